Context: an optimization exercise on an open-source flow, tuned for small area and a short achievable clock period. The choices shown serve that exercise and are no tape-out recipe.
The RTL was checked by simulation tests, not by an equivalence proof against the original design.
Runs are listed by start time; runs that overlapped did not see each other's results, and the first one shown may already differ from the original design.
Some runs may be left out. An edit can pass the tests and still lose a function that they never use.
Power and IR drop assume default switching activity.

**flow/constraint.sdc**
```tcl
create_clock -name core_clock -period 11.0 [get_ports {clk}]
set_input_delay 2.2000 -clock core_clock [delete_from_list [all_inputs] [get_ports {clk}]]
set_output_delay 2.2000 -clock core_clock [all_outputs]
set_load 0.01 [all_outputs]
```
**flow/design.v**
```verilog
module matrix(
	input clk,
	input [16:0] in,
	input [16:0] slope,
	output reg [16:0] out
);
reg [15:0] matrix [15:0];
reg [15:0] temp;
wire [15:0] input1;
assign input1 = in[15:0];
wire [15:0] slope_in;
assign slope_in = slope[15:0];
always @ (*) begin
		matrix[0] = {16{1'b0}};
		matrix[1] = {16{1'b0}};
		matrix[2] = {16{1'b0}};
		matrix[3] = {16{1'b0}};
		matrix[4] = {16{1'b0}};
		matrix[5] = {16{1'b0}};
		matrix[6] = {16{1'b0}};
		matrix[7] = {16{1'b0}};
		matrix[8] = {16{1'b0}};
		matrix[9] = {16{1'b0}};
		matrix[10] = {16{1'b0}};
		matrix[11] = {16{1'b0}};
		matrix[12] = {16{1'b0}};
		matrix[13] = {16{1'b0}};
		matrix[14] = {16{1'b0}};
		matrix[15] = {16{1'b0}};
		case(slope_in)
		16'b0000000000000001: begin
			matrix[0] = 16'b1111111111111111;
			end
		16'b0000000000000011: begin
			matrix[1] = 16'b1111111100000000;
			matrix[0] = 16'b0000000011111111;
			end
		16'b0000000000000111: begin
			matrix[2] = 16'b0011111000000000;
			matrix[1] = 16'b0000000111111000;
			matrix[0] = 16'b0000000000000111;
			end
		16'b0000000000001111: begin
			matrix[3] = 16'b0111100000000000;
			matrix[2] = 16'b0000011110000000;
			matrix[1] = 16'b0000000001111000;
			matrix[0] = 16'b0000000000000111;
			end
		16'b0000000000011111: begin
			matrix[4] = 16'b0111000000000000;
			matrix[3] = 16'b0000111000000000;
			matrix[2] = 16'b0000000111100000;
			matrix[1] = 16'b0000000000011100;
			matrix[0] = 16'b0000000000000011;
			end
		16'b0000000000111111: begin
			matrix[5] = 16'b0110000000000000;
			matrix[4] = 16'b0001110000000000;
			matrix[3] = 16'b0000001110000000;
			matrix[2] = 16'b0000000001100000;
			matrix[1] = 16'b0000000000011100;
			matrix[0] = 16'b0000000000000011;
			end
		16'b0000000001111111: begin
			matrix[6] = 16'b0110000000000000;
			matrix[5] = 16'b0001100000000000;
			matrix[4] = 16'b0000011000000000;
			matrix[3] = 16'b0000000111000000;
			matrix[2] = 16'b0000000000110000;
			matrix[1] = 16'b0000000000001100;
			matrix[0] = 16'b0000000000000011;
			end
		16'b0000000011111111: begin  
			matrix[7] = 16'b1100000000000000;
			matrix[6] = 16'b0011000000000000;
			matrix[5] = 16'b0000110000000000;
			matrix[4] = 16'b0000001100000000;
			matrix[3] = 16'b0000000011000000;
			matrix[2] = 16'b0000000000110000;
			matrix[1] = 16'b0000000000001100;
			matrix[0] = 16'b0000000000000011;
			end
		16'b0000000111111111: begin  
			matrix[8] = 16'b1100000000000000;
			matrix[7] = 16'b0011000000000000;
			matrix[6] = 16'b0000110000000000;
			matrix[5] = 16'b0000001000000000;
			matrix[4] = 16'b0000000110000000;
			matrix[3] = 16'b0000000001100000;
			matrix[2] = 16'b0000000000011000;
			matrix[1] = 16'b0000000000000110;
			matrix[0] = 16'b0000000000000001;
			end
		16'b0000001111111111: begin
			matrix[9] = 16'b1100000000000000;
			matrix[8] = 16'b0010000000000000;
			matrix[7] = 16'b0001100000000000;
			matrix[6] = 16'b0000011000000000;
			matrix[5] = 16'b0000000100000000;
			matrix[4] = 16'b0000000011000000;
			matrix[3] = 16'b0000000000100000;
			matrix[2] = 16'b0000000000011000;
			matrix[1] = 16'b0000000000000110;
			matrix[0] = 16'b0000000000000001;
			end
		16'b0000011111111111: begin
			matrix[10] = 16'b1100000000000000;
			matrix[9] = 16'b0010000000000000;
			matrix[8] = 16'b0001100000000000;
			matrix[7] = 16'b0000010000000000;
			matrix[6] = 16'b0000001000000000;
			matrix[5] = 16'b0000000110000000;
			matrix[4] = 16'b0000000001000000;
			matrix[3] = 16'b0000000000110000;
			matrix[2] = 16'b0000000000001000;
			matrix[1] = 16'b0000000000000110;
			matrix[0] = 16'b0000000000000001;
			end
		16'b0000111111111111: begin
			matrix[11] = 16'b1000000000000000;
			matrix[10] = 16'b0110000000000000;
			matrix[9] = 16'b0001000000000000;
			matrix[8] = 16'b0000100000000000;
			matrix[7] = 16'b0000011000000000;
			matrix[6] = 16'b0000000100000000;
			matrix[5] = 16'b0000000010000000;
			matrix[4] = 16'b0000000001100000;
			matrix[3] = 16'b0000000000010000;
			matrix[2] = 16'b0000000000001000;
			matrix[1] = 16'b0000000000000110;
			matrix[0] = 16'b0000000000000001;
			end
		16'b0001111111111111: begin
			matrix[12] = 16'b1000000000000000;
			matrix[11] = 16'b0110000000000000;
			matrix[10] = 16'b0001000000000000;
			matrix[9] = 16'b0000100000000000;
			matrix[8] = 16'b0000010000000000;
			matrix[7] = 16'b0000001000000000;
			matrix[6] = 16'b0000000110000000;
			matrix[5] = 16'b0000000001000000;
			matrix[4] = 16'b0000000000100000;
			matrix[3] = 16'b0000000000010000;
			matrix[2] = 16'b0000000000001100;
			matrix[1] = 16'b0000000000000010;
			matrix[0] = 16'b0000000000000001;
			end
		16'b0011111111111111: begin
			matrix[13] = 16'b1000000000000000;
			matrix[12] = 16'b0100000000000000;
			matrix[11] = 16'b0010000000000000;
			matrix[10] = 16'b0001100000000000;
			matrix[9] = 16'b0000010000000000;
			matrix[8] = 16'b0000001000000000;
			matrix[7] = 16'b0000000100000000;
			matrix[6] = 16'b0000000010000000;
			matrix[5] = 16'b0000000001000000;
			matrix[4] = 16'b0000000000100000;
			matrix[3] = 16'b0000000000011000;
			matrix[2] = 16'b0000000000000100;
			matrix[1] = 16'b0000000000000010;
			matrix[0] = 16'b0000000000000001;
			end
		16'b0111111111111111: begin
			matrix[14] = 16'b1000000000000000;
			matrix[13] = 16'b0100000000000000;
			matrix[12] = 16'b0010000000000000;
			matrix[11] = 16'b0001000000000000;
			matrix[10] = 16'b0000100000000000;
			matrix[9] = 16'b0000010000000000;
			matrix[8] = 16'b0000001000000000;
			matrix[7] = 16'b0000000110000000;
			matrix[6] = 16'b0000000001000000;
			matrix[5] = 16'b0000000000100000;
			matrix[4] = 16'b0000000000010000;
			matrix[3] = 16'b0000000000001000;
			matrix[2] = 16'b0000000000000100;
			matrix[1] = 16'b0000000000000010;
			matrix[0] = 16'b0000000000000001;
			end
		16'b1111111111111111: begin
			matrix[15] = 16'b1000000000000000;
			matrix[14] = 16'b0100000000000000;
			matrix[13] = 16'b0010000000000000;
			matrix[12] = 16'b0001000000000000;
			matrix[11] = 16'b0000100000000000;
			matrix[10] = 16'b0000010000000000;
			matrix[9] = 16'b0000001000000000;
			matrix[8] = 16'b0000000100000000;
			matrix[7] = 16'b0000000010000000;
			matrix[6] = 16'b0000000001000000;
			matrix[5] = 16'b0000000000100000;
			matrix[4] = 16'b0000000000010000;
			matrix[3] = 16'b0000000000001000;
			matrix[2] = 16'b0000000000000100;
			matrix[1] = 16'b0000000000000010;
			matrix[0] = 16'b0000000000000001;
		end
	endcase
end
always @ (*) begin
		temp[0] = |(input1 & matrix[0]);
		temp[1] = |(input1 & matrix[1]);
		temp[2] = |(input1 & matrix[2]);
		temp[3] = |(input1 & matrix[3]);
		temp[4] = |(input1 & matrix[4]);
		temp[5] = |(input1 & matrix[5]);
		temp[6] = |(input1 & matrix[6]);
		temp[7] = |(input1 & matrix[7]);
		temp[8] = |(input1 & matrix[8]);
		temp[9] = |(input1 & matrix[9]);
		temp[10] = |(input1 & matrix[10]);
		temp[11] = |(input1 & matrix[11]);
		temp[12] = |(input1 & matrix[12]);
		temp[13] = |(input1 & matrix[13]);
		temp[14] = |(input1 & matrix[14]);
		temp[15] = |(input1 & matrix[15]);
end
always @ (posedge clk) begin
		out[15:0] <= temp;
		out[16] <= in[16] ^ slope[16];
end
endmodule
module add(
	input clk,
	input rst,
	input [16:0] in,
	input [32:0] total,
	output reg [32:0] out
);
integer in_count;
integer total_count;
localparam [15:0] ones = 16'b1111111111111111;
reg [15:0] temp;
reg [16:0] pad;
reg [16:0] sum;
reg [32:0] res;
always @ (posedge clk) begin
	res = out;
	if(rst) begin
		res = {33{1'b0}};
	end else begin
	in_count = in[0] + in[1] + in[2] + in[3] + in[4] + in[5] + in[6] + in[7] + in[8] + in[9] + in[10] + in[11] + in[12] + in[13] + in[14] + in[15];
	total_count = total[0] + total[1] + total[2] + total[3] + total[4] + total[5] + total[6] + total[7] + total[8] + total[9] + total[10] + total[11] +
		total[12] + total[13] + total[14] + total[15] + total[16] + total[17] + total[18] + total[19] + total[20] + total[21] + total[22] +
		total[23] + total[24] + total[25] + total[26] + total[27] + total[28] + total[29] + total[30] + total[31];
	if(in[16] == 1'b1 && total[32] == 1'b0) begin
		if(in_count > total_count) begin
			if(total_count - (in_count - total_count) > 0) begin
				res = total >> (total_count - (in_count - total_count));
				res[32] = 1'b1;
			end
			if(total_count - (in_count - total_count) < 0) begin
				res = total << -(total_count - (in_count - total_count));
				temp = ones >> (16-(-(total_count - (in_count - total_count))));
				res = res | temp;
				res[32] = 1'b1;
			end
		end
		if(in_count <= total_count) begin
			res = total >> in_count;
			res[32] = 1'b0;
		end
	end
	if(in[16] == 1'b0 && total[32] == 1'b1) begin
		if(in_count > total_count) begin
			if(total_count - (in_count - total_count) >= 0) begin
				res = total >> (total_count - (in_count - total_count));
				res[32] = 1'b0;
			end
			if(total_count - (in_count - total_count) < 0) begin
				res = total << -(total_count - (in_count - total_count));
				temp = ones >> (16-(-(total_count - (in_count - total_count))));
				res = res | temp;
				res[32] = 1'b0;
			end
		end
		if(total_count > in_count) begin
			res[32] = 1'b0;
			res = total >> in_count;
			res[32] = 1'b1;
		end
	end
	if(in[16] == 1'b1 && total[32] == 1'b1) begin
		res = total << in_count;
		res = res | in;
		res[32] = 1'b1;
	end
	if(in[16] == 1'b0 && total[32] == 1'b0) begin
		res = total << in_count;
		res = res | in;
		res[32] = 1'b0;
	end
	end
	out <= res;
end
endmodule
module squish(
	input [32:0] in,
	output reg [16:0] out
);
integer total;
reg [31:0] matrix [31:0];
localparam integer shift = 2;
localparam [31:0] slope = 32'b00000000000000000000000000000011;
always @ (*) begin 
	matrix[0] = slope;
	matrix[1] = matrix[0] << shift;
	matrix[2] = matrix[1] << shift;
	matrix[3] = matrix[2] << shift;
	matrix[4] = matrix[3] << shift;
	matrix[5] = matrix[4] << shift;
	matrix[6] = matrix[5] << shift;
	matrix[7] = matrix[6] << shift;
	matrix[8] = matrix[7] << shift;
	matrix[9] = matrix[8] << shift;
	matrix[10] = matrix[9] << shift;
	matrix[11] = matrix[10] << shift;
	matrix[12] = matrix[11] << shift;
	matrix[13] = matrix[12] << shift;
	matrix[14] = matrix[13] << shift;
	matrix[15] = matrix[14] << shift;
	total = in[0] + in[1] + in[2] + in[3] + in[4] + in[5] + in[6] + in[7] + in[8] + in[9] + in[10] + in[11] + in[12] + in[13] + in[14] + in[15]
	+ in[16] + in[17] + in[18] + in[19] + in[20] + in[21] + in[22] + in[23] + in[24] + in[25] + in[26] + in[27] + in[28] + in[29] + in[30] + in[31];
	if(total <= 16) begin
		out[15:0] = in[15:0];
		out[16] = in[32];
	end else begin
		out[0] = |(in & matrix[0]);
		out[1] = |(in & matrix[1]);
		out[2] = |(in & matrix[2]);
		out[3] = |(in & matrix[3]);
		out[4] = |(in & matrix[4]);
		out[5] = |(in & matrix[5]);
		out[6] = |(in & matrix[6]);
		out[7] = |(in & matrix[7]);
		out[8] = |(in & matrix[8]);
		out[9] = |(in & matrix[9]);
		out[10] = |(in & matrix[10]);
		out[11] = |(in & matrix[11]);
		out[12] = |(in & matrix[12]);
		out[13] = |(in & matrix[13]);
		out[14] = |(in & matrix[14]);
		out[15] = |(in & matrix[15]);
		out[16] = in[32];
	end
end
endmodule
module sigmoid(
	input [16:0] in,
	output reg [16:0] out
);
integer total;
always @ (*) begin
	case (in)
		17'b01111111111111111: out = 17'b01111111111111111;  
		17'b00111111111111111: out = 17'b01111111111111111;  
		17'b00011111111111111: out = 17'b01111111111111111;  
		17'b00001111111111111: out = 17'b01111111111111111;  
		17'b00000111111111111: out = 17'b01111111111111111;  
		17'b00000011111111111: out = 17'b01111111111111111;  
		17'b00000001111111111: out = 17'b01111111111111111;  
		17'b00000000111111111: out = 17'b01111111111111111;  
		17'b00000000011111111: out = 17'b01111111111111111;  
		17'b00000000001111111: out = 17'b01111111111111111;  
		17'b00000000000111111: out = 17'b01111111111111111;  
		17'b00000000000011111: out = 17'b01111111111111111;  
		17'b00000000000001111: out = 17'b01111111111111111;  
		17'b00000000000000111: out = 17'b00111111111111111;  
		17'b00000000000000011: out = 17'b00011111111111111;  
		17'b00000000000000001: out = 17'b00000111111111111;  
		17'b00000000000000000: out = 17'b00000000011111111;  
		17'b10000000000000001: out = 17'b00000000000001111;  
		17'b10000000000000011: out = 17'b00000000000000011;  
		17'b10000000000000111: out = 17'b00000000000000001;  
		17'b10000000000001111: out = 17'b00000000000000000;  
		17'b10000000000011111: out = 17'b00000000000000000;  
		17'b10000000000111111: out = 17'b00000000000000000;  
		17'b10000000001111111: out = 17'b00000000000000000;  
		17'b10000000011111111: out = 17'b00000000000000000;  
		17'b10000000111111111: out = 17'b00000000000000000;  
		17'b10000001111111111: out = 17'b00000000000000000;  
		17'b10000011111111111: out = 17'b00000000000000000;  
		17'b10000111111111111: out = 17'b00000000000000000;  
		17'b10001111111111111: out = 17'b00000000000000000;  
		17'b10011111111111111: out = 17'b00000000000000000;  
		17'b10111111111111111: out = 17'b00000000000000000;  
		17'b11111111111111111: out = 17'b00000000000000000;  
		default: out = 17'b00000000000000000;
	endcase
end
endmodule
module xortally_net(
	input clk,
	input rst,
	input [16:0] x1,
	input [16:0] x2,
	input [16:0] w1,
	input [16:0] w2,
	input [16:0] w3,
	input [16:0] w4,
	input [16:0] w5,
	input [16:0] w6,
	input [16:0] b1,
	input [16:0] b2,
	input [16:0] b3,
	output [16:0] h1,
	output [16:0] h2,
	output [16:0] y
);
wire [32:0] total1 = {33{1'b0}};
wire [32:0] total2 = {33{1'b0}};
wire [32:0] total3 = {33{1'b0}};
wire [16:0] m1_to_a1;
matrix m1(.clk(clk), .in(x1), .slope(w1), .out(m1_to_a1));
wire [32:0] total_a1;
add a1(.clk(clk), .rst(rst), .in(m1_to_a1), .total(total1), .out(total_a1));
wire [16:0] m2_to_a2;
matrix m2(.clk(clk), .in(x2), .slope(w2), .out(m2_to_a2));
wire [32:0] total_a2;
add a2(.clk(clk), .rst(rst), .in(m2_to_a2), .total(total_a1), .out(total_a2));
wire [32:0] total_a3;
add a3(.clk(clk), .rst(rst), .in(b1), .total(total_a2), .out(total_a3));
wire [16:0] sq1_to_sig1;
squish sq1(.in(total_a3), .out(sq1_to_sig1));
sigmoid sig1(.in(sq1_to_sig1), .out(h1));
wire [16:0] m3_to_a4;
matrix m3(.clk(clk), .in(x1), .slope(w3), .out(m3_to_a4));
wire [32:0] total_a4;
add a4(.clk(clk), .rst(rst), .in(m3_to_a4), .total(total2), .out(total_a4));
wire [16:0] m4_to_a5;
matrix m4(.clk(clk), .in(x2), .slope(w4), .out(m4_to_a5));
wire [32:0] total_a5;
add a5(.clk(clk), .rst(rst), .in(m4_to_a5), .total(total_a4), .out(total_a5));
wire [32:0] total_a6;
add a6(.clk(clk), .rst(rst), .in(b2), .total(total_a5), .out(total_a6));
wire [16:0] sq2_to_sig2;
squish sq2(.in(total_a6), .out(sq2_to_sig2));
sigmoid sig2(.in(sq2_to_sig2), .out(h2));
wire [16:0] m5_to_a7;
matrix m5(.clk(clk), .in(h1), .slope(w5), .out(m5_to_a7));
wire [32:0] total_a7;
add a7(.clk(clk), .rst(rst), .in(m5_to_a7), .total(total3), .out(total_a7));
wire [16:0] m6_to_a8;
matrix m6(.clk(clk), .in(h2), .slope(w6), .out(m6_to_a8));
wire [32:0] total_a8;
add a8(.clk(clk), .rst(rst), .in(m6_to_a8), .total(total_a7), .out(total_a8));
wire [32:0] total_a9;
add a9(.clk(clk), .rst(rst), .in(b3), .total(total_a8), .out(total_a9));
wire [16:0] sq3_to_sig3;
squish sq3(.in(total_a9), .out(sq3_to_sig3));
sigmoid sig3(.in(sq3_to_sig3), .out(y));
endmodule
```
**flow/run.sh**
```bash
#!/bin/bash
# synth_recipe.tcl (not shown) runs the flow's synth.tcl, then flattens the netlist and writes it again
# the make line also repeats each setting of config.mk as NAME=value (left out here)
make -C /OpenROAD-flow-scripts/flow DESIGN_CONFIG=/design/flow/config.mk WORK_HOME=/design/flow/orfs CLKGATE_MAP_FILE= SYNTH_SCRIPT=/design/flow/synth_recipe.tcl finish
```
**flow/config.mk**
```make
export PLATFORM = sky130hd
export DESIGN_NAME = xortally_net
export DESIGN_NICKNAME = xortally_net
export VERILOG_FILES = /design/flow/design.v
export SDC_FILE = /design/flow/constraint.sdc
export NUM_CORES = 4
export LEC_CHECK = 0
export CAP_MARGIN = 20
export CORE_MARGIN = 2
export CORE_UTILIZATION = 40
export SLEW_MARGIN = 20
```
==> results of run 1 <==
-- state kept, by name (all words and copies together), names as in the netlist --
signal,count
a2.out,33
a3.out,33
a5.out,33
a6.out,33
a8.out,33
a9.out,33
a1.out,17
a4.out,17
a7.out,17
m1.out,17
m2.out,17
m3.out,17
m4.out,17
m5.out,17
m6.out,17
-- what timing repair did --
item / 4_1_cts / 5_1_grt
resized for setup: 9 / 20
buffers inserted: 1 / 5
hold buffers: 0 / 0
setup endpoints to repair: 7 / 42
pin swaps: 0 / 3
-- cell usage after synthesis, types with 67 or more instances --
library cell / instances / area share [%]
a31oi_1: 186 / 1.6
xnor2_1: 93 / 1.1
buf_2: 67 / 0.46
or3_1: 70 / 0.60
dfxtp_1: 351 / 9.6
clkbuf_1: 630 / 3.2
o22ai_1: 132 / 1.1
o211ai_1: 181 / 1.9
nor3_1: 305 / 2.1
mux2i_1: 420 / 5.8
nand3_1: 326 / 2.2
fa_1: 264 / 7.2
inv_1: 683 / 3.5
buf_1: 121 / 0.62
nor2_1: 1143 / 5.9
nand4_1: 85 / 0.73
nor2b_1: 82 / 0.70
nor4_1: 93 / 0.80
a21oi_1: 984 / 6.7
and3_1: 124 / 1.1
o31ai_1: 74 / 0.76
ha_1: 213 / 3.6
mux4_2: 103 / 3.2
nand2_1: 1445 / 7.4
a221oi_1: 82 / 0.98
mux2_2: 132 / 2.0
o21ai_0: 898 / 6.1
and2_1: 90 / 0.77
o21a_1: 82 / 0.84
nand2b_1: 76 / 0.65
a211oi_1: 273 / 2.8
-- cell usage in the layout (no fill, tap or decap), types with 123 or more instances in the layout --
| cell type | netlist | final |
|---|---|---|
| nand2_1 | 1445 | 1445 |
| nor2_1 | 1143 | 1139 |
| a21oi_1 | 984 | 979 |
| o21ai_0 | 898 | 895 |
| inv_1 | 683 | 677 |
| mux2i_1 | 420 | 418 |
| buf_4 | 28 | 376 |
| dfxtp_1 | 351 | 349 |
| nand3_1 | 326 | 326 |
| nor3_1 | 305 | 303 |
| a211oi_1 | 273 | 271 |
| fa_1 | 264 | 245 |
| clkdlybuf4s50_1 | 0 | 232 |
| ha_1 | 213 | 213 |
| a31oi_1 | 186 | 185 |
| o211ai_1 | 181 | 181 |
| o22ai_1 | 132 | 132 |
| mux2_2 | 132 | 132 |
| and3_1 | 124 | 123 |
-- worst register-to-register path, delay by kind of cell (launching register included) --
kind,cells,cell delay (ns)
AOI/OAI and AO/OA,6,1.76
adders and majority gates,11,4.34
buffers and inverters,6,0.77
DFF,1,0.64
and+or+nand+nor,5,2.01
-- stage by stage --
stage / instances / hold WS [ns] / worst slack [ns] / cell area (µm²)
after detailed placement: 13100 / 0.457 / 0.496 / 78200
after global placement: 13100 / 0.458 / 0.524 / 78200
after global routing: 13200 / 0.502 / -0.00487 / 80300
after floorplan: 10900 / 0.432 / 0.387 / 73100
final: 13200 / 0.464 / 0.290 / 80300
after CTS: 13200 / 0.465 / 0.0284 / 80100
-- layout make-up --
class / count / area [µm²] / area share (%)
multi-input combinational: 9028 / 60600 / 75.5
sequential: 351 / 7030 / 8.75
timing repair buffer: 615 / 5220 / 6.50
tap: 2370 / 2970 / 3.69
inverter: 701 / 2640 / 3.28
clock buffer: 64 / 1380 / 1.71
clock inverter: 28 / 398 / 0.495
antenna: 27 / 67.6 / 0.0841
-- path summary, 6_finish.rpt --
| kind | to | depth (start not counted) |
|---|---|---|
| min | a7.out[8] | 2 |
| min reg2reg | a7.out[8] | 2 |
| max reg2reg | a8.out[7] | 28 |
| max | h1[0] | 26 |
-- cells by family after synthesis --
| kind of cell | count (synthesis) | share of synthesized area (%) |
|---|---|---|
| and+or+nand+nor | 3989 | 24.5 |
| AOI/OAI and AO/OA | 3740 | 33.2 |
| buffers and inverters | 1551 | 8.26 |
| muxes | 658 | 11.0 |
| adders and majority gates | 480 | 10.9 |
| DFF | 351 | 9.62 |
| xor gates and xnor gates | 158 | 2.43 |
| other | 1 | 0.00513 |
-- per-layer routing --
layer	vias to the layer above	wire (µm)
li1	39700	-
met1	43600	155000
met2	6337	187000
met3	1641	39400
met4	8	43300
met5	-	54
==> results.ini, run 1 <==
[status]
status=complete, no violations

[route]
via_count=91200
first_pass_iters=7
wire_per_inst_um=32.2
drcViolationCount=0
via_per_inst=6.92
ant_nets=0
drtIter0Drc=13100
finalWirelength_mm=424

[sta]
period_share_pct=97.4
relSlewSlack_pct=19.5
hold_viol=0
fin_skew_ns=0.0399
setup_viol=0
tns_ns=0
slew_viol_final=0
fmax_mhz=93.4
worstMarginPinSlew_ns=1.20
min_period_ns=10.71

[place]
place.gp.congestion=1.10
port_buffers=236
dp_hpwl_mm=330

[finish]
fill_cells=18900
fin_nets=11400
synthToLayoutAreaGrowth_pct=9.89
fin_util_pct=44.3
drive_gt1_share_pct=8.79

[logic_synthesis]
synth_cell_type_count=132
synth-main-ff-cell=dfxtp_1
synth_cells=10900
synth_edf_count=0
async_flop_share_pct=0
ys_seq_area_share_pct=9.62
synthesis.area_um2=73100
yosysWarnings=6
ys_ff_latch=351
syn_avg_cell_area_um2=6.69

[global_routing]
gr-total-overflow=0
met1_usage_pct=52.1
grt_max_degree=68
grt_pass1_wl_mm=611
grt_use_total_pct=43.9
grt_pass1_vias=86000
antenna_found_initial=32
grt_util_met3_pct=7.68
gr-max-usage-layer=met2
met2_usage_pct=69.2

[floorplanning]
die_h_um=431
die_x_um=431
rows=156
coreArea_um2=181000
io-pin-count=240
initial_core_util_pct=40.3
dieArea_um2=186000

[worst_setup_path]
r2r-start=a7.out[0]
slowest_stage=fa_1
max_stage_delay_ns=0.54
end_kind=output pin
cpMostUsedCell=fa_1
reg2reg_slack_ns=1.40
crit_arrival_ns=8.51
criticalPathCategory=reg2out
cp-start-kind=flip-flop
worstPathMaxFanout=10
cp-startpoint=a3.out[1]
cp_data_required_time_ns=8.80
critPathBufInv=8
crit_family=adder cells

[cts]
clock_path_buffers=3
cts_buffers=51
worstSkewPairLatency_ns=0.72
cts_tree=yes
cts_max_level=2
clock-sinks=351
cts_root_buf=clkbuf_16
path_clk_slew_ns=0.07

[worst_hold_path]
hp-class=reg2reg
min_from=m5.out[8]

[run]
drv_cap=0

Power of run 1 is not shown: default switching activity piles up to over one toggle a cycle in this logic, so the estimate is an artifact.
==> run 2: changes to the inputs <==
==> flow/design.v (replaced) <==
module matrix(
	input clk,
	input [16:0] in,
	input [16:0] slope,
	output reg [16:0] out
);
function [255:0] rows;
	input [15:0] s;
	begin
		rows = 256'd0;
		case (s)
		16'h0001: rows[15:0] = 16'hffff;
		16'h0003: rows[31:0] = {16'hff00, 16'h00ff};
		16'h0007: rows[47:0] = {16'h3e00, 16'h01f8, 16'h0007};
		16'h000f: rows[63:0] = {16'h7800, 16'h0780, 16'h0078, 16'h0007};
		16'h001f: rows[79:0] = {16'h7000, 16'h0e00, 16'h01e0, 16'h001c, 16'h0003};
		16'h003f: rows[95:0] = {16'h6000, 16'h1c00, 16'h0380, 16'h0060, 16'h001c, 16'h0003};
		16'h007f: rows[111:0] = {16'h6000, 16'h1800, 16'h0600, 16'h01c0, 16'h0030, 16'h000c, 16'h0003};
		16'h00ff: rows[127:0] = {16'hc000, 16'h3000, 16'h0c00, 16'h0300, 16'h00c0, 16'h0030, 16'h000c, 16'h0003};
		16'h01ff: rows[143:0] = {16'hc000, 16'h3000, 16'h0c00, 16'h0200, 16'h0180, 16'h0060, 16'h0018, 16'h0006, 16'h0001};
		16'h03ff: rows[159:0] = {16'hc000, 16'h2000, 16'h1800, 16'h0600, 16'h0100, 16'h00c0, 16'h0020, 16'h0018, 16'h0006, 16'h0001};
		16'h07ff: rows[175:0] = {16'hc000, 16'h2000, 16'h1800, 16'h0400, 16'h0200, 16'h0180, 16'h0040, 16'h0030, 16'h0008, 16'h0006, 16'h0001};
		16'h0fff: rows[191:0] = {16'h8000, 16'h6000, 16'h1000, 16'h0800, 16'h0600, 16'h0100, 16'h0080, 16'h0060, 16'h0010, 16'h0008, 16'h0006, 16'h0001};
		16'h1fff: rows[207:0] = {16'h8000, 16'h6000, 16'h1000, 16'h0800, 16'h0400, 16'h0200, 16'h0180, 16'h0040, 16'h0020, 16'h0010, 16'h000c, 16'h0002, 16'h0001};
		16'h3fff: rows[223:0] = {16'h8000, 16'h4000, 16'h2000, 16'h1800, 16'h0400, 16'h0200, 16'h0100, 16'h0080, 16'h0040, 16'h0020, 16'h0018, 16'h0004, 16'h0002, 16'h0001};
		16'h7fff: rows[239:0] = {16'h8000, 16'h4000, 16'h2000, 16'h1000, 16'h0800, 16'h0400, 16'h0200, 16'h0180, 16'h0040, 16'h0020, 16'h0010, 16'h0008, 16'h0004, 16'h0002, 16'h0001};
		16'hffff: rows = {16'h8000, 16'h4000, 16'h2000, 16'h1000, 16'h0800, 16'h0400, 16'h0200, 16'h0100, 16'h0080, 16'h0040, 16'h0020, 16'h0010, 16'h0008, 16'h0004, 16'h0002, 16'h0001};
		default: rows = 256'd0;
		endcase
	end
endfunction
wire [255:0] r = rows(slope[15:0]);
wire [15:0] prod;
genvar k;
generate for (k = 0; k < 16; k = k + 1) begin : g
	assign prod[k] = |(in[15:0] & r[16*k +: 16]);
end endgenerate
always @(posedge clk) begin
	out[15:0] <= prod;
	out[16] <= in[16] ^ slope[16];
end
endmodule
module add_core(
	input [16:0] in,
	input [32:0] t,
	input [5:0] tc,
	output hold,
	output sign,
	output [31:0] res
);
function [4:0] pc16;
	input [15:0] v;
	integer i;
	begin
		pc16 = 5'd0;
		for (i = 0; i < 16; i = i + 1)
			pc16 = pc16 + v[i];
	end
endfunction
wire si = in[16];
wire st = t[32];
wire [4:0] ic = pc16(in[15:0]);
wire opp = si ^ st;
wire [6:0] d = {tc, 1'b0} - {2'b0, ic};    
wire ile = {1'b0, ic} <= tc;
wire ieq = {1'b0, ic} == tc;
wire dz = d == 7'd0;
wire rsel = opp & (ile | ~d[6]);
wire [4:0] ramt = ile ? ic : d[4:0];
wire [4:0] lamt = opp ? -d[4:0] : ic;
wire [32:0] rs = t >> ramt;
wire [31:0] fill = opp ? ({16'd0, 16'hffff} >> (16 - lamt)) : {15'd0, in};
wire [31:0] ls = (t[31:0] << lamt) | fill;
assign hold = opp & ((st & ieq) | (~st & ~ile & dz));
assign sign = opp ? (ile ? st : si) : si;
assign res = rsel ? rs[31:0] : ls;
endmodule
module squish_sigmoid(
	input [32:0] in,
	output reg [7:0] lv
);
function [5:0] pc32;
	input [31:0] v;
	integer i;
	begin
		pc32 = 6'd0;
		for (i = 0; i < 32; i = i + 1)
			pc32 = pc32 + v[i];
	end
endfunction
reg [15:0] q;
reg th;
integer i;
always @(*) begin
	if (pc32(in[31:0]) <= 6'd16)
		q = in[15:0];
	else
		for (i = 0; i < 16; i = i + 1)
			q[i] = in[2*i] | in[2*i+1];
	th = &(~q[15:1] | q[14:0]);
	if (!th)
		lv = 8'd0;
	else if (!in[32])
		lv = {q[3], q[2], q[1], q[0], 4'b1111};
	else
		lv = {5'd0, q[0] & ~q[1], q[0] & ~q[2], q[0] & ~q[3]};
end
endmodule
module xortally_net(
	input clk,
	input rst,
	input [16:0] x1,
	input [16:0] x2,
	input [16:0] w1,
	input [16:0] w2,
	input [16:0] w3,
	input [16:0] w4,
	input [16:0] w5,
	input [16:0] w6,
	input [16:0] b1,
	input [16:0] b2,
	input [16:0] b3,
	output [16:0] h1,
	output [16:0] h2,
	output [16:0] y
);
wire [7:0] lv1, lv2, lv3;
hidden n1(.clk(clk), .rst(rst), .xa(x1), .wa(w1), .xb(x2), .wb(w2), .b(b1), .lv(lv1));
hidden n2(.clk(clk), .rst(rst), .xa(x1), .wa(w3), .xb(x2), .wb(w4), .b(b2), .lv(lv2));
outer n3(.clk(clk), .rst(rst), .la(lv1), .wa(w5), .lb(lv2), .wb(w6), .b(b3), .lv(lv3));
assign h1 = {1'b0, lv1[7], lv1[6], {2{lv1[5]}}, {4{lv1[4]}}, {4{lv1[3]}}, {2{lv1[2]}}, lv1[1], lv1[0]};
assign h2 = {1'b0, lv2[7], lv2[6], {2{lv2[5]}}, {4{lv2[4]}}, {4{lv2[3]}}, {2{lv2[2]}}, lv2[1], lv2[0]};
assign y = {1'b0, lv3[7], lv3[6], {2{lv3[5]}}, {4{lv3[4]}}, {4{lv3[3]}}, {2{lv3[2]}}, lv3[1], lv3[0]};
endmodule
module hidden(
	input clk,
	input rst,
	input [16:0] xa,
	input [16:0] wa,
	input [16:0] xb,
	input [16:0] wb,
	input [16:0] b,
	output [7:0] lv
);
function [4:0] pc16;
	input [15:0] v;
	integer i;
	begin
		pc16 = 5'd0;
		for (i = 0; i < 16; i = i + 1)
			pc16 = pc16 + v[i];
	end
endfunction
function [5:0] pc32;
	input [31:0] v;
	integer i;
	begin
		pc32 = 6'd0;
		for (i = 0; i < 32; i = i + 1)
			pc32 = pc32 + v[i];
	end
endfunction
wire [16:0] ma, mb;
matrix m_a(.clk(clk), .in(xa), .slope(wa), .out(ma));
matrix m_b(.clk(clk), .in(xb), .slope(wb), .out(mb));
wire [4:0] ca = pc16(ma[15:0]);
reg s1;
reg [15:0] p1;
reg [4:0] c1;
wire h2n, s2n;
wire [31:0] t2n;
reg s2;
reg [31:0] t2;
add_core a2(.in(mb), .t({s1, 16'd0, p1}), .tc({1'b0, c1}), .hold(h2n), .sign(s2n), .res(t2n));
wire h3n, s3n;
wire [31:0] t3n;
reg [32:0] t3;
add_core a3(.in(b), .t({s2, t2}), .tc(pc32(t2)), .hold(h3n), .sign(s3n), .res(t3n));
squish_sigmoid ss(.in(t3), .lv(lv));
always @(posedge clk) begin
	if (rst) begin
		s1 <= 1'b0;
		p1 <= 16'd0;
		c1 <= 5'd0;
		s2 <= 1'b0;
		t2 <= 32'd0;
		t3 <= 33'd0;
	end else begin
		s1 <= ma[16] & (ca != 5'd0);
		p1 <= ma[16] ? ~(16'hffff << ca) : ma[15:0];
		c1 <= ca;
		if (!h2n) begin
			s2 <= s2n;
			t2 <= t2n;
		end
		if (!h3n)
			t3 <= {s3n, t3n};
	end
end
endmodule
module outer(
	input clk,
	input rst,
	input [7:0] la,
	input [16:0] wa,
	input [7:0] lb,
	input [16:0] wb,
	input [16:0] b,
	output [7:0] lv
);
function [4:0] tcount;
	input [15:0] v;
	integer i;
	begin
		tcount = 5'd0;
		for (i = 0; i < 16; i = i + 1)
			if (v[i])
				tcount = i + 1;
	end
endfunction
wire [16:0] ha = {1'b0, la[7], la[6], {2{la[5]}}, {4{la[4]}}, {4{la[3]}}, {2{la[2]}}, la[1], la[0]};
wire [16:0] hb = {1'b0, lb[7], lb[6], {2{lb[5]}}, {4{lb[4]}}, {4{lb[3]}}, {2{lb[2]}}, lb[1], lb[0]};
wire [16:0] ma, mb;
matrix m_a(.clk(clk), .in(ha), .slope(wa), .out(ma));
matrix m_b(.clk(clk), .in(hb), .slope(wb), .out(mb));
wire [4:0] ca = tcount(ma[15:0]);
wire [4:0] cb = tcount(mb[15:0]);
reg s7;
reg [4:0] c7;
reg s8, pv8;
reg [5:0] m8;
reg [3:0] p8;
reg h8n, s8n, pv8n;
reg [5:0] m8n;
reg [3:0] p8n;
reg [5:0] dd;
always @(*) begin
	h8n = 1'b0;
	s8n = mb[16];
	m8n = {1'b0, c7} + {1'b0, cb};
	pv8n = 1'b0;
	p8n = 4'd0;
	dd = {c7, 1'b0} - {1'b0, cb};
	if (mb[16] == s7) begin
		pv8n = mb[16] && m8n <= 6'd16;
	end else if (mb[16]) begin
		if (cb > c7) begin
			h8n = {1'b0, cb} == {c7, 1'b0};
			s8n = 1'b1;
			m8n = cb - c7;
		end else begin
			s8n = 1'b0;
			m8n = c7 - cb;
		end
	end else begin
		if (cb > c7) begin
			s8n = 1'b0;
			m8n = cb - c7;
			pv8n = {c7, 1'b0} > {1'b0, cb};
			p8n = 4'd0 - dd[3:0];
		end else begin
			h8n = cb == c7;
			s8n = 1'b1;
			m8n = c7 - cb;
			pv8n = cb != 5'd0;
			p8n = 4'd0 - cb[3:0];
		end
	end
end
wire [31:0] t8 = ~(32'hffffffff << m8) | ({31'd0, pv8} << {1'b1, p8});
wire h9n, s9n;
wire [31:0] t9n;
reg [32:0] t9;
add_core a9(.in(b), .t({s8, t8}), .tc(m8 + pv8), .hold(h9n), .sign(s9n), .res(t9n));
squish_sigmoid ss(.in(t9), .lv(lv));
always @(posedge clk) begin
	if (rst) begin
		s7 <= 1'b0;
		c7 <= 5'd0;
		s8 <= 1'b0;
		m8 <= 6'd0;
		pv8 <= 1'b0;
		p8 <= 4'd0;
		t9 <= 33'd0;
	end else begin
		s7 <= ma[16] & (ca != 5'd0);
		c7 <= ca;
		if (!h8n) begin
			s8 <= s8n;
			m8 <= m8n;
			pv8 <= pv8n;
			p8 <= p8n;
		end
		if (!h9n)
			t9 <= {s9n, t9n};
	end
end
endmodule
--- a/flow/config.mk
+++ b/flow/config.mk
@@ -5,6 +5,7 @@
 export SDC_FILE = /design/flow/constraint.sdc
 export NUM_CORES = 4
 export LEC_CHECK = 0
+export ABC_AREA = 1
 export CAP_MARGIN = 20
 export CORE_MARGIN = 2
 export CORE_UTILIZATION = 40
==> run 2 against run 1 <==
Clock skew down 0.0079 ns. Worst hold slack better by 0.0075 ns. Synthesized area down 39%. Core utilization down 0.14 points. Flip-flop and latch count down 22. Cell count down 31%. Register-to-register slack better by 1.3 ns. Cell area down 39%. Clock-buffer cell count down 9. Critical path depth unchanged. Synthesized cell count down 30%. Fmax up 6.1%. Largest cell class unchanged.
==> results.ini, run 2 <==
[status]
status=complete, no violations

[place]
dp_hpwl_mm=129  ; -61%
port_buffers=236  ; unchanged
place.gp.congestion=0.960  ; -13%

[global_routing]
grt_use_total_pct=27.9  ; -16 points
grt_pass1_wl_mm=255  ; -58%
grt_pass1_vias=46900  ; -45%
antenna_found_initial=0  ; -100%
grt_util_met3_pct=3.03  ; -4.7 points
met1_usage_pct=37.7  ; -14 points
gr-max-usage-layer=met2
grt_max_degree=112  ; +65%
met2_usage_pct=46.2  ; -23 points
gr-total-overflow=0  ; unchanged

[logic_synthesis]
synth_area_leaders=nand2_1 17%, dfxtp_1 15%, nand3_1 9.1%, inv_1 9.1%, fa_1 9.0%
synth-main-ff-cell=dfxtp_1
synth_cells=7654  ; -30%
async_flop_share_pct=0  ; unchanged
yosys.area.top_type_share_pct=17.5  ; +7.9 points
yosysWarnings=5  ; -1
ys_ff_latch=329  ; -6.3%
yosysTopAreaCell=nand2_1
synth_edf_count=0  ; unchanged
ys_seq_area_share_pct=14.9  ; +5.3 points
syn_avg_cell_area_um2=5.78  ; -14%
synth_cell_type_count=74  ; -44%
yosysMostFrequentCell=nand2_1
yosys-top-cells-count=2060 x nand2_1, 1075 x inv_1, 807 x nand3_1
synthesis.area_um2=44300  ; -39%

[worst_setup_path]
crit_family=adder cells
slowest_stage=o21ai_0
cp_data_required_time_ns=8.80  ; about the same
reg2reg_slack_ns=2.66  ; +1.26 ns
max_stage_delay_ns=0.63  ; +0.09 ns
end_kind=output pin
criticalPathCategory=reg2out
cpMostUsedCell=fa_1
worstPathMaxFanout=27  ; +17
crit_arrival_ns=7.90  ; -0.61 ns
critPathBufInv=7  ; -1
cp-start-kind=flip-flop

[sta]
period_share_pct=91.8  ; -5.6 points
rsz0062_at_grt=no
min_period_ns=10.10  ; -0.615 ns
whs_ns=0.471  ; +0.00748 ns
fmax_mhz=99.1  ; +6.1%
tns_ns=0  ; unchanged
setup_viol=0  ; unchanged
hold_viol=0  ; unchanged
relSlewSlack_pct=27.5  ; +7.9 points
worstMarginPinSlew_ns=1.08  ; -0.117 ns
slew_viol_final=0  ; unchanged
fin_skew_ns=0.0320  ; -0.00789 ns

[cts]
clock-sinks=329  ; -6.3%
cts_max_level=2  ; unchanged
cts_buffers=44  ; -14%
hold_buffers=0  ; unchanged
cts_tree=yes
cts_root_buf=clkbuf_16
worstSkewPairLatency_ns=0.63  ; -0.09 ns
path_clk_slew_ns=0.08  ; about the same
post-cts-setup-buffer-count=0  ; -1
clock_path_buffers=3  ; unchanged
cts_resized=0  ; -9

[floorplanning]
initial_core_util_pct=40.2  ; -0.18 points
io-pin-count=240  ; unchanged
die_x_um=337  ; -22%
dieArea_um2=113000  ; -39%
coreArea_um2=110000  ; -39%
die_h_um=337  ; -22%
rows=122  ; -22%

[worst_hold_path]
hp-class=reg2reg

[route]
via_count=50300  ; -45%
ant_nets=0  ; unchanged
via_per_inst=5.50  ; -20%
drcViolationCount=0  ; unchanged
finalWirelength_mm=162  ; -62%
drtIter0Drc=4898  ; -62%
first_pass_iters=9  ; +2
wire_per_inst_um=17.8  ; -45%

[finish]
drive_gt1_share_pct=3.55  ; -5.2 points
layout_common_cells=2059 x nand2_1, 1073 x inv_1, 807 x nand3_1
synthToLayoutAreaGrowth_pct=10.0
n_antenna_cell=0  ; -100%
largest_registers=n1.t3 x33, n2.t3 x33, n3.t9 x33
fin_nets=8163  ; -28%
final_common_cell=nand2_1

[run]
drv_cap=0  ; unchanged

run 2: cell count changes after synthesis, moves of 259 or more:
cell,previous run,this run
clkbuf_1,630,198
nand2_1,1445,2060
mux2i_1,420,16
a211oi_1,273,14
inv_1,683,1075
nand3_1,326,807
a21oi_1,984,458
nor2_1,1143,631
run 2: cell type report:
type,count,area [µm²]
Clock buffer,55,1210
Clock inverter,27,334
Fill cell,12200,61500
Inverter,1123,4220
Multi-Input combinational cell,5839,31800
Sequential cell,329,6590
Tap cell,1488,1860
Timing Repair Buffer,279,2680
run 2: cell families after synthesis:
logic type / count (synthesis) / synth area share (%)
XOR/XNOR: 49 / 0.987
AO/OA/AOI/OAI: 1590 / 20.3
flip-flops: 329 / 14.9
adder cells (fa/ha/maj): 358 / 13.5
multiplexers: 18 / 0.413
AND/OR/NAND/NOR: 3821 / 36.7
buffers and inverters: 1488 / 13.3
other: 1 / 0.00847
run 2: final timing paths:
path | from | endpoint | cells after the start
worst min register to register | n2.t3[10] | n2.t3[10] | 2
worst min-delay path | n2.t3[10] | n2.t3[10] | 2
worst max-delay path | n3.t9[25] | y[11] | 26
worst max register to register | n2.t2[1] | n2.t3[2] | 28
run 2: worst min-delay path, delay by kind of cell, from the launching register on:
family	cells	cell delay, ns
AO/OA/AOI/OAI	1	0.05
flip-flops	1	0.31
AND/OR/NAND/NOR	1	0.06
run 2: routing by layer:
layer	part of all wire (%)	vias up
met5	0	-
met4	3.2	0
met3	6.3	288
met2	46	1876
met1	44	23200
li1	-	24900
run 2: through the flow:
step | utilization [%] | cells | setup slack [ns] | cell area, µm²
3_5_place_dp | 42.8 | 9058 | 1.59 | 47200
6_report | 44.2 | 9140 | 0.905 | 48700
3_3_place_gp | 42.8 | 9058 | 1.66 | 47200
4_1_cts | 44.2 | 9140 | 0.914 | 48700
2_1_floorplan | - | 7656 | 2.91 | 44300
5_1_grt | 44.2 | 9140 | 0.381 | 48700
Power of run 2 is left out for the same reason.
==> run 3: changes to the inputs <==
--- a/flow/config.mk
+++ b/flow/config.mk
@@ -9,4 +9,5 @@
 export CAP_MARGIN = 20
 export CORE_MARGIN = 2
 export CORE_UTILIZATION = 40
+export SETUP_SLACK_MARGIN = 3
 export SLEW_MARGIN = 20
==> run 3 against run 2 <==
Synthesized cell count did not move. Non-clock buffer count increased by 187. Global-route usage up 0.95 points. Wire length grew 5.7%. First-iteration DRC count up 14%. Clock-buffer cell count did not move. Register-to-register slack better by 0.68 ns. Flip-flop and latch count did not move. Critical path depth rose by 2. Synthesized area did not move. Critical endpoint is now y[12]. Highest routed layer is now met5.
==> results.ini, run 3 <==
[global_routing]
grt_max_degree=111  ; -0.89%
grt_use_total_pct=28.8  ; +0.95 points
gr-total-overflow=0  ; unchanged
antenna_found_initial=1  ; +1
grt_pass1_vias=48200  ; +2.6%
grt_pass1_wl_mm=264  ; +3.4%

[worst_hold_path]
hp-class=reg2reg

[logic_synthesis]
synthesis.area_um2=44300  ; unchanged
async_flop_share_pct=0  ; unchanged
synth-main-ff-cell=dfxtp_1
yosysMostFrequentCell=nand2_1
synth_area_leaders=nand2_1 17%, dfxtp_1 15%, nand3_1 9.1%, inv_1 9.1%, fa_1 9.0%
yosysTopAreaCell=nand2_1
yosys.area.top_type_share_pct=17.5  ; unchanged
synth_cell_type_count=74  ; unchanged
yosys-top-cells-count=2060 x nand2_1, 1075 x inv_1, 807 x nand3_1
synth_edf_count=0  ; unchanged
ys_seq_area_share_pct=14.9  ; unchanged
ys_ff_latch=329  ; unchanged
syn_avg_cell_area_um2=5.78  ; unchanged
yosysWarnings=5  ; unchanged
synth_cells=7654  ; unchanged

[worst_setup_path]
cp-start-kind=flip-flop
criticalPathCategory=reg2out
cp_data_required_time_ns=8.80  ; about the same
critPathBufInv=8  ; +1
slowest_stage=fa_1
worstPathMaxFanout=13  ; -52%
end_kind=output pin
crit_arrival_ns=6.70  ; -1.20 ns
cpMostUsedCell=fa_1
max_stage_delay_ns=0.52  ; -0.11 ns
crit_family=adder cells

[route]
finalWirelength_mm=172  ; +5.7%
wire_per_inst_um=18.3  ; +3.3%
first_pass_iters=9  ; unchanged
ant_nets=0  ; unchanged
via_per_inst=5.60  ; +1.7%
drcViolationCount=0  ; unchanged
drtIter0Drc=5573  ; +14%
via_count=52400  ; +4.1%

[floorplanning]
coreArea_um2=110000  ; unchanged
initial_core_util_pct=40.2  ; unchanged
die_x_um=337  ; unchanged
die_h_um=337  ; unchanged
dieArea_um2=113000  ; unchanged
io-pin-count=240  ; unchanged
rows=122  ; unchanged

[run]
drv_cap=0  ; unchanged

[sta]
min_period_ns=8.90  ; -1.20 ns
fin_skew_ns=0.0359  ; +0.00393 ns
relSlewSlack_pct=31.1  ; +3.7 points
setup_viol=0  ; unchanged
whs_ns=0.486  ; +0.0150 ns
tns_ns=0  ; unchanged
period_share_pct=80.9  ; -11 points
hold_viol=0  ; unchanged
rsz0062_at_grt=yes
worstMarginPinSlew_ns=1.03  ; -0.0491 ns
fmax_mhz=112  ; +13%
slew_viol_final=0  ; unchanged

[place]
place.gp.congestion=0.976  ; +1.7%
dp_hpwl_mm=130  ; +0.62%
port_buffers=236  ; unchanged

[finish]
drive_gt1_share_pct=9.74  ; +6.2 points
largest_registers=n1.t3 x33, n2.t3 x33, n3.t9 x33
layout_common_cells=1978 x nand2_1, 1047 x inv_1, 791 x nand3_1
final_common_cell=nand2_1
fin_nets=8378  ; +2.6%
synthToLayoutAreaGrowth_pct=17.5
n_antenna_cell=0  ; unchanged
fill_cells=11900  ; -2.8%

[cts]
clock_path_buffers=3  ; unchanged
clock-sinks=329  ; unchanged
cts_max_level=2  ; unchanged
path_clk_slew_ns=0.06  ; -0.02 ns
cts_buffers=42  ; -4.5%
worstSkewPairLatency_ns=0.64  ; about the same
cts_root_buf=clkbuf_16
cts_tree=yes

[status]
status=complete, no violations

[run 3: changes by cell type in the layout (fill, tap and decap cells not counted), sizes merged, moves of 7 or more]
cell / previous run / this run
clkdlybuf4s50: 235 / 183
buf: 44 / 272
clkbuf: 55 / 62
nand2: 2077 / 2088
inv: 1110 / 1101
clkinvlp: 5 / 22
[run 3: repair_timing]
item                       4_1_cts  5_1_grt
gates resized for setup        463      251
gates cloned                    22       15
setup buffers                   86       94
setup endpoints to repair      145      145
pin swaps                       86      105
hold buffers                     0        0
[run 3: area by class of cell]
class                           instances  area [µm²]  area share (%)
Clock buffer                           55        1180            2.27
Timing Repair Buffer                  466        4550            8.76
Tap cell                             1488        1860            3.58
Multi-Input combinational cell       5859       33100            63.6
Timing Repair inverter                 10        72.6           0.140
Sequential cell                       329        6640            12.8
Clock inverter                         23         284           0.546
Inverter                             1123        4350            8.37
[run 3: stage by stage]
step	utilization [%]	area [µm²]	setup WS, ns	instances
2_1_floorplan	-	44300	2.97	7656
3_3_place_gp	42.8	47200	1.66	9058
3_5_place_dp	42.8	47200	1.63	9058
4_1_cts	45.5	50200	2.02	9244
5_1_grt	47.2	52000	1.81	9353
6_report	47.2	52000	2.10	9353
[run 3: cell families (layout without fill, tap and decap cells)]
family / after synthesis / count (layout) / share of synthesized area (%)
other: 1 / 3 / 0.00847
and+or+nand+nor: 3821 / 3837 / 36.7
muxes: 18 / 18 / 0.413
adders and majority gates: 358 / 358 / 13.5
xor gates and xnor gates: 49 / 49 / 0.987
buffers and inverters: 1488 / 1677 / 13.3
AOI/OAI and AO/OA: 1590 / 1594 / 20.3
DFF: 329 / 329 / 14.9
[run 3: tightest hold or removal path, stage by stage, from the launching register on]
cell,delay [ns]
dfxtp_1,0.32
nand2_1,0.06
a21oi_1,0.06
[run 3: final timing paths]
kind,start,endpoint,slack (ns),cells past startpoint
worst max-delay path,n3.t9[19],y[12],2.10,28
worst min register to register,n2.t3[10],n2.t3[10],0.49,2
worst max register to register,n1.t2[0],n1.t3[0],3.34,26
worst min-delay path,n2.t3[10],n2.t3[10],0.49,2
[run 3: routing by layer]
metal | routed length (µm) | part of all wire [%] | track usage, % | vias to the layer above
met5 | 13 | 0.0076 | 0 | -
met4 | 6240 | 3.6 | 9.62 | 2
met3 | 12100 | 7.1 | 3.26 | 367
met2 | 79000 | 46 | 47.9 | 2295
met1 | 74200 | 43 | 38.7 | 24300
li1 | - | - | - | 25400
Power of run 3 is left out for the same reason.
==> run 4: changes to the inputs <==
--- a/flow/design.v
+++ b/flow/design.v
@@ -40,6 +40,171 @@
 	out[16] <= in[16] ^ slope[16];
 end
 endmodule
+module matrix_t(
+	input clk,
+	input [16:0] in,
+	input [16:0] slope,
+	output reg sign,
+	output reg [4:0] count
+);
+wire [15:0] w = slope[15:0];
+wire valid = w[0] & (&(w[14:0] | ~w[15:1]));
+wire [16:0] we = {1'b0, w};
+wire [16:1] dec;
+wire [15:0] o;
+genvar n;
+generate for (n = 1; n <= 16; n = n + 1) begin : d
+	assign dec[n] = valid & we[n-1] & ~we[n];
+end endgenerate
+assign o[0] = (dec[1] & in[0])
+	| (dec[2] & in[0])
+	| (dec[3] & in[0])
+	| (dec[4] & in[0])
+	| (dec[5] & in[0])
+	| (dec[6] & in[0])
+	| (dec[7] & in[0])
+	| (dec[8] & in[0])
+	| (dec[9] & in[0])
+	| (dec[10] & in[0])
+	| (dec[11] & in[0])
+	| (dec[12] & in[0])
+	| (dec[13] & in[0])
+	| (dec[14] & in[0])
+	| (dec[15] & in[0])
+	| (dec[16] & in[0]);
+assign o[1] = (dec[2] & in[8])
+	| (dec[3] & in[3])
+	| (dec[4] & in[3])
+	| (dec[5] & in[2])
+	| (dec[6] & in[2])
+	| (dec[7] & in[2])
+	| (dec[8] & in[2])
+	| (dec[9] & in[1])
+	| (dec[10] & in[1])
+	| (dec[11] & in[1])
+	| (dec[12] & in[1])
+	| (dec[13] & in[1])
+	| (dec[14] & in[1])
+	| (dec[15] & in[1])
+	| (dec[16] & in[1]);
+assign o[2] = (dec[3] & in[9])
+	| (dec[4] & in[7])
+	| (dec[5] & in[5])
+	| (dec[6] & in[5])
+	| (dec[7] & in[4])
+	| (dec[8] & in[4])
+	| (dec[9] & in[3])
+	| (dec[10] & in[3])
+	| (dec[11] & in[3])
+	| (dec[12] & in[3])
+	| (dec[13] & in[2])
+	| (dec[14] & in[2])
+	| (dec[15] & in[2])
+	| (dec[16] & in[2]);
+assign o[3] = (dec[4] & in[11])
+	| (dec[5] & in[9])
+	| (dec[6] & in[7])
+	| (dec[7] & in[6])
+	| (dec[8] & in[6])
+	| (dec[9] & in[5])
+	| (dec[10] & in[5])
+	| (dec[11] & in[4])
+	| (dec[12] & in[4])
+	| (dec[13] & in[4])
+	| (dec[14] & in[3])
+	| (dec[15] & in[3])
+	| (dec[16] & in[3]);
+assign o[4] = (dec[5] & in[12])
+	| (dec[6] & in[10])
+	| (dec[7] & in[9])
+	| (dec[8] & in[8])
+	| (dec[9] & in[7])
+	| (dec[10] & in[6])
+	| (dec[11] & in[6])
+	| (dec[12] & in[5])
+	| (dec[13] & in[5])
+	| (dec[14] & in[5])
+	| (dec[15] & in[4])
+	| (dec[16] & in[4]);
+assign o[5] = (dec[6] & in[13])
+	| (dec[7] & in[11])
+	| (dec[8] & in[10])
+	| (dec[9] & in[9])
+	| (dec[10] & in[8])
+	| (dec[11] & in[7])
+	| (dec[12] & in[7])
+	| (dec[13] & in[6])
+	| (dec[14] & in[6])
+	| (dec[15] & in[5])
+	| (dec[16] & in[5]);
+assign o[6] = (dec[7] & in[13])
+	| (dec[8] & in[12])
+	| (dec[9] & in[10])
+	| (dec[10] & in[9])
+	| (dec[11] & in[9])
+	| (dec[12] & in[8])
+	| (dec[13] & in[7])
+	| (dec[14] & in[7])
+	| (dec[15] & in[6])
+	| (dec[16] & in[6]);
+assign o[7] = (dec[8] & in[14])
+	| (dec[9] & in[12])
+	| (dec[10] & in[11])
+	| (dec[11] & in[10])
+	| (dec[12] & in[9])
+	| (dec[13] & in[9])
+	| (dec[14] & in[8])
+	| (dec[15] & in[7])
+	| (dec[16] & in[7]);
+assign o[8] = (dec[9] & in[14])
+	| (dec[10] & in[13])
+	| (dec[11] & in[11])
+	| (dec[12] & in[11])
+	| (dec[13] & in[10])
+	| (dec[14] & in[9])
+	| (dec[15] & in[9])
+	| (dec[16] & in[8]);
+assign o[9] = (dec[10] & in[14])
+	| (dec[11] & in[13])
+	| (dec[12] & in[12])
+	| (dec[13] & in[11])
+	| (dec[14] & in[10])
+	| (dec[15] & in[10])
+	| (dec[16] & in[9]);
+assign o[10] = (dec[11] & in[14])
+	| (dec[12] & in[13])
+	| (dec[13] & in[12])
+	| (dec[14] & in[11])
+	| (dec[15] & in[11])
+	| (dec[16] & in[10]);
+assign o[11] = (dec[12] & in[15])
+	| (dec[13] & in[13])
+	| (dec[14] & in[13])
+	| (dec[15] & in[12])
+	| (dec[16] & in[11]);
+assign o[12] = (dec[13] & in[15])
+	| (dec[14] & in[14])
+	| (dec[15] & in[13])
+	| (dec[16] & in[12]);
+assign o[13] = (dec[14] & in[15])
+	| (dec[15] & in[14])
+	| (dec[16] & in[13]);
+assign o[14] = (dec[15] & in[15])
+	| (dec[16] & in[14]);
+assign o[15] = (dec[16] & in[15]);
+integer i;
+reg [4:0] c;
+always @(*) begin
+	c = 5'd0;
+	for (i = 0; i < 16; i = i + 1)
+		if (o[i])
+			c = i + 1;
+end
+always @(posedge clk) begin
+	sign <= in[16] ^ slope[16];
+	count <= c;
+end
+endmodule
 module add_core(
 	input [16:0] in,
 	input [32:0] t,
@@ -61,50 +226,43 @@
 wire st = t[32];
 wire [4:0] ic = pc16(in[15:0]);
 wire opp = si ^ st;
-wire [6:0] d = {tc, 1'b0} - {2'b0, ic};    
 wire ile = {1'b0, ic} <= tc;
 wire ieq = {1'b0, ic} == tc;
-wire dz = d == 7'd0;
-wire rsel = opp & (ile | ~d[6]);
-wire [4:0] ramt = ile ? ic : d[4:0];
-wire [4:0] lamt = opp ? -d[4:0] : ic;
-wire [32:0] rs = t >> ramt;
-wire [31:0] fill = opp ? ({16'd0, 16'hffff} >> (16 - lamt)) : {15'd0, in};
-wire [31:0] ls = (t[31:0] << lamt) | fill;
-assign hold = opp & ((st & ieq) | (~st & ~ile & dz));
+wire [6:0] base = opp ? {tc, 1'b0} + 7'd16 : 7'd16;
+wire [6:0] sd = base - {2'b0, ic};
+wire [5:0] s = (opp & ile) ? {1'b0, ic} + 6'd16 : sd[5:0];
+wire [48:0] x = {st, t[31:0], {16{opp}}};
+wire [48:0] xs = x >> s;
+assign hold = opp & ((st & ieq) | (~st & ~ile & (sd[5:0] == 6'd16)));
 assign sign = opp ? (ile ? st : si) : si;
-assign res = rsel ? rs[31:0] : ls;
+assign res = xs[31:0] | (opp ? 32'd0 : {15'd0, in});
 endmodule
 module squish_sigmoid(
 	input [32:0] in,
-	output reg [7:0] lv
+	output [7:0] lv
 );
-function [5:0] pc32;
-	input [31:0] v;
+function [4:0] pc16;
+	input [15:0] v;
 	integer i;
 	begin
-		pc32 = 6'd0;
-		for (i = 0; i < 32; i = i + 1)
-			pc32 = pc32 + v[i];
+		pc16 = 5'd0;
+		for (i = 0; i < 16; i = i + 1)
+			pc16 = pc16 + v[i];
 	end
 endfunction
-reg [15:0] q;
-reg th;
-integer i;
-always @(*) begin
-	if (pc32(in[31:0]) <= 6'd16)
-		q = in[15:0];
-	else
-		for (i = 0; i < 16; i = i + 1)
-			q[i] = in[2*i] | in[2*i+1];
-	th = &(~q[15:1] | q[14:0]);
-	if (!th)
-		lv = 8'd0;
-	else if (!in[32])
-		lv = {q[3], q[2], q[1], q[0], 4'b1111};
-	else
-		lv = {5'd0, q[0] & ~q[1], q[0] & ~q[2], q[0] & ~q[3]};
-end
+wire [15:0] dq = in[15:0];
+wire [15:0] pq;
+genvar i;
+generate for (i = 0; i < 16; i = i + 1) begin : p
+	assign pq[i] = in[2*i] | in[2*i+1];
+end endgenerate
+wire dth = &(~dq[15:1] | dq[14:0]);
+wire pth = &(~pq[15:1] | pq[14:0]);
+wire big = pc16(in[31:16]) + pc16(in[15:0]) > 6'd16;
+wire [7:0] dlv = !dth ? 8'd0 :
+	!in[32] ? {dq[3:0], 4'b1111} : {5'd0, dq[0] & ~dq[1], dq[0] & ~dq[2], dq[0] & ~dq[3]};
+wire [7:0] plv = {8{pth & ~in[32]}};
+assign lv = big ? plv : dlv;
 endmodule
 module xortally_net(
 	input clk,
@@ -208,23 +366,12 @@
 	input [16:0] b,
 	output [7:0] lv
 );
-function [4:0] tcount;
-	input [15:0] v;
-	integer i;
-	begin
-		tcount = 5'd0;
-		for (i = 0; i < 16; i = i + 1)
-			if (v[i])
-				tcount = i + 1;
-	end
-endfunction
 wire [16:0] ha = {1'b0, la[7], la[6], {2{la[5]}}, {4{la[4]}}, {4{la[3]}}, {2{la[2]}}, la[1], la[0]};
 wire [16:0] hb = {1'b0, lb[7], lb[6], {2{lb[5]}}, {4{lb[4]}}, {4{lb[3]}}, {2{lb[2]}}, lb[1], lb[0]};
-wire [16:0] ma, mb;
-matrix m_a(.clk(clk), .in(ha), .slope(wa), .out(ma));
-matrix m_b(.clk(clk), .in(hb), .slope(wb), .out(mb));
-wire [4:0] ca = tcount(ma[15:0]);
-wire [4:0] cb = tcount(mb[15:0]);
+wire sa, sb;
+wire [4:0] ca, cb;
+matrix_t m_a(.clk(clk), .in(ha), .slope(wa), .sign(sa), .count(ca));
+matrix_t m_b(.clk(clk), .in(hb), .slope(wb), .sign(sb), .count(cb));
 reg s7;
 reg [4:0] c7;
 reg s8, pv8;
@@ -236,14 +383,14 @@
 reg [5:0] dd;
 always @(*) begin
 	h8n = 1'b0;
-	s8n = mb[16];
+	s8n = sb;
 	m8n = {1'b0, c7} + {1'b0, cb};
 	pv8n = 1'b0;
 	p8n = 4'd0;
 	dd = {c7, 1'b0} - {1'b0, cb};
-	if (mb[16] == s7) begin
-		pv8n = mb[16] && m8n <= 6'd16;
-	end else if (mb[16]) begin
+	if (sb == s7) begin
+		pv8n = sb && m8n <= 6'd16;
+	end else if (sb) begin
 		if (cb > c7) begin
 			h8n = {1'b0, cb} == {c7, 1'b0};
 			s8n = 1'b1;
@@ -283,7 +430,7 @@
 		p8 <= 4'd0;
 		t9 <= 33'd0;
 	end else begin
-		s7 <= ma[16] & (ca != 5'd0);
+		s7 <= sa & (ca != 5'd0);
 		c7 <= ca;
 		if (!h8n) begin
 			s8 <= s8n;
--- a/flow/config.mk
+++ b/flow/config.mk
@@ -8,6 +8,5 @@
 export ABC_AREA = 1
 export CAP_MARGIN = 20
 export CORE_MARGIN = 2
-export CORE_UTILIZATION = 40
-export SETUP_SLACK_MARGIN = 3
+export CORE_UTILIZATION = 60
 export SLEW_MARGIN = 20
==> run 4 against run 3 <==
Register-to-register slack got worse by 0.87 ns. Critical path depth decreased by 9. Global-route usage increased by 7.2 points. Worst hold slack got worse by 0.055 ns. Synthesized cell count decreased by 23%. Cell count decreased by 28%. Clock-buffer cell count decreased by 8. Flip-flop and latch count decreased by 22. Clock skew decreased by 0.016 ns. First-iteration DRC count decreased by 20%. Critical path type unchanged. Highest routed layer is now met4.
==> results.ini, run 4 <==
[worst_setup_path]
crit_chain=inv_1 -> fa_1 -> fa_1 -> fa_1 -> fa_1 -> fa_1 -> fa_1 -> inv_1 -> ha_1 -> fa_1 -> or2_2 -> nor2_1 -> nand3_1 -> a21oi_1 -> nand2_1 -> nand2_1 -> o21ai_0 -> inv_1 -> clkdlybuf4s50_1
cp-start-kind=flip-flop
end_kind=output pin
worstRegToRegCells=25  ; -3.8%
slowest_stage=fa_1
cp_data_required_time_ns=8.80  ; about the same
criticalPathCategory=reg2out
cp-startpoint=n1.t3[0]
crit_arrival_ns=7.38  ; +0.68 ns
cpMostUsedCell=fa_1
max_stage_delay_ns=0.58  ; +0.06 ns
cp_num_cells=19  ; -32%
worstPathMaxFanout=14  ; +1
critPathBufInv=4  ; -4
r2r-start=n2.t2[1]
crit_family=adder cells

[worst_hold_path]
min_from=n3.m_a.count[0]
hp-class=reg2reg
hold_depth=2  ; unchanged

[floorplanning]
rows=90  ; -26%
io-pin-count=240  ; unchanged
coreArea_um2=60100  ; -45%
die_x_um=250  ; -26%
dieArea_um2=62500  ; -45%
initial_core_util_pct=60.4  ; +20 points
die_h_um=250  ; -26%

[sta]
period_share_pct=87.1  ; +6.2 points
worstMarginPinSlew_ns=1.06  ; +0.0304 ns
hold_viol=0  ; unchanged
relSlewSlack_pct=29.1  ; -2.1 points
tns_ns=0  ; unchanged
setup_viol=0  ; unchanged
fin_skew_ns=0.0201  ; -0.0158 ns
min_period_ns=9.58  ; +0.680 ns
slew_viol_final=0  ; unchanged
fmax_mhz=104  ; -7.1%
rsz0062_at_grt=no

[global_routing]
grt_pass1_wl_mm=185  ; -30%
grt_use_total_pct=36.0  ; +7.2 points
gr-total-overflow=0  ; unchanged
grt_max_degree=72  ; -35%
grt_pass1_vias=36300  ; -25%
antenna_found_initial=2  ; +1

[logic_synthesis]
synth_cell_type_count=70  ; -5.4%
ys_seq_area_share_pct=16.9  ; +2.1 points
ys_ff_latch=307  ; -6.7%
synth_area_leaders=dfxtp_1 17%, nand2_1 15%, fa_1 11%, inv_1 10%, o21ai_0 8.0%
yosysMostFrequentCell=nand2_1
synth_edf_count=0  ; unchanged
yosysTopAreaCell=dfxtp_1
synth-main-ff-cell=dfxtp_1
synthesis.area_um2=36300  ; -18%
synth_cells=5913  ; -23%
yosys-top-cells-count=1431 x nand2_1, 982 x inv_1, 582 x o21ai_0
syn_avg_cell_area_um2=6.14  ; +6.1%
async_flop_share_pct=0  ; unchanged
yosys.area.top_type_share_pct=16.9  ; -0.54 points
yosysWarnings=6  ; +1

[route]
drtIter0Drc=4456  ; -20%
finalWirelength_mm=116  ; -33%
drcViolationCount=0  ; unchanged
ant_nets=0  ; unchanged
via_count=39300  ; -25%
wire_per_inst_um=17.2  ; -6.4%
via_per_inst=5.83  ; +4.2%
first_pass_iters=7  ; -2

[cts]
clock_path_buffers=3  ; unchanged
hold_buffers=0  ; unchanged
cts_root_buf=clkbuf_16
worstSkewPairLatency_ns=0.57  ; -0.07 ns
cts_buffers=37  ; -12%
cts_tree=yes
post-cts-setup-buffer-count=0  ; -100%
path_clk_slew_ns=0.07  ; about the same
cts_max_level=2  ; unchanged
cts_resized=0  ; -100%
clock-sinks=307  ; -6.7%

[finish]
stdcell_count=6746  ; -28%
layout_common_cells=1430 x nand2_1, 981 x inv_1, 579 x o21ai_0
largest_registers=n1.t3 x33, n2.t3 x33, n3.t9 x33
drive_gt1_share_pct=3.22  ; -6.5 points
final_common_cell=nand2_1
fin_nets=6479  ; -23%
synthToLayoutAreaGrowth_pct=9.48
fin_util_pct=66.1  ; +19 points
final_area_um2=39700  ; -24%

[status]
status=complete, no violations

[place]
placed_cells=6678  ; -26%
post_dp_cell_area_um2=38500  ; -18%
dp_hpwl_mm=91.8  ; -29%
port_buffers=236  ; unchanged
place.gp.congestion=1.03  ; +5.2%

[run]
drv_cap=0  ; unchanged

[run 4: cell types whose count changed after synthesis, moves of 22 or more]
cell and change:
nor2_1 -200, dfxtp_1 -22, nand3b_1 -22, a21oi_1 -65, nand4_1 -51, nand3_1 -425
clkbuf_1 -42, buf_2 -46, inv_1 -93, nand2_1 -629, o21ai_0 -119
[run 4: layer usage]
layer | share of wire [%] | wire [µm] | global-route usage (%)
met1 | 43 | 49300 | 48.6
met2 | 46 | 52700 | 59.2
met3 | 8.0 | 9260 | 3.96
met4 | 3.9 | 4500 | 13.9
met5 | 0 | 0 | 0
[run 4: cell type report]
cell class	count	area, µm²
multi-input combinational	4319	25000
inverter	1008	3790
clock inverter	19	233
sequential	307	6150
tap	782	978
antenna	2	5.00
fill	5786	20400
clock buffer	47	1020
timing repair buffer	262	2550
[run 4: path summary, 6_finish.rpt]
check	slack [ns]	endpoint
max	1.42	h1[15]
min	0.43	n3.c7[0]
max reg2reg	2.47	n2.t3[6]
min reg2reg	0.43	n3.c7[0]
[run 4: cell families after synthesis]
family / share of synthesized area [%]
flip-flops: 16.9
buffers and inverters: 14.2
other: 0.0103
adder cells (fa/ha/maj): 16.3
multiplexers: 0.303
AO/OA/AOI/OAI: 22.8
XOR/XNOR: 1.25
AND/OR/NAND/NOR: 28.1
[run 4: worst register-to-register path, stage by stage (launching register included)]
cell and delay, ns:
dfxtp_1 0.48, ha_1 0.30, inv_1 0.07, fa_1 0.42, inv_1 0.09, fa_1 0.45
fa_1 0.51, fa_1 0.43, fa_1 0.49, inv_1 0.05, fa_1 0.45, fa_1 0.44
fa_1 0.49, o21ai_1 0.18, xor2_1 0.25, ha_1 0.28, a21oi_1 0.14, o22ai_1 0.09
nand2_1 0.10, nand2_1 0.36, o21ai_4 0.83, inv_2 0.52, a21oi_1 0.61, a21oi_1 0.19
a21oi_1 0.15, nor2_1 0.05
[run 4: per-stage QoR]
stage                     setup WS, ns  hold WS [ns]
after global routing              1.02         0.461
final                             1.42         0.431
after CTS                         1.40         0.436
after floorplan                   3.32         0.400
after detailed placement          1.56         0.427
after global placement            1.69         0.415
Power of run 4 is left out for the same reason.
==> run 5: changes to the inputs <==
--- a/flow/config.mk
+++ b/flow/config.mk
@@ -9,4 +9,5 @@
 export CAP_MARGIN = 20
 export CORE_MARGIN = 2
 export CORE_UTILIZATION = 60
+export SETUP_SLACK_MARGIN = 4
 export SLEW_MARGIN = 20
==> run 5 against run 4 <==
Synthesized area did not move. The run now fails in 5_1_grt. Synthesized cell count did not move.
==> results.ini, run 5 <==
[logic_synthesis]
synth-main-ff-cell=dfxtp_1
yosysMostFrequentCell=nand2_1
ys_ff_latch=307  ; unchanged
synth_area_leaders=dfxtp_1 17%, nand2_1 15%, fa_1 11%, inv_1 10%, o21ai_0 8.0%
yosys.area.top_type_share_pct=16.9  ; unchanged
syn_avg_cell_area_um2=6.14  ; unchanged
synth_cells=5913  ; unchanged
yosysWarnings=6  ; unchanged
ys_seq_area_share_pct=16.9  ; unchanged
synthesis.area_um2=36300  ; unchanged
async_flop_share_pct=0  ; unchanged
yosysTopAreaCell=dfxtp_1
synth_cell_type_count=70  ; unchanged
yosys-top-cells-count=1431 x nand2_1, 982 x inv_1, 582 x o21ai_0
synth_edf_count=0  ; unchanged

[cts]
cts_max_level=2  ; unchanged
clock-sinks=307  ; unchanged
cts_root_buf=clkbuf_16
cts_buffers=37  ; unchanged
clock_path_buffers=3  ; unchanged
hold_buffers=0  ; unchanged

[sta]
worst_endpoint=y[15]
endpoint_type=output port

[status]
status=aborted with a tool error
firstError=[ERROR GRT-0232] Routing congestion too high. Check the congestion heatmap in the GUI.
failed_stage=5_1_grt

[floorplanning]
rows=90  ; unchanged
initial_core_util_pct=60.4  ; unchanged
io-pin-count=240  ; unchanged
die_h_um=250  ; unchanged
die_x_um=250  ; unchanged

[global_routing]
grt_max_degree=84
gr-total-overflow=33
antenna_found_initial=20
grt_use_total_pct=72.2

[place]
port_buffers=236  ; unchanged
dp_hpwl_mm=92.2  ; +0.41%
place.gp.congestion=1.05  ; +2.5%

[run 5: cell counts after synthesis]
No cell type changed its count.
[run 5: cell families after synthesis]
logic type | share of synthesized area (%)
compound gates | 22.8
xor+xnor | 1.25
simple gates | 28.1
mux | 0.303
other cells | 0.0103
buf+inv | 14.2
flops | 16.9
fa+ha+maj | 16.3
[run 5: worst max path at each step]
stage,startpoint,end,slack [ns]
global placement,b3[13],n3.t9[5],2.00
CTS,n1.t3[15],h1[15],2.93
floorplan,n1.t3[1],h1[13],3.64
detailed placement,b3[13],n3.t9[5],1.92
[run 5: through the flow]
stage | utilization, % | cells | cell area (µm²) | hold WS [ns] | setup slack [ns]
global placement | 64.7 | 6678 | 38900 | 0.418 | 2.00
floorplan | - | 5915 | 36900 | 0.400 | 3.64
detailed placement | 64.7 | 6678 | 38900 | 0.416 | 1.92
CTS | 74.8 | 7010 | 45000 | 0.421 | 2.93
[run 5: repair_timing]
item	4_1_cts
pin swaps	257
endpoints found under the hold margin	0
endpoints found under the setup margin	170
resized for setup	984
cloned	56
buffers inserted	209
[run 5: metal layers]
metal | overflow | global-route usage (%)
met4 | 14 | 60.8
met1 | 2 | 75.4
met5 | 0 | 46.0
met2 | 8 | 86.0
met3 | 9 | 59.7
==> run 6: changes to the inputs <==
--- a/flow/design.v
+++ b/flow/design.v
@@ -207,24 +207,15 @@
 endmodule
 module add_core(
 	input [16:0] in,
+	input [4:0] ic,
 	input [32:0] t,
 	input [5:0] tc,
 	output hold,
 	output sign,
 	output [31:0] res
 );
-function [4:0] pc16;
-	input [15:0] v;
-	integer i;
-	begin
-		pc16 = 5'd0;
-		for (i = 0; i < 16; i = i + 1)
-			pc16 = pc16 + v[i];
-	end
-endfunction
 wire si = in[16];
 wire st = t[32];
-wire [4:0] ic = pc16(in[15:0]);
 wire opp = si ^ st;
 wire ile = {1'b0, ic} <= tc;
 wire ieq = {1'b0, ic} == tc;
@@ -237,19 +228,142 @@
 assign sign = opp ? (ile ? st : si) : si;
 assign res = xs[31:0] | (opp ? 32'd0 : {15'd0, in});
 endmodule
+module sort16(
+	input [15:0] v,
+	output [15:0] t
+);
+wire s0h = v[0] | v[1];
+wire s0l = v[0] & v[1];
+wire s1h = v[2] | v[3];
+wire s1l = v[2] & v[3];
+wire s2h = s0h | s1h;
+wire s2l = s0h & s1h;
+wire s3h = s0l | s1l;
+wire s3l = s0l & s1l;
+wire s4h = s3h | s2l;
+wire s4l = s3h & s2l;
+wire s5h = v[4] | v[5];
+wire s5l = v[4] & v[5];
+wire s6h = v[6] | v[7];
+wire s6l = v[6] & v[7];
+wire s7h = s5h | s6h;
+wire s7l = s5h & s6h;
+wire s8h = s5l | s6l;
+wire s8l = s5l & s6l;
+wire s9h = s8h | s7l;
+wire s9l = s8h & s7l;
+wire s10h = s2h | s7h;
+wire s10l = s2h & s7h;
+wire s11h = s4l | s9l;
+wire s11l = s4l & s9l;
+wire s12h = s11h | s10l;
+wire s12l = s11h & s10l;
+wire s13h = s4h | s9h;
+wire s13l = s4h & s9h;
+wire s14h = s3l | s8l;
+wire s14l = s3l & s8l;
+wire s15h = s14h | s13l;
+wire s15l = s14h & s13l;
+wire s16h = s13h | s12h;
+wire s16l = s13h & s12h;
+wire s17h = s15h | s12l;
+wire s17l = s15h & s12l;
+wire s18h = s15l | s11l;
+wire s18l = s15l & s11l;
+wire s19h = v[8] | v[9];
+wire s19l = v[8] & v[9];
+wire s20h = v[10] | v[11];
+wire s20l = v[10] & v[11];
+wire s21h = s19h | s20h;
+wire s21l = s19h & s20h;
+wire s22h = s19l | s20l;
+wire s22l = s19l & s20l;
+wire s23h = s22h | s21l;
+wire s23l = s22h & s21l;
+wire s24h = v[12] | v[13];
+wire s24l = v[12] & v[13];
+wire s25h = v[14] | v[15];
+wire s25l = v[14] & v[15];
+wire s26h = s24h | s25h;
+wire s26l = s24h & s25h;
+wire s27h = s24l | s25l;
+wire s27l = s24l & s25l;
+wire s28h = s27h | s26l;
+wire s28l = s27h & s26l;
+wire s29h = s21h | s26h;
+wire s29l = s21h & s26h;
+wire s30h = s23l | s28l;
+wire s30l = s23l & s28l;
+wire s31h = s30h | s29l;
+wire s31l = s30h & s29l;
+wire s32h = s23h | s28h;
+wire s32l = s23h & s28h;
+wire s33h = s22l | s27l;
+wire s33l = s22l & s27l;
+wire s34h = s33h | s32l;
+wire s34l = s33h & s32l;
+wire s35h = s32h | s31h;
+wire s35l = s32h & s31h;
+wire s36h = s34h | s31l;
+wire s36l = s34h & s31l;
+wire s37h = s34l | s30l;
+wire s37l = s34l & s30l;
+wire s38h = s10h | s29h;
+wire s38l = s10h & s29h;
+wire s39h = s17l | s36l;
+wire s39l = s17l & s36l;
+wire s40h = s39h | s38l;
+wire s40l = s39h & s38l;
+wire s41h = s16l | s35l;
+wire s41l = s16l & s35l;
+wire s42h = s18l | s37l;
+wire s42l = s18l & s37l;
+wire s43h = s42h | s41l;
+wire s43l = s42h & s41l;
+wire s44h = s41h | s40h;
+wire s44l = s41h & s40h;
+wire s45h = s43h | s40l;
+wire s45l = s43h & s40l;
+wire s46h = s43l | s39l;
+wire s46l = s43l & s39l;
+wire s47h = s16h | s35h;
+wire s47l = s16h & s35h;
+wire s48h = s18h | s37h;
+wire s48l = s18h & s37h;
+wire s49h = s48h | s47l;
+wire s49l = s48h & s47l;
+wire s50h = s17h | s36h;
+wire s50l = s17h & s36h;
+wire s51h = s14l | s33l;
+wire s51l = s14l & s33l;
+wire s52h = s51h | s50l;
+wire s52l = s51h & s50l;
+wire s53h = s50h | s49h;
+wire s53l = s50h & s49h;
+wire s54h = s52h | s49l;
+wire s54l = s52h & s49l;
+wire s55h = s52l | s48l;
+wire s55l = s52l & s48l;
+wire s56h = s47h | s44h;
+wire s56l = s47h & s44h;
+wire s57h = s53h | s44l;
+wire s57l = s53h & s44l;
+wire s58h = s53l | s45h;
+wire s58l = s53l & s45h;
+wire s59h = s54h | s45l;
+wire s59l = s54h & s45l;
+wire s60h = s54l | s46h;
+wire s60l = s54l & s46h;
+wire s61h = s55h | s46l;
+wire s61l = s55h & s46l;
+wire s62h = s55l | s42l;
+wire s62l = s55l & s42l;
+assign t = {s51l, s62l, s62h, s61l, s61h, s60l, s60h, s59l, s59h, s58l, s58h, s57l, s57h, s56l, s56h, s38h};
+endmodule
 module squish_sigmoid(
 	input [32:0] in,
 	output [7:0] lv
 );
-function [4:0] pc16;
-	input [15:0] v;
-	integer i;
-	begin
-		pc16 = 5'd0;
-		for (i = 0; i < 16; i = i + 1)
-			pc16 = pc16 + v[i];
-	end
-endfunction
 wire [15:0] dq = in[15:0];
 wire [15:0] pq;
 genvar i;
@@ -258,7 +372,14 @@
 end endgenerate
 wire dth = &(~dq[15:1] | dq[14:0]);
 wire pth = &(~pq[15:1] | pq[14:0]);
-wire big = pc16(in[31:16]) + pc16(in[15:0]) > 6'd16;
+wire [15:0] tl, th;
+sort16 sl(.v(in[15:0]), .t(tl));
+sort16 sh(.v(in[31:16]), .t(th));
+wire [15:0] th_r;
+generate for (i = 0; i < 16; i = i + 1) begin : r
+	assign th_r[i] = th[15 - i];
+end endgenerate
+wire big = |(tl & th_r);
 wire [7:0] dlv = !dth ? 8'd0 :
 	!in[32] ? {dq[3:0], 4'b1111} : {5'd0, dq[0] & ~dq[1], dq[0] & ~dq[2], dq[0] & ~dq[3]};
 wire [7:0] plv = {8{pth & ~in[32]}};
@@ -309,6 +430,18 @@
 			pc16 = pc16 + v[i];
 	end
 endfunction
+function [4:0] tcount16;
+	input [15:0] t;
+	reg [16:0] h;
+	begin
+		h = {t, 1'b1} & ~{1'b0, t};    
+		tcount16[4] = h[16];
+		tcount16[3] = |h[15:8];
+		tcount16[2] = |{h[15:12], h[7:4]};
+		tcount16[1] = |{h[15:14], h[11:10], h[7:6], h[3:2]};
+		tcount16[0] = |{h[15], h[13], h[11], h[9], h[7], h[5], h[3], h[1]};
+	end
+endfunction
 function [5:0] pc32;
 	input [31:0] v;
 	integer i;
@@ -329,11 +462,19 @@
 wire [31:0] t2n;
 reg s2;
 reg [31:0] t2;
-add_core a2(.in(mb), .t({s1, 16'd0, p1}), .tc({1'b0, c1}), .hold(h2n), .sign(s2n), .res(t2n));
+wire [15:0] mbt;
+sort16 mbs(.v(mb[15:0]), .t(mbt));
+add_core a2(.in(mb), .ic(tcount16(mbt)), .t({s1, 16'd0, p1}), .tc({1'b0, c1}), .hold(h2n), .sign(s2n), .res(t2n));
 wire h3n, s3n;
 wire [31:0] t3n;
 reg [32:0] t3;
-add_core a3(.in(b), .t({s2, t2}), .tc(pc32(t2)), .hold(h3n), .sign(s3n), .res(t3n));
+wire [15:0] t2l, t2h;
+sort16 tsl(.v(t2[15:0]), .t(t2l));
+sort16 tsh(.v(t2[31:16]), .t(t2h));
+wire [5:0] tc2 = tcount16(t2l) + tcount16(t2h);
+wire [15:0] bt;
+sort16 bs(.v(b[15:0]), .t(bt));
+add_core a3(.in(b), .ic(tcount16(bt)), .t({s2, t2}), .tc(tc2), .hold(h3n), .sign(s3n), .res(t3n));
 squish_sigmoid ss(.in(t3), .lv(lv));
 always @(posedge clk) begin
 	if (rst) begin
@@ -366,6 +507,27 @@
 	input [16:0] b,
 	output [7:0] lv
 );
+function [4:0] pc16;
+	input [15:0] v;
+	integer i;
+	begin
+		pc16 = 5'd0;
+		for (i = 0; i < 16; i = i + 1)
+			pc16 = pc16 + v[i];
+	end
+endfunction
+function [4:0] tcount16;
+	input [15:0] t;
+	reg [16:0] h;
+	begin
+		h = {t, 1'b1} & ~{1'b0, t};    
+		tcount16[4] = h[16];
+		tcount16[3] = |h[15:8];
+		tcount16[2] = |{h[15:12], h[7:4]};
+		tcount16[1] = |{h[15:14], h[11:10], h[7:6], h[3:2]};
+		tcount16[0] = |{h[15], h[13], h[11], h[9], h[7], h[5], h[3], h[1]};
+	end
+endfunction
 wire [16:0] ha = {1'b0, la[7], la[6], {2{la[5]}}, {4{la[4]}}, {4{la[3]}}, {2{la[2]}}, la[1], la[0]};
 wire [16:0] hb = {1'b0, lb[7], lb[6], {2{lb[5]}}, {4{lb[4]}}, {4{lb[3]}}, {2{lb[2]}}, lb[1], lb[0]};
 wire sa, sb;
@@ -418,7 +580,9 @@
 wire h9n, s9n;
 wire [31:0] t9n;
 reg [32:0] t9;
-add_core a9(.in(b), .t({s8, t8}), .tc(m8 + pv8), .hold(h9n), .sign(s9n), .res(t9n));
+wire [15:0] bt;
+sort16 bs(.v(b[15:0]), .t(bt));
+add_core a9(.in(b), .ic(tcount16(bt)), .t({s8, t8}), .tc(m8 + pv8), .hold(h9n), .sign(s9n), .res(t9n));
 squish_sigmoid ss(.in(t9), .lv(lv));
 always @(posedge clk) begin
 	if (rst) begin
--- a/flow/config.mk
+++ b/flow/config.mk
@@ -8,6 +8,6 @@
 export ABC_AREA = 1
 export CAP_MARGIN = 20
 export CORE_MARGIN = 2
-export CORE_UTILIZATION = 60
+export CORE_UTILIZATION = 45
 export SETUP_SLACK_MARGIN = 4
 export SLEW_MARGIN = 20
==> run 6 against run 5 <==
The run now finishes clean. Synthesized area rose by 14%. Synthesized cell count up 33%.
==> results.ini, run 6 <==
[route]
first_pass_iters=6
via_count=50200
via_per_inst=5.49
ant_nets=0
drtIter0Drc=4875
drcViolationCount=0
finalWirelength_mm=150
wire_per_inst_um=16.4

[floorplanning]
initial_core_util_pct=45.2  ; -15 points
die_h_um=307  ; +23%
die_x_um=307  ; +23%
coreArea_um2=91400
rows=111  ; +23%
dieArea_um2=94300
io-pin-count=240  ; unchanged

[logic_synthesis]
syn_avg_cell_area_um2=5.26  ; -14%
synth_cell_type_count=75  ; +7.1%
yosysTopAreaCell=nand2_1
synth_edf_count=0  ; unchanged
ys_seq_area_share_pct=14.9  ; -2.1 points
synth-main-ff-cell=dfxtp_1
async_flop_share_pct=0  ; unchanged
yosys.area.top_type_share_pct=21.4  ; +4.5 points
yosysMostFrequentCell=nand2_1
yosysWarnings=4  ; -2
synth_area_leaders=nand2_1 21%, dfxtp_1 15%, inv_1 10%, nor2_1 8.5%, nand3_1 7.8%
synthesis.area_um2=41300  ; +14%
ys_ff_latch=307  ; unchanged
synth_cells=7853  ; +33%
yosys-top-cells-count=2358 x nand2_1, 1114 x inv_1, 934 x nor2_1

[run]
drv_cap=0

[finish]
layout_common_cells=2353 x nand2_1, 1108 x inv_1, 927 x nor2_1
synthToLayoutAreaGrowth_pct=12.3
largest_registers=n1.t3 x33, n2.t3 x33, n3.t9 x33
final_common_cell=nand2_1
drive_gt1_share_pct=5.02
fin_nets=8239
final_area_um2=46400

[cts]
clock-sinks=307  ; unchanged
cts_max_level=2  ; unchanged
clock_path_buffers=3  ; unchanged
cts_tree=yes
path_clk_slew_ns=0.06
cts_buffers=39  ; +5.4%
worstSkewPairLatency_ns=0.58
cts_root_buf=clkbuf_16

[sta]
period_share_pct=60.5
fmax_mhz=150
fin_skew_ns=0.0338
setup_viol=0
slew_viol_final=0
tns_ns=0
min_period_ns=6.65
hold_viol=0
rsz0062_at_grt=no
relSlewSlack_pct=29.7
worstMarginPinSlew_ns=1.06

[worst_setup_path]
cp-startpoint=n1.t2[17]
cpMostUsedCell=nand2_1
r2r-start=n1.t2[17]
crit_arrival_ns=7.14
reg2reg_slack_ns=4.35
end_kind=flip-flop
cp_data_required_time_ns=11.48
max_stage_delay_ns=0.46
worstRegToRegCells=39
worstPathMaxFanout=32
slowest_stage=fa_1
r2r-end=n1.t3[5]
criticalPathCategory=reg2reg
cp-start-kind=flip-flop

[global_routing]
gr-total-overflow=0
grt_pass1_wl_mm=237
grt_pass1_vias=45200
antenna_found_initial=9
grt_max_degree=109
grt_use_total_pct=30.5

[status]
status=complete, no violations

[power_and_ir_drop]
power_leakage_nw=22.8
ir_worst_vdd_mv=0.196
p_per_area_nw_per_um2=204

[worst_hold_path]
hp-class=reg2reg
hold_depth=2
min_to=n3.c7[1]
min_from=n3.m_a.count[1]

[place]
port_buffers=236  ; unchanged
dp_hpwl_mm=119  ; +29%
post_dp_cell_area_um2=44100  ; +13%
place.gp.congestion=0.964  ; -8.4%

[run 6: cell types whose count changed after synthesis, moves of 28 or more]
cell / before / now
o21ai_1: 43 / 104
nor3_1: 69 / 134
a31oi_1: 76 / 23
nand4_1: 42 / 117
fa_1: 198 / 30
o22ai_1: 77 / 149
ha_1: 157 / 99
nor2_1: 431 / 934
nor4_1: 16 / 59
nand2_1: 1431 / 2358
nand3_1: 382 / 643
or2_2: 32 / 69
inv_1: 982 / 1114
buf_2: 64 / 92
[run 6: timing repair]
item                       CTS  global route
resized for setup           37           142
hold buffers                 0             0
pin swaps                    3            20
setup endpoints to repair   96           113
gates cloned                 4             9
setup buffers                3            31
[run 6: cell type report]
class	instances	area, µm²
fill	10000	45000
multi-input combinational	6105	29800
sequential	307	6190
inverter	1159	4400
timing repair buffer	307	3130
tap	1186	1480
clock buffer	48	1030
clock inverter	22	317
timing repair inverter	2	15.0
antenna	5	12.5
[run 6: cell families (layout without fill, tap and decap cells)]
logic type      count (synthesis)  in the layout  share of synthesized area, %
buf+inv                      1448           1538                          13.9
xor+xnor                       36             36                         0.781
other cells                     1              8                       0.00907
flops                         307            307                          14.9
simple gates                 4439           4444                          45.1
compound gates               1480           1480                          20.6
fa+ha+maj                     129            129                          4.45
mux                            13             13                         0.315
[run 6: stage by stage]
stage               hold slack (ns)  power (mW)  utilization, %  setup WS, ns  std cells
floorplan                     0.400        6.09               -          4.96       7855
finish                        0.435        9.48            50.8          4.35       9141
global route                  0.463        10.4            50.8          3.96       9136
global placement              0.420        7.57            48.2          2.37       9019
CTS                           0.435        9.06            49.9          4.00       9096
detailed placement            0.423        7.58            48.2          2.33       9019
[run 6: worst max-delay path by stage]
stage	slack, ns	end	depth (start not counted)
after floorplan	4.96	n2.t3[6]	35
after detailed placement	2.33	n3.t9[29]	28
after global placement	2.37	n3.t9[28]	28
after global routing	3.96	n1.t3[16]	40
after CTS	4.00	n2.t3[15]	35
final	4.35	n1.t3[5]	39
[run 6: per-layer routing]
layer / share of wire [%] / wire (µm) / global-route usage (%) / vias to the layer above
li1: - / - / - / 25700
met5: 0.0087 / 13 / 0 / -
met4: 2.6 / 3950 / 8.33 / 2
met2: 45 / 67600 / 50.6 / 1730
met3: 6.8 / 10200 / 3.21 / 260
met1: 46 / 68400 / 41.9 / 22500
[run 6: where the power goes]
part,total [mW],internal [mW],switching (mW)
combinational,6.61,2.16,4.45
sequential,1.49,1.29,0.204
clock,1.38,0.817,0.564
total,9.48,4.26,5.22
[run 6: critical path: cells and delay by family (launching register included)]
kind,cells,cell delay (ns)
AND/OR/NAND/NOR,19,2.58
AO/OA/AOI/OAI,9,1.72
adder cells (fa/ha/maj),3,1.05
buffers and inverters,7,0.65
flip-flops,1,0.36
XOR/XNOR,1,0.17
==> run 7: changes to the inputs <==
==> flow/design.v: back to that of run 4 <==
--- a/flow/config.mk
+++ b/flow/config.mk
@@ -9,5 +9,5 @@
 export CAP_MARGIN = 20
 export CORE_MARGIN = 2
 export CORE_UTILIZATION = 45
-export SETUP_SLACK_MARGIN = 4
+export SETUP_SLACK_MARGIN = 3
 export SLEW_MARGIN = 20
==> run 7 against run 6 <==
Global-route usage down 1.4 points. Critical path type is now reg2out. Register-to-register slack worse by 1.0 ns. Critical path depth down 15. Fmax down 17%. Cell area down 8.6%. Still clean on timing, DRC and antenna. Highest routed layer is now met4. Clock skew down 0.011 ns. Worst hold slack worse by 0.0014 ns. Cell count down 22%. Wire length down 16%. Core utilization up 2.1 points.
==> results.ini, run 7 <==
[status]
status=complete, no violations

[place]
post_dp_cell_area_um2=38800  ; -12%
dp_hpwl_mm=96.4  ; -19%
placed_cells=6959  ; -23%
port_buffers=236  ; unchanged
place.gp.congestion=0.980  ; +1.6%

[cts]
path_clk_slew_ns=0.06  ; about the same
cts_tree=yes
cts_max_level=2  ; unchanged
cts_root_buf=clkbuf_16
cts_buffers=39  ; unchanged
clock_path_buffers=3  ; unchanged
clock-sinks=307  ; unchanged
worstSkewPairLatency_ns=0.59  ; about the same
hold_buffers=0  ; unchanged

[worst_setup_path]
slowest_stage=fa_2
endpoint=y[0]
cp-start-kind=flip-flop
crit_chain=inv_2 -> fa_1 -> fa_1 -> inv_2 -> fa_1 -> inv_2 -> fa_2 -> fa_2 -> fa_2 -> inv_2 -> ha_4 -> inv_4 -> nor2_2 -> a211oi_2 -> xor2_1 -> nand4_1 -> nand2_1 -> nand3_2 -> nor2_2 -> inv_2 -> nand2_4 -> inv_6 -> o31ai_4 -> buf_2
r2r-end=n1.t3[15]
max_stage_delay_ns=0.57  ; +0.11 ns
end_kind=output pin
cp_data_required_time_ns=8.80  ; -2.68 ns
crit_arrival_ns=5.79  ; -1.35 ns
worstPathMaxFanout=5  ; -84%
worstRegToRegCells=29  ; -26%
cpMostUsedCell=inv_2
cp-startpoint=n3.t9[27]
criticalPathCategory=reg2out
r2r-start=n1.t2[1]
reg2reg_slack_ns=3.32  ; -1.03 ns

[logic_synthesis]
yosys.area.top_type_share_pct=16.9  ; -4.5 points
syn_avg_cell_area_um2=6.14  ; +17%
yosysTopAreaCell=dfxtp_1
synthesis.area_um2=36300  ; -12%
ys_ff_latch=307  ; unchanged
yosysMostFrequentCell=nand2_1
synth_cells=5913  ; -25%
synth_area_leaders=dfxtp_1 17%, nand2_1 15%, fa_1 11%, inv_1 10%, o21ai_0 8.0%
synth_edf_count=0  ; unchanged
async_flop_share_pct=0  ; unchanged
yosys-top-cells-count=1431 x nand2_1, 982 x inv_1, 582 x o21ai_0
synth_cell_type_count=70  ; -6.7%
ys_seq_area_share_pct=16.9  ; +2.1 points
synth-main-ff-cell=dfxtp_1
yosysWarnings=6  ; +2

[floorplanning]
coreArea_um2=80200  ; -12%
dieArea_um2=82900  ; -12%
die_h_um=288  ; -6.2%
rows=104  ; -6.3%
die_x_um=288  ; -6.2%
io-pin-count=240  ; unchanged
initial_core_util_pct=45.3  ; +0.051 points

[route]
ant_nets=0  ; unchanged
wire_per_inst_um=17.5  ; +6.6%
finalWirelength_mm=126  ; -16%
via_count=39500  ; -21%
via_per_inst=5.51  ; +0.28%
first_pass_iters=7  ; +1
drcViolationCount=0  ; unchanged
drtIter0Drc=3619  ; -26%

[global_routing]
grt_use_total_pct=29.1  ; -1.4 points
grt_max_degree=74  ; -32%
grt_util_met3_pct=2.29  ; -0.92 points
met1_usage_pct=38.2  ; -3.7 points
gr-max-usage-layer=met2
grt_pass1_wl_mm=196  ; -17%
antenna_found_initial=1  ; -8
grt_pass1_vias=36700  ; -19%
gr-total-overflow=0  ; unchanged
met2_usage_pct=50.5  ; -0.15 points

[worst_hold_path]
hp-class=reg2reg

[finish]
drive_gt1_share_pct=8.82  ; +3.8 points
synthToLayoutAreaGrowth_pct=16.9
n_antenna_cell=0  ; -5
largest_registers=n1.t3 x33, n2.t3 x33, n3.t9 x33
stdcell_count=7174  ; -22%
layout_common_cells=1402 x nand2_1, 943 x inv_1, 542 x o21ai_0
fin_nets=6631  ; -20%
final_area_um2=42400  ; -8.6%
final_common_cell=nand2_1
fill_cells=8376  ; -17%

[run]
drv_cap=0  ; unchanged

[sta]
period_share_pct=72.6  ; +12 points
fmax_mhz=125  ; -17%
rsz0062_at_grt=yes
relSlewSlack_pct=34.3  ; +4.6 points
fin_skew_ns=0.0227  ; -0.0110 ns
whs_ns=0.433  ; -0.00143 ns
min_period_ns=7.99  ; +1.33 ns
worstMarginPinSlew_ns=0.984  ; -0.0708 ns
slew_viol_final=0  ; unchanged
hold_viol=0  ; unchanged
tns_ns=0  ; unchanged
setup_viol=0  ; unchanged

run 7: cell count changes in the layout (fill, tap and decap cells not counted), sizes merged, moves of 42 or more:
cell	previous run	this run
fa	30	198
ha	99	157
or2	104	44
nor3	142	69
o22ai	155	77
inv	1149	995
nor4	59	17
a31oi	23	76
nand4	117	42
nand3	643	384
nor2	946	440
nand2	2385	1450
buf	65	199
run 7: final cells by class:
| type | count | area, µm² | area share (%) |
|---|---|---|---|
| repair inverters | 7 | 50.0 | 0.118 |
| flip-flops and latches | 307 | 6210 | 14.7 |
| well taps | 1060 | 1330 | 3.13 |
| inverters | 1008 | 3880 | 9.15 |
| clock buffers | 49 | 1060 | 2.51 |
| repair buffers | 393 | 3840 | 9.06 |
| multi-input cells | 4331 | 25800 | 60.8 |
| clock inverters | 19 | 255 | 0.602 |
run 7: timing repair:
| item | 4_1_cts | 5_1_grt |
|---|---|---|
| cloned | 8 | 18 |
| endpoints found under the setup margin | 144 | 144 |
| resized for setup | 367 | 192 |
| pin swaps | 64 | 71 |
| setup buffers | 57 | 64 |
run 7: critical path: cells and delay by family (launching register included):
kind	cells	cell delay (ns)
AO/OA/AOI/OAI	2	0.29
XOR/XNOR	1	0.17
adder cells (fa/ha/maj)	7	3.27
buffers and inverters	8	0.52
flip-flops	1	0.35
AND/OR/NAND/NOR	6	0.58
run 7: worst min path at each step:
stage	slack, ns	cells past startpoint	to	from
after CTS	0.43	2	n3.c7[0]	n3.m_a.count[0]
after global placement	0.42	2	n3.c7[0]	n3.m_a.count[0]
after floorplan	0.40	2	n3.c7[1]	n3.m_a.count[1]
after global routing	0.43	2	n3.c7[0]	n3.m_a.count[0]
final	0.43	2	n3.c7[0]	n3.m_a.count[0]
after detailed placement	0.42	2	n3.c7[0]	n3.m_a.count[0]
run 7: cell families (layout without fill, tap and decap cells):
logic type,Yosys count,after routing,synth area share [%]
compound gates,1439,1447,22.8
other cells,1,3,0.0103
buf+inv,1289,1476,14.2
simple gates,2460,2464,28.1
fa+ha+maj,355,355,16.3
xor+xnor,51,51,1.25
flops,307,307,16.9
mux,11,11,0.303
run 7: per-stage QoR:
| stage | setup WS, ns | utilization (%) |
|---|---|---|
| after floorplan | 3.32 | - |
| after global placement | 1.53 | 48.5 |
| after global routing | 2.73 | 52.9 |
| after detailed placement | 1.53 | 48.5 |
| after CTS | 2.87 | 51.2 |
| final | 3.01 | 52.9 |
run 7: metal layers:
metal / vias to the layer above / wire [µm]
met2: 1433 / 60500
met3: 280 / 6460
met1: 18100 / 54200
met4: 0 / 4450
met5: - / 0
li1: 19700 / -
Power of run 7 is not shown: default switching activity piles up to over one toggle a cycle in this logic, so the estimate is an artifact.
==> run 8: changes to the inputs <==
==> flow/design.v: back to that of run 6 <==
--- a/flow/config.mk
+++ b/flow/config.mk
@@ -9,5 +9,5 @@
 export CAP_MARGIN = 20
 export CORE_MARGIN = 2
 export CORE_UTILIZATION = 45
-export SETUP_SLACK_MARGIN = 3
+export SETUP_SLACK_MARGIN = 5
 export SLEW_MARGIN = 20
==> run 8 against run 7 <==
Still clean. Worst hold slack worse by 0.0049 ns. Synthesized area increased by 14%. Die area is 14% higher. First-iteration DRC count rose by 50%. Flip-flop and latch count is the same. Synthesized cell count up 33%. Critical path depth grew 26. Highest routed layer is now met5.
==> results.ini, run 8 <==
[logic_synthesis]
yosys-top-cells-count=2358 x nand2_1, 1114 x inv_1, 934 x nor2_1
synth-main-ff-cell=dfxtp_1
synth_cell_type_count=75  ; +7.1%
ys_ff_latch=307  ; unchanged
yosysMostFrequentCell=nand2_1
async_flop_share_pct=0  ; unchanged
syn_avg_cell_area_um2=5.26  ; -14%
yosysTopAreaCell=nand2_1
yosysWarnings=4  ; -2
synth_cells=7853  ; +33%
synth_edf_count=0  ; unchanged
ys_seq_area_share_pct=14.9  ; -2.1 points
yosys.area.top_type_share_pct=21.4  ; +4.5 points
synthesis.area_um2=41300  ; +14%
synth_area_leaders=nand2_1 21%, dfxtp_1 15%, inv_1 10%, nor2_1 8.5%, nand3_1 7.8%

[worst_setup_path]
worstPathMaxFanout=8  ; +3
end_kind=flip-flop
slowest_stage=fa_2
worstRegToRegCells=50  ; +72%
r2r-end=n2.t3[15]
reg2reg_slack_ns=4.78  ; +1.46 ns
crit_arrival_ns=6.68  ; +0.89 ns
cp_data_required_time_ns=11.46  ; +2.66 ns
r2r-start=n2.t2[20]
max_stage_delay_ns=0.41  ; -0.16 ns
cp-start-kind=flip-flop
criticalPathCategory=reg2reg

[route]
via_per_inst=5.62  ; +2.0%
drtIter0Drc=5423  ; +50%
first_pass_iters=6  ; -1
ant_nets=0  ; unchanged
via_count=52500  ; +33%
wire_per_inst_um=17.1  ; -2.1%
finalWirelength_mm=160  ; +27%
drcViolationCount=0  ; unchanged

[floorplanning]
io-pin-count=240  ; unchanged
die_h_um=307  ; +6.6%
rows=111  ; +6.7%
initial_core_util_pct=45.2  ; -0.051 points
coreArea_um2=91400  ; +14%
die_x_um=307  ; +6.6%
dieArea_um2=94300  ; +14%

[cts]
cts_root_buf=clkbuf_16
cts_tree=yes
worstSkewPairLatency_ns=0.57  ; -0.02 ns
clock-sinks=307  ; unchanged
cts_buffers=39  ; unchanged
path_clk_slew_ns=0.06  ; about the same
clock_path_buffers=3  ; unchanged
cts_max_level=2  ; unchanged

[power_and_ir_drop]
ir_worst_vdd_mv=0.233
power_leakage_nw=25.0
p_per_area_nw_per_um2=234

[place]
dp_hpwl_mm=118  ; +22%
port_buffers=236  ; unchanged
placed_cells=9017  ; +30%
place.gp.congestion=1.00  ; +2.3%

[sta]
tns_ns=0  ; unchanged
relSlewSlack_pct=30.4  ; -3.9 points
setup_viol=0  ; unchanged
period_share_pct=56.5  ; -16 points
worstMarginPinSlew_ns=1.04  ; +0.0595 ns
hold_viol=0  ; unchanged
slew_viol_final=0  ; unchanged
fin_skew_ns=0.0302  ; +0.00747 ns
rsz0062_at_grt=yes
min_period_ns=6.22  ; -1.77 ns
whs_ns=0.429  ; -0.00494 ns
fmax_mhz=161  ; +28%

[global_routing]
antenna_found_initial=7  ; +6
gr-total-overflow=0  ; unchanged
grt_pass1_wl_mm=244  ; +24%
grt_max_degree=86  ; +16%
grt_pass1_vias=47000  ; +28%
grt_use_total_pct=31.3  ; +2.2 points

[finish]
fill_cells=9404  ; +12%
final_common_cell=nand2_1
synthToLayoutAreaGrowth_pct=25.6
stdcell_count=9344  ; +30%
largest_registers=n1.t3 x33, n2.t3 x33, n3.t9 x33
layout_common_cells=2190 x nand2_1, 1007 x inv_1, 818 x nor2_1
multi_input_area_um2=32900  ; +28%
fin_nets=8439  ; +27%
drive_gt1_share_pct=17.5  ; +8.6 points
regArea_um2=6350  ; +2.2%

[worst_hold_path]
min_to=n3.c7[1]
min_from=n3.m_a.count[1]
hold_depth=2  ; unchanged
hp-class=reg2reg

[status]
status=complete, no violations

[run]
drv_cap=0  ; unchanged

-- run 8: changes by cell type after synthesis, moves of 37 or more --
cell,before,now
nand2_1,1431,2358
nor2_1,431,934
nand3_1,382,643
fa_1,198,30
inv_1,982,1114
nand4_1,42,117
o22ai_1,77,149
nor3_1,69,134
o21ai_1,43,104
ha_1,157,99
a31oi_1,76,23
nor4_1,16,59
or2_2,32,69
-- run 8: kinds of logic (layout without fill, tap and decap cells) --
logic type	Yosys count	after routing	synth area share [%]
other cells	1	9	0.00907
buf+inv	1448	1740	13.9
fa+ha+maj	129	129	4.45
xor+xnor	36	36	0.781
compound gates	1480	1480	20.6
mux	13	13	0.315
simple gates	4439	4444	45.1
flops	307	307	14.9
-- run 8: metrics by stage --
stage / worst slack (ns) / utilization [%] / cell area [µm²] / power (mW)
detailed placement: 2.22 / 48.2 / 44000 / 7.56
global placement: 2.24 / 48.2 / 44000 / 7.54
finish: 4.78 / 56.8 / 51900 / 12.2
CTS: 4.81 / 53.0 / 48400 / 10.2
global route: 4.49 / 56.8 / 51900 / 13.0
floorplan: 5.01 / - / 41300 / 6.09
-- run 8: per-layer routing --
metal,global-route usage (%),wire [µm],vias up
met3,3.27,11400,411
met2,52.8,72800,2136
met4,9.43,5590,4
met1,42.1,70300,23800
li1,-,-,26200
met5,0,26,-
-- run 8: worst max-delay path by stage --
stage / from / end / slack, ns / depth (start not counted)
2_1_floorplan: b2[8] / n2.t3[6] / 5.01 / 35
3_3_place_gp: b3[8] / n3.t9[20] / 2.24 / 29
3_5_place_dp: b3[12] / n3.t9[20] / 2.22 / 29
4_1_cts: n2.t2[21] / n2.t3[7] / 4.81 / 49
5_1_grt: n2.t2[17] / n2.t3[15] / 4.49 / 50
6_report: n2.t2[20] / n2.t3[15] / 4.78 / 50
-- run 8: final cells by class --
class	instances	share of cell area, %
Timing Repair inverter	13	0.200
Antenna cell	6	0.0289
Clock inverter	21	0.634
Timing Repair Buffer	496	9.76
Sequential cell	307	12.2
Tap cell	1186	2.86
Inverter	1159	8.78
Multi-Input combinational cell	6105	63.4
Clock buffer	51	2.15
-- run 8: worst max-delay path, delay by kind of cell (launching register included) --
family          cells  cell delay, ns
xor+xnor            1            0.26
compound gates     10            1.46
fa+ha+maj           3            0.84
buf+inv            15            1.33
simple gates       21            1.79
flops               1            0.40
-- run 8: timing repair --
action,in CTS,in global routing
setup endpoints to repair,135,207
hold endpoints to repair,0,0
pin swaps,167,280
hold buffers,0,0
gates resized for setup,597,925
setup buffers,112,97
cloned,25,15
-- run 8: power by group --
group	leakage (nW)	internal (mW)	total, mW	switching [mW]
clock network	0.692	0.889	1.45	0.564
registers	2.55	1.30	1.53	0.232
logic	21.8	3.50	9.18	5.68
total	25.0	5.69	12.2	6.48
==> run 9: changes to the inputs <==
==> flow/flow/run.sh (new file) <==
#!/bin/bash
# Standard layout, with the port buffers taken from the smallest buffer cell.
set -o pipefail
cp standard.sh standard_sh_copy.txt
export BUFFER_PORTS_ARGS="-buffer_cell sky130_fd_sc_hd__buf_1"
bash standard.sh > standard.log 2>&1
==> flow/standard.sh (new file) <==
#!/bin/bash
# synth_recipe.tcl (not shown) runs the flow's synth.tcl, then flattens the netlist and writes it again
# the make line also repeats each setting of config.mk as NAME=value (left out here)
make -C /OpenROAD-flow-scripts/flow DESIGN_CONFIG=/design/flow/config.mk WORK_HOME=/design/flow/orfs CLKGATE_MAP_FILE= SYNTH_SCRIPT=/design/flow/synth_recipe.tcl "${@:-finish}"
--- a/flow/config.mk
+++ b/flow/config.mk
@@ -9,5 +9,5 @@
 export CAP_MARGIN = 20
 export CORE_MARGIN = 2
 export CORE_UTILIZATION = 45
-export SETUP_SLACK_MARGIN = 5
+export SETUP_SLACK_MARGIN = 4
 export SLEW_MARGIN = 20
removed: flow/run.sh
==> run 9 against run 8 <==
Critical path type unchanged. Clock skew fell by 0.0032 ns. Non-clock buffer count fell by 206. Die area is the same.
==> results.ini, run 9 <==
[status]
status=complete, no violations

[route]
via_count=50100  ; -4.6%
via_per_inst=5.49  ; -2.2%
finalWirelength_mm=147  ; -8.3%
first_pass_iters=8  ; +2
drcViolationCount=0  ; unchanged
ant_nets=0  ; unchanged
wire_per_inst_um=16.1  ; -6.1%
drtIter0Drc=4676  ; -14%

[power_and_ir_drop]
ir_worst_vdd_mv=0.231  ; -0.63%
switching_share_pct=55.4  ; +2.2 points
p_per_area_nw_per_um2=209  ; -11%
switchingPower_mw=5.17  ; -20%
power.internal_mw=4.16  ; -27%
power_leakage_nw=21.9  ; -13%
p_clk_share_pct=14.6  ; +2.7 points
share_comb_of_total_power_pct=69.4  ; -6.1 points
seqPwrFrac_pct=16.0  ; +3.4 points

[worst_setup_path]
end_kind=flip-flop
max_stage_delay_ns=0.47  ; +0.06 ns
cp_data_required_time_ns=11.42  ; -0.04 ns
slowest_stage=fa_1
criticalPathCategory=reg2reg
worstPathMaxFanout=32  ; +24
cp-start-kind=flip-flop
crit_arrival_ns=7.07  ; +0.39 ns

[finish]
stdcell_count=9122  ; -2.4%
final_area_um2=44600  ; -14%
largest_registers=n1.t3 x33, n2.t3 x33, n3.t9 x33
synthToLayoutAreaGrowth_pct=7.96
layout_common_cells=2351 x nand2_1, 1107 x inv_1, 925 x nor2_1
final_common_cell=nand2_1
fin_nets=8220  ; -2.6%
drive_gt1_share_pct=4.67  ; -13 points
fill_cells=10300  ; +9.2%

[sta]
tns_ns=0  ; unchanged
fmax_mhz=150  ; -6.5%
worstMarginPinSlew_ns=1.06  ; +0.0141 ns
relSlewSlack_pct=29.5  ; -0.94 points
hold_viol=0  ; unchanged
fin_skew_ns=0.0270  ; -0.00315 ns
period_share_pct=60.5  ; +3.9 points
setup_viol=0  ; unchanged
rsz0062_at_grt=no
slew_viol_final=0  ; unchanged
min_period_ns=6.65  ; +0.434 ns

[floorplanning]
coreArea_um2=91400  ; unchanged
rows=111  ; unchanged
initial_core_util_pct=45.2  ; unchanged
dieArea_um2=94300  ; unchanged
die_h_um=307  ; unchanged
die_x_um=307  ; unchanged
io-pin-count=240  ; unchanged

[cts]
cts_max_level=2  ; unchanged
clock-sinks=307  ; unchanged
path_clk_slew_ns=0.06  ; about the same
worstSkewPairLatency_ns=0.60  ; +0.03 ns
clock_path_buffers=3  ; unchanged
hold_buffers=0  ; unchanged
cts_buffers=39  ; unchanged
cts_tree=yes
cts_root_buf=clkbuf_16

[logic_synthesis]
yosysTopAreaCell=nand2_1
synthesis.area_um2=41300  ; unchanged
ys_ff_latch=307  ; unchanged
yosysWarnings=4  ; unchanged
yosys.area.top_type_share_pct=21.4  ; unchanged
synth_edf_count=0  ; unchanged
yosys-top-cells-count=2358 x nand2_1, 1114 x inv_1, 934 x nor2_1
synth_cells=7853  ; unchanged
ys_seq_area_share_pct=14.9  ; unchanged
syn_avg_cell_area_um2=5.26  ; unchanged
synth_cell_type_count=75  ; unchanged
async_flop_share_pct=0  ; unchanged
synth_area_leaders=nand2_1 21%, dfxtp_1 15%, inv_1 10%, nor2_1 8.5%, nand3_1 7.8%
synth-main-ff-cell=dfxtp_1
yosysMostFrequentCell=nand2_1

[run]
drv_cap=0  ; unchanged

[place]
place.gp.congestion=0.974  ; -2.9%
post_dp_cell_area_um2=42600  ; -3.3%
dp_hpwl_mm=117  ; -0.87%
placed_cells=9018  ; +0.011%
port_buffers=236  ; unchanged

[worst_hold_path]
hp-class=reg2reg

[global_routing]
grt_pass1_vias=44700  ; -4.8%
grt_max_degree=93  ; +8.1%
grt_use_total_pct=29.8  ; -1.6 points
gr-total-overflow=0  ; unchanged
antenna_found_initial=7  ; unchanged
grt_pass1_wl_mm=232  ; -4.6%

[run 9: final cells by class]
type                       instances  area (µm²)  area share, %
timing repair inverter             3        20.0         0.0449
multi-input combinational       6102       29700           66.6
antenna                            6        15.0         0.0336
tap                             1186        1480           3.33
timing repair buffer             290        1460           3.28
inverter                        1159        4400           9.86
sequential                       307        6180           13.9
clock inverter                    17         239          0.536
clock buffer                      52        1080           2.43
[run 9: layer usage]
metal	GRT usage (%)	up-vias	routed length [µm]
li1	-	25700	-
met1	41.7	22400	67600
met2	49.0	1787	65700
met3	2.65	247	9770
met4	7.84	2	3730
met5	0	-	11
[run 9: what timing repair did]
| item | in CTS | in global routing |
|---|---|---|
| buffers inserted | 2 | 18 |
| resized for setup | 16 | 138 |
| gates cloned | 4 | 5 |
| pin swaps | 1 | 15 |
| setup endpoints to repair | 57 | 96 |
[run 9: final timing paths]
path / slack [ns] / depth (start not counted) / from / end
worst min-delay path: 0.42 / 2 / n3.m_a.count[1] / n3.c7[1]
worst max register to register: 4.35 / 37 / n1.t2[14] / n1.t3[24]
worst max-delay path: 4.35 / 37 / n1.t2[14] / n1.t3[24]
worst min register to register: 0.42 / 2 / n3.m_a.count[1] / n3.c7[1]
[run 9: cell families after synthesis]
kind of cell,Yosys count,synth area share (%)
buf+inv,1448,13.9
compound gates,1480,20.6
other cells,1,0.00907
xor+xnor,36,0.781
flops,307,14.9
simple gates,4439,45.1
mux,13,0.315
fa+ha+maj,129,4.45
[run 9: power groups by stage]
stage,registers (mW),logic (mW),clock network (mW)
2_1_floorplan,1.42,4.67,0
3_5_place_dp,1.51,5.96,0
4_1_cts,1.49,6.04,1.38
6_report,1.49,6.48,1.36
3_3_place_gp,1.51,5.94,0
5_1_grt,1.52,7.29,1.42
[run 9: critical path: cells and delay by family, from the launching register on]
family / cells / cell delay (ns)
simple gates: 14 / 2.41
compound gates: 11 / 1.70
fa+ha+maj: 3 / 1.07
buf+inv: 8 / 0.69
flops: 1 / 0.43
xor+xnor: 1 / 0.17
[run 9: metrics by stage]
stage               utilization [%]  power [mW]  setup WS [ns]  hold slack, ns
global route                   48.8        10.2           3.95           0.453
global placement               46.6        7.45           2.86           0.421
floorplan                         -        6.09           4.96           0.400
CTS                            48.1        8.91           3.99           0.424
finish                         48.8        9.34           4.35           0.422
detailed placement             46.6        7.47           2.77           0.415
==> run 10: changes to the inputs <==
==> flow/flow/run.sh (replaced) <==
#!/bin/bash
# The standard layout (standard.sh, which runs the ORFS make targets and
# keeps each step's log under orfs/logs), with the port buffers that ORFS's
# buffer_ports adds taken from the smallest buffer cell instead of the one it
# picks itself. Everything else, synthesis included, is the standard flow.
set -o pipefail
export BUFFER_PORTS_ARGS="-buffer_cell sky130_fd_sc_hd__buf_1"
bash standard.sh > standard.log 2>&1
==> run 10 against run 9 <==
Fmax is the same. Largest power group unchanged. Still clean on timing, DRC and antenna. Register-to-register slack is essentially flat. Global-route usage is the same. Cell count is the same.
==> results.ini, run 10 <==
[status]
status=complete, no violations

[power_and_ir_drop]
ir_worst_vdd_mv=0.231  ; unchanged
p_per_area_nw_per_um2=209  ; unchanged
switching_share_pct=55.4  ; unchanged
power.internal_mw=4.16  ; unchanged
share_comb_of_total_power_pct=69.4  ; about the same
p_total_mw=9.34  ; unchanged
seqPwrFrac_pct=16.0  ; about the same
switchingPower_mw=5.17  ; unchanged
power_leakage_nw=21.9  ; unchanged
p_clk_share_pct=14.6  ; about the same

[finish]
final_area_um2=44600  ; unchanged
layout_common_cells=2351 x nand2_1, 1107 x inv_1, 925 x nor2_1
stdcell_count=9122  ; unchanged
largest_registers=n1.t3 x33, n2.t3 x33, n3.t9 x33
synthToLayoutAreaGrowth_pct=7.96  ; unchanged
fin_util_pct=48.8  ; unchanged
drive_gt1_share_pct=4.67  ; unchanged
fill_cells=10300  ; unchanged
final_common_cell=nand2_1
fin_nets=8220  ; unchanged

[cts]
path_clk_slew_ns=0.06  ; about the same
cts_tree=yes
cts_buffers=39  ; unchanged
clock_path_buffers=3  ; unchanged
cts_max_level=2  ; unchanged
clock-sinks=307  ; unchanged
worstSkewPairLatency_ns=0.60  ; about the same
cts_root_buf=clkbuf_16
hold_buffers=0  ; unchanged

[route]
via_count=50100  ; unchanged
drcViolationCount=0  ; unchanged
top_layer_used=met5
routed-wl-met2_mm=65.7  ; unchanged
drtIter0Drc=4676  ; unchanged
finalWirelength_mm=147  ; unchanged
wire_per_inst_um=16.1  ; unchanged
route.met3.wl_mm=9.77  ; unchanged
ant_nets=0  ; unchanged
first_pass_iters=8  ; unchanged
met1_length_mm=67.6  ; unchanged
via_per_inst=5.49  ; unchanged

[worst_setup_path]
criticalPathCategory=reg2reg
end_kind=flip-flop
slowest_stage=fa_1
worstPathMaxFanout=32  ; unchanged
cp-start-kind=flip-flop
cp_data_required_time_ns=11.42  ; about the same
max_stage_delay_ns=0.47  ; about the same
crit_arrival_ns=7.07  ; about the same

[sta]
period_share_pct=60.5  ; unchanged
hold_viol=0  ; unchanged
slew_viol_final=0  ; unchanged
setup_viol=0  ; unchanged
relSlewSlack_pct=29.5  ; unchanged
min_period_ns=6.65  ; unchanged
rsz0062_at_grt=no
fmax_mhz=150  ; unchanged
whs_ns=0.422  ; unchanged
fin_skew_ns=0.0270  ; unchanged
tns_ns=0  ; unchanged
worstMarginPinSlew_ns=1.06  ; unchanged
setup_ws_ns=4.35  ; unchanged

[place]
post_dp_cell_area_um2=42600  ; unchanged
place.gp.congestion=0.974  ; unchanged
port_buffers=236  ; unchanged
dp_hpwl_mm=117  ; unchanged
placed_cells=9018  ; unchanged
preCtsSetupSlack_ns=2.77  ; unchanged

[logic_synthesis]
synth_cell_type_count=75  ; unchanged
yosys.area.top_type_share_pct=21.4  ; unchanged
syn_avg_cell_area_um2=5.26  ; unchanged
synth-main-ff-cell=dfxtp_1
yosys-top-cells-count=2358 x nand2_1, 1114 x inv_1, 934 x nor2_1
synth_edf_count=0  ; unchanged
ys_ff_latch=307  ; unchanged
yosysWarnings=4  ; unchanged
synth_cells=7853  ; unchanged
yosysTopAreaCell=nand2_1
ys_seq_area_share_pct=14.9  ; unchanged
synthesis.area_um2=41300  ; unchanged
async_flop_share_pct=0  ; unchanged
yosysMostFrequentCell=nand2_1
synth_area_leaders=nand2_1 21%, dfxtp_1 15%, inv_1 10%, nor2_1 8.5%, nand3_1 7.8%

[floorplanning]
die_h_um=307  ; unchanged
io-pin-count=240  ; unchanged
die_x_um=307  ; unchanged
coreArea_um2=91400  ; unchanged
dieArea_um2=94300  ; unchanged
initial_core_util_pct=45.2  ; unchanged
rows=111  ; unchanged

[global_routing]
gr-total-overflow=0  ; unchanged
grt_pass1_vias=44700  ; unchanged
grt_pass1_wl_mm=232  ; unchanged
grt_max_degree=93  ; unchanged
antenna_found_initial=7  ; unchanged
grt_use_total_pct=29.8  ; unchanged

[worst_hold_path]
hp-class=reg2reg

[run]
drv_cap=0  ; unchanged

## run 10: cell counts in the layout (fill, tap and decap cells not counted)
No cell type changed its count.
## run 10: path summary, 6_finish.rpt
kind / to / slack, ns / startpoint / depth (start not counted)
max: n1.t3[24] / 4.35 / n1.t2[14] / 37
max reg2reg: n1.t3[24] / 4.35 / n1.t2[14] / 37
min: n3.c7[1] / 0.42 / n3.m_a.count[1] / 2
min reg2reg: n3.c7[1] / 0.42 / n3.m_a.count[1] / 2
## run 10: timing repair
action	4_1_cts	5_1_grt
gates cloned	4	5
setup buffers	2	18
pin swaps	1	15
resized for setup	16	138
setup endpoints to repair	57	96
## run 10: metal layers
metal	vias up	GRT usage, %
li1	25700	-
met3	247	2.65
met2	1787	49.0
met5	-	0
met1	22400	41.7
met4	2	7.84
## run 10: cells by family (layout without fill, tap and decap cells)
kind of cell    after synthesis  count (layout)  share of synthesized area, %
other cells                   1               9                       0.00907
mux                          13              13                         0.315
flops                       307             307                          14.9
simple gates               4439            4441                          45.1
fa+ha+maj                   129             129                          4.45
buf+inv                    1448            1521                          13.9
compound gates             1480            1480                          20.6
xor+xnor                     36              36                         0.781
## run 10: cell type report
class                           instances  area (µm²)  share of cell area (%)
Inverter                             1159        4400                    9.86
Clock inverter                         17         239                   0.536
Antenna cell                            6        15.0                  0.0336
Multi-Input combinational cell       6102       29700                    66.6
Clock buffer                           52        1080                    2.43
Timing Repair Buffer                  290        1460                    3.28
Tap cell                             1186        1480                    3.33
Timing Repair inverter                  3        20.0                  0.0449
Sequential cell                       307        6180                    13.9
## run 10: critical path: cells and delay by family (launching register included)
kind	cells	cell delay (ns)
adders and majority gates	3	1.07
and+or+nand+nor	14	2.41
buffers and inverters	8	0.69
AOI/OAI and AO/OA	11	1.70
xor gates and xnor gates	1	0.17
DFF	1	0.43
## run 10: power groups by stage
| stage | logic [mW] | registers, mW | clock network [mW] |
|---|---|---|---|
| 5_1_grt | 7.29 | 1.52 | 1.42 |
| 4_1_cts | 6.04 | 1.49 | 1.38 |
| 3_5_place_dp | 5.96 | 1.51 | 0 |
| 2_1_floorplan | 4.67 | 1.42 | 0 |
| 3_3_place_gp | 5.94 | 1.51 | 0 |
| 6_report | 6.48 | 1.49 | 1.36 |
==> run 11: changes to the inputs <==
--- a/flow/config.mk
+++ b/flow/config.mk
@@ -9,5 +9,6 @@
 export CAP_MARGIN = 20
 export CORE_MARGIN = 2
 export CORE_UTILIZATION = 45
+export CTS_BUF_LIST = sky130_fd_sc_hd__clkbuf_2 sky130_fd_sc_hd__clkbuf_4 sky130_fd_sc_hd__clkbuf_8
 export SETUP_SLACK_MARGIN = 4
 export SLEW_MARGIN = 20
==> run 11 against run 10 <==
Die area unchanged. Register-to-register slack improved by 0.02 ns. Power is essentially flat. First-iteration DRC count shrank 2.6%. Critical path type unchanged. Critical endpoint unchanged.
==> results.ini, run 11 <==
[worst_setup_path]
max_stage_delay_ns=0.47  ; about the same
end_kind=flip-flop
crit_arrival_ns=7.18  ; +0.11 ns
criticalPathCategory=reg2reg
r2r-end=n1.t3[24]
reg2reg_slack_ns=4.37  ; +0.02 ns
cp_data_required_time_ns=11.55  ; +0.13 ns
r2r-start=n1.t2[1]
cp-start-kind=flip-flop
crit_family=simple AND/OR/NAND/NOR gates
critPathBufInv=8  ; unchanged
worstPathMaxFanout=32  ; unchanged
worstRegToRegCells=37  ; unchanged
slowest_stage=fa_1

[logic_synthesis]
synth_cells=7853  ; unchanged
synth_edf_count=0  ; unchanged
yosys.area.top_type_share_pct=21.4  ; unchanged
syn_avg_cell_area_um2=5.26  ; unchanged
yosys-top-cells-count=2358 x nand2_1, 1114 x inv_1, 934 x nor2_1
async_flop_share_pct=0  ; unchanged
ys_ff_latch=307  ; unchanged
synth-main-ff-cell=dfxtp_1
synth_area_leaders=nand2_1 21%, dfxtp_1 15%, inv_1 10%, nor2_1 8.5%, nand3_1 7.8%
synthesis.area_um2=41300  ; unchanged
yosysWarnings=4  ; unchanged
synth_cell_type_count=75  ; unchanged
yosysMostFrequentCell=nand2_1
yosysTopAreaCell=nand2_1
ys_seq_area_share_pct=14.9  ; unchanged

[floorplanning]
coreArea_um2=91400  ; unchanged
initial_core_util_pct=45.2  ; unchanged
die_h_um=307  ; unchanged
dieArea_um2=94300  ; unchanged
rows=111  ; unchanged
io-pin-count=240  ; unchanged
die_x_um=307  ; unchanged

[cts]
cts_root_buf=clkbuf_8
clock-sinks=307  ; unchanged
cts_max_level=2  ; unchanged
cts_buffers=58  ; +49%
hold_buffers=0  ; unchanged
cts_tree=yes
path_clk_slew_ns=0.06  ; about the same
worstSkewPairLatency_ns=0.71  ; +0.11 ns
clock_path_buffers=3  ; unchanged

[route]
drcViolationCount=0  ; unchanged
ant_nets=0  ; unchanged
first_pass_iters=6  ; -2
finalWirelength_mm=147  ; about the same
drtIter0Drc=4553  ; -2.6%
via_per_inst=5.49  ; about the same
wire_per_inst_um=16.0  ; -0.35%
via_count=50300  ; +0.41%

[finish]
fill_cells=10200  ; -0.23%
final_area_um2=44700  ; +0.26%
drive_gt1_share_pct=5.32  ; +0.65 points
regArea_um2=6180  ; about the same
synthToLayoutAreaGrowth_pct=8.24
fin_nets=8245  ; +0.30%
layout_common_cells=2350 x nand2_1, 1108 x inv_1, 925 x nor2_1
final_common_cell=nand2_1
multi_input_area_um2=29700  ; about the same
largest_registers=n1.t3 x33, n2.t3 x33, n3.t9 x33

[sta]
slew_viol_final=0  ; unchanged
fmax_mhz=151  ; +0.30%
hold_viol=0  ; unchanged
setup_viol=0  ; unchanged
tns_ns=0  ; unchanged
period_share_pct=60.3  ; -0.18 points
rsz0062_at_grt=no
relSlewSlack_pct=28.1  ; -1.3 points
min_period_ns=6.63  ; -0.0202 ns
worstMarginPinSlew_ns=1.08  ; +0.0202 ns
fin_skew_ns=0.0598  ; +0.0327 ns

[power_and_ir_drop]
p_per_area_nw_per_um2=209  ; -0.25%
power_leakage_nw=22.0  ; +0.40%
ir_worst_vdd_mv=0.236  ; +2.1%
p_total_mw=9.34  ; about the same

[global_routing]
grt_pass1_vias=44800  ; +0.10%
grt_pass1_wl_mm=232  ; -0.24%
antenna_found_initial=7  ; unchanged
gr-total-overflow=0  ; unchanged
grt_use_total_pct=29.7  ; -0.093 points
grt_max_degree=93  ; unchanged

[worst_hold_path]
min_to=n3.c7[1]
hold_depth=2  ; unchanged
min_from=n3.m_a.count[1]
hp-class=reg2reg

[place]
dp_hpwl_mm=117  ; unchanged
port_buffers=236  ; unchanged
post_dp_cell_area_um2=42600  ; unchanged
place.gp.congestion=0.974  ; unchanged

[status]
status=complete, no violations

[run]
drv_cap=0  ; unchanged

==> run 11: changes by cell type in the layout (fill, tap and decap cells not counted), sizes merged <==
cell      change
diode         -1
clkinv        +1
clkinvlp      +5
nand2         -1
inv           -4
clkbuf       +36
buf           +4
==> run 11: metal layers <==
layer  global-route usage [%]  up-vias  routed length [µm]
li1                         -    25700                   -
met1                     41.6    22500               67800
met2                     48.6     1795               65800
met3                     2.74      255                9660
met4                     7.83        2                3710
met5                        0        -                  11
==> run 11: worst max-delay path by stage <==
stage | start | endpoint | slack, ns | cells past startpoint
2_1_floorplan | b2[8] | n2.t3[6] | 4.96 | 35
3_3_place_gp | b2[12] | n2.t3[8] | 2.86 | 35
3_5_place_dp | b2[12] | n2.t3[8] | 2.77 | 35
4_1_cts | n1.t2[8] | n1.t3[3] | 3.99 | 32
5_1_grt | n1.t2[8] | n1.t3[24] | 3.95 | 37
6_report | n1.t2[1] | n1.t3[24] | 4.37 | 37
==> run 11: cell families after synthesis <==
kind of cell             after synthesis  synth area share, %
AO/OA/AOI/OAI                       1480                 20.6
XOR/XNOR                              36                0.781
adder cells (fa/ha/maj)              129                 4.45
buffers and inverters               1448                 13.9
flip-flops                           307                 14.9
multiplexers                          13                0.315
other                                  1              0.00907
AND/OR/NAND/NOR                     4439                 45.1
==> run 11: metrics by stage <==
stage / utilization [%] / worst slack, ns / hold slack, ns / std cells
global placement: 46.6 / 2.86 / 0.421 / 9018
CTS: 48.1 / 3.99 / 0.424 / 9127
finish: 49.0 / 4.37 / 0.422 / 9162
global route: 48.9 / 3.95 / 0.464 / 9158
detailed placement: 46.6 / 2.77 / 0.415 / 9018
floorplan: - / 4.96 / 0.400 / 7855
==> run 11: layout make-up <==
| type | instances | area share (%) |
|---|---|---|
| antenna | 5 | 0.0280 |
| timing repair buffer | 296 | 3.46 |
| timing repair inverter | 4 | 0.0559 |
| tap | 1186 | 3.32 |
| clock buffer | 86 | 2.49 |
| clock inverter | 18 | 0.503 |
| inverter | 1159 | 9.83 |
| multi-input combinational | 6101 | 66.5 |
| sequential | 307 | 13.8 |
==> run 11: report_power, final <==
group	internal (mW)	switching [mW]
logic	2.12	4.42
clock network	0.746	0.550
registers	1.29	0.206
total	4.16	5.18
==> run 11: worst reg2reg max path: cells and delay by family, from the launching register on <==
kind / cells / cell delay, ns
buffers and inverters: 8 / 0.71
xor gates and xnor gates: 1 / 0.17
and+or+nand+nor: 14 / 2.40
DFF: 1 / 0.43
AOI/OAI and AO/OA: 11 / 1.68
adders and majority gates: 3 / 1.07
==> run 11: timing repair <==
| action | CTS | global route |
|---|---|---|
| endpoints found under the setup margin | 42 | 98 |
| endpoints found under the hold margin | 0 | 0 |
| pin swaps | 0 | 17 |
| resized for setup | 12 | 155 |
| gates cloned | 3 | 7 |
| setup buffers | 2 | 23 |
==> run 12: changes to the inputs <==
--- a/flow/config.mk
+++ b/flow/config.mk
@@ -9,6 +9,6 @@
 export CAP_MARGIN = 20
 export CORE_MARGIN = 2
 export CORE_UTILIZATION = 45
-export CTS_BUF_LIST = sky130_fd_sc_hd__clkbuf_2 sky130_fd_sc_hd__clkbuf_4 sky130_fd_sc_hd__clkbuf_8
+export PLACE_DENSITY = 0.75
 export SETUP_SLACK_MARGIN = 4
 export SLEW_MARGIN = 20
==> run 12 against run 11 <==
Core utilization shrank 0.28 points. Fmax grew 0.75%. Die area is the same. Cell count shrank 0.49%. Via count grew 0.18%. Critical path depth grew 4. First-iteration DRC count grew 16%. Setup slack gained 0.049 ns. Still clean. Register-to-register slack gained 0.05 ns. Critical endpoint is now n2.t3[8]. Largest power group unchanged.
==> results.ini, run 12 <==
[status]
status=complete, no violations

[power_and_ir_drop]
p_per_area_nw_per_um2=207  ; -0.84%
ir_worst_vdd_mv=0.195  ; -17%
power_leakage_nw=21.8  ; -0.65%

[route]
first_pass_iters=8  ; +2
met1_length_mm=62.2  ; -8.3%
drcViolationCount=0  ; unchanged
via_count=50400  ; +0.18%
drtIter0Drc=5277  ; +16%
top_layer_used=met4
via_per_inst=5.53  ; +0.68%
routed-wl-met2_mm=62.9  ; -4.4%
wire_per_inst_um=15.2  ; -5.0%
finalWirelength_mm=139  ; -5.4%
ant_nets=0  ; unchanged
route.met3.wl_mm=9.30  ; -3.7%

[logic_synthesis]
yosysWarnings=4  ; unchanged
synth_top_family_by_area=simple AND/OR/NAND/NOR gates
synthSimpleGateAreaFrac_pct=45.1  ; unchanged
async_flop_share_pct=0  ; unchanged
yosysMostFrequentCell=nand2_1
ys_ff_latch=307  ; unchanged
synth_cells=7853  ; unchanged
synth_xor_area_share_pct=0.781  ; unchanged
synth-adder-area-share_pct=4.45  ; unchanged
synth-main-ff-cell=dfxtp_1
synth_edf_count=0  ; unchanged
synth-compound-area-share_pct=20.6  ; unchanged
syn_avg_cell_area_um2=5.26  ; unchanged
ys_seq_area_share_pct=14.9  ; unchanged
synth_cell_type_count=75  ; unchanged
yosysTopAreaCell=nand2_1
synthesis.area_um2=41300  ; unchanged
yosys-top-cells-count=2358 x nand2_1, 1114 x inv_1, 934 x nor2_1
synth_area_leaders=nand2_1 21%, dfxtp_1 15%, inv_1 10%, nor2_1 8.5%, nand3_1 7.8%
synthMuxAreaShare_pct=0.315  ; unchanged
yosys.area.top_type_share_pct=21.4  ; unchanged

[cts]
hold_buffers=0  ; unchanged
worstSkewPairLatency_ns=0.59  ; -0.12 ns
clock-sinks=307  ; unchanged
cts_buffers=38  ; -34%
cts_root_buf=clkbuf_16
path_clk_slew_ns=0.07  ; about the same
cts_max_level=2  ; unchanged
clock_path_buffers=3  ; unchanged
cts_tree=yes

[place]
dp_hpwl_mm=110  ; -5.8%
place.gp.congestion=1.00  ; +2.7%
port_buffers=236  ; unchanged
preCtsSetupSlack_ns=2.66  ; -0.109 ns

[worst_setup_path]
cp-start-kind=flip-flop
max_stage_delay_ns=0.41  ; -0.06 ns
crit_arrival_ns=7.08  ; -0.10 ns
worstPathMaxFanout=16  ; -50%
worstRegToRegCells=41  ; +11%
criticalPathCategory=reg2reg
r2r-end=n2.t3[8]
r2r-start=n2.t2[28]
cp_data_required_time_ns=11.49  ; -0.06 ns
cpMostUsedCell=nand2_1
end_kind=flip-flop
reg2reg_slack_ns=4.42  ; +0.05 ns
slowest_stage=fa_2

[floorplanning]
io-pin-count=240  ; unchanged
coreArea_um2=91400  ; unchanged
die_h_um=307  ; unchanged
dieArea_um2=94300  ; unchanged
die_x_um=307  ; unchanged
initial_core_util_pct=45.2  ; unchanged
rows=111  ; unchanged

[finish]
final_common_cell=nand2_1
drive_gt1_share_pct=4.55  ; -0.77 points
largest_registers=n1.t3 x33, n2.t3 x33, n3.t9 x33
synthToLayoutAreaGrowth_pct=7.62
fin_util_pct=48.7  ; -0.28 points
fin_nets=8220  ; -0.30%
layout_common_cells=2354 x nand2_1, 1106 x inv_1, 927 x nor2_1

[sta]
relSlewSlack_pct=30.0  ; +1.9 points
tns_ns=0  ; unchanged
whs_ns=0.434  ; +0.0120 ns
worstMarginPinSlew_ns=1.05  ; -0.0286 ns
setup_viol=0  ; unchanged
rsz0062_at_grt=yes
min_period_ns=6.58  ; -0.0493 ns
hold_viol=0  ; unchanged
fin_skew_ns=0.0326  ; -0.0272 ns
setup_ws_ns=4.42  ; +0.0493 ns
period_share_pct=59.9  ; -0.45 points
slew_viol_final=0  ; unchanged
fmax_mhz=152  ; +0.75%

[worst_hold_path]
min_from=n3.m_a.count[4]
hp-class=reg2reg
min_to=n3.c7[4]
hold_depth=2  ; unchanged

[global_routing]
antenna_found_initial=4  ; -3
grt_pass1_vias=44600  ; -0.39%
grt_max_degree=73  ; -22%
gr-total-overflow=0  ; unchanged
grt_pass1_wl_mm=223  ; -3.8%
grt_use_total_pct=28.2  ; -1.5 points

[run]
drv_cap=0  ; unchanged

## run 12: cell types whose count changed in the layout (fill, tap and decap cells not counted), moves of 4 or more
cell	delta
clkbuf_8	-69
nand2_1	+4
o21ai_1	-7
clkbuf_1	+6
clkbuf_16	+37
o21ai_0	+11
clkbuf_4	-11
## run 12: critical path, delay by kind of cell, from the launching register on
kind                     cells  cell delay (ns)
AND/OR/NAND/NOR             21             2.72
flip-flops                   1             0.38
buffers and inverters        8             0.73
adder cells (fa/ha/maj)      3             0.96
AO/OA/AOI/OAI                8             1.41
XOR/XNOR                     1             0.25
## run 12: report_power, final
part / switching (mW) / internal, mW / total (mW)
Sequential: 0.194 / 1.29 / 1.48
Combinational: 4.34 / 2.09 / 6.43
Clock: 0.549 / 0.751 / 1.30
## run 12: cell type report
cell class	count	area [µm²]
fillers	9872	46900
multi-input cells	6102	29700
flip-flops and latches	307	6180
inverters	1159	4400
well taps	1186	1480
repair buffers	289	1440
clock buffers	50	1060
clock inverters	16	193
repair inverters	5	30.0
diodes	3	7.51
## run 12: metrics by stage
step | area, µm² | cells | total power, mW
2_1_floorplan | 41300 | 7855 | 6.09
3_3_place_gp | 42500 | 9015 | 7.32
3_5_place_dp | 42500 | 9015 | 7.39
4_1_cts | 43900 | 9091 | 8.80
5_1_grt | 44500 | 9116 | 10.1
6_report | 44500 | 9117 | 9.21
## run 12: per-layer routing
layer / vias up / global-route usage, %
li1: 25700 / -
met1: 22500 / 37.8
met2: 1914 / 46.7
met3: 285 / 2.90
met4: 0 / 9.98
met5: - / 0.310
## run 12: worst max path at each step
stage / startpoint / end / slack (ns)
2_1_floorplan: b2[8] / n2.t3[6] / 4.96
3_3_place_gp: b2[0] / n2.t3[4] / 2.79
3_5_place_dp: b2[9] / n2.t3[4] / 2.66
4_1_cts: b3[12] / n3.t9[20] / 4.00
5_1_grt: n1.t2[9] / n1.t3[24] / 3.93
6_report: n2.t2[28] / n2.t3[8] / 4.42
## run 12: cells by family after synthesis
logic type      Yosys count
compound gates         1480
xor+xnor                 36
fa+ha+maj               129
mux                      13
buf+inv                1448
simple gates           4439
flops                   307
other cells               1
## run 12: what timing repair did
action                                  CTS  global route
pin swaps                                 0            16
resized for setup                        16           115
endpoints found under the setup margin   73            97
setup buffers                             6            16
cloned                                    4             7
==> run 13: changes to the inputs <==
--- a/flow/design.v
+++ b/flow/design.v
@@ -360,30 +360,78 @@
 wire s62l = s55l & s42l;
 assign t = {s51l, s62l, s62h, s61l, s61h, s60l, s60h, s59l, s59h, s58l, s58h, s57l, s57h, s56l, s56h, s38h};
 endmodule
+module sort8(
+	input [7:0] v,
+	output [7:0] t
+);
+wire s0h = v[0] | v[1];
+wire s0l = v[0] & v[1];
+wire s1h = v[2] | v[3];
+wire s1l = v[2] & v[3];
+wire s2h = s0h | s1h;
+wire s2l = s0h & s1h;
+wire s3h = s0l | s1l;
+wire s3l = s0l & s1l;
+wire s4h = s3h | s2l;
+wire s4l = s3h & s2l;
+wire s5h = v[4] | v[5];
+wire s5l = v[4] & v[5];
+wire s6h = v[6] | v[7];
+wire s6l = v[6] & v[7];
+wire s7h = s5h | s6h;
+wire s7l = s5h & s6h;
+wire s8h = s5l | s6l;
+wire s8l = s5l & s6l;
+wire s9h = s8h | s7l;
+wire s9l = s8h & s7l;
+wire s10h = s2h | s7h;
+wire s10l = s2h & s7h;
+wire s11h = s4l | s9l;
+wire s11l = s4l & s9l;
+wire s12h = s11h | s10l;
+wire s12l = s11h & s10l;
+wire s13h = s4h | s9h;
+wire s13l = s4h & s9h;
+wire s14h = s3l | s8l;
+wire s14l = s3l & s8l;
+wire s15h = s14h | s13l;
+wire s15l = s14h & s13l;
+wire s16h = s13h | s12h;
+wire s16l = s13h & s12h;
+wire s17h = s15h | s12l;
+wire s17l = s15h & s12l;
+wire s18h = s15l | s11l;
+wire s18l = s15l & s11l;
+assign t = {s14l, s18l, s18h, s17l, s17h, s16l, s16h, s10h};
+endmodule
 module squish_sigmoid(
 	input [32:0] in,
 	output [7:0] lv
 );
 wire [15:0] dq = in[15:0];
 wire [15:0] pq;
+wire [7:0] full;
 genvar i;
 generate for (i = 0; i < 16; i = i + 1) begin : p
 	assign pq[i] = in[2*i] | in[2*i+1];
 end endgenerate
+generate for (i = 0; i < 8; i = i + 1) begin : f
+	assign full[i] = in[2*i] & in[2*i+1];
+end endgenerate
 wire dth = &(~dq[15:1] | dq[14:0]);
 wire pth = &(~pq[15:1] | pq[14:0]);
-wire [15:0] tl, th;
-sort16 sl(.v(in[15:0]), .t(tl));
+wire [15:0] th;
+wire [7:0] tf;
 sort16 sh(.v(in[31:16]), .t(th));
+sort8 sf(.v(full), .t(tf));
 wire [15:0] th_r;
 generate for (i = 0; i < 16; i = i + 1) begin : r
 	assign th_r[i] = th[15 - i];
 end endgenerate
-wire big = |(tl & th_r);
-wire [7:0] dlv = !dth ? 8'd0 :
-	!in[32] ? {dq[3:0], 4'b1111} : {5'd0, dq[0] & ~dq[1], dq[0] & ~dq[2], dq[0] & ~dq[3]};
-wire [7:0] plv = {8{pth & ~in[32]}};
-assign lv = big ? plv : dlv;
+wire big_d = |(dq & th_r);
+wire big_p = th[8] | (|(tf & {th[0], th[1], th[2], th[3], th[4], th[5], th[6], th[7]}));
+wire [7:0] dlv = !in[32] ? {dq[3:0], 4'b1111} : {5'd0, dq[0] & ~dq[1], dq[0] & ~dq[2], dq[0] & ~dq[3]};
+assign lv = dth ? (big_d ? {8{pth & ~in[32]}} : dlv) : {8{pth & ~in[32] & big_p}};
 endmodule
 module xortally_net(
 	input clk,
--- a/flow/config.mk
+++ b/flow/config.mk
@@ -9,6 +9,5 @@
 export CAP_MARGIN = 20
 export CORE_MARGIN = 2
 export CORE_UTILIZATION = 45
-export PLACE_DENSITY = 0.75
 export SETUP_SLACK_MARGIN = 4
 export SLEW_MARGIN = 20
==> run 13 against run 12 <==
Fmax is 0.33% higher. Worst hold slack better by 0.044 ns. Register-to-register slack better by 0.06 ns. Still clean on timing, DRC and antenna. Largest cell class unchanged.
==> results.ini, run 13 <==
[worst_hold_path]
hp-class=reg2reg
hold_depth=2  ; unchanged

[route]
via_per_inst=5.53  ; about the same
finalWirelength_mm=137  ; -1.1%
drtIter0Drc=4855  ; -8.0%
wire_per_inst_um=15.9  ; +4.0%
via_count=47900  ; -4.9%
ant_nets=0  ; unchanged
drcViolationCount=0  ; unchanged
first_pass_iters=6  ; -2

[logic_synthesis]
syn_avg_cell_area_um2=5.36  ; +1.9%
synth_cell_type_count=75  ; unchanged
synth-main-ff-cell=dfxtp_1
yosysMostFrequentCell=nand2_1
yosysWarnings=4  ; unchanged
yosysTopAreaCell=nand2_1
ys_seq_area_share_pct=15.5  ; +0.58 points
ys_ff_latch=307  ; unchanged
yosys-top-cells-count=2146 x nand2_1, 1053 x inv_1, 847 x nor2_1
synth_area_leaders=nand2_1 20%, dfxtp_1 15%, inv_1 9.9%, nor2_1 8.0%, o21ai_0 6.8%
yosys.area.top_type_share_pct=20.3  ; -1.2 points
synthesis.area_um2=39800  ; -3.8%
synth_edf_count=0  ; unchanged
synth_cells=7419  ; -5.5%
async_flop_share_pct=0  ; unchanged

[cts]
clock_path_buffers=3  ; unchanged
path_clk_slew_ns=0.06  ; about the same
cts_max_level=2  ; unchanged
worstSkewPairLatency_ns=0.58  ; about the same
cts_buffers=40  ; +5.3%
cts_root_buf=clkbuf_16
cts_tree=yes
clock-sinks=307  ; unchanged

[status]
status=complete, no violations

[sta]
relSlewSlack_pct=30.2  ; +0.14 points
fmax_mhz=152  ; +0.33%
worstMarginPinSlew_ns=1.05  ; -0.00209 ns
fin_skew_ns=0.0280  ; -0.00456 ns
slew_viol_final=0  ; unchanged
hold_viol=0  ; unchanged
min_period_ns=6.56  ; -0.0218 ns
period_share_pct=59.7  ; -0.20 points
tns_ns=0  ; unchanged
setup_viol=0  ; unchanged
rsz0062_at_grt=no

[global_routing]
grt_pass1_vias=42700  ; -4.3%
grt_pass1_wl_mm=219  ; -2.0%
grt_max_degree=95  ; +30%
grt_use_total_pct=28.9  ; +0.73 points
gr-total-overflow=0  ; unchanged
antenna_found_initial=2  ; -2

[finish]
largest_registers=n1.t3 x33, n2.t3 x33, n3.t9 x33
final_common_cell=nand2_1
drive_gt1_share_pct=4.91  ; +0.35 points
layout_common_cells=2142 x nand2_1, 1052 x inv_1, 844 x nor2_1
fill_cells=9607  ; -2.7%
fin_util_pct=48.9  ; +0.19 points
synthToLayoutAreaGrowth_pct=8.08
n_antenna_cell=0  ; -3
fin_nets=7790  ; -5.2%

[worst_setup_path]
max_stage_delay_ns=0.61  ; +0.20 ns
criticalPathCategory=reg2out
slowest_stage=a2111oi_0
crit_chain=nor2_1 -> nor2_1 -> or2_2 -> nand2_1 -> o211ai_1 -> or2_2 -> nor2_1 -> nand2_1 -> nand2_1 -> nand4_1 -> a2111oi_0 -> nand2_1 -> o21ai_0 -> nand2_1 -> nand2_1 -> inv_1 -> a21oi_1 -> buf_1
crit_arrival_ns=4.36  ; -2.72 ns
cpMostUsedCell=nand2_1
end_kind=output pin
worstPathMaxFanout=7  ; -9
cp-start-kind=flip-flop
cp_data_required_time_ns=8.80  ; -2.69 ns
worstRegToRegCells=36  ; -12%

[run]
drv_cap=0  ; unchanged

[floorplanning]
dieArea_um2=90800  ; -3.7%
rows=109  ; -1.8%
coreArea_um2=88000  ; -3.7%
die_x_um=301  ; -1.9%
io-pin-count=240  ; unchanged
die_h_um=301  ; -1.9%
initial_core_util_pct=45.2  ; about the same

[power_and_ir_drop]
power_leakage_nw=20.6  ; -5.6%
ir_worst_vdd_mv=0.198  ; +1.4%
p_per_area_nw_per_um2=207  ; +0.20%
p_total_mw=8.91  ; -3.2%

[place]
port_buffers=236  ; unchanged
place.gp.congestion=0.970  ; -3.0%
dp_hpwl_mm=109  ; -0.96%

-- run 13: cell types whose count changed in the layout (fill, tap and decap cells not counted), sizes merged, moves of 28 or more --
cell    before   now
nand2     2382  2164
nand3      643   460
nor2       945   858
o21ai      681   738
a21oi      388   354
o211ai      51    80
o22ai      155   184
inv       1147  1119
-- run 13: what timing repair did --
action,in CTS,in global routing
endpoints found under the setup margin,61,97
pin swaps,1,19
resized for setup,13,140
hold buffers,0,0
cloned,0,6
buffers inserted,1,12
-- run 13: cells by family (layout without fill, tap and decap cells) --
family	Yosys count	after routing	share of synthesized area, %
muxes	15	15	0.377
AOI/OAI and AO/OA	1594	1595	23.3
buffers and inverters	1405	1484	14.0
other	1	3	0.00943
adders and majority gates	129	129	4.62
xor gates and xnor gates	38	38	0.912
DFF	307	307	15.5
and+or+nand+nor	3930	3931	41.3
-- run 13: through the flow --
stage | cell area [µm²] | setup WS [ns] | hold WS [ns] | std cells
finish | 43000 | 4.44 | 0.478 | 8667
global route | 43000 | 3.98 | 0.492 | 8667
floorplan | 39800 | 4.74 | 0.400 | 7421
global placement | 41000 | 3.19 | 0.470 | 8576
CTS | 42400 | 4.02 | 0.480 | 8649
detailed placement | 41000 | 3.10 | 0.471 | 8576
-- run 13: area by class of cell --
type,count,area [µm²],share of cell area (%)
sequential,307,6170,14.4
clock inverter,21,262,0.608
inverter,1132,4310,10.0
clock buffer,51,1090,2.54
timing repair buffer,280,1360,3.16
tap,1165,1460,3.39
multi-input combinational,5711,28300,65.9
-- run 13: metal layers --
layer	part of all wire, %	vias up	GRT usage [%]	routed length [µm]
met5	0.0080	-	0	11
li1	-	24500	-	-
met4	3.2	2	9.07	4370
met3	5.9	287	2.51	8160
met1	44	21400	38.4	61200
met2	46	1741	49.3	63800
-- run 13: critical path, delay by kind of cell (launching register included) --
kind,cells,cell delay (ns)
simple gates,12,1.88
buf+inv,2,0.32
compound gates,4,1.25
flops,1,0.32
-- run 13: power by group --
part | switching [mW] | internal (mW) | total [mW]
combinational | 4.15 | 1.90 | 6.05
sequential | 0.238 | 1.28 | 1.52
clock | 0.536 | 0.806 | 1.34
-- run 13: path summary, 6_finish.rpt --
| kind | startpoint | to | slack [ns] |
|---|---|---|---|
| setup / recovery | n3.t9[24] | y[11] | 4.44 |
| hold / removal | n3.t9[25] | n3.t9[25] | 0.48 |
| hold reg to reg | n3.t9[25] | n3.t9[25] | 0.48 |
| setup reg to reg | n1.t2[4] | n1.t3[4] | 4.48 |
==> run 14: changes to the inputs <==
--- a/flow/config.mk
+++ b/flow/config.mk
@@ -9,5 +9,6 @@
 export CAP_MARGIN = 20
 export CORE_MARGIN = 2
 export CORE_UTILIZATION = 45
+export PLACE_DENSITY = 0.75
 export SETUP_SLACK_MARGIN = 4
 export SLEW_MARGIN = 20
==> run 14 against run 13 <==
Wire length decreased by 1.9%. Fmax decreased by 1.2%. First-iteration DRC count is 1.1% higher. Cell area increased by 0.11%. Via count grew 1.2%. Register-to-register slack worse by 0.05 ns. Critical path depth is 15 higher. Combinational power fell by 3%. Clock power increased by 7%. Synthesized cell count stayed put. Die area unchanged. Core utilization rose by 0.054 points.
==> results.ini, run 14 <==
[finish]
drive_gt1_share_pct=4.86  ; -0.042 points
final_common_cell=nand2_1
largest_registers=n1.t3 x33, n2.t3 x33, n3.t9 x33
fin_nets=7792  ; +0.026%
fin_util_pct=48.9  ; +0.054 points
synthToLayoutAreaGrowth_pct=8.20
n_antenna_cell=0  ; unchanged
final_area_um2=43000  ; +0.11%
layout_common_cells=2140 x nand2_1, 1051 x inv_1, 845 x nor2_1

[global_routing]
antenna_found_initial=0  ; -2
grt_max_degree=78  ; -18%
grt_pass1_vias=44000  ; +3.2%
grt_use_total_pct=28.5  ; -0.40 points
grt_pass1_wl_mm=217  ; -0.69%
gr-total-overflow=0  ; unchanged

[floorplanning]
io-pin-count=240  ; unchanged
dieArea_um2=90800  ; unchanged
coreArea_um2=88000  ; unchanged
initial_core_util_pct=45.2  ; unchanged
die_x_um=301  ; unchanged
die_h_um=301  ; unchanged
rows=109  ; unchanged

[worst_setup_path]
reg2reg_slack_ns=4.43  ; -0.05 ns
r2r-start=n1.t2[26]
cp-start-kind=input pin
crit_arrival_ns=7.14  ; +2.78 ns
worstRegToRegCells=37  ; +2.8%
cpMostUsedCell=nand2_1
end_kind=flip-flop
cp_data_required_time_ns=11.50  ; +2.70 ns
r2r-end=n1.t3[11]
slowest_stage=nor3_2
max_stage_delay_ns=0.32  ; -0.29 ns
crit_family=simple AND/OR/NAND/NOR gates
worstPathMaxFanout=45  ; +38
critPathBufInv=9  ; +7
criticalPathCategory=in2reg

[status]
status=complete, no violations

[place]
port_buffers=236  ; unchanged
dp_hpwl_mm=105  ; -3.5%
place.gp.congestion=0.978  ; +0.80%
post_dp_cell_area_um2=41000  ; unchanged

[sta]
slew_viol_final=0  ; unchanged
rsz0062_at_grt=yes
setup_viol=0  ; unchanged
period_share_pct=60.4  ; +0.75 points
min_period_ns=6.65  ; +0.0829 ns
relSlewSlack_pct=34.4  ; +4.3 points
fin_skew_ns=0.0560  ; +0.0280 ns
whs_ns=0.470  ; -0.00800 ns
worstMarginPinSlew_ns=0.975  ; -0.0729 ns
tns_ns=0  ; unchanged
fmax_mhz=150  ; -1.2%
hold_viol=0  ; unchanged

[worst_hold_path]
min_to=n2.p1[15]
hold_depth=2  ; unchanged
min_from=n2.m_a.out[15]
hp-class=reg2reg

[logic_synthesis]
syn_avg_cell_area_um2=5.36  ; unchanged
yosysMostFrequentCell=nand2_1
yosysTopAreaCell=nand2_1
synth_edf_count=0  ; unchanged
synthesis.area_um2=39800  ; unchanged
synth_cell_type_count=75  ; unchanged
yosysWarnings=4  ; unchanged
yosys-top-cells-count=2146 x nand2_1, 1053 x inv_1, 847 x nor2_1
synth-main-ff-cell=dfxtp_1
synth_area_leaders=nand2_1 20%, dfxtp_1 15%, inv_1 9.9%, nor2_1 8.0%, o21ai_0 6.8%
yosys.area.top_type_share_pct=20.3  ; unchanged
ys_ff_latch=307  ; unchanged
ys_seq_area_share_pct=15.5  ; unchanged
synth_cells=7419  ; unchanged
async_flop_share_pct=0  ; unchanged

[cts]
worstSkewPairLatency_ns=0.60  ; +0.02 ns
cts_max_level=2  ; unchanged
cts_buffers=40  ; unchanged
clock_path_buffers=3  ; unchanged
path_clk_slew_ns=0.06  ; about the same
clock-sinks=307  ; unchanged
cts_root_buf=clkbuf_16
cts_tree=yes

[run]
drv_cap=0  ; unchanged

[route]
drcViolationCount=0  ; unchanged
drtIter0Drc=4910  ; +1.1%
first_pass_iters=7  ; +1
via_per_inst=5.59  ; +1.1%
via_count=48500  ; +1.2%
ant_nets=0  ; unchanged
finalWirelength_mm=135  ; -1.9%
wire_per_inst_um=15.6  ; -1.9%

[power_and_ir_drop]
ir_worst_vdd_mv=0.246  ; +25%
p_total_mw=8.84  ; -0.80%
power_leakage_nw=20.6  ; about the same
p_per_area_nw_per_um2=205  ; -0.91%

==> run 14: layout make-up <==
cell class | count | area (µm²)
timing repair inverter | 2 | 15.0
fill | 9465 | 44900
timing repair buffer | 279 | 1360
clock buffer | 51 | 1080
inverter | 1132 | 4320
tap | 1165 | 1460
clock inverter | 22 | 338
multi-input combinational | 5712 | 28300
sequential | 307 | 6180
==> run 14: worst min-delay path: cells and delay by family (launching register included) <==
family	cells	cell delay, ns
compound gates	1	0.06
flops	1	0.31
simple gates	1	0.06
==> run 14: what timing repair did <==
item                       4_1_cts  5_1_grt
pin swaps                        1       20
setup endpoints to repair       91       96
gates cloned                     1        8
hold buffers                     0        0
setup buffers                    1       11
gates resized for setup         13      130
==> run 14: layer usage <==
metal / vias up / global-route usage (%) / share of wire, %
li1: 24500 / - / -
met1: 21400 / 37.0 / 43
met2: 2148 / 47.9 / 45
met3: 403 / 2.92 / 7.3
met4: 0 / 11.9 / 4.4
met5: - / 0 / 0
==> run 14: cell families (layout without fill, tap and decap cells) <==
logic type	Yosys count	count (layout)	share of synthesized area, %
simple gates	3930	3931	41.3
compound gates	1594	1596	23.3
buf+inv	1405	1486	14.0
flops	307	307	15.5
fa+ha+maj	129	129	4.62
xor+xnor	38	38	0.912
mux	15	15	0.377
other cells	1	3	0.00943
==> run 14: per-stage QoR <==
stage | instances | worst slack [ns]
after CTS | 8651 | 4.02
final | 8670 | 4.35
after global routing | 8670 | 3.94
after detailed placement | 8576 | 2.99
after floorplan | 7421 | 4.74
after global placement | 8576 | 3.05
==> run 14: worst max path at each step <==
stage,from,endpoint,slack [ns],depth (start not counted)
floorplan,b1[12],n1.t3[18],4.74,31
global placement,b1[8],n1.t3[2],3.05,29
detailed placement,b1[0],n1.t3[2],2.99,29
CTS,n1.t2[24],n1.t3[2],4.02,39
global route,b3[8],n3.t9[4],3.94,31
finish,b3[7],n3.t9[7],4.35,33
==> run 14: power by group <==
part           leakage, nW  internal (mW)  switching, mW
combinational         17.4           1.88           4.01
clock                0.677          0.852          0.575
sequential            2.52           1.28          0.241
==> run 15: changes to the inputs <==
--- a/flow/config.mk
+++ b/flow/config.mk
@@ -10,5 +10,5 @@
 export CORE_MARGIN = 2
 export CORE_UTILIZATION = 45
 export PLACE_DENSITY = 0.75
-export SETUP_SLACK_MARGIN = 4
+export SETUP_SLACK_MARGIN = 4.5
 export SLEW_MARGIN = 20
==> run 15 against run 14 <==
Worst hold slack better by 0.0017 ns. Sequential share of layout area down 0.22 points. Power up 5.4%. First-iteration DRC count up 6.0%. Synthesized cell count unchanged. Cell area up 2.2%. Flip-flop and latch count unchanged. Core utilization up 1.1 points.
==> results.ini, run 15 <==
[sta]
tns_ns=0  ; unchanged
rsz0062_at_grt=yes
period_share_pct=57.2  ; -3.2 points
fmax_mhz=159  ; +5.6%
min_period_ns=6.29  ; -0.352 ns
whs_ns=0.472  ; +0.00174 ns
fin_skew_ns=0.0553  ; -0.000789 ns
hold_viol=0  ; unchanged
relSlewSlack_pct=36.9  ; +2.4 points
setup_viol=0  ; unchanged
slew_viol_final=0  ; unchanged
worstMarginPinSlew_ns=0.939  ; -0.0361 ns

[logic_synthesis]
synth_cells=7419  ; unchanged
synth_edf_count=0  ; unchanged
syn_avg_cell_area_um2=5.36  ; unchanged
ys_seq_area_share_pct=15.5  ; unchanged
synth-compound-area-share_pct=23.3  ; unchanged
synth-main-ff-cell=dfxtp_1
ys_ff_latch=307  ; unchanged
synth_area_leaders=nand2_1 20%, dfxtp_1 15%, inv_1 9.9%, nor2_1 8.0%, o21ai_0 6.8%
yosys-top-cells-count=2146 x nand2_1, 1053 x inv_1, 847 x nor2_1
yosysWarnings=4  ; unchanged
async_flop_share_pct=0  ; unchanged
synthMuxAreaShare_pct=0.378  ; unchanged
synthesis.area_um2=39800  ; unchanged
yosysMostFrequentCell=nand2_1
synth_cell_type_count=75  ; unchanged
synth-adder-area-share_pct=4.62  ; unchanged
synthSimpleGateAreaFrac_pct=41.3  ; unchanged
yosysTopAreaCell=nand2_1
synth_top_family_by_area=simple AND/OR/NAND/NOR gates
yosys.area.top_type_share_pct=20.3  ; unchanged
synth_xor_area_share_pct=0.912  ; unchanged

[finish]
n_antenna_cell=0  ; unchanged
largest_registers=n1.t3 x33, n2.t3 x33, n3.t9 x33
final_common_cell=nand2_1
fin_util_pct=50.0  ; +1.1 points
fin_nets=7829  ; +0.47%
drive_gt1_share_pct=7.05  ; +2.2 points
layout_common_cells=2121 x nand2_1, 1048 x inv_1, 837 x nor2_1
stdcell_count=8707  ; +0.43%
synthToLayoutAreaGrowth_pct=10.6
fill_cells=9314  ; -1.6%

[power_and_ir_drop]
p_per_area_nw_per_um2=212  ; +3.2%
ir_worst_vdd_mv=0.194  ; -21%
power_leakage_nw=21.0  ; +2.0%
p_total_mw=9.32  ; +5.4%

[route]
via_count=49100  ; +1.2%
drtIter0Drc=5207  ; +6.0%
first_pass_iters=10  ; +3
drcViolationCount=0  ; unchanged
routed-wl-met2_mm=62.5  ; +2.5%
met1_length_mm=58.1  ; -0.11%
via_per_inst=5.64  ; +0.77%
top_layer_used=met4
finalWirelength_mm=137  ; +1.6%
route.met3.wl_mm=10.3  ; +4.2%
wire_per_inst_um=15.7  ; +1.1%
ant_nets=0  ; unchanged

[worst_setup_path]
crit_arrival_ns=6.79  ; -0.35 ns
r2r-start=n2.t2[16]
cp-start-kind=flip-flop
slowest_stage=nor4_2
cp_data_required_time_ns=11.50  ; about the same
criticalPathCategory=reg2reg
end_kind=flip-flop
max_stage_delay_ns=0.38  ; +0.06 ns
worstPathMaxFanout=24  ; -47%
cp-startpoint=n2.t2[16]

[floorplanning]
io-pin-count=240  ; unchanged
rows=109  ; unchanged
die_x_um=301  ; unchanged
dieArea_um2=90800  ; unchanged
initial_core_util_pct=45.2  ; unchanged
die_h_um=301  ; unchanged
coreArea_um2=88000  ; unchanged

[global_routing]
gr-total-overflow=0  ; unchanged
grt_pass1_wl_mm=218  ; +0.51%
grt_max_degree=78  ; unchanged
antenna_found_initial=0  ; unchanged
grt_use_total_pct=28.6  ; +0.14 points
grt_pass1_vias=44200  ; +0.41%

[cts]
cts_root_buf=clkbuf_16
clock-sinks=307  ; unchanged
path_clk_slew_ns=0.06  ; about the same
cts_max_level=2  ; unchanged
clock_path_buffers=3  ; unchanged
cts_buffers=40  ; unchanged
worstSkewPairLatency_ns=0.60  ; about the same
cts_tree=yes

[place]
port_buffers=236  ; unchanged
placed_cells=8576  ; unchanged
place.gp.congestion=0.978  ; unchanged
dp_hpwl_mm=105  ; unchanged

[status]
status=complete, no violations

[worst_hold_path]
hp-class=reg2reg
min_from=n2.m_a.out[15]

[run]
drv_cap=0  ; unchanged

run 15: cell counts after synthesis:
Identical to the previous run, type by type.
run 15: cell families after synthesis:
kind of cell,count (synthesis)
and+or+nand+nor,3930
adders and majority gates,129
xor gates and xnor gates,38
muxes,15
other,1
DFF,307
AOI/OAI and AO/OA,1594
buffers and inverters,1405
run 15: where the power goes:
group          internal, mW  switching, mW
registers              1.28          0.244
clock network         0.852          0.578
logic                  2.15           4.22
total                  4.28           5.04
run 15: worst max-delay path: cells and delay by family, from the launching register on:
family	cells	cell delay, ns
compound gates	8	1.29
xor+xnor	1	0.16
fa+ha+maj	3	0.94
buf+inv	6	0.61
flops	1	0.36
simple gates	18	2.82
run 15: area by class of cell:
| class | instances | area [µm²] | area share, % |
|---|---|---|---|
| inverter | 1132 | 4350 | 9.88 |
| timing repair buffer | 312 | 1730 | 3.94 |
| tap | 1165 | 1460 | 3.31 |
| multi-input combinational | 5715 | 28800 | 65.5 |
| clock buffer | 51 | 1080 | 2.46 |
| sequential | 307 | 6220 | 14.1 |
| clock inverter | 22 | 338 | 0.768 |
| timing repair inverter | 3 | 18.8 | 0.0427 |
run 15: worst paths after layout:
path / endpoint / slack [ns] / cells past startpoint
setup / recovery: n2.t3[16] / 4.71 / 36
hold / removal: n2.p1[15] / 0.47 / 2
setup reg to reg: n2.t3[16] / 4.71 / 36
hold reg to reg: n2.p1[15] / 0.47 / 2
run 15: metrics by stage:
| step | setup WS (ns) | cell area [µm²] |
|---|---|---|
| after CTS | 4.44 | 42700 |
| final | 4.71 | 44000 |
| after floorplan | 4.74 | 39800 |
| after global routing | 4.38 | 44000 |
| after detailed placement | 2.99 | 41000 |
| after global placement | 3.05 | 41000 |
run 15: routing by layer:
layer	GRT usage, %	vias to the layer above
met4	12.2	0
met5	0	-
li1	-	24600
met1	37.1	21900
met2	48.1	2210
met3	3.01	410
run 15: what timing repair did:
action / in CTS / in global routing
gates cloned: 4 / 13
resized for setup: 76 / 262
buffers inserted: 4 / 37
hold buffers: 0 / 0
setup endpoints to repair: 100 / 138
pin swaps: 9 / 57
==> run 16: changes to the inputs <==
--- a/flow/design.v
+++ b/flow/design.v
@@ -510,9 +510,7 @@
 wire [31:0] t2n;
 reg s2;
 reg [31:0] t2;
-wire [15:0] mbt;
-sort16 mbs(.v(mb[15:0]), .t(mbt));
-add_core a2(.in(mb), .ic(tcount16(mbt)), .t({s1, 16'd0, p1}), .tc({1'b0, c1}), .hold(h2n), .sign(s2n), .res(t2n));
+add_core a2(.in(mb), .ic(pc16(mb[15:0])), .t({s1, 16'd0, p1}), .tc({1'b0, c1}), .hold(h2n), .sign(s2n), .res(t2n));
 wire h3n, s3n;
 wire [31:0] t3n;
 reg [32:0] t3;
--- a/flow/config.mk
+++ b/flow/config.mk
@@ -9,6 +9,5 @@
 export CAP_MARGIN = 20
 export CORE_MARGIN = 2
 export CORE_UTILIZATION = 45
-export PLACE_DENSITY = 0.75
-export SETUP_SLACK_MARGIN = 4.5
+export SETUP_SLACK_MARGIN = 4
 export SLEW_MARGIN = 20
==> run 16 against run 15 <==
Highest routed layer is now met5. Worst hold slack got worse by 0.038 ns. Largest power group unchanged. Global-route usage increased by 1.4 points. Critical path type unchanged. Cell area down 1.7%. Synthesized cell count down 3.4%.
==> results.ini, run 16 <==
[status]
status=complete, no violations

[sta]
relSlewSlack_pct=30.0  ; -6.8 points
fin_skew_ns=0.0195  ; -0.0358 ns
hold_viol=0  ; unchanged
period_share_pct=61.0  ; +3.8 points
fmax_mhz=149  ; -6.2%
worstMarginPinSlew_ns=1.04  ; +0.102 ns
setup_viol=0  ; unchanged
rsz0062_at_grt=yes
tns_ns=0  ; unchanged
min_period_ns=6.71  ; +0.419 ns
slew_viol_final=0  ; unchanged

[cts]
hold_buffers=0  ; unchanged
cts_buffers=39  ; -2.5%
cts_max_level=2  ; unchanged
worstSkewPairLatency_ns=0.59  ; about the same
cts_root_buf=clkbuf_16
path_clk_slew_ns=0.07  ; about the same
clock_path_buffers=3  ; unchanged
cts_tree=yes
clock-sinks=307  ; unchanged

[logic_synthesis]
synth-adder-area-share_pct=6.01  ; +1.4 points
synthSimpleGateAreaFrac_pct=39.4  ; -1.9 points
synth_area_leaders=nand2_1 19%, dfxtp_1 16%, inv_1 9.9%, nor2_1 7.5%, o21ai_0 6.8%
synthMuxAreaShare_pct=0.305  ; -0.072 points
synthesis.area_um2=39400  ; -1.0%
synth-main-ff-cell=dfxtp_1
ys_seq_area_share_pct=15.6  ; +0.16 points
ys_ff_latch=307  ; unchanged
yosysTopAreaCell=nand2_1
async_flop_share_pct=0  ; unchanged
synth_xor_area_share_pct=1.06  ; +0.15 points
synth_cells=7166  ; -3.4%
synth_edf_count=0  ; unchanged
yosys-top-cells-count=2002 x nand2_1, 1039 x inv_1, 789 x nor2_1
yosysWarnings=4  ; unchanged
syn_avg_cell_area_um2=5.49  ; +2.5%
synth_cell_type_count=83  ; +11%
yosysMostFrequentCell=nand2_1
synth_top_family_by_area=simple AND/OR/NAND/NOR gates
synth-compound-area-share_pct=23.5  ; +0.18 points
yosys.area.top_type_share_pct=19.1  ; -1.2 points

[finish]
largest_registers=n1.t3 x33, n2.t3 x33, n3.t9 x33
final_area_um2=43200  ; -1.7%
fin_nets=7624  ; -2.6%
synthToLayoutAreaGrowth_pct=9.80
drive_gt1_share_pct=6.96  ; -0.097 points
layout_common_cells=1990 x nand2_1, 1024 x inv_1, 771 x nor2_1
final_common_cell=nand2_1
n_antenna_cell=0  ; unchanged

[global_routing]
grt_pass1_wl_mm=223  ; +2.4%
grt_pass1_vias=42200  ; -4.6%
gr-total-overflow=0  ; unchanged
grt_max_degree=74  ; -5.1%
antenna_found_initial=1  ; +1
grt_use_total_pct=30.0  ; +1.4 points

[route]
via_count=47000  ; -4.2%
finalWirelength_mm=142  ; +3.4%
ant_nets=0  ; unchanged
first_pass_iters=7  ; -3
drtIter0Drc=4374  ; -16%
via_per_inst=5.56  ; -1.4%
wire_per_inst_um=16.8  ; +6.5%
drcViolationCount=0  ; unchanged

[floorplanning]
die_x_um=300  ; -0.51%
rows=108  ; -0.92%
coreArea_um2=86800  ; -1.4%
dieArea_um2=89900  ; -1.0%
initial_core_util_pct=45.4  ; +0.16 points
die_h_um=300  ; -0.51%
io-pin-count=240  ; unchanged

[power_and_ir_drop]
seqPwrFrac_pct=19.4  ; +3.0 points
p_per_area_nw_per_um2=178  ; -16%
share_comb_of_total_power_pct=63.1  ; -5.2 points
p_clk_share_pct=17.5  ; +2.2 points
switching_share_pct=53.4  ; -0.69 points
ir_worst_vdd_mv=0.145  ; -25%
power.internal_mw=3.59  ; -16%
power_leakage_nw=20.0  ; -4.8%
switchingPower_mw=4.11  ; -18%

[worst_setup_path]
cpMostUsedCell=inv_1
criticalPathCategory=reg2reg
slowest_stage=fa_1
max_stage_delay_ns=0.49  ; +0.11 ns
cp-start-kind=flip-flop
crit_arrival_ns=7.21  ; +0.42 ns
worstPathMaxFanout=7  ; -71%
end_kind=flip-flop
cp_data_required_time_ns=11.50  ; about the same

[worst_hold_path]
hp-class=reg2reg

[place]
post_dp_cell_area_um2=40600  ; -1.1%
port_buffers=236  ; unchanged
dp_hpwl_mm=112  ; +6.1%
place.gp.congestion=1.03  ; +5.2%

[run]
drv_cap=0  ; unchanged

-- run 16: final timing paths --
check | slack [ns] | depth (start not counted) | to | start
max | 4.29 | 30 | n1.t2[26] | n1.m_b.out[0]
min | 0.43 | 2 | n3.c7[1] | n3.m_a.count[1]
max reg2reg | 4.29 | 30 | n1.t2[26] | n1.m_b.out[0]
min reg2reg | 0.43 | 2 | n3.c7[1] | n3.m_a.count[1]
-- run 16: power groups by stage --
stage	Combinational [mW]	Clock (mW)	Sequential (mW)
4_1_cts	4.56	1.37	1.49
3_3_place_gp	4.42	0	1.52
2_1_floorplan	3.49	0	1.42
5_1_grt	5.44	1.41	1.52
6_report	4.86	1.35	1.50
3_5_place_dp	4.42	0	1.51
-- run 16: metrics by stage --
step | utilization [%] | total power, mW | hold WS [ns] | cells | worst slack (ns)
2_1_floorplan | - | 4.91 | 0.400 | 7168 | 4.82
3_3_place_gp | 46.8 | 5.93 | 0.415 | 8315 | 3.07
3_5_place_dp | 46.8 | 5.94 | 0.428 | 8315 | 3.12
4_1_cts | 48.7 | 7.42 | 0.429 | 8397 | 4.00
5_1_grt | 49.8 | 8.37 | 0.453 | 8457 | 3.97
6_report | 49.8 | 7.70 | 0.434 | 8457 | 4.29
-- run 16: repair_timing --
item                                    4_1_cts  5_1_grt
pin swaps                                     3       27
gates resized for setup                      53      194
endpoints found under the setup margin      146      160
cloned                                        8       17
setup buffers                                 7       43
-- run 16: cells by family (layout without fill, tap and decap cells) --
group	count (synthesis)	count (layout)
mux	12	12
fa+ha+maj	159	159
compound gates	1555	1560
buf+inv	1392	1518
flops	307	307
other cells	1	3
simple gates	3695	3698
xor+xnor	45	45
-- run 16: cell type report --
type	instances	area (µm²)
Clock inverter	16	240
Timing Repair inverter	13	88.8
Tap cell	1155	1450
Multi-Input combinational cell	5477	28200
Inverter	1116	4270
Fill cell	9540	43500
Clock buffer	51	1090
Sequential cell	307	6170
Timing Repair Buffer	322	1690
-- run 16: critical path, delay by kind of cell, from the launching register on --
kind	cells	cell delay, ns
and+or+nand+nor	7	1.21
AOI/OAI and AO/OA	6	0.90
buffers and inverters	9	0.97
DFF	1	0.32
adders and majority gates	8	3.22
-- run 16: layer usage --
metal / track usage (%) / up-vias / routed length [µm] / part of all wire [%]
met2: 49.0 / 1794 / 63300 / 45
met3: 3.07 / 294 / 9260 / 6.5
met4: 9.51 / 2 / 5040 / 3.6
li1: - / 23700 / - / -
met5: 0 / - / 13 / 0.0092
met1: 41.5 / 21200 / 64100 / 45
==> run 17: changes to the inputs <==
--- a/flow/config.mk
+++ b/flow/config.mk
@@ -9,5 +9,5 @@
 export CAP_MARGIN = 20
 export CORE_MARGIN = 2
 export CORE_UTILIZATION = 45
-export SETUP_SLACK_MARGIN = 4
+export SETUP_SLACK_MARGIN = 4.5
 export SLEW_MARGIN = 20
==> run 17 against run 16 <==
Worst hold slack improved by 0.0036 ns. Synthesized area did not move. First-iteration DRC count rose by 14%. Highest routed layer is now met4. Critical endpoint is now n1.t2[20]. Core utilization rose by 2.9 points. Clock skew fell by 0.00062 ns. Cell area rose by 5.7%. Die area did not move. Flip-flop and latch count did not move.
==> results.ini, run 17 <==
[logic_synthesis]
yosys-top-cells-count=2002 x nand2_1, 1039 x inv_1, 789 x nor2_1
synth_edf_count=0  ; unchanged
synth-main-ff-cell=dfxtp_1
ys_ff_latch=307  ; unchanged
yosysMostFrequentCell=nand2_1
yosys.area.top_type_share_pct=19.1  ; unchanged
synth_cells=7166  ; unchanged
syn_avg_cell_area_um2=5.49  ; unchanged
async_flop_share_pct=0  ; unchanged
yosysTopAreaCell=nand2_1
ys_seq_area_share_pct=15.6  ; unchanged
synthesis.area_um2=39400  ; unchanged
synth_area_leaders=nand2_1 19%, dfxtp_1 16%, inv_1 9.9%, nor2_1 7.5%, o21ai_0 6.8%
synth_cell_type_count=83  ; unchanged
yosysWarnings=4  ; unchanged

[sta]
period_share_pct=59.1  ; -2.0 points
whs_ns=0.438  ; +0.00357 ns
hold_viol=0  ; unchanged
fmax_mhz=154  ; +3.3%
rsz0062_at_grt=yes
tns_ns=0  ; unchanged
slew_viol_final=0  ; unchanged
relSlewSlack_pct=31.8  ; +1.8 points
min_period_ns=6.50  ; -0.217 ns
setup_viol=0  ; unchanged
fin_skew_ns=0.0188  ; -0.000625 ns
worstMarginPinSlew_ns=1.01  ; -0.0269 ns

[power_and_ir_drop]
p_clk_share_pct=16.8  ; -0.7 points
power_leakage_nw=21.0  ; +5.1%
share_comb_of_total_power_pct=64.6  ; +1.5 points
p_per_area_nw_per_um2=176  ; -1.3%
switching_share_pct=53.2  ; -0.20 points
power.internal_mw=3.76  ; +4.9%
switchingPower_mw=4.27  ; +4.0%
p_total_mw=8.04  ; +4.4%
seqPwrFrac_pct=18.6  ; -0.8 points
ir_worst_vdd_mv=0.145  ; -0.47%

[place]
placed_cells=8315  ; unchanged
place.gp.congestion=1.03  ; unchanged
post_dp_cell_area_um2=40600  ; unchanged
port_buffers=236  ; unchanged
dp_hpwl_mm=112  ; unchanged

[global_routing]
grt_util_met3_pct=3.15  ; +0.079 points
gr-total-overflow=0  ; unchanged
antenna_found_initial=0  ; -1
grt_pass1_vias=42900  ; +1.6%
grt_max_degree=74  ; unchanged
grt_pass1_wl_mm=227  ; +1.5%
met1_usage_pct=41.9  ; +0.38 points
gr-max-usage-layer=met2
grt_use_total_pct=30.5  ; +0.50 points
met2_usage_pct=49.8  ; +0.82 points

[route]
drcViolationCount=0  ; unchanged
wire_per_inst_um=17.3  ; +3.0%
ant_nets=0  ; unchanged
drtIter0Drc=4984  ; +14%
first_pass_iters=8  ; +1
finalWirelength_mm=148  ; +4.6%
via_per_inst=5.62  ; +1.1%
via_count=48200  ; +2.6%

[worst_setup_path]
cpMostUsedCell=fa_1
max_stage_delay_ns=0.50  ; about the same
r2r-start=n1.m_b.out[0]
crit_arrival_ns=6.91  ; -0.30 ns
reg2reg_slack_ns=4.50  ; +0.22 ns
worstRegToRegCells=29  ; -3.3%
end_kind=flip-flop
slowest_stage=fa_1
criticalPathCategory=reg2reg
endpoint=n1.t2[20]
r2r-end=n1.t2[20]
worstPathMaxFanout=9  ; +2
cp-start-kind=flip-flop
cp-startpoint=n1.m_b.out[0]
cp_data_required_time_ns=11.41  ; -0.09 ns

[finish]
n_antenna_cell=0  ; unchanged
fin_nets=7748  ; +1.6%
synthToLayoutAreaGrowth_pct=16.1
drive_gt1_share_pct=12.0  ; +5.0 points
final_common_cell=nand2_1
layout_common_cells=1949 x nand2_1, 992 x inv_1, 748 x nor2_1
final_area_um2=45700  ; +5.7%
fill_cells=9303  ; -2.5%
largest_registers=n1.t3 x33, n2.t3 x33, n3.t9 x33
stdcell_count=8581  ; +1.5%

[cts]
path_clk_slew_ns=0.07  ; about the same
cts_max_level=2  ; unchanged
cts_buffers=39  ; unchanged
cts_tree=yes
hold_buffers=0  ; unchanged
worstSkewPairLatency_ns=0.59  ; about the same
clock-sinks=307  ; unchanged
cts_root_buf=clkbuf_16
clock_path_buffers=3  ; unchanged

[run]
drv_cap=0  ; unchanged

[status]
status=complete, no violations

[floorplanning]
die_x_um=300  ; unchanged
initial_core_util_pct=45.4  ; unchanged
coreArea_um2=86800  ; unchanged
io-pin-count=240  ; unchanged
rows=108  ; unchanged
dieArea_um2=89900  ; unchanged
die_h_um=300  ; unchanged

[worst_hold_path]
hp-class=reg2reg

-- run 17: cell counts after synthesis --
No cell type changed its count.
-- run 17: worst min path at each step --
stage / start / to / slack (ns) / depth (start not counted)
after global routing: n3.m_a.count[0] / n3.c7[0] / 0.45 / 2
final: n3.m_a.count[3] / n3.c7[3] / 0.44 / 2
after detailed placement: n3.m_a.count[0] / n3.c7[0] / 0.43 / 2
after global placement: n3.m_a.count[1] / n3.c7[1] / 0.41 / 2
after CTS: n3.m_a.count[0] / n3.c7[0] / 0.43 / 2
after floorplan: n3.m_a.count[1] / n3.c7[1] / 0.40 / 2
-- run 17: kinds of logic (layout without fill, tap and decap cells) --
kind of cell	Yosys count	after routing	synth area share, %
AO/OA/AOI/OAI	1555	1560	23.5
XOR/XNOR	45	45	1.06
adder cells (fa/ha/maj)	159	159	6.01
buffers and inverters	1392	1638	14.1
flip-flops	307	307	15.6
multiplexers	12	12	0.305
other	1	3	0.00953
AND/OR/NAND/NOR	3695	3702	39.4
-- run 17: critical path, delay by kind of cell, from the launching register on --
kind | cells | cell delay (ns)
buf+inv | 8 | 0.80
fa+ha+maj | 8 | 3.22
flops | 1 | 0.34
compound gates | 7 | 1.20
simple gates | 6 | 0.74
-- run 17: power groups by stage --
stage               registers [mW]  clock network (mW)  logic, mW
floorplan                     1.42                   0       3.49
global placement              1.52                   0       4.42
detailed placement            1.51                   0       4.42
CTS                           1.49                1.37       4.70
global route                  1.51                1.41       5.76
finish                        1.49                1.35       5.20
-- run 17: layout make-up --
class                   instances  area, µm²  area share (%)
clock buffers                  51       1090            2.39
flip-flops and latches        307       6240            13.7
repair buffers                434       2850            6.23
repair inverters               21        146           0.320
multi-input cells            5481      29300            64.2
well taps                    1155       1450            3.16
clock inverters                16        240           0.526
inverters                    1116       4360            9.53
-- run 17: per-stage QoR --
step	setup WS (ns)	util (%)
after floorplan	4.82	-
after global placement	3.07	46.8
after detailed placement	3.12	46.8
after CTS	4.46	49.6
after global routing	4.26	52.7
final	4.50	52.7
-- run 17: metal layers --
layer	routed length (µm)	share of wire [%]
met5	0	0
met4	5420	3.7
met3	10600	7.2
met2	66700	45
met1	65400	44
-- run 17: what timing repair did --
action | in CTS | in global routing
gates cloned | 25 | 24
setup endpoints to repair | 160 | 172
pin swaps | 25 | 137
gates resized for setup | 191 | 499
setup buffers | 39 | 111
==> run 18: changes to the inputs <==
--- a/flow/design.v
+++ b/flow/design.v
@@ -510,7 +510,9 @@
 wire [31:0] t2n;
 reg s2;
 reg [31:0] t2;
-add_core a2(.in(mb), .ic(pc16(mb[15:0])), .t({s1, 16'd0, p1}), .tc({1'b0, c1}), .hold(h2n), .sign(s2n), .res(t2n));
+wire [15:0] mbt;
+sort16 mbs(.v(mb[15:0]), .t(mbt));
+add_core a2(.in(mb), .ic(tcount16(mbt)), .t({s1, 16'd0, p1}), .tc({1'b0, c1}), .hold(h2n), .sign(s2n), .res(t2n));
 wire h3n, s3n;
 wire [31:0] t3n;
 reg [32:0] t3;
==> run 18 against run 17 <==
Register-to-register slack gained 0.27 ns. Non-clock buffer count shrank 103. Cell area shrank 2.9%. Clock-buffer cell count is the same. Critical path type is now in2reg. Critical endpoint is now n1.t3[32]. Largest cell class unchanged. Largest power group unchanged.
==> results.ini, run 18 <==
[sta]
fin_skew_ns=0.0284  ; +0.00959 ns
worstMarginPinSlew_ns=1.06  ; +0.0434 ns
hold_viol=0  ; unchanged
setup_ws_ns=4.70  ; +0.197 ns
min_period_ns=6.30  ; -0.197 ns
tns_ns=0  ; unchanged
rsz0062_at_grt=yes
relSlewSlack_pct=29.6  ; -2.3 points
period_share_pct=57.3  ; -1.8 points
fmax_mhz=159  ; +3.1%
whs_ns=0.478  ; +0.0400 ns
setup_viol=0  ; unchanged
slew_viol_final=0  ; unchanged

[place]
dp_hpwl_mm=109  ; -2.4%
place.gp.congestion=0.970  ; -5.7%
preCtsSetupSlack_ns=3.10  ; -0.0257 ns
port_buffers=236  ; unchanged

[worst_setup_path]
crit_arrival_ns=6.75  ; -0.16 ns
end_kind=flip-flop
crit_family=buffers and inverters
worstPathMaxFanout=4  ; -5
cpMostUsedCell=buf_4
slowest_stage=ha_1
cp-start-kind=input pin
max_stage_delay_ns=0.29  ; -0.21 ns
critPathBufInv=16  ; +8
criticalPathCategory=in2reg
cp_data_required_time_ns=11.46  ; +0.05 ns

[cts]
worstSkewPairLatency_ns=0.58  ; about the same
cts_root_buf=clkbuf_16
cts_tree=yes
cts_buffers=40  ; +2.6%
clock-sinks=307  ; unchanged
hold_buffers=0  ; unchanged
cts_max_level=2  ; unchanged
path_clk_slew_ns=0.06  ; about the same
clock_path_buffers=3  ; unchanged

[route]
drtIter0Drc=4500  ; -9.7%
finalWirelength_mm=139  ; -5.9%
via_per_inst=5.55  ; -1.2%
first_pass_iters=6  ; -2
via_count=48400  ; +0.38%
wire_per_inst_um=16.0  ; -7.5%
ant_nets=0  ; unchanged
drcViolationCount=0  ; unchanged

[finish]
regArea_um2=6240  ; about the same
final_common_cell=nand2_1
n_antenna_cell=0  ; unchanged
multi_input_area_um2=29100  ; -0.92%
fill_cells=9434  ; +1.4%
largest_registers=n1.t3 x33, n2.t3 x33, n3.t9 x33
fin_nets=7844  ; +1.2%
drive_gt1_share_pct=8.36  ; -3.6 points
layout_common_cells=2113 x nand2_1, 1037 x inv_1, 827 x nor2_1
synthToLayoutAreaGrowth_pct=11.6

[logic_synthesis]
synth-main-ff-cell=dfxtp_1
yosysTopAreaCell=nand2_1
yosys.area.top_type_share_pct=20.3  ; +1.2 points
syn_avg_cell_area_um2=5.36  ; -2.4%
yosys-top-cells-count=2146 x nand2_1, 1053 x inv_1, 847 x nor2_1
synth_edf_count=0  ; unchanged
synth_cell_type_count=75  ; -9.6%
async_flop_share_pct=0  ; unchanged
synth_area_leaders=nand2_1 20%, dfxtp_1 15%, inv_1 9.9%, nor2_1 8.0%, o21ai_0 6.8%
synth_cells=7419  ; +3.5%
synthesis.area_um2=39800  ; +1.0%
ys_seq_area_share_pct=15.5  ; -0.16 points
yosysWarnings=4  ; unchanged
yosysMostFrequentCell=nand2_1
ys_ff_latch=307  ; unchanged

[power_and_ir_drop]
seqPwrFrac_pct=16.0  ; -2.6 points
p_total_mw=9.50  ; +18%
p_clk_share_pct=14.1  ; -2.7 points
switchingPower_mw=5.18  ; +21%
share_comb_of_total_power_pct=69.9  ; +5.3 points
power_leakage_nw=21.2  ; +0.91%
power.internal_mw=4.32  ; +15%
p_per_area_nw_per_um2=214  ; +22%
ir_worst_vdd_mv=0.229  ; +58%
switching_share_pct=54.6  ; +1.4 points

[run]
drv_cap=0  ; unchanged

[global_routing]
gr-total-overflow=0  ; unchanged
grt_pass1_wl_mm=221  ; -2.6%
grt_use_total_pct=29.2  ; -1.4 points
grt_max_degree=95  ; +28%
met2_usage_pct=50.0  ; +0.23 points
grt_pass1_vias=43000  ; +0.28%
gr-max-usage-layer=met2
antenna_found_initial=3  ; +3
met1_usage_pct=38.6  ; -3.3 points
grt_util_met3_pct=2.43  ; -0.72 points

[floorplanning]
dieArea_um2=90800  ; +1.0%
die_x_um=301  ; +0.51%
rows=109  ; +0.93%
coreArea_um2=88000  ; +1.4%
die_h_um=301  ; +0.51%
initial_core_util_pct=45.2  ; -0.16 points
io-pin-count=240  ; unchanged

[worst_hold_path]
hp-class=reg2reg

[status]
status=complete, no violations

run 18: cell types whose count changed after synthesis, moves of 13 or more:
| cell | change |
|---|---|
| a21oi_1 | +25 |
| a21oi_2 | -13 |
| a31oi_1 | -25 |
| buf_2 | +28 |
| clkbuf_1 | -14 |
| fa_1 | -20 |
| inv_1 | +14 |
| nand2_1 | +144 |
| nand2_2 | -18 |
| nand4_1 | +49 |
| nor2_1 | +58 |
| nor3_1 | +16 |
| o21ai_1 | +29 |
| o22ai_1 | +47 |
run 18: final cells by class:
| class | count | area share (%) |
|---|---|---|
| timing repair buffer | 331 | 4.29 |
| inverter | 1132 | 9.81 |
| clock inverter | 21 | 0.589 |
| multi-input combinational | 5712 | 65.5 |
| sequential | 307 | 14.1 |
| clock buffer | 51 | 2.46 |
| timing repair inverter | 2 | 0.0282 |
| tap | 1165 | 3.28 |
run 18: kinds of logic (layout without fill, tap and decap cells):
logic type | Yosys count | in the layout | share of synthesized area (%)
DFF | 307 | 307 | 15.5
AOI/OAI and AO/OA | 1594 | 1595 | 23.3
and+or+nand+nor | 3930 | 3932 | 41.3
muxes | 15 | 15 | 0.377
buffers and inverters | 1405 | 1537 | 14.0
xor gates and xnor gates | 38 | 38 | 0.912
adders and majority gates | 129 | 129 | 4.62
other | 1 | 3 | 0.00943
run 18: per-layer routing:
metal	vias up	wire length (µm)
met5	-	11
met4	2	4430
li1	24600	-
met2	1802	65300
met3	305	8410
met1	21700	61100
run 18: worst paths after layout:
kind,from,endpoint,slack (ns),cells after the start
setup / recovery,b1[13],n1.t3[32],4.70,32
hold reg to reg,n2.t3[23],n2.t3[23],0.48,2
hold / removal,n2.t3[23],n2.t3[23],0.48,2
setup reg to reg,n1.t2[17],n1.t3[32],4.77,38
run 18: worst reg2reg max path, delay by kind of cell (launching register included):
family | cells | cell delay [ns]
and+or+nand+nor | 9 | 1.52
xor gates and xnor gates | 1 | 0.16
buffers and inverters | 17 | 1.92
DFF | 1 | 0.37
adders and majority gates | 3 | 0.89
AOI/OAI and AO/OA | 8 | 1.28
run 18: power groups by stage:
stage                     Combinational (mW)  Clock, mW  Sequential, mW
after CTS                               5.82       1.37            1.52
after global routing                    7.34       1.42            1.54
after global placement                  5.48          0            1.54
final                                   6.64       1.34            1.52
after detailed placement                5.48          0            1.54
after floorplan                         4.26          0            1.43
run 18: repair_timing:
action,in CTS,in global routing
cloned,4,8
gates resized for setup,103,360
setup buffers,24,37
setup endpoints to repair,100,149
pin swaps,18,73
run 18: through the flow:
| step | utilization (%) | std cells | area, µm² |
|---|---|---|---|
| floorplan | - | 7421 | 39800 |
| global placement | 46.7 | 8576 | 41000 |
| detailed placement | 46.7 | 8576 | 41000 |
| CTS | 48.8 | 8676 | 42900 |
| global route | 50.5 | 8721 | 44400 |
| finish | 50.5 | 8721 | 44400 |
==> run 19: changes to the inputs <==
--- a/flow/config.mk
+++ b/flow/config.mk
@@ -8,6 +8,7 @@
 export ABC_AREA = 1
 export CAP_MARGIN = 20
 export CORE_MARGIN = 2
-export CORE_UTILIZATION = 45
+export CORE_UTILIZATION = 55
+export PLACE_DENSITY = 0.75
 export SETUP_SLACK_MARGIN = 4.5
 export SLEW_MARGIN = 20
==> run 19 against run 18 <==
Combinational power is 7.5% lower. Flip-flop and latch count stayed put. Fmax is 0.48% higher. Largest cell class unchanged.
==> results.ini, run 19 <==
[worst_setup_path]
cp_data_required_time_ns=11.52  ; +0.06 ns
worstPathMaxFanout=11  ; +7
end_kind=flip-flop
criticalPathCategory=in2reg
critPathBufInv=8  ; -8
crit_family=simple AND/OR/NAND/NOR gates
crit_arrival_ns=6.78  ; +0.03 ns
cp-start-kind=input pin
cpMostUsedCell=nand2_1
max_stage_delay_ns=0.35  ; +0.06 ns
slowest_stage=mux2i_1

[place]
post_dp_cell_area_um2=40800  ; -0.69%
preCtsSetupSlack_ns=3.37  ; +0.272 ns
placed_cells=8359  ; -2.5%
dp_hpwl_mm=103  ; -5.2%
place.gp.congestion=1.01  ; +4.0%
port_buffers=236  ; unchanged

[finish]
final_area_um2=43400  ; -2.1%
multi_input_area_um2=28700  ; -1.3%
fin_nets=7819  ; -0.32%
stdcell_count=8478  ; -2.8%
final_common_cell=nand2_1
synthToLayoutAreaGrowth_pct=9.20
drive_gt1_share_pct=6.51  ; -1.9 points
fin_util_pct=60.8  ; +10 points
largest_registers=n1.t3 x33, n2.t3 x33, n3.t9 x33
layout_common_cells=2130 x nand2_1, 1046 x inv_1, 841 x nor2_1
regArea_um2=6220  ; -0.28%
fill_cells=7298  ; -23%
n_antenna_cell=0  ; unchanged

[cts]
hold_buffers=0  ; unchanged
cts_buffers=38  ; -5.0%
cts_tree=yes
cts_root_buf=clkbuf_16
clock_path_buffers=3  ; unchanged
path_clk_slew_ns=0.06  ; about the same
worstSkewPairLatency_ns=0.60  ; +0.02 ns
clock-sinks=307  ; unchanged
cts_max_level=2  ; unchanged

[route]
via_per_inst=5.76  ; +3.9%
drtIter0Drc=5136  ; +14%
wire_per_inst_um=15.8  ; -0.83%
finalWirelength_mm=134  ; -3.6%
via_count=48900  ; +0.99%
first_pass_iters=8  ; +2
ant_nets=0  ; unchanged
drcViolationCount=0  ; unchanged

[sta]
fmax_mhz=160  ; +0.48%
whs_ns=0.399  ; -0.0789 ns
fin_skew_ns=0.0385  ; +0.0100 ns
worstMarginPinSlew_ns=1.00  ; -0.0535 ns
min_period_ns=6.27  ; -0.0301 ns
setup_ws_ns=4.73  ; +0.0301 ns
hold_viol=0  ; unchanged
tns_ns=0  ; unchanged
rsz0062_at_grt=no
slew_viol_final=0  ; unchanged
setup_viol=0  ; unchanged
period_share_pct=57.0  ; -0.27 points
relSlewSlack_pct=33.1  ; +3.6 points

[logic_synthesis]
synth-main-ff-cell=dfxtp_1
yosysTopAreaCell=nand2_1
yosysMostFrequentCell=nand2_1
synth_edf_count=0  ; unchanged
async_flop_share_pct=0  ; unchanged
yosys-top-cells-count=2146 x nand2_1, 1053 x inv_1, 847 x nor2_1
syn_avg_cell_area_um2=5.36  ; unchanged
yosys.area.top_type_share_pct=20.3  ; unchanged
ys_ff_latch=307  ; unchanged
yosysWarnings=4  ; unchanged
synth_area_leaders=nand2_1 20%, dfxtp_1 15%, inv_1 9.9%, nor2_1 8.0%, o21ai_0 6.8%
synthesis.area_um2=39800  ; unchanged
synth_cell_type_count=75  ; unchanged
ys_seq_area_share_pct=15.5  ; unchanged
synth_cells=7419  ; unchanged

[global_routing]
gr-total-overflow=0  ; unchanged
grt_pass1_vias=43400  ; +0.95%
grt_use_total_pct=34.2  ; +5.0 points
antenna_found_initial=1  ; -2
grt_max_degree=72  ; -24%
grt_pass1_wl_mm=214  ; -3.2%

[status]
status=complete, no violations

[floorplanning]
initial_core_util_pct=55.6  ; +10 points
die_x_um=273  ; -9.4%
die_h_um=273  ; -9.4%
io-pin-count=240  ; unchanged
rows=98  ; -10%
dieArea_um2=74500  ; -18%
coreArea_um2=71500  ; -19%

[power_and_ir_drop]
p_total_mw=8.94  ; -5.9%
power_leakage_nw=20.9  ; -1.5%
p_per_area_nw_per_um2=206  ; -3.9%
ir_worst_vdd_mv=0.279  ; +22%

[run]
drv_cap=0  ; unchanged

[worst_hold_path]
hp-class=reg2reg

[run 19: cell counts after synthesis]
No cell type changed its count.
[run 19: path summary, 6_finish.rpt]
kind	from	cells after the start	slack, ns	to
worst min register to register	n3.m_a.count[0]	2	0.40	n3.c7[0]
worst max register to register	n1.t2[25]	39	4.82	n1.t3[20]
worst max-delay path	b2[1]	32	4.73	n2.t3[16]
worst min-delay path	n3.m_a.count[0]	2	0.40	n3.c7[0]
[run 19: metal layers]
metal	track usage, %	part of all wire, %	vias up
met5	0	0	-
met4	14.9	4.5	0
met3	2.95	6.6	395
met2	58.9	46	2064
met1	43.5	42	21900
li1	-	-	24500
[run 19: kinds of logic (layout without fill, tap and decap cells)]
group / count (synthesis) / in the layout / synth area share, %
compound gates: 1594 / 1595 / 23.3
xor+xnor: 38 / 38 / 0.912
fa+ha+maj: 129 / 129 / 4.62
buf+inv: 1405 / 1508 / 14.0
flops: 307 / 307 / 15.5
mux: 15 / 15 / 0.377
other cells: 1 / 3 / 0.00943
simple gates: 3930 / 3933 / 41.3
[run 19: area by class of cell]
cell class | instances | area share, %
clock buffer | 49 | 2.45
timing repair inverter | 2 | 0.0346
clock inverter | 18 | 0.467
multi-input combinational | 5713 | 66.1
inverter | 1132 | 9.99
timing repair buffer | 307 | 3.94
sequential | 307 | 14.3
tap | 950 | 2.74
[run 19: timing repair]
action                     4_1_cts  5_1_grt
hold endpoints to repair         0        0
cloned                           3       10
pin swaps                        9       43
setup endpoints to repair       97      140
setup buffers                    5       34
gates resized for setup         61      243
[run 19: worst register-to-register path: cells and delay by family, from the launching register on]
kind	cells	cell delay, ns
XOR/XNOR	1	0.27
AND/OR/NAND/NOR	16	2.19
flip-flops	1	0.37
AO/OA/AOI/OAI	9	1.31
adder cells (fa/ha/maj)	3	0.79
buffers and inverters	9	1.02
multiplexers	1	0.11
[run 19: power by group]
group	switching (mW)	internal (mW)
clock network	0.546	0.720
registers	0.249	1.28
logic	4.08	2.06
total	4.87	4.07
==> run 20: changes to the inputs <==
--- a/flow/config.mk
+++ b/flow/config.mk
@@ -8,7 +8,7 @@
 export ABC_AREA = 1
 export CAP_MARGIN = 20
 export CORE_MARGIN = 2
-export CORE_UTILIZATION = 55
-export PLACE_DENSITY = 0.75
+export CORE_UTILIZATION = 62
+export PLACE_DENSITY = 0.8
 export SETUP_SLACK_MARGIN = 4.5
 export SLEW_MARGIN = 20
==> run 20 against run 19 <==
Still clean. Cell area up 0.65%. Critical path depth grew 1. Worst hold slack improved by 0.082 ns. Combinational power up 5.5%. Synthesized cell count did not move. Largest cell class unchanged. Highest routed layer is now met5.
==> results.ini, run 20 <==
[status]
status=complete, no violations

[route]
ant_nets=0  ; unchanged
first_pass_iters=10  ; +2
via_count=50000  ; +2.4%
via_per_inst=5.96  ; +3.4%
finalWirelength_mm=136  ; +0.96%
wire_per_inst_um=16.2  ; +2.0%
drcViolationCount=0  ; unchanged
drtIter0Drc=6066  ; +18%

[floorplanning]
io-pin-count=240  ; unchanged
die_x_um=257  ; -5.7%
coreArea_um2=63200  ; -12%
die_h_um=257  ; -5.7%
dieArea_um2=66200  ; -11%
rows=92  ; -6.1%
initial_core_util_pct=62.9  ; +7.3 points

[cts]
hold_buffers=0  ; unchanged
cts_max_level=2  ; unchanged
cts_tree=yes
cts_root_buf=clkbuf_16
clock-sinks=307  ; unchanged
clock_path_buffers=3  ; unchanged
path_clk_slew_ns=0.06  ; about the same
worstSkewPairLatency_ns=0.60  ; about the same
cts_buffers=40  ; +5.3%

[worst_setup_path]
end_kind=flip-flop
worstPathMaxFanout=34  ; +23
cp-start-kind=input pin
criticalPathCategory=in2reg
cp_data_required_time_ns=11.46  ; -0.06 ns
slowest_stage=ha_1
max_stage_delay_ns=0.30  ; -0.05 ns
crit_arrival_ns=6.83  ; +0.05 ns
cpMostUsedCell=nand2_1

[finish]
synthToLayoutAreaGrowth_pct=9.91
fin_util_pct=69.2  ; +8.4 points
drive_gt1_share_pct=7.45  ; +0.94 points
fill_cells=5996  ; -18%
final_area_um2=43700  ; +0.65%
stdcell_count=8391  ; -1.0%
n_antenna_cell=0  ; unchanged
largest_registers=n1.t3 x33, n2.t3 x33, n3.t9 x33
fin_nets=7836  ; +0.22%
layout_common_cells=2125 x nand2_1, 1043 x inv_1, 833 x nor2_1
final_common_cell=nand2_1

[logic_synthesis]
synthMuxAreaShare_pct=0.378  ; unchanged
synth_cell_type_count=75  ; unchanged
ys_seq_area_share_pct=15.5  ; unchanged
yosys.area.top_type_share_pct=20.3  ; unchanged
synth-adder-area-share_pct=4.62  ; unchanged
synth_xor_area_share_pct=0.912  ; unchanged
synth_top_family_by_area=simple AND/OR/NAND/NOR gates
synth-compound-area-share_pct=23.3  ; unchanged
yosys-top-cells-count=2146 x nand2_1, 1053 x inv_1, 847 x nor2_1
synth-main-ff-cell=dfxtp_1
yosysWarnings=4  ; unchanged
ys_ff_latch=307  ; unchanged
synthesis.area_um2=39800  ; unchanged
synth_edf_count=0  ; unchanged
async_flop_share_pct=0  ; unchanged
synthSimpleGateAreaFrac_pct=41.3  ; unchanged
synth_area_leaders=nand2_1 20%, dfxtp_1 15%, inv_1 9.9%, nor2_1 8.0%, o21ai_0 6.8%
yosysMostFrequentCell=nand2_1
syn_avg_cell_area_um2=5.36  ; unchanged
yosysTopAreaCell=nand2_1
synth_cells=7419  ; unchanged

[power_and_ir_drop]
power_leakage_nw=21.1  ; +0.96%
p_per_area_nw_per_um2=213  ; +3.6%
ir_worst_vdd_mv=0.232  ; -17%

[run]
drv_cap=0  ; unchanged

[global_routing]
grt_pass1_vias=44600  ; +2.8%
grt_pass1_wl_mm=214  ; +0.28%
grt_max_degree=72  ; unchanged
antenna_found_initial=5  ; +4
grt_use_total_pct=38.2  ; +4.0 points
gr-total-overflow=0  ; unchanged

[place]
place.gp.congestion=1.04  ; +3.3%
dp_hpwl_mm=103  ; -0.62%
port_buffers=236  ; unchanged
placed_cells=8257  ; -1.2%
post_dp_cell_area_um2=40600  ; -0.28%

[sta]
min_period_ns=6.37  ; +0.102 ns
worstMarginPinSlew_ns=1.14  ; +0.141 ns
setup_viol=0  ; unchanged
relSlewSlack_pct=23.0  ; -10 points
fmax_mhz=157  ; -1.6%
tns_ns=0  ; unchanged
hold_viol=0  ; unchanged
rsz0062_at_grt=yes
slew_viol_final=0  ; unchanged
fin_skew_ns=0.0262  ; -0.0123 ns
period_share_pct=57.9  ; +0.93 points

[worst_hold_path]
hp-class=reg2reg

-- run 20: cell counts after synthesis --
Identical to the previous run, type by type.
-- run 20: kinds of logic after synthesis --
group                    Yosys count
AND/OR/NAND/NOR                 3930
AO/OA/AOI/OAI                   1594
buffers and inverters           1405
flip-flops                       307
adder cells (fa/ha/maj)          129
XOR/XNOR                          38
multiplexers                      15
other                              1
-- run 20: worst max-delay path, delay by kind of cell --
| kind | cells | cell delay, ns |
|---|---|---|
| fa+ha+maj | 1 | 0.30 |
| buf+inv | 6 | 0.69 |
| compound gates | 7 | 1.16 |
| simple gates | 19 | 2.44 |
-- run 20: through the flow --
| stage | hold slack (ns) | power [mW] | worst slack, ns |
|---|---|---|---|
| after floorplan | 0.400 | 5.69 | 4.74 |
| after global placement | 0.468 | 6.85 | 3.19 |
| after detailed placement | 0.471 | 6.89 | 3.04 |
| after CTS | 0.480 | 8.51 | 4.50 |
| after global routing | 0.500 | 10.0 | 4.28 |
| final | 0.481 | 9.32 | 4.63 |
-- run 20: layout make-up --
cell class                      instances  area (µm²)  share of cell area, %
Multi-Input combinational cell       5715       28900                   66.0
Sequential cell                       307        6240                   14.3
Inverter                             1132        4350                   9.95
Timing Repair Buffer                  320        1850                   4.24
Clock buffer                           51        1110                   2.54
Tap cell                              846        1060                   2.42
Clock inverter                         18         221                  0.507
Timing Repair inverter                  2        12.5                 0.0286
-- run 20: layer usage --
layer	track usage [%]	vias to the layer above	share of wire (%)	routed length, µm
li1	-	24600	-	-
met1	48.1	22100	40	54100
met2	64.9	2715	46	62200
met3	4.44	588	9.1	12300
met4	18.1	6	5.2	7020
met5	0	-	0.021	29
-- run 20: timing repair --
action	CTS	global route
resized for setup	78	302
pin swaps	13	52
endpoints found under the setup margin	101	141
buffers inserted	7	43
gates cloned	6	9
-- run 20: final timing paths --
kind | startpoint | end | slack, ns | cells after the start
min | n2.t3[18] | n2.t3[18] | 0.48 | 2
min reg2reg | n2.t3[18] | n2.t3[18] | 0.48 | 2
max | b1[0] | n1.t3[14] | 4.63 | 33
max reg2reg | n2.t2[16] | n2.t3[1] | 4.75 | 40
-- run 20: power breakdown --
group | total [mW] | leakage (nW) | switching (mW) | internal (mW)
Clock | 1.32 | 0.649 | 0.545 | 0.773
Sequential | 1.52 | 2.53 | 0.242 | 1.28
Combinational | 6.48 | 17.9 | 4.30 | 2.18
Total | 9.32 | 21.1 | 5.09 | 4.23
==> run 21: changes to the inputs <==
--- a/flow/config.mk
+++ b/flow/config.mk
@@ -8,7 +8,7 @@
 export ABC_AREA = 1
 export CAP_MARGIN = 20
 export CORE_MARGIN = 2
-export CORE_UTILIZATION = 62
-export PLACE_DENSITY = 0.8
-export SETUP_SLACK_MARGIN = 4.5
+export CORE_UTILIZATION = 55
+export PLACE_DENSITY = 0.75
+export SETUP_SLACK_MARGIN = 5
 export SLEW_MARGIN = 20
==> run 21 against run 20 <==
The layout now fails its checks (max-capacitance violations, max-slew violations). Cell count is 2.8% higher. Global-route usage decreased by 2.8 points. Non-clock buffer count is 120 higher. Synthesized cell count did not move. Cell area rose by 11%. Power is 20% higher. Clock-buffer cell count is 3 lower. Largest power group unchanged. Highest routed layer is now met4.
==> results.ini, run 21 <==
[logic_synthesis]
yosysMostFrequentCell=nand2_1
yosysTopAreaCell=nand2_1
yosys.area.top_type_share_pct=20.3  ; unchanged
synth_cells=7419  ; unchanged
synth-main-ff-cell=dfxtp_1
syn_avg_cell_area_um2=5.36  ; unchanged
yosys-top-cells-count=2146 x nand2_1, 1053 x inv_1, 847 x nor2_1
ys_ff_latch=307  ; unchanged
yosysWarnings=4  ; unchanged
ys_seq_area_share_pct=15.5  ; unchanged
synth_edf_count=0  ; unchanged
synthesis.area_um2=39800  ; unchanged
async_flop_share_pct=0  ; unchanged
synth_cell_type_count=75  ; unchanged
synth_area_leaders=nand2_1 20%, dfxtp_1 15%, inv_1 9.9%, nor2_1 8.0%, o21ai_0 6.8%

[cts]
cts_max_level=2  ; unchanged
worstSkewPairLatency_ns=0.59  ; about the same
clock_path_buffers=3  ; unchanged
clock-sinks=307  ; unchanged
hold_buffers=0  ; unchanged
path_clk_slew_ns=0.05  ; about the same
cts_buffers=37  ; -7.5%
cts_root_buf=clkbuf_16
cts_tree=yes

[power_and_ir_drop]
share_comb_of_total_power_pct=74.8  ; +5.3 points
p_per_area_nw_per_um2=230  ; +8.0%
seqPwrFrac_pct=13.8  ; -2.6 points
power.internal_mw=5.02  ; +18%
p_clk_share_pct=11.4  ; -2.7 points
switchingPower_mw=6.16  ; +21%
ir_worst_vdd_mv=0.362  ; +56%
switching_share_pct=55.1  ; +0.54 points
power_leakage_nw=22.8  ; +8.3%

[place]
port_buffers=236  ; unchanged
placed_cells=8358  ; +1.2%
place.gp.congestion=1.01  ; -2.9%
post_dp_cell_area_um2=40800  ; +0.34%
dp_hpwl_mm=104  ; +1.6%

[finish]
fill_cells=6326  ; +5.5%
synthToLayoutAreaGrowth_pct=22.0
final_area_um2=48500  ; +11%
largest_registers=n1.t3 x33, n2.t3 x33, n3.t9 x33
stdcell_count=8629  ; +2.8%
fin_nets=7968  ; +1.7%
final_common_cell=nand2_1
layout_common_cells=1952 x nand2_1, 950 x inv_1, 774 x nor2_1
drive_gt1_share_pct=17.2  ; +9.7 points

[route]
drcViolationCount=0  ; unchanged
ant_nets=0  ; unchanged
finalWirelength_mm=154  ; +14%
first_pass_iters=30  ; +20
wire_per_inst_um=17.9  ; +11%
via_count=52900  ; +5.7%
drtIter0Drc=7000  ; +15%
via_per_inst=6.13  ; +2.7%

[worst_setup_path]
cpMostUsedCell=nand2_4
slowest_stage=o211ai_1
cp-start-kind=input pin
end_kind=flip-flop
cp_data_required_time_ns=11.42  ; -0.04 ns
crit_arrival_ns=6.82  ; about the same
criticalPathCategory=in2reg
max_stage_delay_ns=0.64  ; +0.34 ns
worstPathMaxFanout=8  ; -76%

[sta]
slew_viol_final=3  ; +3
hold_viol=0  ; unchanged
rsz0062_at_grt=yes
period_share_pct=58.2  ; +0.32 points
worstMarginPinSlew_ns=1.68  ; +0.535 ns
whs_ns=0.477  ; -0.00324 ns
min_period_ns=6.41  ; +0.0351 ns
setup_viol=0  ; unchanged
tns_ns=0  ; unchanged
fmax_mhz=156  ; -0.55%
fin_skew_ns=0.0251  ; -0.00107 ns
relSlewSlack_pct=-13.2  ; -36 points

[floorplanning]
io-pin-count=240  ; unchanged
initial_core_util_pct=55.6  ; -7.3 points
dieArea_um2=74500  ; +13%
die_h_um=273  ; +6.1%
die_x_um=273  ; +6.1%
coreArea_um2=71500  ; +13%
rows=98  ; +6.5%

[global_routing]
grt_pass1_vias=45000  ; +1.0%
gr-total-overflow=0  ; unchanged
grt_use_total_pct=35.4  ; -2.8 points
grt_pass1_wl_mm=222  ; +3.5%
antenna_found_initial=4  ; -1
grt_max_degree=77  ; +6.9%

[worst_hold_path]
hp-class=reg2reg

[status]
so.violations=max-capacitance violations, max-slew violations
status=failed layout checks

[run]
drv_cap=1  ; +1

## run 21: logic make-up after synthesis
family          after synthesis  synth area share (%)
compound gates             1594                  23.3
xor+xnor                     38                 0.912
fa+ha+maj                   129                  4.62
buf+inv                    1405                  14.0
flops                       307                  15.5
mux                          15                 0.377
other cells                   1               0.00943
simple gates               3930                  41.3
## run 21: cell type report
cell class,count,area [µm²],area share [%]
clock buffers,48,1050,2.16
clock inverters,17,206,0.425
diodes,3,7.51,0.0155
inverters,1132,4540,9.35
repair inverters,11,146,0.302
flip-flops and latches,307,6320,13.0
repair buffers,440,3310,6.83
well taps,950,1190,2.45
multi-input cells,5721,31800,65.5
## run 21: critical path, delay by kind of cell
| family | cells | cell delay (ns) |
|---|---|---|
| AOI/OAI and AO/OA | 6 | 1.56 |
| buffers and inverters | 7 | 0.81 |
| adders and majority gates | 1 | 0.19 |
| and+or+nand+nor | 18 | 2.07 |
## run 21: layer usage
metal  wire (µm)  track usage [%]
met1       58100             44.3
met2       69500             60.2
met3       16300             4.63
met4       10500             16.7
met5           0                0
## run 21: path summary, 6_finish.rpt
path | endpoint | from | depth (start not counted) | slack (ns)
min | n3.t9[23] | n3.t9[23] | 2 | 0.48
max | n3.t9[30] | b3[1] | 32 | 4.59
max reg2reg | n1.t3[13] | n1.t2[8] | 40 | 4.65
min reg2reg | n3.t9[23] | n3.t9[23] | 2 | 0.48
## run 21: metrics by stage
step	setup slack, ns	power [mW]	utilization, %
after floorplan	5.00	5.71	-
after global placement	3.12	6.84	57.1
after detailed placement	2.98	6.88	57.1
after CTS	5.00	8.94	61.2
after global routing	4.28	11.8	67.9
final	4.59	11.2	67.9
## run 21: power by group through the flow
stage          combinational (mW)  sequential (mW)  clock (mW)
2_1_floorplan                4.28             1.43           0
5_1_grt                      8.91             1.55        1.33
3_5_place_dp                 5.35             1.53           0
3_3_place_gp                 5.32             1.53           0
4_1_cts                      6.15             1.51        1.28
6_report                     8.36             1.54        1.28
## run 21: repair_timing
| action | in CTS | in global routing |
|---|---|---|
| resized for setup | 315 | 1112 |
| buffers inserted | 73 | 86 |
| pin swaps | 79 | 327 |
| setup endpoints to repair | 121 | 187 |
| gates cloned | 14 | 30 |

## port drivers added, routing unchanged
Ports are ideal in the flow. The routed layouts listed here were re-timed in OpenROAD. Step 1 assumes that a clkbuf_16 drives the clock port and a buf_2 every other input. Step 2, shift: input delay + t, output delay - t, t = (earliest + latest rising clock arrival at the registers) / 2. This alone moves slack from input paths to output paths. Slacks: ideal / step 1 / step 2; pairs: ideal / step 1.
| run | shift t [ns] | slack for setup (ns) | hold WS [ns] | latest minus earliest clock arrival (ns) | cell pins on the clock port's net |
|---|---|---|---|---|---|
| run 1 | 0.810 | 0.290 / 0.189 / 0.213 | 0.464 / 0.464 / 0.464 | 0.054 / 0.054 | 1 |
| run 2 | 0.689 | 0.905 / 0.830 / 1.519 | 0.471 / 0.471 / 0.471 | 0.034 / 0.034 | 1 |
| run 3 | 0.696 | 2.104 / 2.024 / 2.561 | 0.486 / 0.486 / 0.486 | 0.042 / 0.042 | 1 |
| run 4 | 0.629 | 1.423 / 1.357 / 1.490 | 0.431 / 0.431 / 0.431 | 0.020 / 0.021 | 1 |
| run 6 | 0.639 | 4.346 / 4.316 / 3.759 | 0.435 / 0.435 / 0.435 | 0.039 / 0.039 | 1 |
| run 7 | 0.642 | 3.012 / 2.946 / 2.678 | 0.433 / 0.433 / 0.433 | 0.023 / 0.022 | 1 |
| run 8 | 0.630 | 4.781 / 4.781 / 4.234 | 0.429 / 0.429 / 0.429 | 0.043 / 0.044 | 1 |
| run 9 | 0.653 | 4.346 / 4.330 / 3.873 | 0.422 / 0.422 / 0.422 | 0.030 / 0.029 | 1 |
| run 10 | 0.653 | 4.346 / 4.330 / 3.873 | 0.422 / 0.422 / 0.422 | 0.030 / 0.029 | 1 |
| run 11 | 0.742 | 4.366 / 4.366 / 3.730 | 0.422 / 0.422 / 0.422 | 0.063 / 0.063 | 1 |
| run 12 | 0.640 | 4.416 / 4.416 / 3.848 | 0.434 / 0.434 / 0.434 | 0.045 / 0.044 | 1 |
| run 13 | 0.646 | 4.437 / 4.364 / 3.903 | 0.478 / 0.478 / 0.478 | 0.035 / 0.036 | 1 |
| run 14 | 0.647 | 4.355 / 4.369 / 3.755 | 0.470 / 0.470 / 0.470 | 0.056 / 0.057 | 1 |
| run 15 | 0.649 | 4.707 / 4.707 / 4.097 | 0.472 / 0.472 / 0.472 | 0.056 / 0.056 | 1 |
| run 16 | 0.645 | 4.287 / 4.287 / 3.882 | 0.434 / 0.434 / 0.434 | 0.027 / 0.028 | 1 |
| run 17 | 0.647 | 4.504 / 4.504 / 4.229 | 0.438 / 0.438 / 0.438 | 0.027 / 0.027 | 1 |
| run 18 | 0.645 | 4.701 / 4.746 / 4.102 | 0.478 / 0.478 / 0.478 | 0.035 / 0.035 | 1 |
| run 19 | 0.655 | 4.731 / 4.778 / 4.123 | 0.399 / 0.399 / 0.399 | 0.041 / 0.041 | 1 |
| run 20 | 0.652 | 4.629 / 4.669 / 4.017 | 0.481 / 0.481 / 0.481 | 0.027 / 0.026 | 1 |
| run 21 | 0.643 | 4.594 / 4.627 / 3.984 | 0.477 / 0.477 / 0.477 | 0.031 / 0.030 | 1 |
The setup slack of run 11, which loses most, moves by 0.000 ns with the drivers and by -0.636 ns with both steps.
